Background: an optimization exercise with open tools, aiming at small area. Do not read the settings as production practice. Only simulation tests tie the RTL to the original design; equivalence was not proved. Order is by start time. A run may have started before the one above it ended, and the first run may already hold edits. The series may have gaps, and a smaller design here may also do less where the tests do not look. No activity file was given, so power comes from the tool's default toggle rates.

<file path="design/flow/config.mk">
export PLATFORM = sky130hd
export DESIGN_NAME = video_core
export DESIGN_NICKNAME = video_core
export VERILOG_FILES = /design/flow/design.v
export SDC_FILE = /design/flow/constraint.sdc
export NUM_CORES = 4
export LEC_CHECK = 0
export CAP_MARGIN = 20
export CORE_MARGIN = 2
export CORE_UTILIZATION = 40
export PLACE_DENSITY = 0.6
export SLEW_MARGIN = 20
</file>
<file path="design/flow/design.v">
`timescale 1ns / 1ps
module SAA7113_decode(
							reset,llck,vpo,capture,error,flag, Img_mean,Iris_int,
							RAM_OE,RAM_WE,RAM_CE,laddr,ldata,
							enhance_enable, 
							addr_4newtable, data_4newtable,
							max_gray
							,vpo_dly,vpo_dly1,vpo_dly2
							);
		input reset;
		input llck;				 
		input [7:0] vpo;		 
		input capture;			 
		output error;				 
		output RAM_OE;
		output RAM_WE;
		output RAM_CE;
		output [19:0] laddr;		 
		output [15:0] ldata;		 
		output	flag;
		output	Iris_int;
		output	[7:0] Img_mean;
		output	[7:0] max_gray;
		reg	[7:0] max_gray;
		reg	[7:0] max_gray_buff;
		input		enhance_enable;
		output	[9:0]	addr_4newtable;		 
		input		[7:0] data_4newtable;				 	
		output	[7:0]vpo_dly;
		output	[7:0]vpo_dly1;
		output	[7:0]vpo_dly2;
		reg	[7:0] data_enhanced;
		wire	[7:0]	addr_4newtable_tmp;
		reg	[7:0]	addr_4newtable_tmppp;
		assign	addr_4newtable = (512*(!flag)) + addr_4newtable_tmp; 
		reg Iris_int;
		reg	[31:0]Img_mean_buff;
		assign	Img_mean = (Img_mean_buff>>17);
		reg [19:0] laddr;
		reg [15:0] ldata;
		reg RAM_OE;
		reg RAM_WE;
		reg RAM_CE;
		reg [7:0]LB_data;
		reg error;																    
		reg		[7:0]	vpo_dly;
		reg		[7:0]	vpo_dly1;
		reg		[7:0]	vpo_dly2;
		always @ (posedge llck or negedge reset) 
		begin
			if(~reset)
			begin
				vpo_dly <= 0;
				vpo_dly1 <= 0;
				vpo_dly2 <= 0;
			end
			else 
			begin
				vpo_dly  <= vpo;
				vpo_dly1  <= vpo_dly;
				vpo_dly2  <= vpo_dly1;
			end		
		end
		reg [3:0] State;
		reg [3:0] returnState;
		parameter 	stIdle = 4'b0000;					 
		parameter	stWaitForEscape = 4'b0001;		 
		parameter	stCheckEscape1 = 4'b0010;		 
		parameter	stCheckEscape2 = 4'b0011;		 
		parameter	stCheckForNewPage = 4'b0100;	 
		parameter	stCheckForFirstLine = 4'b0101; 
		parameter	stChromaBlue = 4'b0110;			 
		parameter	stLumaBlue = 4'b0111;			 
		parameter	stChromaRed = 4'b1000;			 
		parameter	stLumaRed = 4'b1001;				 
		parameter	stCheckForEndLine = 4'b1010;	 
		parameter	stCheckForNewLine = 4'b1011;	 
		parameter	stError = 4'b1100;				 
		reg [9:0] cntr_hori; 
		reg [9:0] cntr_vert; 
		reg [19:0] cntr_pixel;
		reg flag;
		reg field;
		assign	addr_4newtable_tmp = (enhance_enable && (State==stChromaBlue || State==stChromaRed))?vpo_dly:addr_4newtable_tmppp;
		wire [19:0] paraSUM_neg=(field==1'b0)? 20'h329FF :20'h653FF ; 
		always @(posedge llck or negedge reset)
		begin
			if (!reset)
				begin
					State <= stIdle;						
					returnState <= stIdle;							
					cntr_hori <= 10'h000;
					cntr_vert <= 10'h00;
					cntr_pixel <= 20'h00000;
					Img_mean_buff <= 32'h00000000;
					flag <= 1'b0;
					field <= 1'b0;
					Iris_int <= 1'b0;
					error <= 1'b0;
					RAM_OE <= 1'b1; 
					RAM_WE <= 1'b1;
					RAM_CE <= 1'b1;					
					max_gray <= 8'h00;
					max_gray_buff<=8'h00;
					addr_4newtable_tmppp <= 8'h00;
					laddr <=	20'h00000;	
				end
			else 
			begin
				case (State)
					stIdle: 
						begin
							if (capture == 1'b1)
								begin
									error <= 1'b0;											
									cntr_hori <= 10'h000; 
									cntr_vert <= 10'h000; 
									cntr_pixel <= 20'h00000;
									field <= 1'b0;
									flag <= ~flag;
									Img_mean_buff <= 32'h00000000;							
									Iris_int <= 1'b0;
									RAM_OE <= 1'b1; 
									RAM_WE <= 1'b1;
									RAM_CE <= 1'b1; 
									laddr	<= 20'h00000;
									max_gray<=max_gray_buff;
									State <= stWaitForEscape;	 
									returnState <= stCheckForNewPage; 
								end
							else
								State <= stIdle;
						end
					stWaitForEscape: 
						begin		
						if (vpo_dly1 == 8'hFF)
							begin	
							State <= stCheckEscape1;				
							end
						else
							State <= stWaitForEscape;
						end
					stCheckEscape1: 
						begin										
						if (vpo_dly1 == 8'h00)
								State <= stCheckEscape2;
						else
							State <= stError;
						end
					stCheckEscape2: 
						if (vpo_dly1 == 8'h00)
							State <= returnState;
						else
							State <= stError;
					stCheckForNewPage: 
						if (vpo_dly1[6:5] == 2'b01)  
							begin
								State <= stWaitForEscape;
								returnState <= stCheckForFirstLine;																			
								cntr_hori <= 10'h000; 
								cntr_vert <= 10'h000; 
								cntr_pixel <= 20'h00000;
							end
						else   
							begin
								State <= stWaitForEscape;
								returnState <= stCheckForNewPage;
							end
					stCheckForFirstLine: 
					begin
						if (vpo_dly1[6:4] == 3'b000)   
							begin
								State <= stChromaBlue;													
								RAM_CE <= 1'b0;														
							end
						else   
							begin
								State <= stWaitForEscape;
								returnState <= stCheckForFirstLine;
							end
					end
					stChromaBlue: 
					begin																	
						RAM_WE <= 1'b1; 						
						if (vpo_dly1 == 8'hFF)  
							begin
								State <= stCheckEscape1; 
								returnState <= stCheckForEndLine; 
							end
						else if (vpo_dly1 == 8'h00)
							State <= stError;			
						else  
							begin
								State <= stLumaBlue;	
								RAM_CE <= 1'b0;
								LB_data <= vpo_dly1;	
								cntr_hori <= cntr_hori+1;	 
								laddr <= (20'h32A00*(field)) +(720*(cntr_vert) + cntr_hori);
								addr_4newtable_tmppp<=addr_4newtable_tmp;																																																					 		
							end
					end
					stLumaBlue: 
						if ((vpo_dly1 !== 8'hFF) && (vpo_dly1 !== 8'h00))
							begin
								State <= stChromaRed;																							
								cntr_pixel <= cntr_pixel+1;
								if((field == 0)&&(cntr_hori>=104)&&(cntr_hori<616)&&(cntr_vert>=30)&&(cntr_vert<286))	
									Img_mean_buff <= Img_mean_buff + (vpo_dly1);
								if(vpo_dly1>=max_gray_buff)
									max_gray_buff <= vpo_dly1;
								RAM_WE <= 1'b0;
								ldata[7:0] <= LB_data;
								ldata[15:8] <=  (enhance_enable)? data_4newtable : (vpo_dly1);
							end
						else
							begin								
								State <= stError;
							end
					stChromaRed: 
					begin	
						RAM_WE <= 1'b1; 
						if ((vpo_dly1 !== 8'hFF) && (vpo_dly1 !== 8'h00))
							begin
								State <= stLumaRed;	
								LB_data <= vpo_dly1;		
								cntr_hori <= cntr_hori+1;	 
								laddr <= (20'h32A00*(field)) +(720*(cntr_vert) + cntr_hori);
								addr_4newtable_tmppp<=addr_4newtable_tmp;																										
							end
						else
							State <= stError;
					end
					stLumaRed: 
						if ((vpo_dly1 !== 8'hFF) && (vpo_dly1 !== 8'h00))
							begin
								State <= stChromaBlue;						
								cntr_pixel <= cntr_pixel+1;
								if((field == 0)&&(cntr_hori>=104)&&(cntr_hori<616)&&(cntr_vert>=30)&&(cntr_vert<286))	
									Img_mean_buff <= Img_mean_buff + (vpo_dly1);
								if(vpo_dly1>=max_gray_buff)
									max_gray_buff <= vpo_dly1;
								RAM_WE <= 1'b0;
								ldata[7:0] <= LB_data;
								ldata[15:8] <=  (enhance_enable)? data_4newtable : (vpo_dly1);
							end
						else
							State <= stError;
					stCheckForEndLine: 
					begin
						RAM_OE <= 1'b1; 
						RAM_WE <= 1'b1;
						RAM_CE <= 1'b1; 
						laddr	<= 20'h00000;						
						if (vpo_dly1[6:4] == 3'b111)  
							begin
								State <= stIdle;						
								field <= 0;
								cntr_hori <= 10'h000; 
								cntr_vert <= 10'h000; 
								cntr_pixel <= 20'h00000;
							end
						else if (vpo_dly1[6:4] == 3'b011)  
							begin
								State <= stWaitForEscape;
								returnState <= stCheckForNewLine; 
								field <= 1;
								Iris_int <= 1'b0;
								cntr_hori <= 10'h000;  
								cntr_vert <= 10'h000; 
								cntr_pixel <= 20'h00000;
							end
						else if (vpo_dly1[5:4] == 2'b01)  
								begin																		
									cntr_hori <= 10'h000;
									cntr_vert <= cntr_vert + 1;
									if((field == 0)&&(cntr_vert==286))
									begin	
										Iris_int <= 1'b1;
									end
									State <= stWaitForEscape;
									returnState <= stCheckForNewLine; 
								end
							else  
								State <= stError;
					end
					stCheckForNewLine: 
					begin						
						if (vpo_dly1[5:4] == 2'b00)
							begin
								State <= stChromaBlue; 
								RAM_CE <= 1'b0;	
 							end
						else	 
							begin
								State <= stWaitForEscape;
								returnState <= stCheckForNewLine;
							end
					end
					stError: 
						if (capture == 1'b1)
							begin
								State <= stIdle;
							end
						else
							begin
								RAM_OE <= 1'b1; 
								RAM_WE <= 1'b1;
								RAM_CE <= 1'b1; 
								laddr	<= 20'h00000;
								State <= stError;
								error <= 1'b1; 
							end
					default:
						State <= stError;
				endcase
			end
		end
endmodule
`timescale 1ns / 1ps
module adv7179_video_out(
								rst,					
								qd,
								clk,
								qd_out,
								clkout,
								field,
								data_saaSRAM,
								addr_saaSRAM,
								ce_saaSRAM,
								oe_saaSRAM,
								we_saaSRAM,
								config_done,
								video_zoom,
								cross_output,
								video_pip
								,qfv,qfv_cnt,qfv_cnt_2,qd_dly,qd_dly1
								);					
input		rst;
input		[7:0]	qd;
input		clk;
input		video_zoom;
input		cross_output;
input		video_pip;
input 	[15:0]data_saaSRAM;
output	[19:0]addr_saaSRAM;
output	ce_saaSRAM,oe_saaSRAM,we_saaSRAM;
output	[7:0]	qd_out; 
output   clkout;
output	field;
output	qfv;
output		[10:0]qfv_cnt;	 
output		[10:0]qfv_cnt_2;
output		[7:0]	qd_dly;
output		[7:0] qd_dly1;
input		config_done;
reg		ce_saaSRAM,oe_saaSRAM,we_saaSRAM;
wire		[19:0]addr_saaSRAM;
wire		[19:0]addr_saaSRAM_ZOOM;
wire		[19:0]addr_saaSRAM_PIP;
reg		[19:0]addr_saaSRAM_buff;
reg		video_pip_dly;
reg		video_pip_dly1;
	always @(posedge clk or negedge rst)
		begin
			if(!rst)
				begin
					video_pip_dly <= 1'b0;
					video_pip_dly1 <= 1'b0;
				end
			else
				begin
					video_pip_dly  <= video_pip;
					video_pip_dly1 <= video_pip_dly;	
				end	
		end
reg 		qfv;
reg		[10:0]qfv_cnt;	 
wire		[10:0]qfv_cnt_2;
reg		[7:0]	qd_dly,qd_dly1;
reg 		[7:0]	MP;
reg		[8:0] line_cnt;
wire 		clkout;
assign 	clkout = clk;
always @ (posedge clk or negedge rst) 
begin
	if(~rst)
	begin
		qd_dly <= 0;
		qd_dly1 <= 0;
	end
	else 
	begin
	qd_dly  <= qd;
	qd_dly1 <= qd_dly;
	end
end
reg video_zoom_dly;
reg video_zoom_dly1;
reg video_zoom_cmd;	
always @(posedge clk or negedge rst)
	begin
		if(!rst)
			begin
				video_zoom_dly <= 1'b0;
				video_zoom_dly1 <= 1'b0;
			end
		else
			begin
				video_zoom_dly  <= video_zoom;
				video_zoom_dly1 <= video_zoom_dly;	
			end	
	end
reg	flag_cross;
reg	error;
reg	field;
reg	[3:0]	STATE;
reg	[3:0] nextSTATE;
parameter stIdle			 		= 4'd0;
parameter stWaitForEscape 		= 4'd1;
parameter stCheckEscape1  		= 4'd2;
parameter stCheckEscape2  		= 4'd3;
parameter stCheckNEWpage   	= 4'd4;
parameter stCheckODD    		= 4'd5;
parameter stACTIVE    			= 4'd6;	
parameter stCheckForEndLine   = 4'd7;
parameter stCheckForNewLine   = 4'd8;
parameter stError 				= 4'd9;
reg [7:0] Y0,Y1;
reg [7:0] Cb,Cr;
reg [7:0] CbCr;	
assign qfv_cnt_2 = (qfv_cnt >> 1);
assign addr_saaSRAM_ZOOM = (qfv_cnt%8==0)?((20'h32A00*(field)) + 52020 + ((line_cnt>>1)*720) + (qfv_cnt_2>>1)):(addr_saaSRAM_buff+1); 
assign addr_saaSRAM = (video_zoom_dly1)? addr_saaSRAM_ZOOM: ((20'h32A00*(field)) + (line_cnt*720) + qfv_cnt_2 );	 
always @ (posedge clk or negedge rst)
begin
	if(!rst) 
		begin
			STATE <= stIdle;
			nextSTATE <= stIdle;
			qfv_cnt <= 11'b00000000000;
			qfv<=1'b0;
			line_cnt <= 9'h000;
			error <= 1'b0;
			MP <= 8'h00;
			ce_saaSRAM<=1'b1;
			oe_saaSRAM<=1'b1;
			we_saaSRAM<=1'b1;
			Y0	<= 8'h10;
			Y1	<= 8'h10;
			Cb	<= 8'h80; 
			Cr	<= 8'h80; 
			CbCr <= 8'h80;
			flag_cross  <= 0;
			addr_saaSRAM_buff <= 20'h00000;
			field <= 1'b0;
		end
	else
		begin
			case(STATE)
			stIdle:
					begin	
						if(config_done)
						begin
							STATE <= stWaitForEscape;
							nextSTATE <= stCheckNEWpage;
							qfv_cnt <= 11'b00000000000;
							qfv <= 1'b0;
							line_cnt <= 9'h000;
							error <= 1'b0;
							MP <= 8'h00;
							ce_saaSRAM<=1'b1;
							oe_saaSRAM<=1'b1;
							we_saaSRAM<=1'b1;
							Y0	<= 8'h10;
							Y1	<= 8'h10;
							Cb	<= 8'h80; 
							Cr	<= 8'h80; 
							CbCr <= 8'h80;
							flag_cross <= 0;
							field <= 1'b0;
						end
						else
						begin
							STATE <= stIdle;
							nextSTATE <= stIdle;
						end
					end
			stWaitForEscape: 			
					begin
						MP <= 8'h00;
						if(qd_dly==8'hff)
							STATE <= stCheckEscape1;
						else
							STATE <= stWaitForEscape;
					end
			stCheckEscape1:
					begin
						MP <= 8'h00;
						if(qd_dly==8'h00)
							STATE <= stCheckEscape2;
						else 
							STATE <= stError;
					end
			stCheckEscape2:	
					begin
						MP <= 8'h00;
						if(qd_dly==8'h00)
							STATE <= nextSTATE;
						else
							STATE <= stError;
					end
			stCheckNEWpage:
					begin
						MP <= 8'h00;
						if(qd_dly[6:5]==2'b01)
							begin
								STATE <= stWaitForEscape;
								nextSTATE <= stCheckODD;
							end
						else
							begin
								STATE <= stWaitForEscape;
								nextSTATE <= stCheckNEWpage;
							end	
					end
			stCheckODD:	
					begin
						MP <= 8'h00;
						if(qd_dly[6:4] == 3'b000)
							begin
								STATE <= stACTIVE;	 																
								field <= 1'b0;
								ce_saaSRAM<=1'b0;
								oe_saaSRAM<=1'b0;
								we_saaSRAM<=1'b1;
							end
						else
							begin
								STATE <= stWaitForEscape;
								nextSTATE <= stCheckODD;
							end
					end
			stACTIVE: 
					begin								
						if(qd_dly==8'hff)
							begin
								MP <= 8'h00;
								STATE <= stCheckEscape1;
								nextSTATE <= stCheckForEndLine;
							end	
						else
							begin					
								if(qfv_cnt == 11'd1439)
									begin					
										qfv_cnt <= 11'b00000000000;
										qfv <= 1'b0;												
										MP <= 8'h00;
										STATE <= stWaitForEscape;
										nextSTATE <= stCheckForEndLine;
									end
								else
									begin	  								
										qfv_cnt <= qfv_cnt + 1'b1;	
										qfv <= 1'b1;
										if(qfv_cnt%2==0)
											begin
												if( (cross_output == 1)&&(( (line_cnt == 144) && (qfv_cnt_2 >= 335) && (qfv_cnt_2 < 385) ) || ( (qfv_cnt_2 == 360) && (line_cnt > 134) && (line_cnt <= 154) )) )
													begin
														MP <= 8'h80;
													end
												else
												if(video_zoom_dly1) 
													begin
														if(qfv_cnt%8==0) 	
															begin													
																MP <= data_saaSRAM[7:0]; 
																Cb <= data_saaSRAM[7:0];
																Y0 <= data_saaSRAM[15:8];  
																addr_saaSRAM_buff<= addr_saaSRAM;
															end
														else
														if (qfv_cnt%8==2)
															begin
																MP <=data_saaSRAM[7:0]; 
																Cr <= data_saaSRAM[7:0];
																Y1 <= data_saaSRAM[15:8]; 
															end
														else
														if (qfv_cnt%8==4)
															MP <=189;  
														else
														if	(qfv_cnt%8==6)
															MP <= Cr;
													end														 
												else
													begin															
														MP <= 49;
													end																		
											end	
										else
											begin							
												if( (cross_output == 1)&&(( (line_cnt == 144) && (qfv_cnt_2 >= 335) && (qfv_cnt_2 < 385) ) || ( (qfv_cnt_2 == 360) && (line_cnt > 134) && (line_cnt <= 154) )) )
													begin
														MP <= (data_saaSRAM[15:8] > 128)? 20 : 220; 
													end
												else
												if(video_zoom_dly1)  
													begin
														if(qfv_cnt%8==1) 																	
															begin																			
																MP <= Y0;
															end
														else
														if(qfv_cnt%8==3)	 
															begin
																MP <= Y0;																			
															end
														else
														if(qfv_cnt%8==5)	 
															begin
																MP <= Y1;																			
															end
														else
														if(qfv_cnt%8==7)	 
															begin
																MP <= Y1;																			
															end		
													end
												else
													begin
														MP <= data_saaSRAM[15:8];
													end			
											end
										STATE <= stACTIVE;
									end
							end
					end
			stCheckForEndLine:
					begin
						ce_saaSRAM<=1'b1;
						oe_saaSRAM<=1'b1;
						we_saaSRAM<=1'b1;
						MP <= 8'h00;
						if (qd_dly[6:4] == 3'b111)  
								begin
									STATE <= stIdle;						
								end
							else if (qd_dly[6:4] == 3'b011)  
								begin
									STATE <= stWaitForEscape;
									nextSTATE <= stCheckForNewLine;
									field <= 1'b1;
									line_cnt <= 9'h000;	
								end
							else if (qd_dly[5:4] == 2'b01)  
										begin																					
											STATE <= stWaitForEscape;
											nextSTATE <= stCheckForNewLine;
											line_cnt <= line_cnt+1;							
										end
									else 
										STATE <= stError;
					end
			stCheckForNewLine:
					begin
						MP <= 8'h00;
						if (qd_dly[5:4] == 2'b00)
							begin
								STATE <= stACTIVE; 
								ce_saaSRAM<=1'b0;
								oe_saaSRAM<=1'b0;
								we_saaSRAM<=1'b1;																												
							end
						else
							begin
								STATE <= stWaitForEscape;
								nextSTATE <= stCheckForNewLine;
							end
					end
			stError:
					begin
						MP <= 8'h00;
						if (config_done)
						begin
							STATE <= stIdle;
							nextSTATE <= stIdle;
						end
						else
						begin
							STATE <= stError;
							error <= 1'b1; 
							ce_saaSRAM<=1'b1;
							oe_saaSRAM<=1'b1;
							we_saaSRAM<=1'b1;
						end
					end
			default:
						STATE <= stError;
			endcase
		end			
end
wire	[7:0]	qd_out = (qfv)?MP:qd_dly1;
endmodule
`timescale 1ns / 1ps
module bus_control(
							sram_flag,
							data_CH1,addr_CH1,ce_CH1,oe_CH1,we_CH1,
							data_CH2,addr_CH2,ce_CH2,oe_CH2,we_CH2,
							sram1_Ab,sram1_Din,sram1_Dout,sram1_Doe,sram1_ce,sram1_we,sram1_oe,
							sram2_Ab,sram2_Din,sram2_Dout,sram2_Doe,sram2_ce,sram2_we,sram2_oe
							);
	input	sram_flag;
	input		[19:0] addr_CH1;
	input		ce_CH1;
	input		oe_CH1;
	input		we_CH1;
	output	[15:0]data_CH1;
	input		[19:0]addr_CH2;	
	input		ce_CH2;
	input		oe_CH2;
	input		we_CH2;
	input		[15:0]data_CH2;
	output [19:0] 	sram1_Ab;
	input  [15:0] 	sram1_Din;
	output [15:0] 	sram1_Dout;
	output			sram1_Doe;
	output			sram1_ce;
	output			sram1_we;
	output			sram1_oe;
	output [19:0] 	sram2_Ab;
	input  [15:0] 	sram2_Din;
	output [15:0] 	sram2_Dout;
	output			sram2_Doe;
	output			sram2_ce;
	output			sram2_we;
	output			sram2_oe;
	assign	sram1_Ab = (sram_flag)?addr_CH2:addr_CH1;
	assign	sram1_ce = (sram_flag)?ce_CH2:ce_CH1;	
	assign	sram1_we = (sram_flag)?we_CH2:we_CH1;
	assign	sram1_oe	= (sram_flag)?oe_CH2:oe_CH1;
	assign	sram1_Dout = data_CH2;
	assign	sram1_Doe = sram_flag;
	assign	sram2_Ab = (!sram_flag)?addr_CH2:addr_CH1;
	assign	sram2_ce = (!sram_flag)?ce_CH2:ce_CH1;	
	assign	sram2_we = (!sram_flag)?we_CH2:we_CH1;
	assign	sram2_oe	= (!sram_flag)?oe_CH2:oe_CH1;
	assign	sram2_Dout = data_CH2;
	assign	sram2_Doe = !sram_flag;
	assign 	data_CH1 = (sram_flag)?sram2_Din:sram1_Din;
endmodule
`timescale 1ns / 1ps
module video_core(
	input         clk,
	input         rst_n,
	input  [7:0]  vpo,
	input         config_done,
	input         enhance_enable,
	input         video_zoom,
	input         cross_output,
	output [9:0]  lut_addr,
	input  [7:0]  lut_data,
	output [19:0] sram_a_addr,
	output        sram_a_ce_n,
	output        sram_a_we_n,
	output        sram_a_oe_n,
	output [15:0] sram_a_dout,
	output        sram_a_doe,
	input  [15:0] sram_a_din,
	output [19:0] sram_b_addr,
	output        sram_b_ce_n,
	output        sram_b_we_n,
	output        sram_b_oe_n,
	output [15:0] sram_b_dout,
	output        sram_b_doe,
	input  [15:0] sram_b_din,
	output [7:0]  enc_data,
	output        frame_flag,
	output        decode_error,
	output [7:0]  img_mean,
	output        iris_int,
	output [7:0]  max_gray
);
wire        oe_wr, we_wr, ce_wr;
wire [19:0] addr_wr;
wire [15:0] data_wr;
wire        ce_rd, oe_rd, we_rd;
wire [15:0] data_rd;
wire [19:0] addr_rd;
SAA7113_decode decode_u(
	.reset(rst_n),
	.llck(clk),
	.vpo(vpo),
	.capture(config_done),
	.error(decode_error),
	.flag(frame_flag),
	.Img_mean(img_mean),
	.Iris_int(iris_int),
	.max_gray(max_gray),
	.RAM_OE(oe_wr),
	.RAM_WE(we_wr),
	.RAM_CE(ce_wr),
	.laddr(addr_wr),
	.ldata(data_wr),
	.enhance_enable(enhance_enable),
	.addr_4newtable(lut_addr),
	.data_4newtable(lut_data),
	.vpo_dly(),
	.vpo_dly1(),
	.vpo_dly2()
);
adv7179_video_out video_out_u(
	.rst(rst_n),
	.config_done(config_done),
	.qd(vpo),
	.clk(clk),
	.qd_out(enc_data),
	.clkout(),
	.field(),
	.qfv(),
	.qfv_cnt(),
	.qfv_cnt_2(),
	.qd_dly(),
	.qd_dly1(),
	.data_saaSRAM(data_rd),
	.addr_saaSRAM(addr_rd),
	.ce_saaSRAM(ce_rd),
	.oe_saaSRAM(oe_rd),
	.we_saaSRAM(we_rd),
	.video_zoom(video_zoom),
	.cross_output(cross_output),
	.video_pip(1'b0)
);
bus_control bus_u(
	.sram_flag(frame_flag),
	.data_CH1(data_rd),
	.addr_CH1(addr_rd),
	.ce_CH1(ce_rd),
	.oe_CH1(oe_rd),
	.we_CH1(we_rd),
	.addr_CH2(addr_wr),
	.data_CH2(data_wr),
	.ce_CH2(ce_wr),
	.oe_CH2(oe_wr),
	.we_CH2(we_wr),
	.sram1_Ab(sram_b_addr),
	.sram1_Din(sram_b_din),
	.sram1_Dout(sram_b_dout),
	.sram1_Doe(sram_b_doe),
	.sram1_ce(sram_b_ce_n),
	.sram1_we(sram_b_we_n),
	.sram1_oe(sram_b_oe_n),
	.sram2_Ab(sram_a_addr),
	.sram2_Din(sram_a_din),
	.sram2_Dout(sram_a_dout),
	.sram2_Doe(sram_a_doe),
	.sram2_ce(sram_a_ce_n),
	.sram2_we(sram_a_we_n),
	.sram2_oe(sram_a_oe_n)
);
endmodule
</file>
<file path="design/flow/run.sh">
#!/bin/bash
# synth_recipe.tcl (not shown) runs the flow's synth.tcl, then flattens the netlist and writes it again
# the make line also repeats each setting of config.mk as NAME=value (left out here)
make -C /OpenROAD-flow-scripts/flow DESIGN_CONFIG=/design/flow/config.mk WORK_HOME=/design/flow/orfs CLKGATE_MAP_FILE= SYNTH_SCRIPT=/design/flow/synth_recipe.tcl finish
</file>
<file path="design/flow/constraint.sdc">
create_clock -name core_clock -period 10.0 [get_ports {clk}]
set_input_delay 2.0000 -clock core_clock [delete_from_list [all_inputs] [get_ports {clk}]]
set_output_delay 2.0000 -clock core_clock [all_outputs]
set_load 0.01 [all_outputs]
</file>
==> results of run 1 <==
[metrics by stage]
step | cell area (um2) | instances | setup slack, ns | hold WS, ns
2_1_floorplan | 17500 | 1939 | 3.25 | 0.331
6_report | 20400 | 2639 | 1.75 | 0.419
5_1_grt | 20400 | 2639 | 1.33 | 0.427
3_3_place_gp | 19500 | 2591 | 2.43 | 0.403
3_5_place_dp | 19500 | 2591 | 2.36 | 0.405
4_1_cts | 20400 | 2639 | 1.76 | 0.419
[power breakdown]
| part | total, mW | switching, mW | leakage [nW] | internal [mW] |
|---|---|---|---|---|
| clock network | 1.03 | 0.397 | 0.467 | 0.634 |
| registers | 1.23 | 0.166 | 2.92 | 1.06 |
| logic | 2.52 | 1.42 | 6.04 | 1.10 |
[state kept, by name, summed over array words and instances, names as in the netlist, 3 cells and up]
register	flops
video_out_u.Cr	8
video_out_u.nextSTATE	4
video_out_u.qd_dly	8
video_out_u.qfv_cnt	11
decode_u.Img_mean_buff	25
video_out_u.STATE	4
decode_u.returnState	3
decode_u.max_gray_buff	8
decode_u.laddr	20
decode_u.State	4
video_out_u.addr_saaSRAM_buff	20
video_out_u.qd_dly1	8
decode_u.addr_4newtable_tmppp	8
decode_u.LB_data	8
decode_u.cntr_vert	10
decode_u.max_gray	8
video_out_u.line_cnt	9
decode_u.ldata	16
video_out_u.Y0	8
video_out_u.Y1	8
video_out_u.MP	8
decode_u.cntr_hori	10
[critical path: stages (launching register included)]
cell             delay, ns
dfrtp_1               0.51
ha_1                  0.43
ha_1                  0.30
inv_1                 0.05
fa_1                  0.57
inv_1                 0.06
ha_1                  0.29
a21oi_1               0.15
nor2_1                0.07
o21ai_0               0.13
o21ai_0               0.10
a21oi_1               0.31
o21bai_1              0.18
xnor2_1               0.15
ha_1                  0.38
a21o_1                0.20
a21o_1                0.21
nand2_1               0.09
o211ai_1              0.12
or4_1                 0.41
nand3_1               0.11
o21ai_0               0.14
o21ai_0               0.19
clkdlybuf4s50_1       0.56
[kinds of logic after synthesis]
| logic type | Yosys count | share of synthesized area (%) |
|---|---|---|
| AND/OR/NAND/NOR | 579 | 16.2 |
| AO/OA/AOI/OAI | 441 | 15.8 |
| buffers and inverters | 268 | 6.54 |
| flip-flops | 227 | 33.1 |
| adder cells (fa/ha/maj) | 188 | 14.9 |
| multiplexers | 121 | 7.76 |
| XOR/XNOR | 114 | 5.77 |
| other | 1 | 0.0214 |
[worst max path at each step]
stage / end / slack [ns]
final: sram_b_addr[18] / 1.75
after global routing: sram_a_addr[18] / 1.33
after CTS: sram_a_addr[18] / 1.76
after detailed placement: sram_a_addr[18] / 2.36
after global placement: sram_a_addr[18] / 2.43
after floorplan: sram_a_addr[18] / 3.25
[area by class of cell]
class,count,area (um2),share of cell area [%]
clock buffer,39,811,3.97
timing repair buffer,178,1760,8.64
multi-input combinational,1444,10600,51.9
sequential,227,5810,28.5
clock inverter,9,120,0.589
tap,585,732,3.59
inverter,157,589,2.89
[layer usage]
layer  wire length [um]  global-route usage [%]
met1              20900                    27.2
met2              23200                    34.9
met3               1710                    2.46
met4               1300                    5.99
met5                  0                       0
[layout by cell type (no fill, tap or decap), types with 6 or more instances in the layout]
master and count:
a211oi_1 8, a21o_1 22, a21oi_1 105, a22o_1 11, a31oi_1 17, and2_1 10
and3_1 36, buf_4 9, clkbuf_16 27, clkbuf_8 10, clkdlybuf4s50_1 168, clkinv_2 6
dfrtp_1 196, dfstp_2 6, edfxtp_1 24, fa_1 34, ha_1 154, inv_1 156
mux2_2 82, mux2_4 9, mux2i_1 29, nand2_1 169, nand2b_1 20, nand3_1 47
nand4_1 26, nor2_1 165, nor2b_1 20, nor3_1 28, o211ai_1 12, o21a_1 9
o21ai_0 164, o21bai_1 6, o22ai_1 7, o31ai_1 20, or3_1 10, xnor2_1 51
xor2_1 62
==> flow_metrics.py, run 1 <==
metrics = {
    "run_status": {
        "outcome": "finished clean",
    },
    "detailed_routing": {
        "num_vias": 14300,
        "drt_first_pass_iters": 5,
        "antenna_left": 0,
        "via_per_inst": 5.41,
        "routed_wl_mm": 47.1,
        "drt_iter0_markers": 833,
        "drc": 0,
        "wl_per_cell_um": 17.8,
    },
    "min_path": {
        "min_from": "decode_u.LB_data[2]",
        "whs_path_depth": 0,
        "hold_end": "decode_u.ldata[2]",
        "hold_path.class": "reg -> reg",
    },
    "timing": {
        "grt_setup_unrepaired": "false",
        "setup_tns_ns": 0,
        "tightest_slew_ns": 1.06,
        "period_minus_slack_ns": 8.25,
        "drv_slew": 0,
        "final-setup-viol-count": 0,
        "final_hold_viol_count": 0,
        "clock_skew_ns": 0.0161,
        "timing.final.crit_share_pct": 82.5,
        "fmax_mhz": 121,
        "relSlewSlack_pct": 29.0,
    },
    "pwr": {
        "ir_worst_vdd_v": 0.000128,
        "p_leak_nw": 9.43,
        "power_density_nw_per_um2": 234,
        "total_power_mw": 4.77,
    },
    "finish": {
        "nNetsFinal": 2276,
        "syn_to_final_growth_pct": 16.4,
        "fin_util_pct": 47.3,
        "drive_above_1_share_pct": 9.25,
        "fill_cells": 4146,
        "diodes": 0,
    },
    "clock_tree": {
        "cts.sinks": 227,
        "cts-root-buf": "clkbuf_16",
        "cts_tree": "built",
        "cts_made_buffers": 26,
        "cts_resized": 0,
        "clkSlewWorstSetupHoldPaths_ns": 0.06,
        "clockBufferDepth": 3,
        "htreeDepth": 1,
        "cts_hold_buffers": 0,
        "postCtsSetupBuffers": 0,
        "clk_latency_ns": 0.55,
    },
    "run": {
        "maxCapViolCount": 0,
    },
    "floorplan": {
        "dieArea_um2": 45500,
        "core_um2": 43200,
        "pin_count": 171,
        "die_h_um": 213,
        "start_util_pct": 40.6,
        "die_w_um": 213,
        "rows": 76,
    },
    "synth": {
        "synth_enable_flop_cells": 24,
        "yosysMostFrequentCell": "dfrtp_1",
        "synth_top_cell_by_area": "dfrtp_1",
        "synthesis.instances": 1939,
        "ys_seq_area_share_pct": 33.1,
        "synthTopCellsByCount": "197 x dfrtp_1, 169 x nand2_1, 165 x nor2_1",
        "syn_area_um2": 17500,
        "syn_area_per_cell_um2": 9.04,
        "netlist_top_cells_area": "dfrtp_1 28%, ha_1 11%, mux2_2 5.3%",
        "synth_top_area_share_pct": 28.1,
        "ys_warn_count": 2,
        "synth.distinct_cells": 100,
        "synth_nets": 2181,
        "async_flop_share_pct": 89.4,
        "ys_ff_latch": 227,
        "synthFlopType": "dfrtp_1",
    },
    "setup_path": {
        "r2r_cells": 22,
        "critPathKind": "reg -> out",
        "crit_arrival_ns": 6.25,
        "worstReg2RegStart": "video_out_u.line_cnt[1]",
        "crit_path_start_kind": "register",
        "reg2reg_setup_slack_ns": 4.79,
        "startpoint": "video_out_u.line_cnt[1]",
        "reg2reg_to": "video_out_u.addr_saaSRAM_buff[19]",
        "endpoint_kind": "output port",
        "cp.required_ns": 8.00,
        "cp_max_fo": 11,
    },
    "placement": {
        "numPortBuffers": 169,
        "gp_congestion": 0.867,
        "dp_hpwl_mm": 35.4,
    },
    "global_routing": {
        "grt_max_degree": 97,
        "grt_pass1_vias": 13900,
        "overflow": 0,
        "grtUsageTotal_pct": 20.4,
        "grt_pass1_wl_mm": 74.1,
        "antenna_found_initial": 1,
    },
}
==> run 2, diff against run 1 <==
==> design/flow/design.v (replaced) <==
`timescale 1ns / 1ps
module video_core(
	input         clk,
	input         rst_n,
	input  [7:0]  vpo,
	input         config_done,
	input         enhance_enable,
	input         video_zoom,
	input         cross_output,
	output [9:0]  lut_addr,
	input  [7:0]  lut_data,
	output [19:0] sram_a_addr,
	output        sram_a_ce_n,
	output        sram_a_we_n,
	output        sram_a_oe_n,
	output [15:0] sram_a_dout,
	output        sram_a_doe,
	input  [15:0] sram_a_din,
	output [19:0] sram_b_addr,
	output        sram_b_ce_n,
	output        sram_b_we_n,
	output        sram_b_oe_n,
	output [15:0] sram_b_dout,
	output        sram_b_doe,
	input  [15:0] sram_b_din,
	output [7:0]  enc_data,
	output        frame_flag,
	output        decode_error,
	output [7:0]  img_mean,
	output        iris_int,
	output [7:0]  max_gray
);
function [19:0] radd;
	input [19:0] a;
	input [19:0] b;
	input        ci;
	integer i;
	reg c;
	begin
		c = ci;
		for (i = 0; i < 20; i = i + 1) begin
			radd[i] = a[i] ^ b[i] ^ c;
			c = (a[i] & b[i]) | (a[i] & c) | (b[i] & c);
		end
	end
endfunction
reg [7:0] d1, d2;
always @(posedge clk or negedge rst_n)
	if (!rst_n) begin
		d1 <= 8'h00;
		d2 <= 8'h00;
	end else begin
		d1 <= vpo;
		d2 <= d1;
	end
localparam DI  = 4'd0,  DW  = 4'd1,  DE1 = 4'd2,  DE2 = 4'd3,
           DNP = 4'd4,  DFL = 4'd5,  DCB = 4'd6,  DLB = 4'd7,
           DCR = 4'd8,  DLR = 4'd9,  DEL = 4'd10, DNL = 4'd11, DER = 4'd12;
localparam RNP = 2'd0, RFL = 2'd1, REL = 2'd2, RNL = 2'd3;
reg [3:0]  ds;
reg [1:0]  dr;
reg [9:0]  hp;           
reg [9:0]  vc;           
reg        fld;
reg        flag;
reg        iris;
reg        err;
reg        we_w;
reg        ce_w;
reg [7:0]  mgb;          
reg [7:0]  mg;
reg [7:0]  lutr;
reg [24:17] img_hi;
reg [16:0] img_lo;
reg [7:0]  dlo, dhi;     
wire d_ff = (d2 == 8'hFF);
wire d_00 = (d2 == 8'h00);
wire d_ok = !d_ff && !d_00;
wire is_chroma = (ds == DCB) || (ds == DCR);
wire is_luma   = (ds == DLB) || (ds == DLR);
wire [7:0] lut_lo = (enhance_enable && is_chroma) ? d1 : lutr;
assign lut_addr = {!flag, 1'b0, lut_lo};
wire [19:0] img_lo_sum = radd({3'd0, img_lo}, {12'd0, d2}, 1'b0);
wire img_cy = img_lo_sum[17];
wire win = !fld && (hp >= 10'd103) && (hp < 10'd615) && (vc >= 10'd30) && (vc < 10'd286);
always @(posedge clk or negedge rst_n)
	if (!rst_n) begin
		ds <= DI;
		flag <= 1'b0;
		iris <= 1'b0;
		err <= 1'b0;
		we_w <= 1'b1;
		ce_w <= 1'b1;
		mgb <= 8'h00;
		mg <= 8'h00;
		lutr <= 8'h00;
		img_hi <= 8'h00;
	end else begin
		case (ds)
		DI:
			if (config_done) begin
				err <= 1'b0;
				flag <= ~flag;
				img_hi <= 8'h00;
				iris <= 1'b0;
				we_w <= 1'b1;
				ce_w <= 1'b1;
				mg <= mgb;
				ds <= DW;
			end
		DW:
			if (d_ff) ds <= DE1;
		DE1:
			ds <= d_00 ? DE2 : DER;
		DE2:
			if (!d_00) ds <= DER;
			else case (dr)
				RNP: ds <= DNP;
				RFL: ds <= DFL;
				REL: ds <= DEL;
				default: ds <= DNL;
			endcase
		DNP:
			ds <= DW;
		DFL:
			if (d2[6:4] == 3'b000) begin
				ds <= DCB;
				ce_w <= 1'b0;
			end else
				ds <= DW;
		DCB: begin
			we_w <= 1'b1;
			if (d_ff) ds <= DE1;
			else if (d_00) ds <= DER;
			else ds <= DLB;
		end
		DCR: begin
			we_w <= 1'b1;
			if (d_ok) ds <= DLR;
			else ds <= DER;
		end
		DLB, DLR:
			if (d_ok) begin
				ds <= (ds == DLB) ? DCR : DCB;
				if (win) img_hi <= radd({12'd0, img_hi}, 20'd0, img_cy);
				if (d2 >= mgb) mgb <= d2;
				we_w <= 1'b0;
			end else
				ds <= DER;
		DEL: begin
			we_w <= 1'b1;
			ce_w <= 1'b1;
			if (d2[6:4] == 3'b111)
				ds <= DI;
			else if (d2[6:4] == 3'b011) begin
				ds <= DW;
				iris <= 1'b0;
			end else if (d2[5:4] == 2'b01) begin
				if (!fld && vc == 10'd286) iris <= 1'b1;
				ds <= DW;
			end else
				ds <= DER;
		end
		DNL:
			if (d2[5:4] == 2'b00) begin
				ds <= DCB;
				ce_w <= 1'b0;
			end else
				ds <= DW;
		DER:
			if (config_done)
				ds <= DI;
			else begin
				we_w <= 1'b1;
				ce_w <= 1'b1;
				err <= 1'b1;
			end
		default:
			ds <= DER;
		endcase
		if (is_chroma && d_ok && enhance_enable) lutr <= d1;
	end
always @(posedge clk) begin
	case (ds)
	DI:
		if (config_done) begin
			dr <= RNP;
			hp <= 10'h3FF;
			vc <= 10'd0;
			fld <= 1'b0;
			img_lo <= 17'd0;
		end
	DNP:
		if (d2[6:5] == 2'b01) begin
			dr <= RFL;
			hp <= 10'h3FF;
			vc <= 10'd0;
		end
	DCB:
		if (d_ff) dr <= REL;
		else if (!d_00) hp <= radd({10'd0, hp}, 20'd0, 1'b1);
	DCR:
		if (d_ok) hp <= radd({10'd0, hp}, 20'd0, 1'b1);
	DLB, DLR:
		if (d_ok && win) img_lo <= img_lo_sum[16:0];
	DEL:
		if (d2[6:4] == 3'b111) begin
			fld <= 1'b0;
			hp <= 10'h3FF;
			vc <= 10'd0;
		end else if (d2[6:4] == 3'b011) begin
			dr <= RNL;
			fld <= 1'b1;
			hp <= 10'h3FF;
			vc <= 10'd0;
		end else if (d2[5:4] == 2'b01) begin
			hp <= 10'h3FF;
			vc <= radd({10'd0, vc}, 20'd0, 1'b1);
			dr <= RNL;
		end
	default: ;
	endcase
	if (!is_luma) dlo <= d2;
	dhi <= enhance_enable ? lut_data : d2;
end
wire [19:0] vf   = radd({10'd0, vc}, {11'd0, fld, 2'd0, fld, 5'd0}, 1'b0);
wire [19:0] vf5  = radd(vf, {vf[17:0], 2'd0}, 1'b0);
wire [19:0] vf45 = radd(vf5, {vf5[16:0], 3'd0}, 1'b0);
wire [19:0] wr_hi = radd(vf45, {14'd0, hp[9:4]}, 1'b0);
wire [19:0] wr_addr = {wr_hi[15:0], hp[3:0]};
wire [15:0] wr_data = {dhi, dlo};
assign img_mean = img_hi;
assign max_gray = mg;
assign iris_int = iris;
assign decode_error = err;
assign frame_flag = flag;
localparam EI  = 4'd0, EW  = 4'd1, EE1 = 4'd2, EE2 = 4'd3, ENP = 4'd4,
           EOD = 4'd5, EAC = 4'd6, EEL = 4'd7, ENL = 4'd8, EER = 4'd9;
localparam NNP = 2'd0, NOD = 2'd1, NEL = 2'd2, NNL = 2'd3;
reg [3:0]  es;
reg [1:0]  en;
reg        zd, zd1;
reg [10:0] q;
reg        qfv;
reg [8:0]  lc;
reg [7:0]  mp;
reg        ce_r;
reg        fe;
reg [7:0]  y0, y1, cr;
reg [19:1] bf;
wire [15:0] rd_data = flag ? sram_a_din : sram_b_din;
wire [9:0]  q2 = q[10:1];
wire [8:0]  rx  = zd1 ? {1'b0, lc[8:1]} : lc;
wire [9:0]  ry  = zd1 ? {1'b0, q[10:2]} : q[10:1];
wire [19:0] rxf = radd({11'd0, rx}, {11'd0, fe, 1'b0, zd1, fe, 1'b0, zd1, 3'd0}, 1'b0);
wire [19:0] ryk = radd({10'd0, ry}, {12'd0, zd1, 1'b0, zd1, zd1, 1'b0, zd1, 2'd0}, 1'b0);
wire [19:0] rx5  = radd(rxf, {rxf[17:0], 2'd0}, 1'b0);
wire [19:0] rx45 = radd(rx5, {rx5[16:0], 3'd0}, 1'b0);
wire [19:0] rd_hi = radd(rx45, {14'd0, ryk[9:4]}, 1'b0);
wire [19:0] a_calc = {rd_hi[15:0], ryk[3:0]};
wire [19:0] rd_addr = (zd1 && q[2:0] != 3'd0) ? {bf, 1'b1} : a_calc;
wire e_ff = (d1 == 8'hFF);
wire e_00 = (d1 == 8'h00);
wire xhair = cross_output && (((lc == 9'd144) && (q2 >= 10'd335) && (q2 < 10'd385)) ||
                              ((q2 == 10'd360) && (lc > 9'd134) && (lc <= 9'd154)));
always @(posedge clk or negedge rst_n)
	if (!rst_n) begin
		es <= EI;
		qfv <= 1'b0;
		ce_r <= 1'b1;
		bf <= 19'd0;
	end else begin
		case (es)
		EI:
			if (config_done) begin
				es <= EW;
				qfv <= 1'b0;
				ce_r <= 1'b1;
			end
		EW:
			if (e_ff) es <= EE1;
		EE1:
			es <= e_00 ? EE2 : EER;
		EE2:
			if (!e_00) es <= EER;
			else case (en)
				NNP: es <= ENP;
				NOD: es <= EOD;
				NEL: es <= EEL;
				default: es <= ENL;
			endcase
		ENP:
			es <= EW;
		EOD:
			if (d1[6:4] == 3'b000) begin
				es <= EAC;
				ce_r <= 1'b0;
			end else
				es <= EW;
		EAC:
			if (e_ff)
				es <= EE1;
			else if (q == 11'd1439) begin
				qfv <= 1'b0;
				es <= EW;
			end else begin
				qfv <= 1'b1;
				if (!q[0] && !xhair && zd1 && q[2:1] == 2'd0)
					bf <= a_calc[19:1];
			end
		EEL: begin
			ce_r <= 1'b1;
			if (d1[6:4] == 3'b111)
				es <= EI;
			else if (d1[6:4] == 3'b011 || d1[5:4] == 2'b01)
				es <= EW;
			else
				es <= EER;
		end
		ENL:
			if (d1[5:4] == 2'b00) begin
				es <= EAC;
				ce_r <= 1'b0;
			end else
				es <= EW;
		EER:
			if (config_done)
				es <= EI;
			else
				ce_r <= 1'b1;
		default:
			es <= EER;
		endcase
	end
always @(posedge clk) begin
	zd <= video_zoom;
	zd1 <= zd;
	mp <= 8'h00;
	case (es)
	EI:
		if (config_done) begin
			en <= NNP;
			q <= 11'd0;
			lc <= 9'd0;
			y0 <= 8'h10;
			y1 <= 8'h10;
			cr <= 8'h80;
			fe <= 1'b0;
		end else
			mp <= mp;
	ENP:
		if (d1[6:5] == 2'b01) en <= NOD;
	EOD:
		if (d1[6:4] == 3'b000) fe <= 1'b0;
	EAC:
		if (e_ff)
			en <= NEL;
		else if (q == 11'd1439) begin
			q <= 11'd0;
			en <= NEL;
		end else begin
			q <= radd({9'd0, q}, 20'd0, 1'b1);
			if (!q[0]) begin
				if (xhair)
					mp <= 8'h80;
				else if (zd1)
					case (q[2:1])
					2'd0: begin
						mp <= rd_data[7:0];
						y0 <= rd_data[15:8];
					end
					2'd1: begin
						mp <= rd_data[7:0];
						cr <= rd_data[7:0];
						y1 <= rd_data[15:8];
					end
					2'd2: mp <= 8'd189;
					default: mp <= cr;
					endcase
				else
					mp <= 8'd49;
			end else begin
				if (xhair)
					mp <= (rd_data[15:8] > 8'd128) ? 8'd20 : 8'd220;
				else if (zd1)
					mp <= q[2] ? y1 : y0;
				else
					mp <= rd_data[15:8];
			end
		end
	EEL:
		if (d1[6:4] == 3'b111)
			;
		else if (d1[6:4] == 3'b011) begin
			en <= NNL;
			fe <= 1'b1;
			lc <= 9'd0;
		end else if (d1[5:4] == 2'b01) begin
			en <= NNL;
			lc <= radd({11'd0, lc}, 20'd0, 1'b1);
		end
	default: ;
	endcase
end
assign enc_data = qfv ? mp : d2;
assign sram_b_addr = flag ? wr_addr : rd_addr;
assign sram_b_ce_n = flag ? ce_w : ce_r;
assign sram_b_we_n = flag ? we_w : 1'b1;
assign sram_b_oe_n = flag ? 1'b1 : ce_r;
assign sram_b_dout = wr_data;
assign sram_b_doe  = flag;
assign sram_a_addr = flag ? rd_addr : wr_addr;
assign sram_a_ce_n = flag ? ce_r : ce_w;
assign sram_a_we_n = flag ? 1'b1 : we_w;
assign sram_a_oe_n = flag ? ce_r : 1'b1;
assign sram_a_dout = wr_data;
assign sram_a_doe  = !flag;
endmodule
==> run 2 against run 1 <==
Effect of this change:
- highest routed layer unchanged
- setup slack got worse by 1.3 ns
- flip-flop and latch count decreased by 32
- still clean on timing, DRC and antenna
- first-iteration DRC count decreased by 13%
- global-route usage decreased by 2.1 points
- sequential share of layout area increased by 5.7 points
- wire length decreased by 34%
- largest cell class unchanged
==> flow_metrics.py, run 2 <==
metrics = {
    "run_status": {
        "outcome": "finished clean",
    },
    "synth": {
        "ys_ff_latch": 195,
        "synth_top_area_share_pct": 23.5,
        "syn_area_um2": 13200,
        "synth_enable_flop_cells": 103,
        "synth_top_cell_by_area": "edfxtp_1",
        "synthesis.instances": 1258,
        "syn_area_per_cell_um2": 10.5,
        "async_flop_share_pct": 42.1,
        "synth.distinct_cells": 83,
        "synth_nets": 1451,
        "netlist_top_cells_area": "edfxtp_1 24%, dfrtp_1 15%, ha_1 9.7%",
        "synthTopCellsByCount": "103 x edfxtp_1, 102 x ha_1, 101 x nor2_1",
        "yosysMostFrequentCell": "edfxtp_1",
        "synthFlopType": "edfxtp_1",
        "ys_seq_area_share_pct": 40.6,
        "ys_warn_count": 1,
    },
    "setup_path": {
        "cp_num_buf_inv": 3,
        "worstReg2RegStart": "d2[0]",
        "path_cells": "inv_1, fa_1, fa_1, fa_1, fa_1, fa_1, fa_1, fa_1, fa_1, o31ai_1, a22oi_4, maj3_2, xor2_1, ha_1, ha_1, ha_1, xor2_1, inv_1, nand3_1, mux2i_1, a311o_1, clkdlybuf4s50_1",
        "crit_slowest_cell": "fa_1",
        "reg2reg_to": "img_hi[24]",
        "endpoint": "sram_b_addr[19]",
        "path_common_cell": "fa_1",
        "r2r_cells": 28,
        "crit_arrival_ns": 7.56,
        "startpoint": "vc[1]",
        "crit_family": "adder cells",
        "endpoint_kind": "output port",
        "crit_path_start_kind": "register",
        "reg2reg_setup_slack_ns": 3.11,
        "slowest_delay_ns": 0.58,
        "cp.required_ns": 8.00,
        "crit_cells": 22,
        "cp_max_fo": 8,
        "critPathKind": "reg -> out",
    },
    "clock_tree": {
        "cts_tree": "built",
        "clockBufferDepth": 2,
        "cts_made_buffers": 17,
        "htreeDepth": 4,
        "cts.sinks": 195,
        "cts_resized": 0,
        "cts_hold_buffers": 0,
        "clk_latency_ns": 0.44,
        "cts-root-buf": "clkbuf_16",
        "postCtsSetupBuffers": 0,
        "clkSlewWorstSetupHoldPaths_ns": 0.07,
    },
    "timing": {
        "relSlewSlack_pct": 28.9,
        "drv_slew": 0,
        "tightest_slew_ns": 1.06,
        "final_hold_viol_count": 0,
        "period_minus_slack_ns": 9.56,
        "timing.final.crit_share_pct": 95.6,
        "setup_tns_ns": 0,
        "final-setup-viol-count": 0,
        "fmax_mhz": 105,
        "grt_setup_unrepaired": "false",
        "clock_skew_ns": 0.0151,
        "whs_ns": 0.438,
    },
    "detailed_routing": {
        "drt_iter0_markers": 727,
        "num_vias": 9617,
        "antenna_left": 0,
        "drt_first_pass_iters": 5,
        "drc": 0,
        "wl_per_cell_um": 16.8,
        "via_per_inst": 5.24,
        "routed_wl_mm": 30.9,
    },
    "placement": {
        "dp_hpwl_mm": 23.0,
        "gp_congestion": 0.890,
        "numPortBuffers": 169,
        "place_area_um2": 15100,
    },
    "global_routing": {
        "grt_max_degree": 66,
        "busiest_layer": "met2",
        "grtUsageTotal_pct": 18.3,
        "grtUsageMet1_pct": 24.8,
        "overflow": 0,
        "grt_pass1_vias": 9541,
        "grt_use_met2_pct": 30.7,
        "grt_use_met3_pct": 2.36,
        "antenna_found_initial": 1,
        "grt_pass1_wl_mm": 49.6,
    },
    "finish": {
        "layout_commonest_cell": "clkdlybuf4s50_1",
        "syn_to_final_growth_pct": 19.1,
        "fill_cells": 3024,
        "reg_top3": "bf (19), img_lo (17), q (11)",
        "largest_register_ff_count": 19,
        "top_register": "bf",
        "nNetsFinal": 1572,
        "drive_above_1_share_pct": 9.34,
        "diodes": 0,
        "mostFrequentLayoutCells": "168 x clkdlybuf4s50_1, 103 x edfxtp_1, 102 x ha_1",
        "stdcell_area_um2": 15700,
    },
    "floorplan": {
        "die_h_um": 185,
        "pin_count": 171,
        "core_um2": 32500,
        "die_w_um": 185,
        "dieArea_um2": 34400,
        "start_util_pct": 40.6,
        "rows": 66,
    },
    "min_path": {
        "hold_path.class": "reg -> reg",
    },
    "run": {
        "maxCapViolCount": 0,
    },
}
run 2: final cells by class:
type / count / area, um2 / area share, %
repair buffers: 180 / 1770 / 11.3
flip-flops and latches: 195 / 5350 / 34.1
inverters: 77 / 289 / 1.84
clock inverters: 13 / 133 / 0.846
clock buffers: 19 / 464 / 2.96
well taps: 442 / 553 / 3.53
multi-input cells: 908 / 7120 / 45.4
run 2: stage by stage:
step / setup slack, ns / util, % / cells
after floorplan: 1.44 / - / 1258
after global placement: 1.02 / 46.5 / 1802
after detailed placement: 0.924 / 46.5 / 1802
after CTS: 0.431 / 48.3 / 1834
after global routing: 0.143 / 48.3 / 1834
final: 0.438 / 48.3 / 1834
run 2: cell families (layout without fill, tap and decap cells):
logic type,count (synthesis),after routing,share of synthesized area [%]
adder cells (fa/ha/maj),144,144,15.7
multiplexers,120,120,9.82
other,1,1,0.0285
XOR/XNOR,48,48,3.19
flip-flops,195,195,40.6
AO/OA/AOI/OAI,221,221,10.9
AND/OR/NAND/NOR,374,374,14.4
buffers and inverters,155,289,5.30
run 2: layer usage:
| layer | wire length (um) | share of wire (%) |
|---|---|---|
| met3 | 1120 | 3.6 |
| met4 | 465 | 1.5 |
| met1 | 14400 | 47 |
| met5 | 0 | 0 |
| met2 | 14900 | 48 |
run 2: worst min-delay path by stage:
stage          start  endpoint  slack, ns  cells past startpoint
2_1_floorplan     zd       zd1       0.31                      0
3_3_place_gp      zd       zd1       0.43                      0
3_5_place_dp      zd       zd1       0.42                      0
4_1_cts           zd       zd1       0.45                      0
5_1_grt           zd       zd1       0.46                      0
6_report          zd       zd1       0.44                      0
Power of run 2 is not shown: default switching activity piles up to over one toggle a cycle in this logic, so the estimate is an artifact.
==> run 3, diff against run 2 <==
--- a/design/flow/design.v
+++ b/design/flow/design.v
@@ -55,6 +55,7 @@
 	end
-localparam DI  = 4'd0,  DW  = 4'd1,  DE1 = 4'd2,  DE2 = 4'd3,
-           DNP = 4'd4,  DFL = 4'd5,  DCB = 4'd6,  DLB = 4'd7,
-           DCR = 4'd8,  DLR = 4'd9,  DEL = 4'd10, DNL = 4'd11, DER = 4'd12;
-localparam RNP = 2'd0, RFL = 2'd1, REL = 2'd2, RNL = 2'd3;
+localparam DI  = 4'b0000, DW  = 4'b0001, DE1 = 4'b0010, DE2 = 4'b0011,
+           DCB = 4'b0100, DLB = 4'b0101, DCR = 4'b0110, DLR = 4'b0111,
+           DNP = 4'b1000, DFL = 4'b1001, DEL = 4'b1010, DNL = 4'b1011,
+           DER = 4'b1100;
+localparam RNP = 2'b00, RFL = 2'b01, REL = 2'b10, RNL = 2'b11;
 reg [3:0]  ds;
@@ -72,3 +73,3 @@
 reg [7:0]  lutr;
-reg [24:17] img_hi;
+reg [7:0]  img_hi;       
 reg [16:0] img_lo;
@@ -78,9 +79,13 @@
 wire d_ok = !d_ff && !d_00;
-wire is_chroma = (ds == DCB) || (ds == DCR);
-wire is_luma   = (ds == DLB) || (ds == DLR);
+wire in_line   = (ds[3:2] == 2'b01);
+wire is_chroma = in_line && !ds[0];
+wire is_luma   = in_line && ds[0];
+wire st_di  = (ds == DI);
+wire st_del = (ds == DEL);
+wire cap_go = st_di && config_done;
 wire [7:0] lut_lo = (enhance_enable && is_chroma) ? d1 : lutr;
 assign lut_addr = {!flag, 1'b0, lut_lo};
-wire [19:0] img_lo_sum = radd({3'd0, img_lo}, {12'd0, d2}, 1'b0);
-wire img_cy = img_lo_sum[17];
 wire win = !fld && (hp >= 10'd103) && (hp < 10'd615) && (vc >= 10'd30) && (vc < 10'd286);
+wire acc = is_luma && d_ok && win;
+wire [19:0] img_lo_sum = radd({3'd0, img_lo}, {12'd0, acc ? d2 : 8'd0}, 1'b0);
 always @(posedge clk or negedge rst_n)
@@ -103,3 +108,2 @@
 				flag <= ~flag;
-				img_hi <= 8'h00;
 				iris <= 1'b0;
@@ -115,9 +119,3 @@
 		DE2:
-			if (!d_00) ds <= DER;
-			else case (dr)
-				RNP: ds <= DNP;
-				RFL: ds <= DFL;
-				REL: ds <= DEL;
-				default: ds <= DNL;
-			endcase
+			ds <= d_00 ? {2'b10, dr} : DER;
 		DNP:
@@ -138,4 +136,3 @@
 			we_w <= 1'b1;
-			if (d_ok) ds <= DLR;
-			else ds <= DER;
+			ds <= d_ok ? DLR : DER;
 		end
@@ -143,4 +140,3 @@
 			if (d_ok) begin
-				ds <= (ds == DLB) ? DCR : DCB;
-				if (win) img_hi <= radd({12'd0, img_hi}, 20'd0, img_cy);
+				ds <= ds[1] ? DCB : DCR;
 				if (d2 >= mgb) mgb <= d2;
@@ -181,43 +177,15 @@
 		if (is_chroma && d_ok && enhance_enable) lutr <= d1;
+		img_hi <= cap_go ? 8'h00 : radd({12'd0, img_hi}, 20'd0, img_lo_sum[17]);
 	end
 always @(posedge clk) begin
-	case (ds)
-	DI:
-		if (config_done) begin
-			dr <= RNP;
-			hp <= 10'h3FF;
-			vc <= 10'd0;
-			fld <= 1'b0;
-			img_lo <= 17'd0;
-		end
-	DNP:
-		if (d2[6:5] == 2'b01) begin
-			dr <= RFL;
-			hp <= 10'h3FF;
-			vc <= 10'd0;
-		end
-	DCB:
-		if (d_ff) dr <= REL;
-		else if (!d_00) hp <= radd({10'd0, hp}, 20'd0, 1'b1);
-	DCR:
-		if (d_ok) hp <= radd({10'd0, hp}, 20'd0, 1'b1);
-	DLB, DLR:
-		if (d_ok && win) img_lo <= img_lo_sum[16:0];
-	DEL:
-		if (d2[6:4] == 3'b111) begin
-			fld <= 1'b0;
-			hp <= 10'h3FF;
-			vc <= 10'd0;
-		end else if (d2[6:4] == 3'b011) begin
-			dr <= RNL;
-			fld <= 1'b1;
-			hp <= 10'h3FF;
-			vc <= 10'd0;
-		end else if (d2[5:4] == 2'b01) begin
-			hp <= 10'h3FF;
-			vc <= radd({10'd0, vc}, 20'd0, 1'b1);
-			dr <= RNL;
-		end
-	default: ;
-	endcase
+	if (st_di) dr <= RNP;
+	else if (ds == DNP && d2[6:5] == 2'b01) dr <= RFL;
+	else if (in_line) dr <= REL;
+	else if (st_del) dr <= RNL;
+	hp <= in_line ? radd({10'd0, hp}, 20'd0, is_chroma && d_ok) : 10'h3FF;
+	vc <= (st_di || (st_del && d2[6:4] == 3'b011)) ? 10'd0 :
+	      radd({10'd0, vc}, 20'd0, st_del && d2[5:4] == 2'b01);
+	if (st_di) fld <= 1'b0;
+	else if (st_del && d2[6:4] == 3'b011) fld <= 1'b1;
+	img_lo <= st_di ? 17'd0 : img_lo_sum[16:0];
 	if (!is_luma) dlo <= d2;
@@ -236,5 +204,6 @@
 assign frame_flag = flag;
-localparam EI  = 4'd0, EW  = 4'd1, EE1 = 4'd2, EE2 = 4'd3, ENP = 4'd4,
-           EOD = 4'd5, EAC = 4'd6, EEL = 4'd7, ENL = 4'd8, EER = 4'd9;
-localparam NNP = 2'd0, NOD = 2'd1, NEL = 2'd2, NNL = 2'd3;
+localparam EI  = 4'b0000, EW  = 4'b0001, EE1 = 4'b0010, EE2 = 4'b0011,
+           EAC = 4'b0100, EER = 4'b0101,
+           ENP = 4'b1000, EOD = 4'b1001, EEL = 4'b1010, ENL = 4'b1011;
+localparam NNP = 2'b00, NOD = 2'b01, NEL = 2'b10, NNL = 2'b11;
 reg [3:0]  es;
@@ -263,4 +232,13 @@
 wire e_00 = (d1 == 8'h00);
+wire st_ei  = (es == EI);
+wire st_eac = (es == EAC);
+wire st_eel = (es == EEL);
+wire enc_go = st_ei && config_done;
+wire q_end  = (q == 11'd1439);
+wire run    = st_eac && !e_ff && !q_end;
 wire xhair = cross_output && (((lc == 9'd144) && (q2 >= 10'd335) && (q2 < 10'd385)) ||
                               ((q2 == 10'd360) && (lc > 9'd134) && (lc <= 9'd154)));
+wire zload  = run && !q[0] && !xhair && zd1;
+wire load0  = zload && (q[2:1] == 2'd0);
+wire load2  = zload && (q[2:1] == 2'd1);
 always @(posedge clk or negedge rst_n)
@@ -284,9 +262,3 @@
 		EE2:
-			if (!e_00) es <= EER;
-			else case (en)
-				NNP: es <= ENP;
-				NOD: es <= EOD;
-				NEL: es <= EEL;
-				default: es <= ENL;
-			endcase
+			es <= e_00 ? {2'b10, en} : EER;
 		ENP:
@@ -302,10 +274,7 @@
 				es <= EE1;
-			else if (q == 11'd1439) begin
+			else if (q_end) begin
 				qfv <= 1'b0;
 				es <= EW;
-			end else begin
+			end else
 				qfv <= 1'b1;
-				if (!q[0] && !xhair && zd1 && q[2:1] == 2'd0)
-					bf <= a_calc[19:1];
-			end
 		EEL: begin
@@ -333,2 +302,3 @@
 		endcase
+		if (load0) bf <= a_calc[19:1];
 	end
@@ -337,68 +307,44 @@
 	zd1 <= zd;
+	if (st_ei) en <= NNP;
+	else if (es == ENP && d1[6:5] == 2'b01) en <= NOD;
+	else if (st_eac) en <= NEL;
+	else if (st_eel) en <= NNL;
+	q <= (enc_go || (st_eac && !e_ff && q_end)) ? 11'd0 : radd({9'd0, q}, 20'd0, run);
+	lc <= (enc_go || (st_eel && d1[6:4] == 3'b011)) ? 9'd0 :
+	      radd({11'd0, lc}, 20'd0, st_eel && d1[5:4] == 2'b01);
+	if (enc_go) fe <= 1'b0;
+	else if (st_eel && d1[6:4] == 3'b011) fe <= 1'b1;
+	if (enc_go) begin
+		y0 <= 8'h10;
+		y1 <= 8'h10;
+		cr <= 8'h80;
+	end else begin
+		if (load0) y0 <= rd_data[15:8];
+		if (load2) begin
+			y1 <= rd_data[15:8];
+			cr <= rd_data[7:0];
+		end
+	end
 	mp <= 8'h00;
-	case (es)
-	EI:
-		if (config_done) begin
-			en <= NNP;
-			q <= 11'd0;
-			lc <= 9'd0;
-			y0 <= 8'h10;
-			y1 <= 8'h10;
-			cr <= 8'h80;
-			fe <= 1'b0;
-		end else
-			mp <= mp;
-	ENP:
-		if (d1[6:5] == 2'b01) en <= NOD;
-	EOD:
-		if (d1[6:4] == 3'b000) fe <= 1'b0;
-	EAC:
-		if (e_ff)
-			en <= NEL;
-		else if (q == 11'd1439) begin
-			q <= 11'd0;
-			en <= NEL;
+	if (run) begin
+		if (!q[0]) begin
+			if (xhair)
+				mp <= 8'h80;
+			else if (zd1)
+				case (q[2:1])
+				2'd0, 2'd1: mp <= rd_data[7:0];
+				2'd2: mp <= 8'd189;
+				default: mp <= cr;
+				endcase
+			else
+				mp <= 8'd49;
 		end else begin
-			q <= radd({9'd0, q}, 20'd0, 1'b1);
-			if (!q[0]) begin
-				if (xhair)
-					mp <= 8'h80;
-				else if (zd1)
-					case (q[2:1])
-					2'd0: begin
-						mp <= rd_data[7:0];
-						y0 <= rd_data[15:8];
-					end
-					2'd1: begin
-						mp <= rd_data[7:0];
-						cr <= rd_data[7:0];
-						y1 <= rd_data[15:8];
-					end
-					2'd2: mp <= 8'd189;
-					default: mp <= cr;
-					endcase
-				else
-					mp <= 8'd49;
-			end else begin
-				if (xhair)
-					mp <= (rd_data[15:8] > 8'd128) ? 8'd20 : 8'd220;
-				else if (zd1)
-					mp <= q[2] ? y1 : y0;
-				else
-					mp <= rd_data[15:8];
-			end
-		end
-	EEL:
-		if (d1[6:4] == 3'b111)
-			;
-		else if (d1[6:4] == 3'b011) begin
-			en <= NNL;
-			fe <= 1'b1;
-			lc <= 9'd0;
-		end else if (d1[5:4] == 2'b01) begin
-			en <= NNL;
-			lc <= radd({11'd0, lc}, 20'd0, 1'b1);
+			if (xhair)
+				mp <= (rd_data[15:8] > 8'd128) ? 8'd20 : 8'd220;
+			else if (zd1)
+				mp <= q[2] ? y1 : y0;
+			else
+				mp <= rd_data[15:8];
 		end
-	default: ;
-	endcase
+	end
 end
==> run 3 against run 2 <==
Effect of this change:
- synthesized cell count fell by 7.9%
- final cell count shrank 8.4%
- non-clock buffer count rose by 2
- first-iteration DRC count decreased by 25%
- critical path depth increased by 5
- critical endpoint unchanged
- still clean
- synthesized area fell by 10%
- hold slack worse by 0.086 ns
- clock skew increased by 0.0083 ns
- highest routed layer unchanged
- final area is 8.4% lower
- via count shrank 10%
==> flow_metrics.py, run 3 <==
metrics = {
    "synth": {
        "ys_ff_latch": 195,
        "syn_area_um2": 11800,
        "netlist_top_cells_area": "dfxtp_1 18%, dfrtp_1 17%, ha_1 11%",
        "synth_enable_flop_cells": 8,
        "ys_seq_area_share_pct": 37.2,
        "async_flop_share_pct": 42.1,
        "synth_nets": 1370,
        "yosysMostFrequentCell": "dfxtp_1",
        "synthesis.instances": 1159,
        "synthTopCellsByCount": "105 x dfxtp_1, 101 x ha_1, 101 x nor2_1",
        "synthFlopType": "dfxtp_1",
        "synth.distinct_cells": 74,
        "synth_top_cell_by_area": "dfxtp_1",
        "ys_warn_count": 1,
        "syn_area_per_cell_um2": 10.2,
        "synth_top_area_share_pct": 17.8,
    },
    "setup_path": {
        "crit_cells": 27,
        "r2r_cells": 31,
        "worstReg2RegStart": "d2[5]",
        "reg2reg_setup_slack_ns": 1.80,
        "crit_family": "adder cells",
        "path_common_cell": "fa_1",
        "crit_path_start_kind": "register",
        "crit_slowest_cell": "clkdlybuf4s50_1",
        "reg2reg_to": "img_hi[7]",
        "endpoint": "sram_b_addr[19]",
        "slowest_delay_ns": 0.51,
        "cp.required_ns": 8.00,
        "cp_max_fo": 12,
        "cp_num_buf_inv": 7,
        "critPathKind": "reg -> out",
        "crit_arrival_ns": 7.53,
        "startpoint": "zd1",
        "endpoint_kind": "output port",
    },
    "finish": {
        "mostFrequentLayoutCells": "168 x clkdlybuf4s50_1, 104 x dfxtp_1, 101 x nor2_1, 101 x ha_1, 87 x inv_1",
        "reg_top3": "bf (19), img_lo (17), q (11)",
        "top_register": "bf",
        "syn_to_final_growth_pct": 21.4,
        "drive_above_1_share_pct": 10.6,
        "diodes": 0,
        "largest_register_ff_count": 19,
        "nNetsFinal": 1494,
        "fill_cells": 2677,
        "layout_commonest_cell": "clkdlybuf4s50_1",
    },
    "global_routing": {
        "overflow": 0,
        "grtUsageTotal_pct": 19.1,
        "grt_pass1_vias": 8711,
        "antenna_found_initial": 0,
        "grt_max_degree": 58,
        "grt_pass1_wl_mm": 46.6,
    },
    "floorplan": {
        "start_util_pct": 40.9,
        "pin_count": 171,
        "rows": 62,
        "core_um2": 28900,
        "dieArea_um2": 31000,
        "die_w_um": 176,
        "die_h_um": 176,
    },
    "clock_tree": {
        "cts_tree": "built",
        "clkSlewWorstSetupHoldPaths_ns": 0.08,
        "cts_hold_buffers": 0,
        "cts.sinks": 195,
        "cts_made_buffers": 17,
        "clockBufferDepth": 2,
        "htreeDepth": 4,
        "clk_latency_ns": 0.45,
        "cts-root-buf": "clkbuf_16",
    },
    "pwr": {
        "p_clk_share_pct": 20.5,
        "intPower_mw": 2.11,
        "ir_worst_vdd_v": 0.000218,
        "power_frac_seq_pct": 34.3,
        "power_frac_comb_pct": 45.2,
        "p_sw_mw": 1.31,
        "p_leak_nw": 6.34,
        "power_density_nw_per_um2": 238,
        "swShare_pct": 38.2,
    },
    "placement": {
        "numPortBuffers": 169,
        "preCtsSetupSlack_ns": 0.771,
        "gp_congestion": 0.820,
        "dp_hpwl_mm": 21.1,
    },
    "run": {
        "maxCapViolCount": 0,
    },
    "timing": {
        "fmax_mhz": 105,
        "final-setup-viol-count": 0,
        "layout_setup_ws_ns": 0.469,
        "setup_tns_ns": 0,
        "drv_slew": 0,
        "timing.final.crit_share_pct": 95.3,
        "relSlewSlack_pct": 44.7,
        "final_hold_viol_count": 0,
        "period_minus_slack_ns": 9.53,
        "grt_setup_unrepaired": "false",
        "tightest_slew_ns": 0.830,
        "clock_skew_ns": 0.0234,
    },
    "run_status": {
        "outcome": "finished clean",
    },
    "detailed_routing": {
        "drt_first_pass_iters": 4,
        "drt_iter0_markers": 547,
        "wl_per_cell_um": 16.8,
        "routed_wl_mm": 28.2,
        "via_per_inst": 5.15,
        "antenna_left": 0,
        "num_vias": 8649,
        "drc": 0,
    },
    "min_path": {
        "hold_path.class": "reg -> reg",
    },
}
[run 3: changes by cell type after synthesis, moves of 11 or more]
cell / change
and3_1: -16
o21ai_0: -14
nand3_1: -26
edfxtp_1: -95
dfxtp_1: +95
mux2i_1: +14
a211oi_1: +13
fa_1: +19
mux2_1: -11
inv_1: +11
nand2_1: -31
xnor2_1: -23
[run 3: cells by family after synthesis]
kind of cell | count (synthesis) | synth area share (%)
mux | 130 | 11.8
flops | 195 | 37.2
simple gates | 310 | 13.9
buf+inv | 166 | 6.09
xor+xnor | 15 | 1.11
compound gates | 185 | 9.73
other cells | 1 | 0.0317
fa+ha+maj | 157 | 20.1
[run 3: timing repair]
item                       4_1_cts  5_1_grt
setup endpoints to repair        0        4
gates resized for setup          0        3
buffers inserted                 0        0
[run 3: power by group through the flow]
stage	clock (mW)	sequential [mW]	combinational, mW
after global placement	0	1.18	1.54
after floorplan	0	1.10	0.979
final	0.702	1.17	1.54
after global routing	0.751	1.20	1.71
after detailed placement	0	1.19	1.55
after CTS	0.721	1.17	1.56
[run 3: metrics by stage]
| step | total power, mW | hold slack [ns] | area, um2 | util (%) | cells |
|---|---|---|---|---|---|
| floorplan | 2.07 | 0.310 | 11800 | - | 1159 |
| global placement | 2.72 | 0.375 | 13700 | 47.4 | 1646 |
| detailed placement | 2.74 | 0.352 | 13700 | 47.4 | 1646 |
| CTS | 3.45 | 0.362 | 14300 | 49.5 | 1678 |
| global route | 3.67 | 0.357 | 14400 | 49.7 | 1680 |
| finish | 3.42 | 0.352 | 14400 | 49.7 | 1680 |
[run 3: worst min path at each step]
stage / start / endpoint / cells past startpoint
6_report: zd / zd1 / 0
4_1_cts: zd / zd1 / 0
2_1_floorplan: zd / zd1 / 0
5_1_grt: zd / zd1 / 0
3_5_place_dp: zd / zd1 / 0
3_3_place_gp: zd / zd1 / 0
[run 3: area by class of cell]
class                      count  area [um2]  area share (%)
clock buffer                  18         429            2.99
clock inverter                14         185            1.29
inverter                      89         334            2.32
multi-input combinational    798        6730            46.8
sequential                   195        4400            30.6
tap                          384         480            3.34
timing repair buffer         182        1810            12.6
[run 3: metal layers]
layer / part of all wire [%] / vias to the layer above / GRT usage [%]
li1: - / 4228 / -
met1: 47 / 4185 / 25.8
met2: 46 / 216 / 31.0
met3: 6.0 / 20 / 4.54
met4: 1.0 / 0 / 4.27
met5: 0 / - / 0
==> run 4, diff against run 3 <==
==> design/flow/flow/run.sh (new file) <==
#!/bin/bash
# Standard layout, with the port buffers made from the smallest buffer cell.
set -euo pipefail
export BUFFER_PORTS_ARGS="-buffer_cell sky130_fd_sc_hd__buf_1"
bash standard.sh > standard_flow.log 2>&1
==> design/flow/standard.sh (new file) <==
#!/bin/bash
# synth_recipe.tcl (not shown) runs the flow's synth.tcl, then flattens the netlist and writes it again
# the make line also repeats each setting of config.mk as NAME=value (left out here)
make -C /OpenROAD-flow-scripts/flow DESIGN_CONFIG=/design/flow/config.mk WORK_HOME=/design/flow/orfs CLKGATE_MAP_FILE= SYNTH_SCRIPT=/design/flow/synth_recipe.tcl "${@:-finish}"
removed: design/flow/run.sh
==> run 4 against run 3 <==
Effect of this change:
- final area fell by 7.5%
- first-iteration DRC count down 28%
- global-route usage decreased by 0.63 points
- still clean
- sequential power hardly changed
- synthesized cell count unchanged
- setup slack gained 0.18 ns
==> flow_metrics.py, run 4 <==
metrics = {
    "detailed_routing": {
        "antenna_left": 0,
        "wl_per_cell_um": 16.3,
        "num_vias": 8608,
        "drc": 0,
        "drt_iter0_markers": 396,
        "routed_wl_mm": 27.3,
        "via_per_inst": 5.13,
        "drt_first_pass_iters": 5,
    },
    "timing": {
        "relSlewSlack_pct": 42.4,
        "layout_setup_ws_ns": 0.649,
        "setup_tns_ns": 0,
        "fmax_mhz": 107,
        "clock_skew_ns": 0.0201,
        "final_hold_viol_count": 0,
        "timing.final.crit_share_pct": 93.5,
        "grt_setup_unrepaired": "false",
        "drv_slew": 0,
        "period_minus_slack_ns": 9.35,
        "tightest_slew_ns": 0.863,
        "final-setup-viol-count": 0,
    },
    "clock_tree": {
        "clockBufferDepth": 2,
        "cts_made_buffers": 17,
        "cts_resized": 0,
        "cts-root-buf": "clkbuf_16",
        "cts.sinks": 195,
        "cts_hold_buffers": 0,
        "htreeDepth": 4,
        "clkSlewWorstSetupHoldPaths_ns": 0.08,
        "cts_tree": "built",
        "clk_latency_ns": 0.45,
        "postCtsSetupBuffers": 0,
    },
    "global_routing": {
        "grt_pass1_vias": 8473,
        "grtUsageTotal_pct": 18.4,
        "grt_max_degree": 64,
        "overflow": 0,
        "grt_pass1_wl_mm": 44.8,
        "antenna_found_initial": 0,
    },
    "synth": {
        "async_flop_share_pct": 42.1,
        "synthFlopType": "dfxtp_1",
        "yosysMostFrequentCell": "dfxtp_1",
        "ys_warn_count": 1,
        "ys_seq_area_share_pct": 37.2,
        "synthTopCellsByCount": "105 x dfxtp_1, 101 x ha_1, 101 x nor2_1",
        "syn_area_per_cell_um2": 10.2,
        "synth_enable_flop_cells": 8,
        "synth.distinct_cells": 74,
        "synth_nets": 1370,
        "ys_ff_latch": 195,
        "syn_area_um2": 11800,
        "synth_top_area_share_pct": 17.8,
        "synth_top_cell_by_area": "dfxtp_1",
        "synthesis.instances": 1159,
        "netlist_top_cells_area": "dfxtp_1 18%, dfrtp_1 17%, ha_1 11%",
    },
    "floorplan": {
        "die_w_um": 176,
        "die_h_um": 176,
        "pin_count": 171,
        "start_util_pct": 40.9,
        "dieArea_um2": 31000,
        "rows": 62,
        "core_um2": 28900,
    },
    "pwr": {
        "power_frac_comb_pct": 39.9,
        "p_sw_mw": 1.29,
        "p_clk_share_pct": 22.6,
        "p_leak_nw": 5.89,
        "intPower_mw": 1.88,
        "swShare_pct": 40.7,
        "power_frac_seq_pct": 37.5,
        "power_density_nw_per_um2": 238,
        "ir_worst_vdd_v": 0.000175,
    },
    "finish": {
        "mostFrequentLayoutCells": "168 x buf_1, 104 x dfxtp_1, 101 x nor2_1, 101 x ha_1, 87 x inv_1",
        "syn_to_final_growth_pct": 12.3,
        "reg_top3": "bf (19), img_lo (17), q (11)",
        "fin_util_pct": 46.0,
        "nNetsFinal": 1492,
        "largest_register_ff_count": 19,
        "layout_commonest_cell": "buf_1",
        "fill_cells": 2786,
        "top_register": "bf",
        "diodes": 0,
        "drive_above_1_share_pct": 10.6,
    },
    "setup_path": {
        "reg2reg_to": "img_hi[7]",
        "endpoint": "sram_b_addr[19]",
        "startpoint": "zd1",
        "critPathKind": "reg -> out",
        "crit_path_start_kind": "register",
        "reg2reg_setup_slack_ns": 1.90,
        "endpoint_kind": "output port",
        "cp.required_ns": 8.00,
        "cp_max_fo": 37,
        "worstReg2RegStart": "d2[5]",
        "crit_arrival_ns": 7.35,
        "r2r_cells": 31,
    },
    "min_path": {
        "whs_path_depth": 0,
        "hold_path.class": "reg -> reg",
    },
    "placement": {
        "preCtsSetupSlack_ns": 1.08,
        "numPortBuffers": 169,
        "dp_hpwl_mm": 20.5,
        "gp_congestion": 0.830,
    },
    "run_status": {
        "outcome": "finished clean",
    },
    "run": {
        "maxCapViolCount": 0,
    },
}
## run 4: cell type report
| cell class | instances | area [um2] | share of cell area, % |
|---|---|---|---|
| clock buffer | 19 | 475 | 3.58 |
| clock inverter | 13 | 148 | 1.11 |
| inverter | 89 | 334 | 2.51 |
| multi-input combinational | 798 | 6730 | 50.6 |
| sequential | 195 | 4400 | 33.1 |
| tap | 384 | 480 | 3.61 |
| timing repair buffer | 180 | 728 | 5.48 |
## run 4: critical path, stage by stage, from the launching register on
cell     delay (ns)
dfxtp_2        0.47
buf_4          0.44
nand2_1        0.10
o21ai_0        0.12
ha_1           0.21
fa_1           0.42
inv_1          0.13
fa_1           0.47
fa_1           0.46
fa_1           0.38
fa_1           0.39
fa_1           0.39
fa_1           0.39
fa_1           0.39
fa_1           0.37
inv_1          0.08
fa_1           0.16
ha_1           0.13
inv_1          0.05
fa_1           0.47
inv_1          0.04
ha_1           0.20
xor2_1         0.18
nor2_1         0.06
a21oi_1        0.18
mux2i_1        0.09
buf_1          0.15
## run 4: worst min path at each step
stage	startpoint	end	slack (ns)
2_1_floorplan	zd	zd1	0.31
3_3_place_gp	zd	zd1	0.36
3_5_place_dp	zd	zd1	0.34
4_1_cts	zd	zd1	0.37
5_1_grt	zd	zd1	0.38
6_report	zd	zd1	0.37
## run 4: through the flow
stage | hold slack, ns | total power [mW] | cell area [um2] | cells
final | 0.370 | 3.17 | 13300 | 1678
after global routing | 0.383 | 3.40 | 13300 | 1678
after CTS | 0.371 | 3.20 | 13300 | 1677
after detailed placement | 0.339 | 2.47 | 12700 | 1645
after global placement | 0.364 | 2.45 | 12700 | 1645
after floorplan | 0.310 | 2.07 | 11800 | 1159
## run 4: power groups by stage
stage	combinational [mW]	clock [mW]	sequential, mW
floorplan	0.979	0	1.10
global placement	1.25	0	1.20
detailed placement	1.27	0	1.20
CTS	1.28	0.738	1.19
global route	1.41	0.771	1.22
finish	1.26	0.716	1.19
## run 4: per-layer routing
metal,vias to the layer above,share of wire (%),track usage [%]
met3,14,4.4,3.40
met1,4168,49,25.9
met2,204,45,29.7
met5,-,0,0
li1,4222,-,-
met4,0,0.99,4.20
## run 4: cell families after synthesis
family / count (synthesis) / synth area share (%)
compound gates: 185 / 9.73
buf+inv: 166 / 6.09
xor+xnor: 15 / 1.11
fa+ha+maj: 157 / 20.1
mux: 130 / 11.8
other cells: 1 / 0.0317
flops: 195 / 37.2
simple gates: 310 / 13.9
==> run 5, diff against run 4 <==
--- a/design/flow/design.v
+++ b/design/flow/design.v
@@ -63,3 +63,3 @@
 reg [9:0]  hp;           
-reg [9:0]  vc;           
+reg [15:0] pv;           
 reg        fld;
@@ -87,3 +87,5 @@
 assign lut_addr = {!flag, 1'b0, lut_lo};
-wire win = !fld && (hp >= 10'd103) && (hp < 10'd615) && (vc >= 10'd30) && (vc < 10'd286);
+wire pv_last = (pv == (fld ? 16'd58995 : 16'd46035));
+wire pv_inc  = st_del && d2[5:4] == 2'b01;
+wire win = !fld && (hp >= 10'd103) && (hp < 10'd615) && (pv >= 16'd1350) && (pv < 16'd12870);
 wire acc = is_luma && d_ok && win;
@@ -154,3 +156,3 @@
 			end else if (d2[5:4] == 2'b01) begin
-				if (!fld && vc == 10'd286) iris <= 1'b1;
+				if (!fld && pv == 16'd12870) iris <= 1'b1;
 				ds <= DW;
@@ -185,4 +187,10 @@
 	hp <= in_line ? radd({10'd0, hp}, 20'd0, is_chroma && d_ok) : 10'h3FF;
-	vc <= (st_di || (st_del && d2[6:4] == 3'b011)) ? 10'd0 :
-	      radd({10'd0, vc}, 20'd0, st_del && d2[5:4] == 2'b01);
+	if (st_di)
+		pv <= 16'd0;
+	else if ((st_del && d2[6:4] == 3'b011) || (pv_inc && pv_last && fld))
+		pv <= 16'd12960;
+	else if (pv_inc && pv_last)
+		pv <= 16'd0;
+	else
+		pv <= radd({4'd0, pv}, {14'd0, pv_inc, 1'b0, pv_inc, pv_inc, 1'b0, pv_inc}, 1'b0);
 	if (st_di) fld <= 1'b0;
@@ -193,6 +201,3 @@
 end
-wire [19:0] vf   = radd({10'd0, vc}, {11'd0, fld, 2'd0, fld, 5'd0}, 1'b0);
-wire [19:0] vf5  = radd(vf, {vf[17:0], 2'd0}, 1'b0);
-wire [19:0] vf45 = radd(vf5, {vf5[16:0], 3'd0}, 1'b0);
-wire [19:0] wr_hi = radd(vf45, {14'd0, hp[9:4]}, 1'b0);
+wire [19:0] wr_hi = radd({4'd0, pv}, {14'd0, hp[9:4]}, 1'b0);
 wire [19:0] wr_addr = {wr_hi[15:0], hp[3:0]};
==> design/flow/flow/run.sh (replaced) <==
#!/bin/bash
# Standard layout, with the port buffers made from the smallest buffer cell
# and a clock tree of mid-size buffers without dummy loads.
set -euo pipefail
export BUFFER_PORTS_ARGS="-buffer_cell sky130_fd_sc_hd__buf_1"
export CTS_ARGS="-sink_clustering_enable -repair_clock_nets -dont_use_dummy_load -buf_list sky130_fd_sc_hd__clkbuf_8 -sink_clustering_size 30"
bash standard.sh > standard_flow.log 2>&1
==> run 5 against run 4 <==
Effect of this change:
- die area decreased by 2.7%
- clock skew rose by 0.046 ns
- non-clock buffer count grew 4
- register-to-register slack got worse by 0.19 ns
- clock power is 11% lower
- setup slack lost 0.16 ns
- critical path depth is 1 higher
- sequential power is essentially flat
- combinational power shrank 9%
- maximum frequency is 1.7% lower
- via count increased by 1.1%
- global-route usage decreased by 0.53 points
==> flow_metrics.py, run 5 <==
metrics = {
    "global_routing": {
        "busiest_layer": "met2",
        "grt_use_met3_pct": 2.83,
        "antenna_found_initial": 0,
        "overflow": 0,
        "grtUsageTotal_pct": 17.9,
        "grt_use_met2_pct": 30.2,
        "grtUsageMet1_pct": 23.9,
        "grt_pass1_wl_mm": 43.8,
        "grt_pass1_vias": 8267,
        "grt_max_degree": 67,
    },
    "finish": {
        "nNetsFinal": 1484,
        "layout_commonest_cell": "buf_1",
        "drive_above_1_share_pct": 11.2,
        "mostFrequentLayoutCells": "168 x buf_1, 111 x dfxtp_1, 95 x ha_1",
        "fin_util_pct": 45.1,
        "reg_top3": "bf (19), img_lo (17), pv (16)",
        "diodes": 0,
        "largest_register_ff_count": 19,
        "top_register": "bf",
        "fill_cells": 2841,
        "stdcell_area_um2": 12900,
        "syn_to_final_growth_pct": 11.9,
    },
    "floorplan": {
        "dieArea_um2": 30200,
        "pin_count": 171,
        "start_util_pct": 40.3,
        "die_w_um": 174,
        "die_h_um": 174,
        "core_um2": 28500,
        "rows": 62,
    },
    "timing": {
        "setup_tns_ns": 0,
        "tightest_slew_ns": 0.957,
        "clock_skew_ns": 0.0663,
        "period_minus_slack_ns": 9.51,
        "timing.final.crit_share_pct": 95.1,
        "final_hold_viol_count": 0,
        "fmax_mhz": 105,
        "final-setup-viol-count": 0,
        "relSlewSlack_pct": 35.6,
        "drv_slew": 0,
        "layout_setup_ws_ns": 0.489,
        "grt_setup_unrepaired": "false",
    },
    "detailed_routing": {
        "via_per_inst": 5.19,
        "antenna_left": 0,
        "drt_first_pass_iters": 5,
        "wl_per_cell_um": 16.2,
        "num_vias": 8703,
        "drt_iter0_markers": 558,
        "drc": 0,
        "routed_wl_mm": 27.2,
    },
    "setup_path": {
        "critPathKind": "reg -> out",
        "crit_family": "adder cells",
        "slowest_delay_ns": 0.59,
        "cp_num_buf_inv": 7,
        "crit_arrival_ns": 7.51,
        "crit_slowest_cell": "dfxtp_1",
        "crit_path_start_kind": "register",
        "cp_max_fo": 14,
        "cp.required_ns": 8.00,
        "path_common_cell": "fa_1",
        "endpoint_kind": "output port",
    },
    "min_path": {
        "hold_path.class": "reg -> reg",
    },
    "clock_tree": {
        "clkSlewWorstSetupHoldPaths_ns": 0.06,
        "htreeDepth": 2,
        "clockBufferDepth": 3,
        "cts.sinks": 201,
        "cts_hold_buffers": 0,
        "postCtsSetupBuffers": 0,
        "cts-root-buf": "clkbuf_8",
        "cts_tree": "built",
        "cts_resized": 0,
        "cts_made_buffers": 38,
        "clk_latency_ns": 0.54,
    },
    "synth": {
        "ys_warn_count": 1,
        "synthTopCellsByCount": "111 x dfxtp_1, 95 x ha_1, 81 x nor2_1",
        "netlist_top_cells_area": "dfxtp_1 19%, dfrtp_1 17%, ha_1 10%",
        "syn_area_um2": 11500,
        "ys_ff_latch": 201,
        "synth.distinct_cells": 69,
        "yosysMostFrequentCell": "dfxtp_1",
        "synth_enable_flop_cells": 8,
        "synth_top_cell_by_area": "dfxtp_1",
        "synth_nets": 1340,
        "synthesis.instances": 1152,
        "synth_top_area_share_pct": 19.3,
        "syn_area_per_cell_um2": 10.0,
        "synthFlopType": "dfxtp_1",
        "ys_seq_area_share_pct": 39.2,
        "async_flop_share_pct": 40.8,
    },
    "placement": {
        "preCtsSetupSlack_ns": 0.977,
        "place_area_um2": 12400,
        "gp_congestion": 0.821,
        "dp_hpwl_mm": 19.9,
        "numPortBuffers": 169,
    },
    "run": {
        "maxCapViolCount": 0,
    },
    "pwr": {
        "power_density_nw_per_um2": 228,
        "ir_worst_vdd_v": 0.0000923,
        "p_leak_nw": 5.61,
        "total_power_mw": 2.94,
    },
    "run_status": {
        "outcome": "finished clean",
    },
}
==> run 5: cell count changes in the layout (fill, tap and decap cells not counted), sizes merged, moves of 13 or more <==
| cell | previous run | this run |
|---|---|---|
| nor2 | 101 | 81 |
| and2 | 34 | 56 |
| a211oi | 25 | 9 |
| inv | 98 | 59 |
| nand2b | 20 | 7 |
| nand3 | 7 | 33 |
| o21ai | 45 | 60 |
| fa | 56 | 39 |
| nand2 | 45 | 69 |
| mux2i | 61 | 41 |
| a21oi | 67 | 80 |
| nor2b | 32 | 6 |
| clkbuf | 20 | 39 |
==> run 5: area by class of cell <==
class                           count  area, um2  share of cell area, %
Sequential cell                   201       4520                   35.1
Timing Repair Buffer              184        751                   5.83
Clock buffer                       38        523                   4.06
Inverter                           59        221                   1.72
Multi-Input combinational cell    812       6390                   49.6
Tap cell                          384        480                   3.73
==> run 5: routing by layer <==
layer / vias up / part of all wire (%)
met5: - / 0
met4: 0 / 1.4
met3: 38 / 4.0
met2: 203 / 49
met1: 4182 / 46
li1: 4280 / -
==> run 5: through the flow <==
step | cells | hold slack [ns]
after detailed placement | 1640 | 0.392
final | 1678 | 0.427
after CTS | 1678 | 0.414
after global placement | 1640 | 0.396
after global routing | 1678 | 0.421
after floorplan | 1152 | 0.310
==> run 5: cells by family after synthesis <==
family | Yosys count | synth area share, %
AND/OR/NAND/NOR | 331 | 14.8
AO/OA/AOI/OAI | 215 | 11.4
flip-flops | 201 | 39.2
buffers and inverters | 139 | 5.36
adder cells (fa/ha/maj) | 134 | 17.1
multiplexers | 117 | 11.0
XOR/XNOR | 14 | 1.06
other | 1 | 0.0326
==> run 5: power by group <==
group          internal, mW  switching [mW]  leakage (nW)
combinational         0.464           0.682          3.34
sequential            0.983           0.175          2.00
clock                 0.334           0.305         0.273
==> run 5: final timing paths <==
| check | start | depth (start not counted) | slack (ns) | endpoint |
|---|---|---|---|---|
| min in group asynchronous | rst_n | 1 | 1.42 | img_hi[1] |
| worst max-delay path | zd1 | 27 | 0.49 | sram_a_addr[19] |
| worst max register to register | d2[7] | 32 | 1.71 | img_hi[7] |
| worst min register to register | zd | 0 | 0.43 | zd1 |
| max in group asynchronous | rst_n | 2 | 7.45 | es[3] |
| worst min-delay path | zd | 0 | 0.43 | zd1 |
==> run 6, diff against run 5 <==
==> design/flow/flow/run.sh (replaced) <==
#!/bin/bash
# Standard layout, with the port buffers made from the smallest buffer cell
# and a clock tree of mid-size buffers without dummy loads.
set -euo pipefail
export BUFFER_PORTS_ARGS="-buffer_cell sky130_fd_sc_hd__buf_1"
export CTS_ARGS="-sink_clustering_enable -repair_clock_nets -dont_use_dummy_load -buf_list sky130_fd_sc_hd__clkbuf_4 -sink_clustering_size 20"
bash standard.sh > standard_flow.log 2>&1
==> run 6 against run 5 <==
Effect of this change:
- combinational power about the same
- clock power shrank 15%
- setup slack worse by 0.012 ns
- total power down 3.2%
- clock skew is 0.021 ns higher
- final area decreased by 0.83%
==> flow_metrics.py, run 6 <==
metrics = {
    "synth": {
        "ys_ff_latch": 201,
        "ys_seq_area_share_pct": 39.2,
        "syn_area_per_cell_um2": 10.0,
        "synth.distinct_cells": 69,
        "synthFlopType": "dfxtp_1",
        "syn_area_um2": 11500,
        "netlist_top_cells_area": "dfxtp_1 19%, dfrtp_1 17%, ha_1 10%",
        "synthesis.instances": 1152,
        "async_flop_share_pct": 40.8,
        "synth_nets": 1340,
        "synth_top_cell_by_area": "dfxtp_1",
        "yosysMostFrequentCell": "dfxtp_1",
        "synthTopCellsByCount": "111 x dfxtp_1, 95 x ha_1, 81 x nor2_1",
        "ys_warn_count": 1,
        "synth_enable_flop_cells": 8,
        "synth_top_area_share_pct": 19.3,
    },
    "global_routing": {
        "grt_pass1_wl_mm": 43.7,
        "grt_pass1_vias": 8387,
        "antenna_found_initial": 1,
        "grt_max_degree": 67,
        "overflow": 0,
        "grtUsageTotal_pct": 17.9,
    },
    "pwr": {
        "p_leak_nw": 5.59,
        "power_density_nw_per_um2": 223,
        "total_power_mw": 2.85,
        "ir_worst_vdd_v": 0.0000840,
    },
    "setup_path": {
        "cp_max_fo": 14,
        "startpoint": "zd1",
        "endpoint": "sram_a_addr[19]",
        "critPathKind": "reg -> out",
        "endpoint_kind": "output port",
        "crit_path_start_kind": "register",
        "cp.required_ns": 8.00,
        "reg2reg_to": "img_hi[7]",
        "cp_num_buf_inv": 7,
        "crit_slowest_cell": "dfxtp_2",
        "r2r_cells": 32,
        "crit_cells": 27,
        "crit_family": "adder cells",
        "path_common_cell": "fa_1",
        "worstReg2RegStart": "d2[7]",
        "crit_arrival_ns": 7.52,
        "reg2reg_setup_slack_ns": 1.67,
        "slowest_delay_ns": 0.47,
    },
    "run": {
        "maxCapViolCount": 0,
    },
    "finish": {
        "largest_register_ff_count": 19,
        "mostFrequentLayoutCells": "168 x buf_1, 110 x dfxtp_1, 95 x ha_1",
        "fin_util_pct": 44.8,
        "layout_commonest_cell": "buf_1",
        "syn_to_final_growth_pct": 11.0,
        "reg_top3": "bf (19), img_lo (17), pv (16)",
        "final-instance-count-excl-fill": 1696,
        "stdcell_area_um2": 12800,
        "drive_above_1_share_pct": 12.4,
        "top_register": "bf",
        "nNetsFinal": 1501,
    },
    "placement": {
        "numPortBuffers": 169,
        "gp_congestion": 0.821,
        "preCtsSetupSlack_ns": 0.977,
        "dp.cells": 1640,
        "place_area_um2": 12400,
        "dp_hpwl_mm": 19.9,
    },
    "timing": {
        "fmax_mhz": 105,
        "final_hold_viol_count": 0,
        "timing.final.crit_share_pct": 95.2,
        "drv_slew": 0,
        "grt_setup_unrepaired": "false",
        "clock_skew_ns": 0.0874,
        "whs_ns": 0.398,
        "tightest_slew_ns": 0.962,
        "final-setup-viol-count": 0,
        "layout_setup_ws_ns": 0.477,
        "period_minus_slack_ns": 9.52,
        "relSlewSlack_pct": 35.3,
        "setup_tns_ns": 0,
    },
    "detailed_routing": {
        "wl_per_cell_um": 16.0,
        "drt_first_pass_iters": 5,
        "via_per_inst": 5.19,
        "drt_iter0_markers": 576,
        "antenna_left": 0,
        "num_vias": 8799,
        "routed_wl_mm": 27.2,
        "drc": 0,
    },
    "clock_tree": {
        "cts_tree": "built",
        "clockBufferDepth": 3,
        "clkSlewWorstSetupHoldPaths_ns": 0.06,
        "cts-root-buf": "clkbuf_4",
        "cts_made_buffers": 55,
        "cts_hold_buffers": 0,
        "clk_latency_ns": 0.68,
        "htreeDepth": 2,
        "cts.sinks": 201,
    },
    "floorplan": {
        "start_util_pct": 40.3,
        "pin_count": 171,
        "die_w_um": 174,
        "rows": 62,
        "core_um2": 28500,
        "dieArea_um2": 30200,
        "die_h_um": 174,
    },
    "run_status": {
        "outcome": "finished clean",
    },
    "min_path": {
        "hold_path.class": "reg -> reg",
    },
}
run 6: cell counts after synthesis:
No cell type changed its count.
run 6: how the worst min path moves through the flow:
stage / start / endpoint / slack (ns) / cells past startpoint
after floorplan: zd / zd1 / 0.31 / 0
after global placement: zd / zd1 / 0.40 / 0
after detailed placement: zd / zd1 / 0.39 / 0
after CTS: zd / zd1 / 0.40 / 0
after global routing: zd / zd1 / 0.40 / 0
final: zd / zd1 / 0.40 / 0
run 6: what timing repair did:
item                       4_1_cts  5_1_grt
hold endpoints to repair         0        0
buffers inserted                 0        0
gates resized for setup          0        1
setup endpoints to repair        0        2
run 6: layout make-up:
cell class	count	area [um2]
diodes	1	2.50
clock buffers	55	413
fillers	2865	15800
inverters	59	221
multi-input cells	812	6390
flip-flops and latches	201	4520
well taps	384	480
repair buffers	184	751
run 6: logic make-up (layout without fill, tap and decap cells):
logic type / count (synthesis) / in the layout / share of synthesized area (%)
AO/OA/AOI/OAI: 215 / 215 / 11.4
XOR/XNOR: 14 / 14 / 1.06
adder cells (fa/ha/maj): 134 / 134 / 17.1
buffers and inverters: 139 / 298 / 5.36
flip-flops: 201 / 201 / 39.2
multiplexers: 117 / 117 / 11.0
other: 1 / 2 / 0.0326
AND/OR/NAND/NOR: 331 / 331 / 14.8
run 6: where the power goes:
part           internal [mW]  switching, mW
registers              0.983          0.175
clock network          0.247          0.299
logic                  0.464          0.682
total                   1.69           1.16
run 6: layer usage:
metal	vias up	GRT usage (%)	routed length [um]	share of wire (%)
li1	4352	-	-	-
met1	4182	23.7	12200	45
met2	206	29.8	13100	48
met3	59	3.38	1290	4.7
met4	0	5.50	604	2.2
met5	-	0	0	0
==> run 7, diff against run 6 <==
==> design/flow/flow/run.sh (replaced) <==
#!/bin/bash
# Standard layout, with the port buffers made from the smallest buffer cell
# and a clock tree of mid-size buffers without dummy loads.
set -euo pipefail
export BUFFER_PORTS_ARGS="-buffer_cell sky130_fd_sc_hd__buf_1"
export CTS_ARGS="-sink_clustering_enable -repair_clock_nets -dont_use_dummy_load -buf_list sky130_fd_sc_hd__clkbuf_16 -sink_clustering_size 28 -sink_clustering_max_diameter 80 -sink_buffer_max_cap_derate 1.0"
bash standard.sh > standard_flow.log 2>&1
==> run 7 against run 6 <==
Effect of this change:
- still clean
- clock skew down 0.036 ns
- die area unchanged
- final cell count down 2.5%
- via count down 2.3%
- flip-flop and latch count unchanged
- count of clock-buffer cells in the layout down 41
- register-to-register slack worse by 0.03 ns
- critical path type unchanged
- largest power group unchanged
==> flow_metrics.py, run 7 <==
metrics = {
    "setup_path": {
        "worstReg2RegStart": "d2[7]",
        "cp_max_fo": 14,
        "crit_path_start_kind": "register",
        "critPathKind": "reg -> out",
        "crit_slowest_cell": "dfxtp_1",
        "cp.required_ns": 8.00,
        "startpoint": "zd1",
        "crit_arrival_ns": 7.53,
        "endpoint_kind": "output port",
        "slowest_delay_ns": 0.61,
        "path_common_cell": "fa_1",
    },
    "global_routing": {
        "grt_max_degree": 67,
        "overflow": 0,
        "grtUsageTotal_pct": 17.6,
        "grt_pass1_vias": 8070,
        "grt_pass1_wl_mm": 43.2,
        "antenna_found_initial": 0,
    },
    "synth": {
        "synthesis.instances": 1152,
        "yosysMostFrequentCell": "dfxtp_1",
        "ys_warn_count": 1,
        "ys_ff_latch": 201,
        "synth_top_area_share_pct": 19.3,
        "synth_enable_flop_cells": 8,
        "synth.distinct_cells": 69,
        "async_flop_share_pct": 40.8,
        "syn_area_per_cell_um2": 10.0,
        "synthFlopType": "dfxtp_1",
        "synthTopCellsByCount": "111 x dfxtp_1, 95 x ha_1, 81 x nor2_1",
        "synth_nets": 1340,
        "synth_top_cell_by_area": "dfxtp_1",
        "ys_seq_area_share_pct": 39.2,
        "syn_area_um2": 11500,
        "netlist_top_cells_area": "dfxtp_1 19%, dfrtp_1 17%, ha_1 10%",
    },
    "placement": {
        "dp.cells": 1640,
        "place_area_um2": 12400,
        "numPortBuffers": 169,
        "gp_congestion": 0.821,
        "dp_hpwl_mm": 19.9,
    },
    "finish": {
        "syn_to_final_growth_pct": 10.4,
        "stdcell_area_um2": 12700,
        "nNetsFinal": 1460,
        "fin_util_pct": 44.5,
        "mostFrequentLayoutCells": "168 x buf_1, 111 x dfxtp_1, 95 x ha_1",
        "reg_top3": "bf (19), img_lo (17), pv (16)",
        "largest_register_ff_count": 19,
        "multiInputGateArea_um2": 6390,
        "top_register": "bf",
        "regArea_um2": 4520,
        "drive_above_1_share_pct": 9.53,
        "diodes": 0,
        "final-instance-count-excl-fill": 1654,
        "fill_cells": 2840,
        "layout_commonest_cell": "buf_1",
    },
    "timing": {
        "relSlewSlack_pct": 34.9,
        "period_minus_slack_ns": 9.53,
        "timing.final.crit_share_pct": 95.3,
        "final-setup-viol-count": 0,
        "setup_tns_ns": 0,
        "final_hold_viol_count": 0,
        "drv_slew": 0,
        "fmax_mhz": 105,
        "clock_skew_ns": 0.0513,
        "tightest_slew_ns": 0.967,
        "grt_setup_unrepaired": "false",
    },
    "floorplan": {
        "die_h_um": 174,
        "dieArea_um2": 30200,
        "core_um2": 28500,
        "die_w_um": 174,
        "pin_count": 171,
        "start_util_pct": 40.3,
        "rows": 62,
    },
    "run_status": {
        "outcome": "finished clean",
    },
    "detailed_routing": {
        "drc": 0,
        "via_per_inst": 5.20,
        "num_vias": 8599,
        "drt_iter0_markers": 608,
        "antenna_left": 0,
        "routed_wl_mm": 26.8,
        "wl_per_cell_um": 16.2,
        "drt_first_pass_iters": 5,
    },
    "clock_tree": {
        "cts.sinks": 201,
        "cts_made_buffers": 14,
        "clkSlewWorstSetupHoldPaths_ns": 0.09,
        "cts-root-buf": "clkbuf_16",
        "clockBufferDepth": 3,
        "cts_tree": "built",
        "htreeDepth": 1,
        "cts_hold_buffers": 0,
        "clk_latency_ns": 0.49,
        "cts_resized": 0,
        "postCtsSetupBuffers": 0,
    },
    "pwr": {
        "power_density_nw_per_um2": 222,
        "ir_worst_vdd_v": 0.000100,
        "p_leak_nw": 5.51,
        "total_power_mw": 2.82,
    },
    "min_path": {
        "min_from": "zd",
        "hold_path.class": "reg -> reg",
    },
    "run": {
        "maxCapViolCount": 0,
    },
}
-- run 7: cell counts after synthesis --
No cell type changed its count.
-- run 7: cells by family (layout without fill, tap and decap cells) --
kind of cell    Yosys count  after routing  synth area share, %
simple gates            331            331                 14.8
compound gates          215            215                 11.4
flops                   201            201                 39.2
buf+inv                 139            257                 5.36
fa+ha+maj               134            134                 17.1
mux                     117            117                 11.0
xor+xnor                 14             14                 1.06
other cells               1              1               0.0326
-- run 7: path summary, 6_finish.rpt --
| path | end | slack [ns] | cells after the start |
|---|---|---|---|
| max reg2reg | img_hi[7] | 1.64 | 32 |
| min reg2reg | zd1 | 0.40 | 0 |
| min | zd1 | 0.40 | 0 |
| max in group asynchronous | es[3] | 7.42 | 2 |
| min in group asynchronous | img_hi[0] | 1.47 | 1 |
| max | sram_a_addr[19] | 0.47 | 27 |
-- run 7: power by group --
group	switching [mW]	internal [mW]	leakage, nW	total, mW
logic	0.680	0.464	3.34	1.14
clock network	0.272	0.250	0.173	0.522
registers	0.174	0.980	2.00	1.15
-- run 7: per-layer routing --
layer  part of all wire [%]  wire length [um]  GRT usage [%]
met3                    4.4              1170           1.93
met5                      0                 0              0
met2                     48             13000           29.7
met4                    1.6               426           3.92
met1                     46             12200           24.3
-- run 7: cell type report --
class                           instances  area share [%]
Multi-Input combinational cell        812            50.3
Sequential cell                       201            35.5
Timing Repair Buffer                  184            5.90
Tap cell                              384            3.78
Clock buffer                           14            2.76
Inverter                               59            1.74
-- run 7: critical path: cells and delay by family (launching register included) --
family                   cells  cell delay, ns
buffers and inverters        7            0.55
AND/OR/NAND/NOR              1            0.06
adder cells (fa/ha/maj)     15            4.89
XOR/XNOR                     1            0.18
multiplexers                 2            0.53
flip-flops                   1            0.61
AO/OA/AOI/OAI                1            0.20
-- run 7: per-stage QoR --
| step | setup slack [ns] | hold WS [ns] |
|---|---|---|
| floorplan | 1.04 | 0.310 |
| global placement | 1.12 | 0.396 |
| detailed placement | 0.977 | 0.392 |
| CTS | 0.430 | 0.407 |
| global route | 0.0905 | 0.415 |
| finish | 0.466 | 0.402 |
==> run 8, diff against run 7 <==
==> design/flow/flow/run.sh (replaced) <==
#!/bin/bash
# Standard layout, with the port buffers made from the smallest buffer cell
# and a clock tree of mid-size buffers without dummy loads.
set -euo pipefail
export BUFFER_PORTS_ARGS="-buffer_cell sky130_fd_sc_hd__buf_1"
export CTS_ARGS="-sink_clustering_enable -repair_clock_nets -dont_use_dummy_load -buf_list sky130_fd_sc_hd__clkbuf_8 -sink_clustering_size 15 -sink_clustering_max_diameter 60 -sink_buffer_max_cap_derate 1.0"
bash standard.sh > standard_flow.log 2>&1
==> run 8 against run 7 <==
Effect of this change:
- non-clock buffer count unchanged
- still clean on timing, DRC and antenna
- sequential share of layout area up 0.095 points
- sequential power about the same
- count of clock-buffer cells in the layout up 9
- total power down 1.6%
- setup slack worse by 0.035 ns
==> flow_metrics.py, run 8 <==
metrics = {
    "run_status": {
        "outcome": "finished clean",
    },
    "synth": {
        "netlist_top_cells_area": "dfxtp_1 19%, dfrtp_1 17%, ha_1 10%",
        "synthFlopType": "dfxtp_1",
        "ys_seq_area_share_pct": 39.2,
        "synthesis.instances": 1152,
        "synth_compound_area_share_pct": 11.4,
        "synthMuxAreaShare_pct": 11.0,
        "synth_xor_area_share_pct": 1.06,
        "syn_area_um2": 11500,
        "synth-simple-area-share_pct": 14.8,
        "synth.distinct_cells": 69,
        "synth_top_cell_by_area": "dfxtp_1",
        "synthAdderAreaFrac_pct": 17.1,
        "ys_warn_count": 1,
        "synth_nets": 1340,
        "syn_area_per_cell_um2": 10.0,
        "synth_enable_flop_cells": 8,
        "synth_top_family_by_area": "adder cells",
        "synthTopCellsByCount": "111 x dfxtp_1, 95 x ha_1, 81 x nor2_1",
        "async_flop_share_pct": 40.8,
        "ys_ff_latch": 201,
        "yosysMostFrequentCell": "dfxtp_1",
        "synth_top_area_share_pct": 19.3,
    },
    "finish": {
        "fill_cells": 2849,
        "layout_commonest_cell": "buf_1",
        "largest_register_ff_count": 19,
        "diodes": 0,
        "regArea_um2": 4520,
        "multiInputGateArea_um2": 6390,
        "nNetsFinal": 1469,
        "drive_above_1_share_pct": 10.2,
        "fin_util_pct": 44.4,
        "syn_to_final_growth_pct": 10.1,
        "mostFrequentLayoutCells": "168 x buf_1, 111 x dfxtp_1, 95 x ha_1",
        "reg_top3": "bf (19), img_lo (17), pv (16)",
        "top_register": "bf",
    },
    "placement": {
        "preCtsSetupSlack_ns": 0.977,
        "dp_hpwl_mm": 19.9,
        "numPortBuffers": 169,
        "gp_congestion": 0.821,
    },
    "floorplan": {
        "rows": 62,
        "die_w_um": 174,
        "die_h_um": 174,
        "dieArea_um2": 30200,
        "core_um2": 28500,
        "start_util_pct": 40.3,
        "pin_count": 171,
    },
    "clock_tree": {
        "cts_tree": "built",
        "clockBufferDepth": 3,
        "postCtsSetupBuffers": 0,
        "cts-root-buf": "clkbuf_8",
        "htreeDepth": 1,
        "clk_latency_ns": 0.54,
        "clkSlewWorstSetupHoldPaths_ns": 0.07,
        "cts_resized": 0,
        "cts_hold_buffers": 0,
        "cts.sinks": 201,
        "cts_made_buffers": 23,
    },
    "min_path": {
        "hold_path.class": "reg -> reg",
        "whs_path_depth": 0,
    },
    "pwr": {
        "ir_worst_vdd_v": 0.0000957,
        "total_power_mw": 2.78,
        "p_leak_nw": 5.50,
        "power_density_nw_per_um2": 219,
    },
    "detailed_routing": {
        "antenna_left": 0,
        "via_per_inst": 5.17,
        "routed_wl_mm": 27.0,
        "num_vias": 8603,
        "drt_iter0_markers": 556,
        "drc": 0,
        "wl_per_cell_um": 16.2,
        "drt_first_pass_iters": 5,
    },
    "global_routing": {
        "grt_max_degree": 67,
        "grt_pass1_wl_mm": 43.2,
        "grtUsageTotal_pct": 17.6,
        "grt_pass1_vias": 8113,
        "antenna_found_initial": 0,
        "overflow": 0,
    },
    "setup_path": {
        "r2r_cells": 32,
        "cp.required_ns": 8.00,
        "critPathKind": "reg -> out",
        "crit_arrival_ns": 7.57,
        "crit_path_start_kind": "register",
        "endpoint_kind": "output port",
        "cp_max_fo": 14,
    },
    "timing": {
        "tightest_slew_ns": 0.978,
        "grt_setup_unrepaired": "false",
        "fmax_mhz": 105,
        "whs_ns": 0.376,
        "setup_tns_ns": 0,
        "period_minus_slack_ns": 9.57,
        "drv_slew": 0,
        "clock_skew_ns": 0.0546,
        "final-setup-viol-count": 0,
        "timing.final.crit_share_pct": 95.7,
        "relSlewSlack_pct": 34.2,
        "layout_setup_ws_ns": 0.431,
        "final_hold_viol_count": 0,
    },
    "run": {
        "maxCapViolCount": 0,
    },
}
run 8: cell counts after synthesis:
No cell type changed its count.
run 8: critical path, cell delays in order (launching register included):
cell     delay (ns)
dfxtp_1        0.60
mux2_2         0.43
ha_1           0.20
fa_1           0.36
inv_1          0.08
fa_1           0.45
inv_1          0.10
fa_1           0.16
inv_1          0.05
fa_1           0.37
fa_1           0.39
fa_1           0.40
fa_1           0.39
fa_1           0.42
fa_1           0.40
fa_1           0.38
inv_1          0.08
fa_1           0.17
ha_1           0.14
inv_1          0.04
fa_1           0.47
inv_1          0.04
ha_1           0.19
xor2_1         0.18
nor2_1         0.06
a21oi_1        0.20
mux2i_1        0.10
buf_1          0.16
run 8: cell type report:
type                    instances  share of cell area (%)
repair buffers                184                    5.92
inverters                      59                    1.75
well taps                     384                    3.79
flip-flops and latches        201                    35.6
multi-input cells             812                    50.4
clock buffers                  23                    2.50
run 8: worst paths after layout:
| path | start | end | slack (ns) |
|---|---|---|---|
| max | zd1 | sram_a_addr[19] | 0.43 |
| min | zd | zd1 | 0.38 |
| max reg2reg | d2[7] | img_hi[7] | 1.67 |
| min reg2reg | zd | zd1 | 0.38 |
| max in group asynchronous | rst_n | mgb[1] | 7.47 |
| min in group asynchronous | rst_n | img_hi[0] | 1.43 |
run 8: cell families after synthesis:
group           Yosys count
compound gates          215
simple gates            331
mux                     117
other cells               1
buf+inv                 139
fa+ha+maj               134
xor+xnor                 14
flops                   201
run 8: report_power, final:
| part | total, mW | switching [mW] | internal, mW |
|---|---|---|---|
| Combinational | 1.14 | 0.681 | 0.464 |
| Clock | 0.475 | 0.271 | 0.204 |
| Sequential | 1.16 | 0.175 | 0.981 |
| Total | 2.78 | 1.13 | 1.65 |
run 8: per-layer routing:
metal / vias to the layer above / routed length (um) / GRT usage (%)
li1: 4263 / - / -
met1: 4122 / 12500 / 24.1
met2: 175 / 12900 / 29.6
met3: 43 / 1120 / 2.46
met4: 0 / 512 / 4.31
met5: - / 0 / 0
run 8: per-stage QoR:
step | std cells | instance area [um2]
4_1_cts | 1663 | 12700
6_report | 1663 | 12700
3_5_place_dp | 1640 | 12400
2_1_floorplan | 1152 | 11500
3_3_place_gp | 1640 | 12400
5_1_grt | 1663 | 12700
==> run 9, diff against run 8 <==
==> design/flow/flow/run.sh (replaced) <==
#!/bin/bash
# Standard layout with three changes: an area-oriented ABC script in
# synthesis, port buffers made from the smallest buffer cell, and a clock
# tree of mid-size buffers without dummy loads.
set -euo pipefail
W="$(cd "$(dirname "$0")/.." && pwd)"
export AREA_ABC_SCRIPT="$W/flow/area.abc"
export FLOW_SYNTH_TCL="$W/synth_recipe.tcl"
export BUFFER_PORTS_ARGS="-buffer_cell sky130_fd_sc_hd__buf_1"
export CTS_ARGS="-sink_clustering_enable -repair_clock_nets -dont_use_dummy_load -buf_list sky130_fd_sc_hd__clkbuf_8 -sink_clustering_size 15 -sink_clustering_max_diameter 60 -sink_buffer_max_cap_derate 1.0"
sed "s|SYNTH_SCRIPT=[^ ]*|SYNTH_SCRIPT=$W/flow/synth_area.tcl|" "$W/standard.sh" > "$W/standard_area.sh"
grep -q "SYNTH_SCRIPT=$W/flow/synth_area.tcl" "$W/standard_area.sh"
bash "$W/standard_area.sh" > "$W/standard_flow.log" 2>&1
==> design/flow/flow/area.abc (new file) <==
strash
dch
amap
topo
stime -c
dnsize -c
==> design/flow/flow/synth_area.tcl (new file) <==
# The standard flow's synthesis script, with the ABC step run on an area-oriented script
# (flow/area.abc) instead of ORFS's delay-oriented one.  Everything else,
# including flip-flop mapping, is synth_recipe.tcl unchanged.
proc abc {args} {
  set i [lsearch $args -script]
  if {$i >= 0} { lset args [expr {$i + 1}] $::env(AREA_ABC_SCRIPT) }
  yosys abc {*}$args
}
source $::env(FLOW_SYNTH_TCL)
==> run 9 against run 8 <==
Effect of this change:
- synthesized cell count fell by 1.1%
- critical path depth rose by 1
- combinational power rose by 5%
- clock power fell by 5.5%
- highest routed layer unchanged
==> flow_metrics.py, run 9 <==
metrics = {
    "run_status": {
        "outcome": "finished clean",
    },
    "setup_path": {
        "cp_max_fo": 12,
        "slowest_delay_ns": 0.48,
        "endpoint_kind": "output port",
        "cp_num_buf_inv": 9,
        "critPathKind": "reg -> out",
        "crit_slowest_cell": "dfxtp_2",
        "cp.required_ns": 8.00,
        "path_common_cell": "fa_1",
        "crit_family": "adder cells",
        "crit_arrival_ns": 7.63,
        "crit_path_start_kind": "register",
        "reg2reg_setup_slack_ns": 1.31,
    },
    "placement": {
        "preCtsSetupSlack_ns": 0.640,
        "gp_congestion": 0.901,
        "dp.cells": 1640,
        "numPortBuffers": 169,
        "dp_hpwl_mm": 20.8,
    },
    "synth": {
        "netlist_top_cells_area": "dfxtp_1 20%, dfrtp_1 18%, ha_1 11%",
        "synth_compound_area_share_pct": 19.0,
        "yosysMostFrequentCell": "clkinv_1",
        "synth_top_area_share_pct": 20.5,
        "async_flop_share_pct": 40.8,
        "synthesis.instances": 1139,
        "synth_enable_flop_cells": 8,
        "synth_top_family_by_area": "compound AO/OA/AOI/OAI gates",
        "synth_top_cell_by_area": "dfxtp_1",
        "synthTopCellsByCount": "157 x clkinv_1, 119 x nor2_1, 111 x dfxtp_1",
        "ys_warn_count": 1,
        "syn_area_per_cell_um2": 9.52,
        "ys_ff_latch": 201,
        "ys_seq_area_share_pct": 41.7,
        "synthAdderAreaFrac_pct": 18.2,
        "synth_nets": 1327,
        "synth_xor_area_share_pct": 0,
        "syn_area_um2": 10800,
        "synth.distinct_cells": 48,
        "synthFlopType": "dfxtp_1",
        "synth-simple-area-share_pct": 14.4,
        "synthMuxAreaShare_pct": 0,
    },
    "clock_tree": {
        "clk_latency_ns": 0.54,
        "cts_tree": "built",
        "clockBufferDepth": 3,
        "cts_made_buffers": 20,
        "htreeDepth": 1,
        "cts_hold_buffers": 0,
        "clkSlewWorstSetupHoldPaths_ns": 0.09,
        "cts.sinks": 201,
        "cts-root-buf": "clkbuf_8",
    },
    "floorplan": {
        "start_util_pct": 40.5,
        "die_h_um": 169,
        "dieArea_um2": 28400,
        "die_w_um": 169,
        "pin_count": 171,
        "core_um2": 26800,
        "rows": 60,
    },
    "detailed_routing": {
        "num_vias": 8946,
        "drt_first_pass_iters": 5,
        "wl_per_cell_um": 16.6,
        "via_per_inst": 5.39,
        "drt_iter0_markers": 714,
        "drc": 0,
        "routed_wl_mm": 27.6,
        "antenna_left": 0,
    },
    "pwr": {
        "p_sw_mw": 1.17,
        "total_power_mw": 2.77,
        "p_leak_nw": 5.02,
        "ir_worst_vdd_v": 0.000105,
        "power_frac_comb_pct": 43.5,
        "p_clk_share_pct": 16.2,
        "swShare_pct": 42.1,
        "intPower_mw": 1.60,
        "power_density_nw_per_um2": 228,
        "power_frac_seq_pct": 40.3,
    },
    "run": {
        "maxCapViolCount": 0,
    },
    "timing": {
        "whs_ns": 0.410,
        "fmax_mhz": 104,
        "relSlewSlack_pct": 39.1,
        "tightest_slew_ns": 0.908,
        "final-setup-viol-count": 0,
        "clock_skew_ns": 0.0766,
        "period_minus_slack_ns": 9.63,
        "drv_slew": 0,
        "final_hold_viol_count": 0,
        "timing.final.crit_share_pct": 96.3,
        "layout_setup_ws_ns": 0.374,
    },
    "global_routing": {
        "grt_pass1_wl_mm": 44.2,
        "overflow": 0,
        "antenna_found_initial": 0,
        "grtUsageTotal_pct": 19.3,
        "grt_pass1_vias": 8554,
        "grt_max_degree": 63,
    },
    "min_path": {
        "hold_path.class": "reg -> reg",
    },
    "finish": {
        "drive_above_1_share_pct": 3.11,
        "mostFrequentLayoutCells": "168 x buf_1, 155 x clkinv_1, 118 x nor2_1",
        "syn_to_final_growth_pct": 12.0,
        "layout_commonest_cell": "buf_1",
        "diodes": 0,
        "fin_util_pct": 45.3,
        "nNetsFinal": 1509,
        "largest_register_ff_count": 19,
        "top_register": "bf",
        "final-instance-count-excl-fill": 1660,
        "reg_top3": "bf (19), img_lo (17), pv (16)",
        "fill_cells": 2572,
    },
}
-- run 9: repair_timing --
action | CTS | global route
gates resized for setup | 0 | 4
setup buffers | 0 | 0
setup endpoints to repair | 0 | 4
-- run 9: through the flow --
stage | TNS, ns | instance area [um2]
floorplan | 0 | 10800
finish | 0 | 12100
global route | -0.000739 | 12100
global placement | 0 | 11800
detailed placement | 0 | 11800
CTS | 0 | 12100
-- run 9: cell families (layout without fill, tap and decap cells) --
| group | count (synthesis) | after routing |
|---|---|---|
| DFF | 201 | 201 |
| AOI/OAI and AO/OA | 299 | 299 |
| and+or+nand+nor | 328 | 328 |
| other | 1 | 1 |
| adders and majority gates | 134 | 134 |
| buffers and inverters | 176 | 356 |
-- run 9: layout make-up --
class | count | area (um2) | share of cell area, %
timing repair buffer | 179 | 713 | 5.87
clock buffer | 20 | 275 | 2.27
inverter | 157 | 593 | 4.88
sequential | 201 | 4520 | 37.2
multi-input combinational | 762 | 5610 | 46.2
tap | 341 | 427 | 3.51
-- run 9: power by group through the flow --
stage / registers [mW] / logic [mW] / clock network, mW
finish: 1.12 / 1.20 / 0.449
global route: 1.14 / 1.35 / 0.491
CTS: 1.12 / 1.21 / 0.466
detailed placement: 1.13 / 1.21 / 0
global placement: 1.13 / 1.19 / 0
floorplan: 1.14 / 0.797 / 0
-- run 9: final timing paths --
path                       startpoint         endpoint  cells past startpoint
max                               zd1  sram_a_addr[19]                     28
min                             d1[7]            d2[7]                      0
max reg2reg                     d2[3]        img_hi[6]                     34
min reg2reg                     d1[7]            d2[7]                      0
max in group asynchronous       rst_n             ce_w                      2
min in group asynchronous       rst_n        img_hi[7]                      1
-- run 9: per-layer routing --
metal,track usage [%],share of wire (%),vias up
met5,0,0,-
met4,6.22,2.8,0
met3,2.57,4.7,52
met2,32.4,48,249
met1,25.8,44,4213
li1,-,-,4432
==> run 10, diff against run 9 <==
==> design/flow/flow/run.sh (replaced) <==
#!/bin/bash
# Standard layout with three changes: an area-oriented ABC script in
# synthesis, port buffers made from the smallest buffer cell, and a clock
# tree of small buffers without dummy loads.
set -euo pipefail
W="$(cd "$(dirname "$0")/.." && pwd)"
export AREA_ABC_SCRIPT="$W/flow/area.abc"
export FLOW_SYNTH_TCL="$W/synth_recipe.tcl"
export BUFFER_PORTS_ARGS="-buffer_cell sky130_fd_sc_hd__buf_1"
export CTS_ARGS="-sink_clustering_enable -repair_clock_nets -dont_use_dummy_load -buf_list sky130_fd_sc_hd__clkbuf_4 -sink_clustering_size 10 -sink_clustering_max_diameter 50 -sink_buffer_max_cap_derate 1.0"
sed "s|SYNTH_SCRIPT=[^ ]*|SYNTH_SCRIPT=$W/flow/synth_area.tcl|" "$W/standard.sh" > "$W/standard_area.sh"
grep -q "SYNTH_SCRIPT=$W/flow/synth_area.tcl" "$W/standard_area.sh"
bash "$W/standard_area.sh" > "$W/standard_flow.log" 2>&1
==> design/flow/flow/area.abc (replaced) <==
strash
ifraig
dc2
dch -f
amap -m -F 2 -A 8
topo
stime -c
dnsize -c
==> run 10 against run 9 <==
Effect of this change:
- still clean
- final area is 0.99% lower
- setup slack improved by 0.047 ns
- wire length rose by 0.82%
- utilization increased by 0.57 points
- non-clock buffer count increased by 2
- final cell count down 1.7%
- global-route usage rose by 0.35 points
- via count decreased by 0.66%
- largest power group unchanged
==> flow_metrics.py, run 10 <==
metrics = {
    "timing": {
        "whs_ns": 0.428,
        "timing.final.crit_share_pct": 95.8,
        "clock_skew_ns": 0.0747,
        "tightest_slew_ns": 0.929,
        "setup_tns_ns": 0,
        "period_minus_slack_ns": 9.58,
        "fmax_mhz": 104,
        "final-setup-viol-count": 0,
        "layout_setup_ws_ns": 0.421,
        "relSlewSlack_pct": 36.5,
        "drv_slew": 0,
        "final_hold_viol_count": 0,
    },
    "synth": {
        "synthFlopType": "dfxtp_1",
        "ys_warn_count": 1,
        "synthTopCellsByCount": "148 x clkinv_1, 111 x dfxtp_1, 106 x o22ai_1",
        "syn_area_um2": 10700,
        "async_flop_share_pct": 40.8,
        "syn_area_per_cell_um2": 9.69,
        "synth.distinct_cells": 48,
        "ys_seq_area_share_pct": 42.2,
        "synth_nets": 1294,
        "netlist_top_cells_area": "dfxtp_1 21%, dfrtp_1 18%, ha_1 11%",
        "ys_ff_latch": 201,
        "synth_top_area_share_pct": 20.7,
        "synthesis.instances": 1106,
        "synth_enable_flop_cells": 8,
        "yosysMostFrequentCell": "clkinv_1",
        "synth_top_cell_by_area": "dfxtp_1",
    },
    "detailed_routing": {
        "drt_iter0_markers": 613,
        "antenna_left": 0,
        "drt_first_pass_iters": 5,
        "drc": 0,
        "routed_wl_mm": 27.9,
        "wl_per_cell_um": 17.1,
        "num_vias": 8887,
        "via_per_inst": 5.45,
    },
    "clock_tree": {
        "clockBufferDepth": 3,
        "cts_made_buffers": 27,
        "cts_tree": "built",
        "clk_latency_ns": 0.69,
        "cts-root-buf": "clkbuf_4",
        "htreeDepth": 1,
        "cts.sinks": 201,
        "clkSlewWorstSetupHoldPaths_ns": 0.08,
    },
    "run": {
        "maxCapViolCount": 0,
    },
    "pwr": {
        "ir_worst_vdd_v": 0.000139,
        "power_density_nw_per_um2": 219,
        "total_power_mw": 2.63,
        "p_leak_nw": 5.00,
    },
    "setup_path": {
        "endpoint_kind": "output port",
        "crit_path_start_kind": "register",
        "cp.required_ns": 8.00,
        "crit_slowest_cell": "fa_1",
        "slowest_delay_ns": 0.50,
        "crit_arrival_ns": 7.58,
        "cp_max_fo": 12,
        "critPathKind": "reg -> out",
        "path_common_cell": "fa_1",
    },
    "finish": {
        "stdcell_area_um2": 12000,
        "layout_commonest_cell": "buf_1",
        "regArea_um2": 4530,
        "reg_top3": "bf (19), img_lo (17), pv (16)",
        "final-instance-count-excl-fill": 1632,
        "mostFrequentLayoutCells": "167 x buf_1, 145 x clkinv_1, 108 x dfxtp_1",
        "largest_register_ff_count": 19,
        "syn_to_final_growth_pct": 12.2,
        "drive_above_1_share_pct": 4.71,
        "nNetsFinal": 1485,
        "top_register": "bf",
        "fill_cells": 2552,
        "fin_util_pct": 45.9,
        "multiInputGateArea_um2": 5570,
    },
    "floorplan": {
        "die_h_um": 168,
        "dieArea_um2": 28100,
        "rows": 59,
        "start_util_pct": 40.9,
        "core_um2": 26200,
        "die_w_um": 168,
        "pin_count": 171,
    },
    "placement": {
        "dp_hpwl_mm": 20.5,
        "place_area_um2": 11700,
        "preCtsSetupSlack_ns": 0.541,
        "dp.cells": 1600,
        "gp_congestion": 0.956,
        "numPortBuffers": 169,
    },
    "global_routing": {
        "grtUsageTotal_pct": 19.6,
        "grt_max_degree": 68,
        "grt_pass1_vias": 8513,
        "overflow": 0,
        "antenna_found_initial": 3,
        "grt_pass1_wl_mm": 44.6,
    },
    "run_status": {
        "outcome": "finished clean",
    },
    "min_path": {
        "hold_path.class": "reg -> reg",
    },
}
-- run 10: cell types whose count changed after synthesis, moves of 5 or more --
cell / change
and3_1: +9
clkinv_1: -9
nand2_1: -8
nor2_1: -15
nor2b_1: -6
o21a_1: +5
-- run 10: cell families after synthesis --
group           after synthesis  share of synthesized area [%]
flops                       201                           42.2
simple gates                304                           13.7
other cells                   1                         0.0350
mux                           1                          0.105
buf+inv                     167                           6.52
fa+ha+maj                   134                           18.4
compound gates              298                           19.1
-- run 10: path summary, 6_finish.rpt --
check / from / end / slack, ns / depth (start not counted)
setup / recovery: zd1 / sram_b_addr[19] / 0.42 / 30
hold / removal: zd / zd1 / 0.43 / 0
setup reg to reg: d2[1] / img_hi[6] / 1.48 / 36
hold reg to reg: zd / zd1 / 0.43 / 0
max in group asynchronous: rst_n / flag / 7.54 / 2
min in group asynchronous: rst_n / bf[1] / 1.19 / 1
-- run 10: timing repair --
action,in CTS,in global routing
hold buffers,0,0
resized for setup,3,19
pin swaps,0,1
endpoints found under the setup margin,4,4
buffers inserted,0,2
hold endpoints to repair,0,0
-- run 10: layout make-up --
type | instances | area share, %
Multi-Input combinational cell | 738 | 46.3
Sequential cell | 201 | 37.6
Timing Repair Buffer | 181 | 6.13
Inverter | 148 | 4.68
Tap cell | 335 | 3.49
Clock buffer | 27 | 1.69
Antenna cell | 2 | 0.0416
-- run 10: power by group --
part	leakage (nW)	internal (mW)	switching [mW]	total, mW
Combinational	2.87	0.411	0.730	1.14
Clock	0.124	0.123	0.264	0.387
Sequential	2.01	0.985	0.119	1.10
-- run 10: critical path: cells and delay by family, from the launching register on --
kind	cells	cell delay, ns
buffers and inverters	9	0.83
adder cells (fa/ha/maj)	15	5.00
AND/OR/NAND/NOR	2	0.23
AO/OA/AOI/OAI	4	0.44
flip-flops	1	0.44
-- run 10: per-layer routing --
layer	vias up	wire (um)	global-route usage (%)
met3	43	1370	3.21
met2	260	13000	32.3
met1	4213	12800	26.7
met4	0	671	5.90
li1	4371	-	-
met5	-	0	0
==> run 11, diff against run 10 <==
--- a/design/flow/flow/run.sh
+++ b/design/flow/flow/run.sh
@@ -9,3 +9,3 @@
 export BUFFER_PORTS_ARGS="-buffer_cell sky130_fd_sc_hd__buf_1"
-export CTS_ARGS="-sink_clustering_enable -repair_clock_nets -dont_use_dummy_load -buf_list sky130_fd_sc_hd__clkbuf_4 -sink_clustering_size 10 -sink_clustering_max_diameter 50 -sink_buffer_max_cap_derate 1.0"
+export CTS_ARGS="-sink_clustering_enable -repair_clock_nets -dont_use_dummy_load -buf_list sky130_fd_sc_hd__clkbuf_4 -sink_clustering_size 8 -sink_clustering_max_diameter 40 -sink_buffer_max_cap_derate 1.0"
 sed "s|SYNTH_SCRIPT=[^ ]*|SYNTH_SCRIPT=$W/flow/synth_area.tcl|" "$W/standard.sh" > "$W/standard_area.sh"
==> run 11 against run 10 <==
Effect of this change:
- flip-flop and latch count unchanged
- first-iteration DRC count up 3.4%
- register-to-register slack about the same
- largest cell class unchanged
- via count up 0.92%
- critical endpoint unchanged
==> flow_metrics.py, run 11 <==
metrics = {
    "run_status": {
        "outcome": "finished clean",
    },
    "run": {
        "maxCapViolCount": 0,
    },
    "min_path": {
        "whs_path_depth": 0,
        "hold_end": "zd1",
        "min_from": "zd",
        "hold_path.class": "reg -> reg",
    },
    "clock_tree": {
        "htreeDepth": 2,
        "cts_tree": "built",
        "cts_made_buffers": 36,
        "clkSlewWorstSetupHoldPaths_ns": 0.08,
        "cts-root-buf": "clkbuf_4",
        "cts.sinks": 201,
        "clk_latency_ns": 0.64,
        "clockBufferDepth": 3,
    },
    "floorplan": {
        "start_util_pct": 40.9,
        "dieArea_um2": 28100,
        "die_h_um": 168,
        "pin_count": 171,
        "core_um2": 26200,
        "die_w_um": 168,
        "rows": 59,
    },
    "placement": {
        "preCtsSetupSlack_ns": 0.541,
        "dp_hpwl_mm": 20.5,
        "numPortBuffers": 169,
        "gp_congestion": 0.956,
    },
    "setup_path": {
        "reg2reg_to": "img_hi[6]",
        "r2r_cells": 36,
        "worstReg2RegStart": "d2[0]",
        "cp.required_ns": 8.00,
        "crit_slowest_cell": "fa_1",
        "path_common_cell": "fa_1",
        "reg2reg_setup_slack_ns": 1.47,
        "endpoint_kind": "output port",
        "cp_max_fo": 12,
        "startpoint": "zd1",
        "slowest_delay_ns": 0.49,
        "crit_arrival_ns": 7.56,
        "crit_path_start_kind": "register",
        "critPathKind": "reg -> out",
    },
    "synth": {
        "synth_top_area_share_pct": 20.7,
        "syn_area_per_cell_um2": 9.69,
        "yosysMostFrequentCell": "clkinv_1",
        "synth_enable_flop_cells": 8,
        "async_flop_share_pct": 40.8,
        "netlist_top_cells_area": "dfxtp_1 21%, dfrtp_1 18%, ha_1 11%",
        "synth.distinct_cells": 48,
        "synth_top_cell_by_area": "dfxtp_1",
        "synthesis.instances": 1106,
        "ys_warn_count": 1,
        "syn_area_um2": 10700,
        "synth_nets": 1294,
        "synthFlopType": "dfxtp_1",
        "ys_ff_latch": 201,
        "synthTopCellsByCount": "148 x clkinv_1, 111 x dfxtp_1, 106 x o22ai_1",
        "ys_seq_area_share_pct": 42.2,
    },
    "detailed_routing": {
        "antenna_left": 0,
        "wl_per_cell_um": 17.1,
        "num_vias": 8969,
        "via_per_inst": 5.47,
        "routed_wl_mm": 28.0,
        "drt_iter0_markers": 634,
        "drc": 0,
        "drt_first_pass_iters": 5,
    },
    "timing": {
        "clock_skew_ns": 0.0621,
        "relSlewSlack_pct": 37.5,
        "period_minus_slack_ns": 9.56,
        "final_hold_viol_count": 0,
        "final-setup-viol-count": 0,
        "tightest_slew_ns": 0.930,
        "timing.final.crit_share_pct": 95.6,
        "layout_setup_ws_ns": 0.444,
        "setup_tns_ns": 0,
        "drv_slew": 0,
        "fmax_mhz": 105,
    },
    "finish": {
        "drive_above_1_share_pct": 4.83,
        "nNetsFinal": 1494,
        "layout_commonest_cell": "buf_1",
        "fin_util_pct": 46.0,
        "reg_top3": "bf (19), img_lo (17), pv (16)",
        "largest_register_ff_count": 19,
        "mostFrequentLayoutCells": "168 x buf_1, 146 x clkinv_1, 109 x dfxtp_1",
        "top_register": "bf",
        "syn_to_final_growth_pct": 12.5,
    },
    "pwr": {
        "total_power_mw": 2.69,
        "p_leak_nw": 5.04,
        "ir_worst_vdd_v": 0.000139,
        "power_density_nw_per_um2": 223,
    },
    "global_routing": {
        "grtUsageTotal_pct": 19.8,
        "overflow": 0,
        "grt_max_degree": 68,
        "antenna_found_initial": 2,
        "grt_pass1_vias": 8537,
        "grt_pass1_wl_mm": 44.8,
    },
}
==> run 11: cell counts after synthesis <==
Identical to the previous run, type by type.
==> run 11: area by class of cell <==
| type | count | area, um2 |
|---|---|---|
| diodes | 2 | 5.00 |
| clock buffers | 36 | 270 |
| fillers | 2578 | 14100 |
| inverters | 148 | 559 |
| multi-input cells | 738 | 5540 |
| flip-flops and latches | 201 | 4520 |
| well taps | 335 | 419 |
| repair buffers | 181 | 736 |
==> run 11: critical path, delay by kind of cell (launching register included) <==
family / cells / cell delay, ns
buf+inv: 9 / 0.81
simple gates: 1 / 0.07
fa+ha+maj: 15 / 5.01
compound gates: 4 / 0.63
flops: 1 / 0.41
==> run 11: layer usage <==
layer	GRT usage (%)	wire length, um	share of wire [%]	vias to the layer above
met5	0	0	0	-
met4	6.77	804	2.9	0
met3	3.57	1390	5.0	64
met2	32.1	12900	46	293
met1	26.9	12900	46	4225
li1	-	-	-	4387
==> run 11: cell families (layout without fill, tap and decap cells) <==
family | Yosys count | count (layout) | share of synthesized area (%)
compound gates | 298 | 298 | 19.1
other cells | 1 | 3 | 0.0350
buf+inv | 167 | 365 | 6.52
fa+ha+maj | 134 | 134 | 18.4
mux | 1 | 1 | 0.105
flops | 201 | 201 | 42.2
simple gates | 304 | 304 | 13.7
==> run 11: through the flow <==
stage / cells / hold WS, ns / cell area, um2
2_1_floorplan: 1106 / 0.310 / 10700
3_3_place_gp: 1600 / 0.415 / 11700
3_5_place_dp: 1600 / 0.419 / 11700
5_1_grt: 1640 / 0.414 / 12100
6_report: 1641 / 0.405 / 12100
4_1_cts: 1636 / 0.398 / 12000
==> run 11: where the power goes <==
| part | internal, mW | total, mW | switching (mW) | leakage [nW] |
|---|---|---|---|---|
| clock network | 0.166 | 0.443 | 0.277 | 0.166 |
| logic | 0.410 | 1.14 | 0.730 | 2.87 |
| registers | 0.985 | 1.10 | 0.119 | 2.01 |
| total | 1.56 | 2.69 | 1.13 | 5.04 |
==> run 11: timing repair <==
item	4_1_cts	5_1_grt
setup endpoints to repair	4	4
gates resized for setup	2	10
pin swaps	0	0
setup buffers	0	2
hold buffers	0	0
==> run 11: worst max-delay path by stage <==
stage,endpoint,slack (ns),cells after the start
6_report,sram_b_addr[19],0.44,29
5_1_grt,sram_b_addr[19],-0.03,27
4_1_cts,sram_b_addr[19],0.12,29
3_5_place_dp,sram_b_addr[19],0.54,25
3_3_place_gp,sram_b_addr[19],0.74,25
2_1_floorplan,sram_b_addr[19],0.41,29
==> run 12, diff against run 11 <==
==> design/flow/flow/run.sh (replaced) <==
#!/bin/bash
# Standard layout with three changes: an area-oriented ABC script in
# synthesis, port buffers made from the smallest buffer cell, and a clock
# tree of mid-size buffers without dummy loads.
set -euo pipefail
W="$(cd "$(dirname "$0")/.." && pwd)"
export AREA_ABC_SCRIPT="$W/flow/area.abc"
export FLOW_SYNTH_TCL="$W/synth_recipe.tcl"
export BUFFER_PORTS_ARGS="-buffer_cell sky130_fd_sc_hd__buf_1"
export CTS_ARGS="-sink_clustering_enable -repair_clock_nets -dont_use_dummy_load -buf_list sky130_fd_sc_hd__clkbuf_8 -sink_clustering_size 15 -sink_clustering_max_diameter 60 -sink_buffer_max_cap_derate 1.0"
sed "s|SYNTH_SCRIPT=[^ ]*|SYNTH_SCRIPT=$W/flow/synth_area.tcl|" "$W/standard.sh" > "$W/standard_area.sh"
grep -q "SYNTH_SCRIPT=$W/flow/synth_area.tcl" "$W/standard_area.sh"
bash "$W/standard_area.sh" > "$W/standard_flow.log" 2>&1
==> design/flow/flow/area.abc (replaced) <==
strash
dc2
dch -f
amap -m -F 2 -A 8
topo
stime -c
dnsize -c
==> run 12 against run 11 <==
Effect of this change:
- still clean
- count of clock-buffer cells in the layout fell by 15
- sequential power rose by 5%
- critical path depth did not move
- largest cell class unchanged
==> flow_metrics.py, run 12 <==
metrics = {
    "run_status": {
        "outcome": "finished clean",
    },
    "setup_path": {
        "path_common_cell": "fa_1",
        "cp_num_buf_inv": 9,
        "crit_path_start_kind": "register",
        "cp.required_ns": 8.00,
        "crit_slowest_cell": "fa_1",
        "slowest_delay_ns": 0.49,
        "crit_arrival_ns": 7.59,
        "cp_max_fo": 15,
        "endpoint_kind": "output port",
        "crit_family": "adder cells",
        "critPathKind": "reg -> out",
    },
    "timing": {
        "grt_setup_unrepaired": "false",
        "final-setup-viol-count": 0,
        "relSlewSlack_pct": 24.3,
        "tightest_slew_ns": 1.13,
        "drv_slew": 0,
        "final_hold_viol_count": 0,
        "period_minus_slack_ns": 9.59,
        "fmax_mhz": 104,
        "whs_ns": 0.401,
        "setup_tns_ns": 0,
        "timing.final.crit_share_pct": 95.9,
        "clock_skew_ns": 0.0666,
        "layout_setup_ws_ns": 0.410,
    },
    "detailed_routing": {
        "via_per_inst": 5.38,
        "antenna_left": 0,
        "num_vias": 8741,
        "drt_iter0_markers": 618,
        "routed_wl_mm": 27.8,
        "wl_per_cell_um": 17.1,
        "drt_first_pass_iters": 5,
        "drc": 0,
    },
    "synth": {
        "yosysMostFrequentCell": "clkinv_1",
        "syn_area_um2": 10700,
        "synthTopCellsByCount": "148 x clkinv_1, 113 x nor2_1, 112 x o22ai_1",
        "synth_xor_area_share_pct": 0,
        "synth_nets": 1295,
        "synthFlopType": "dfxtp_1",
        "ys_warn_count": 1,
        "synth_compound_area_share_pct": 19.0,
        "synthesis.instances": 1107,
        "ys_seq_area_share_pct": 42.2,
        "synth_enable_flop_cells": 8,
        "ys_ff_latch": 201,
        "netlist_top_cells_area": "dfxtp_1 21%, dfrtp_1 18%, ha_1 11%",
        "synth.distinct_cells": 49,
        "synthAdderAreaFrac_pct": 18.4,
        "synth_top_area_share_pct": 20.8,
        "synth-simple-area-share_pct": 13.9,
        "synth_top_cell_by_area": "dfxtp_1",
        "synth_top_family_by_area": "compound AO/OA/AOI/OAI gates",
        "synthMuxAreaShare_pct": 0,
        "syn_area_per_cell_um2": 9.67,
        "async_flop_share_pct": 40.8,
    },
    "clock_tree": {
        "clockBufferDepth": 3,
        "htreeDepth": 1,
        "cts_hold_buffers": 0,
        "clk_latency_ns": 0.54,
        "cts_tree": "built",
        "clkSlewWorstSetupHoldPaths_ns": 0.09,
        "cts.sinks": 201,
        "cts-root-buf": "clkbuf_8",
        "cts_made_buffers": 21,
    },
    "floorplan": {
        "core_um2": 26100,
        "start_util_pct": 41.0,
        "dieArea_um2": 28100,
        "die_w_um": 168,
        "pin_count": 171,
        "die_h_um": 168,
        "rows": 59,
    },
    "placement": {
        "preCtsSetupSlack_ns": 0.569,
        "gp_congestion": 0.904,
        "place_area_um2": 11700,
        "numPortBuffers": 169,
        "dp.cells": 1603,
        "dp_hpwl_mm": 20.6,
    },
    "global_routing": {
        "grtUsageTotal_pct": 19.6,
        "grt_max_degree": 64,
        "antenna_found_initial": 0,
        "grt_pass1_vias": 8303,
        "grt_pass1_wl_mm": 44.4,
        "overflow": 0,
    },
    "finish": {
        "reg_top3": "bf (19), img_lo (17), pv (16)",
        "diodes": 0,
        "final-instance-count-excl-fill": 1624,
        "regArea_um2": 4520,
        "syn_to_final_growth_pct": 12.4,
        "fill_cells": 2670,
        "multiInputGateArea_um2": 5520,
        "top_register": "bf",
        "nNetsFinal": 1479,
        "mostFrequentLayoutCells": "168 x buf_1, 146 x clkinv_1, 112 x nor2_1",
        "layout_commonest_cell": "buf_1",
        "drive_above_1_share_pct": 3.57,
        "fin_util_pct": 46.0,
        "largest_register_ff_count": 19,
        "stdcell_area_um2": 12000,
    },
    "pwr": {
        "total_power_mw": 2.95,
        "power_density_nw_per_um2": 245,
        "ir_worst_vdd_v": 0.000155,
        "p_leak_nw": 5.06,
    },
    "run": {
        "maxCapViolCount": 0,
    },
    "min_path": {
        "hold_path.class": "reg -> reg",
    },
}
## run 12: changes by cell type in the layout (fill, tap and decap cells not counted), sizes merged, moves of 4 or more
cell / previous run / this run
a221oi: 7 / 3
clkbuf: 37 / 22
nand2: 50 / 46
nor2: 104 / 113
nor3: 36 / 26
o22ai: 106 / 112
or4: 3 / 7
## run 12: worst paths after layout
| path | start | to | slack (ns) | cells after the start |
|---|---|---|---|---|
| setup / recovery | zd1 | sram_a_addr[19] | 0.41 | 29 |
| hold / removal | zd | zd1 | 0.40 | 0 |
| setup reg to reg | d2[2] | img_hi[6] | 1.44 | 37 |
| hold reg to reg | zd | zd1 | 0.40 | 0 |
| max in group asynchronous | rst_n | flag | 7.41 | 2 |
| min in group asynchronous | rst_n | err | 1.45 | 1 |
## run 12: cells by family (layout without fill, tap and decap cells)
group,count (synthesis),in the layout
adder cells (fa/ha/maj),134,134
AND/OR/NAND/NOR,306,306
AO/OA/AOI/OAI,298,298
flip-flops,201,201
buffers and inverters,167,349
other,1,1
## run 12: area by class of cell
cell class	count	share of cell area [%]
clock buffer	21	2.40
inverter	148	4.64
multi-input combinational	739	45.9
sequential	201	37.6
tap	335	3.48
timing repair buffer	180	5.99
## run 12: power by group
group	switching [mW]	internal, mW
sequential	0.137	1.02
combinational	0.854	0.483
clock	0.269	0.187
total	1.26	1.69
## run 12: layer usage
metal,vias to the layer above,wire [um],GRT usage [%]
li1,4331,-,-
met4,0,817,5.97
met5,-,0,0
met3,50,1110,2.46
met1,4152,13100,27.8
met2,208,12800,31.2
## run 12: what timing repair did
item                                    4_1_cts  5_1_grt
setup buffers                                 0        0
endpoints found under the setup margin        2        4
gates resized for setup                       1        5
cloned                                        0        0
==> run 13, diff against run 12 <==
==> design/flow/flow/area.abc (replaced) <==
strash
ifraig
dc2
&get -n
&deepsyn -T 60
&put
dch -f
amap -m -F 2 -A 8
topo
stime -c
dnsize -c
==> run 13 against run 12 <==
Effect of this change:
- non-clock buffer count fell by 1
- total power is 13% lower
- largest power group is now registers
- critical path depth shrank 2
- sequential share of layout area is 0.70 points higher
- first-iteration DRC count decreased by 30%
- flip-flop and latch count unchanged
- highest routed layer unchanged
- wire length down 5.5%
- sequential power shrank 8%
- still clean on timing, DRC and antenna
- hold slack got worse by 0.062 ns
- via count decreased by 4.3%
==> flow_metrics.py, run 13 <==
metrics = {
    "synth": {
        "synth.distinct_cells": 48,
        "synthFlopType": "dfxtp_1",
        "netlist_top_cells_area": "dfxtp_1 21%, dfrtp_1 19%, ha_1 11%",
        "yosysMostFrequentCell": "clkinv_1",
        "synth_enable_flop_cells": 8,
        "synthTopCellsByCount": "142 x clkinv_1, 111 x dfxtp_1, 95 x ha_1",
        "synth_top_area_share_pct": 21.2,
        "syn_area_per_cell_um2": 9.88,
        "async_flop_share_pct": 40.8,
        "synth_top_cell_by_area": "dfxtp_1",
        "ys_warn_count": 1,
        "ys_ff_latch": 201,
        "ys_seq_area_share_pct": 43.1,
        "synth_nets": 1249,
        "synthesis.instances": 1061,
        "syn_area_um2": 10500,
    },
    "clock_tree": {
        "clkSlewWorstSetupHoldPaths_ns": 0.07,
        "cts.sinks": 201,
        "htreeDepth": 1,
        "cts_hold_buffers": 0,
        "cts-root-buf": "clkbuf_8",
        "cts_tree": "built",
        "clk_latency_ns": 0.55,
        "cts_made_buffers": 22,
        "clockBufferDepth": 3,
    },
    "detailed_routing": {
        "antenna_left": 0,
        "routed_wl_mm": 26.2,
        "drc": 0,
        "drt_first_pass_iters": 6,
        "drt_iter0_markers": 435,
        "num_vias": 8366,
        "via_per_inst": 5.30,
        "wl_per_cell_um": 16.6,
    },
    "timing": {
        "grt_setup_unrepaired": "false",
        "tightest_slew_ns": 1.04,
        "layout_setup_ws_ns": 0.385,
        "clock_skew_ns": 0.0727,
        "final_hold_viol_count": 0,
        "final-setup-viol-count": 0,
        "drv_slew": 0,
        "fmax_mhz": 104,
        "period_minus_slack_ns": 9.62,
        "relSlewSlack_pct": 30.3,
        "setup_tns_ns": 0,
        "timing.final.crit_share_pct": 96.2,
    },
    "finish": {
        "stdcell_area_um2": 11800,
        "nNetsFinal": 1433,
        "largest_register_ff_count": 19,
        "fin_util_pct": 45.6,
        "reg_top3": "bf (19), img_lo (17), pv (16)",
        "fill_cells": 2483,
        "diodes": 0,
        "syn_to_final_growth_pct": 12.6,
        "drive_above_1_share_pct": 3.38,
        "mostFrequentLayoutCells": "168 x buf_1, 140 x clkinv_1, 111 x dfxtp_1",
        "layout_commonest_cell": "buf_1",
        "top_register": "bf",
    },
    "setup_path": {
        "cp_max_fo": 23,
        "cp.required_ns": 8.00,
        "cp_num_buf_inv": 7,
        "worstReg2RegStart": "d2[5]",
        "reg2reg_setup_slack_ns": 1.43,
        "path_common_cell": "fa_1",
        "endpoint_kind": "output port",
        "crit_family": "adder cells",
        "slowest_delay_ns": 0.53,
        "crit_path_start_kind": "register",
        "critPathKind": "reg -> out",
        "r2r_cells": 33,
        "reg2reg_to": "img_hi[6]",
        "crit_slowest_cell": "fa_1",
        "crit_arrival_ns": 7.62,
    },
    "global_routing": {
        "antenna_found_initial": 0,
        "grtUsageTotal_pct": 18.6,
        "grt_pass1_vias": 7929,
        "overflow": 0,
        "grt_pass1_wl_mm": 41.9,
        "grt_max_degree": 68,
    },
    "floorplan": {
        "start_util_pct": 40.5,
        "die_h_um": 166,
        "rows": 59,
        "die_w_um": 166,
        "dieArea_um2": 27500,
        "pin_count": 171,
        "core_um2": 25900,
    },
    "pwr": {
        "p_leak_nw": 4.93,
        "power_density_nw_per_um2": 218,
        "ir_worst_vdd_v": 0.000141,
        "total_power_mw": 2.58,
    },
    "min_path": {
        "hold_end": "zd1",
        "whs_path_depth": 0,
        "min_from": "zd",
        "hold_path.class": "reg -> reg",
    },
    "placement": {
        "preCtsSetupSlack_ns": 0.757,
        "gp_congestion": 0.882,
        "place_area_um2": 11500,
        "dp_hpwl_mm": 19.7,
        "numPortBuffers": 169,
    },
    "run_status": {
        "outcome": "finished clean",
    },
    "run": {
        "maxCapViolCount": 0,
    },
}
## run 13: routing by layer
metal / global-route usage [%] / part of all wire (%) / vias up
met3: 2.38 / 4.6 / 34
li1: - / - / 4140
met2: 31.6 / 47 / 225
met5: 0 / 0 / -
met4: 4.99 / 2.1 / 0
met1: 25.3 / 46 / 3967
## run 13: repair_timing
item / 4_1_cts / 5_1_grt
setup endpoints to repair: 0 / 4
hold endpoints to repair: 0 / 0
gates resized for setup: 0 / 5
buffers inserted: 0 / 1
## run 13: per-stage QoR
stage | hold WS, ns | instances
floorplan | 0.310 | 1061
global placement | 0.368 | 1555
detailed placement | 0.369 | 1555
CTS | 0.348 | 1577
global route | 0.338 | 1578
finish | 0.340 | 1578
## run 13: kinds of logic after synthesis
kind of cell / count (synthesis) / synth area share [%]
other: 1 / 0.0358
AO/OA/AOI/OAI: 291 / 19.1
adder cells (fa/ha/maj): 134 / 18.8
buffers and inverters: 161 / 6.44
AND/OR/NAND/NOR: 273 / 12.6
flip-flops: 201 / 43.1
## run 13: how the worst max path moves through the flow
stage               from              end  slack (ns)  depth (start not counted)
floorplan            zd1  sram_a_addr[18]        0.78                         22
global placement     zd1  sram_b_addr[19]        0.88                         26
detailed placement   zd1  sram_b_addr[19]        0.76                         26
CTS                  zd1  sram_b_addr[19]        0.20                         26
global route         zd1  sram_a_addr[19]       0.007                         27
finish               zd1  sram_b_addr[19]        0.38                         27
## run 13: power by group
part / leakage [nW] / internal (mW) / switching, mW
sequential: 1.98 / 0.965 / 0.109
clock: 0.158 / 0.196 / 0.268
combinational: 2.79 / 0.392 / 0.648
total: 4.93 / 1.55 / 1.03
## run 13: area by class of cell
class	count	area [um2]	share of cell area, %
clock buffer	22	303	2.56
sequential	201	4520	38.3
multi-input combinational	699	5310	45.0
tap	335	419	3.55
timing repair buffer	179	717	6.07
inverter	142	537	4.55
==> run 14, diff against run 13 <==
--- a/design/flow/flow/run.sh
+++ b/design/flow/flow/run.sh
@@ -2,3 +2,3 @@
 # Standard layout with three changes: an area-oriented ABC script in
-# synthesis, port buffers made from the smallest buffer cell, and a clock
+# synthesis (with a time-bounded &deepsyn pass), port buffers made from the smallest buffer cell, and a clock
 # tree of mid-size buffers without dummy loads.
==> design/flow/flow/area.abc (replaced) <==
strash
ifraig
dc2
&get -n
&deepsyn -T 120 -S 7
&put
resub -K 8
rewrite -z
dch -f
amap -m -F 2 -A 8
topo
stime -c
dnsize -c
==> run 14 against run 13 <==
Effect of this change:
- global-route usage is 0.19 points higher
- critical endpoint is now sram_a_addr[19]
- wire length is 1.5% higher
- clock power shrank 2%
- count of clock-buffer cells in the layout fell by 1
- highest routed layer unchanged
- synthesized cell count increased by 0.85%
- critical path type unchanged
==> flow_metrics.py, run 14 <==
metrics = {
    "run_status": {
        "outcome": "finished clean",
    },
    "floorplan": {
        "rows": 59,
        "die_h_um": 166,
        "start_util_pct": 40.5,
        "dieArea_um2": 27600,
        "pin_count": 171,
        "die_w_um": 166,
        "core_um2": 25900,
    },
    "detailed_routing": {
        "num_vias": 8429,
        "antenna_left": 0,
        "drt_first_pass_iters": 5,
        "routed_wl_mm": 26.6,
        "wl_per_cell_um": 16.8,
        "drt_iter0_markers": 456,
        "via_per_inst": 5.31,
        "drc": 0,
    },
    "setup_path": {
        "critPathKind": "reg -> out",
        "cp.required_ns": 8.00,
        "endpoint_kind": "output port",
        "crit_arrival_ns": 7.63,
        "r2r_cells": 36,
        "reg2reg_to": "img_hi[6]",
        "slowest_delay_ns": 0.48,
        "crit_slowest_cell": "fa_1",
        "crit_path_start_kind": "register",
        "path_common_cell": "fa_1",
        "cp_max_fo": 12,
        "worstReg2RegStart": "d2[7]",
        "reg2reg_setup_slack_ns": 1.58,
    },
    "placement": {
        "place_area_um2": 11500,
        "preCtsSetupSlack_ns": 0.706,
        "numPortBuffers": 169,
        "gp_congestion": 0.902,
        "dp_hpwl_mm": 20.1,
    },
    "global_routing": {
        "grt_pass1_wl_mm": 42.0,
        "grt_pass1_vias": 7820,
        "grt_use_met2_pct": 30.6,
        "grtUsageTotal_pct": 18.8,
        "overflow": 0,
        "grt_use_met3_pct": 2.79,
        "antenna_found_initial": 0,
        "grt_max_degree": 63,
        "grtUsageMet1_pct": 26.4,
        "busiest_layer": "met2",
    },
    "synth": {
        "synth_nets": 1258,
        "yosysMostFrequentCell": "clkinv_1",
        "ys_warn_count": 1,
        "synth_top_area_share_pct": 21.2,
        "ys_ff_latch": 201,
        "synth_enable_flop_cells": 8,
        "async_flop_share_pct": 40.8,
        "ys_seq_area_share_pct": 43.0,
        "synthesis.instances": 1070,
        "synthFlopType": "dfxtp_1",
        "synthTopCellsByCount": "142 x clkinv_1, 111 x dfxtp_1, 104 x nor2_1",
        "netlist_top_cells_area": "dfxtp_1 21%, dfrtp_1 19%, ha_1 11%",
        "syn_area_um2": 10500,
        "syn_area_per_cell_um2": 9.81,
        "synth.distinct_cells": 47,
        "synth_top_cell_by_area": "dfxtp_1",
    },
    "timing": {
        "setup_tns_ns": 0,
        "fmax_mhz": 104,
        "relSlewSlack_pct": 31.2,
        "final_hold_viol_count": 0,
        "grt_setup_unrepaired": "false",
        "period_minus_slack_ns": 9.63,
        "timing.final.crit_share_pct": 96.3,
        "tightest_slew_ns": 1.02,
        "layout_setup_ws_ns": 0.370,
        "final-setup-viol-count": 0,
        "clock_skew_ns": 0.0770,
        "drv_slew": 0,
    },
    "clock_tree": {
        "cts_hold_buffers": 0,
        "cts_made_buffers": 21,
        "clkSlewWorstSetupHoldPaths_ns": 0.08,
        "cts_tree": "built",
        "clk_latency_ns": 0.55,
        "cts_resized": 0,
        "cts.sinks": 201,
        "postCtsSetupBuffers": 0,
        "htreeDepth": 1,
        "clockBufferDepth": 3,
        "cts-root-buf": "clkbuf_8",
    },
    "pwr": {
        "power_density_nw_per_um2": 222,
        "ir_worst_vdd_v": 0.000183,
        "p_leak_nw": 4.99,
    },
    "finish": {
        "fin_util_pct": 45.6,
        "mostFrequentLayoutCells": "168 x buf_1, 141 x clkinv_1, 110 x dfxtp_1",
        "reg_top3": "bf (19), img_lo (17), pv (16)",
        "nNetsFinal": 1441,
        "syn_to_final_growth_pct": 12.4,
        "top_register": "bf",
        "diodes": 0,
        "drive_above_1_share_pct": 3.36,
        "fill_cells": 2556,
        "layout_commonest_cell": "buf_1",
        "largest_register_ff_count": 19,
        "stdcell_area_um2": 11800,
    },
    "min_path": {
        "whs_path_depth": 0,
        "hold_path.class": "reg -> reg",
        "min_from": "d1[1]",
        "hold_end": "d2[1]",
    },
    "run": {
        "maxCapViolCount": 0,
    },
}
==> run 14: changes by cell type after synthesis, sizes merged, moves of 4 or more <==
cell / change
o22ai: -6
nor3: +5
nor2: +13
nand3: -7
o22a: +4
o21ai: +4
==> run 14: worst max path at each step <==
stage,startpoint,endpoint,slack [ns],depth (start not counted)
after floorplan,zd1,sram_a_addr[19],0.71,28
after global placement,zd1,sram_a_addr[19],0.86,29
after detailed placement,zd1,sram_a_addr[19],0.71,28
after CTS,zd1,sram_a_addr[19],0.18,28
after global routing,zd1,sram_a_addr[19],0.001,28
final,zd1,sram_a_addr[19],0.37,28
==> run 14: layout make-up <==
cell class                 instances  area [um2]  area share (%)
tap                              335         419            3.55
inverter                         142         534            4.53
multi-input combinational        708        5330            45.1
timing repair buffer             179         713            6.04
clock buffer                      21         289            2.45
sequential                       201        4520            38.3
==> run 14: critical path: cells and delay by family, from the launching register on <==
kind            cells  cell delay [ns]
flops               1             0.46
compound gates      4             0.83
fa+ha+maj          15             4.89
buf+inv             9             0.94
==> run 14: kinds of logic after synthesis <==
family / share of synthesized area [%]
flops: 43.0
fa+ha+maj: 18.8
buf+inv: 6.44
simple gates: 12.8
other cells: 0.0357
compound gates: 18.9
==> run 14: where the power goes <==
group / switching (mW) / internal (mW)
combinational: 0.678 / 0.415
clock: 0.266 / 0.187
sequential: 0.105 / 0.966
==> run 14: per-stage QoR <==
stage,power [mW],cells,hold slack [ns]
finish,2.62,1586,0.390
floorplan,1.80,1070,0.310
global placement,2.17,1565,0.367
CTS,2.65,1586,0.391
global route,2.81,1586,0.404
detailed placement,2.18,1565,0.361
==> run 14: per-layer routing <==
metal,part of all wire (%),wire length [um]
met1,47,12500
met2,46,12300
met3,4.5,1200
met4,2.3,618
met5,0,0
==> run 15, diff against run 14 <==
==> design/flow/flow/run.sh (replaced) <==
#!/bin/bash
# Standard layout with three changes: an area-oriented ABC script in
# synthesis (with a time-bounded &deepsyn pass), port buffers made from the smallest buffer cell, and a clock
# tree of small buffers without dummy loads.
set -euo pipefail
W="$(cd "$(dirname "$0")/.." && pwd)"
export AREA_ABC_SCRIPT="$W/flow/area.abc"
export FLOW_SYNTH_TCL="$W/synth_recipe.tcl"
export BUFFER_PORTS_ARGS="-buffer_cell sky130_fd_sc_hd__buf_1"
export CTS_ARGS="-sink_clustering_enable -repair_clock_nets -dont_use_dummy_load -buf_list sky130_fd_sc_hd__clkbuf_4 -sink_clustering_size 7 -sink_clustering_max_diameter 35 -sink_buffer_max_cap_derate 1.0"
sed "s|SYNTH_SCRIPT=[^ ]*|SYNTH_SCRIPT=$W/flow/synth_area.tcl|" "$W/standard.sh" > "$W/standard_area.sh"
grep -q "SYNTH_SCRIPT=$W/flow/synth_area.tcl" "$W/standard_area.sh"
bash "$W/standard_area.sh" > "$W/standard_flow.log" 2>&1
==> run 15 against run 14 <==
Effect of this change:
- still clean
- synthesized area did not move
- flip-flop and latch count did not move
- total power rose by 0.58%
- largest power group unchanged
- non-clock buffer count did not move
- synthesized cell count did not move
- count of clock-buffer cells in the layout rose by 20
- utilization barely moved
- sequential power barely moved
- register-to-register slack improved by 0.05 ns
- wire length rose by 0.48%
==> flow_metrics.py, run 15 <==
metrics = {
    "run_status": {
        "outcome": "finished clean",
    },
    "synth": {
        "ys_ff_latch": 201,
        "syn_area_per_cell_um2": 9.81,
        "synthTopCellsByCount": "142 x clkinv_1, 111 x dfxtp_1, 104 x nor2_1",
        "synthFlopType": "dfxtp_1",
        "ys_warn_count": 1,
        "synth_nets": 1258,
        "syn_area_um2": 10500,
        "synth.distinct_cells": 47,
        "synth_enable_flop_cells": 8,
        "async_flop_share_pct": 40.8,
        "synth_top_cell_by_area": "dfxtp_1",
        "netlist_top_cells_area": "dfxtp_1 21%, dfrtp_1 19%, ha_1 11%",
        "synth_top_area_share_pct": 21.2,
        "synthesis.instances": 1070,
        "ys_seq_area_share_pct": 43.0,
        "yosysMostFrequentCell": "clkinv_1",
    },
    "timing": {
        "setup_tns_ns": 0,
        "final_hold_viol_count": 0,
        "whs_ns": 0.390,
        "drv_slew": 0,
        "clock_skew_ns": 0.0975,
        "relSlewSlack_pct": 31.1,
        "tightest_slew_ns": 1.03,
        "timing.final.crit_share_pct": 95.6,
        "grt_setup_unrepaired": "false",
        "final-setup-viol-count": 0,
        "fmax_mhz": 105,
        "period_minus_slack_ns": 9.56,
    },
    "finish": {
        "regArea_um2": 4520,
        "multiInputGateArea_um2": 5310,
        "layout_commonest_cell": "buf_1",
        "fill_cells": 2584,
        "nNetsFinal": 1461,
        "drive_above_1_share_pct": 4.72,
        "largest_register_ff_count": 19,
        "mostFrequentLayoutCells": "168 x buf_1, 140 x clkinv_1, 110 x dfxtp_1",
        "reg_top3": "bf (19), img_lo (17), pv (16)",
        "syn_to_final_growth_pct": 12.4,
        "top_register": "bf",
    },
    "setup_path": {
        "cp_num_buf_inv": 9,
        "crit_family": "adder cells",
        "endpoint_kind": "output port",
        "crit_cells": 28,
        "r2r_cells": 36,
        "cp_max_fo": 12,
        "crit_arrival_ns": 7.56,
        "critPathKind": "reg -> out",
        "crit_path_start_kind": "register",
        "slowest_delay_ns": 0.48,
        "path_common_cell": "fa_1",
        "cp.required_ns": 8.00,
        "crit_slowest_cell": "fa_1",
        "worstReg2RegStart": "d2[7]",
        "startpoint": "zd1",
    },
    "detailed_routing": {
        "num_vias": 8544,
        "antenna_left": 0,
        "routed_wl_mm": 26.7,
        "drt_first_pass_iters": 5,
        "drt_iter0_markers": 463,
        "wl_per_cell_um": 16.6,
        "drc": 0,
        "via_per_inst": 5.32,
    },
    "min_path": {
        "whs_path_depth": 0,
        "hold_path.class": "reg -> reg",
        "min_from": "d1[1]",
    },
    "placement": {
        "dp_hpwl_mm": 20.1,
        "numPortBuffers": 169,
        "gp_congestion": 0.902,
    },
    "clock_tree": {
        "htreeDepth": 2,
        "clockBufferDepth": 3,
        "cts_tree": "built",
        "postCtsSetupBuffers": 0,
        "cts-root-buf": "clkbuf_4",
        "cts_hold_buffers": 0,
        "clk_latency_ns": 0.65,
        "cts.sinks": 201,
        "cts_made_buffers": 41,
        "clkSlewWorstSetupHoldPaths_ns": 0.08,
    },
    "pwr": {
        "p_leak_nw": 5.02,
        "power_density_nw_per_um2": 223,
        "total_power_mw": 2.63,
        "ir_worst_vdd_v": 0.000186,
    },
    "floorplan": {
        "core_um2": 25900,
        "die_w_um": 166,
        "start_util_pct": 40.5,
        "die_h_um": 166,
        "rows": 59,
        "dieArea_um2": 27600,
        "pin_count": 171,
    },
    "global_routing": {
        "overflow": 0,
        "grt_pass1_wl_mm": 42.3,
        "grtUsageTotal_pct": 19.1,
        "grt_max_degree": 63,
        "grt_pass1_vias": 7970,
        "antenna_found_initial": 1,
    },
    "run": {
        "maxCapViolCount": 0,
    },
}
## run 15: changes by cell type in the layout (fill, tap and decap cells not counted), moves of 3 or more
cell,previous run,this run
o22ai_2,3,0
o22ai_1,61,64
clkbuf_8,21,0
clkbuf_4,1,42
## run 15: cell type report
class / count / area share (%)
sequential: 201 / 38.3
antenna: 1 / 0.0212
inverter: 142 / 4.53
clock buffer: 41 / 2.61
timing repair buffer: 179 / 6.04
tap: 335 / 3.55
multi-input combinational: 708 / 45.0
## run 15: where the power goes
group / switching [mW] / internal, mW
combinational: 0.676 / 0.415
clock: 0.281 / 0.188
sequential: 0.106 / 0.966
total: 1.06 / 1.57
## run 15: worst paths after layout
| kind | endpoint | slack (ns) |
|---|---|---|
| max in group asynchronous | flag | 7.52 |
| worst min-delay path | d2[1] | 0.39 |
| worst max-delay path | sram_a_addr[19] | 0.44 |
| min in group asynchronous | mg[6] | 1.32 |
| worst max register to register | img_hi[6] | 1.63 |
| worst min register to register | d2[1] | 0.39 |
## run 15: logic make-up (layout without fill, tap and decap cells)
logic type	after synthesis	count (layout)	synth area share (%)
DFF	201	201	43.0
other	1	2	0.0357
and+or+nand+nor	283	283	12.8
AOI/OAI and AO/OA	290	290	18.9
adders and majority gates	134	134	18.8
buffers and inverters	161	362	6.44
## run 15: layer usage
| metal | global-route usage, % | vias to the layer above | wire (um) |
|---|---|---|---|
| met1 | 25.9 | 4060 | 12300 |
| met3 | 3.79 | 54 | 1420 |
| li1 | - | 4194 | - |
| met4 | 5.90 | 0 | 577 |
| met5 | 0 | - | 0 |
| met2 | 30.8 | 236 | 12400 |
## run 15: timing repair
| action | in CTS | in global routing |
|---|---|---|
| endpoints found under the hold margin | 0 | 0 |
| resized for setup | 0 | 3 |
| setup endpoints to repair | 0 | 4 |
## run 15: stage by stage
step / instances / worst slack [ns] / utilization [%] / instance area (um2)
after floorplan: 1070 / 0.707 / - / 10500
after global placement: 1565 / 0.860 / 44.4 / 11500
after detailed placement: 1565 / 0.706 / 44.4 / 11500
after CTS: 1606 / 0.0784 / 45.5 / 11800
after global routing: 1607 / 0.0585 / 45.6 / 11800
final: 1607 / 0.440 / 45.6 / 11800
==> run 16, diff against run 15 <==
--- a/design/flow/flow/run.sh
+++ b/design/flow/flow/run.sh
@@ -9,3 +9,3 @@
 export BUFFER_PORTS_ARGS="-buffer_cell sky130_fd_sc_hd__buf_1"
-export CTS_ARGS="-sink_clustering_enable -repair_clock_nets -dont_use_dummy_load -buf_list sky130_fd_sc_hd__clkbuf_4 -sink_clustering_size 7 -sink_clustering_max_diameter 35 -sink_buffer_max_cap_derate 1.0"
+export CTS_ARGS="-sink_clustering_enable -repair_clock_nets -dont_use_dummy_load -buf_list \"sky130_fd_sc_hd__clkbuf_4 sky130_fd_sc_hd__clkbuf_8\" -sink_clustering_size 10 -sink_clustering_max_diameter 45 -sink_buffer_max_cap_derate 1.0"
 sed "s|SYNTH_SCRIPT=[^ ]*|SYNTH_SCRIPT=$W/flow/synth_area.tcl|" "$W/standard.sh" > "$W/standard_area.sh"
==> run 16 against run 15 <==
Effect of this change:
- still clean on timing, DRC and antenna
- count of clock-buffer cells in the layout fell by 12
- first-iteration DRC count shrank 4.8%
- global-route usage decreased by 0.15 points
- wire length shrank 1.1%
- hold slack lost 0.024 ns
- critical path depth shrank 1
- final area is 0.15% lower
- maximum frequency fell by 0.43%
- largest power group is now registers
==> flow_metrics.py, run 16 <==
metrics = {
    "detailed_routing": {
        "drc": 0,
        "num_vias": 8422,
        "routed_wl_mm": 26.5,
        "drt_iter0_markers": 441,
        "wl_per_cell_um": 16.6,
        "via_per_inst": 5.27,
        "drt_first_pass_iters": 5,
        "antenna_left": 0,
    },
    "clock_tree": {
        "clockBufferDepth": 3,
        "cts_made_buffers": 29,
        "htreeDepth": 1,
        "cts.sinks": 201,
        "cts-root-buf": "clkbuf_4",
        "clkSlewWorstSetupHoldPaths_ns": 0.10,
        "clk_latency_ns": 0.69,
        "cts_tree": "built",
    },
    "placement": {
        "numPortBuffers": 169,
        "gp_congestion": 0.856,
        "place_area_um2": 11500,
        "dp_hpwl_mm": 20.0,
    },
    "synth": {
        "synthTopCellsByCount": "145 x clkinv_1, 111 x dfxtp_1, 103 x nor2_1",
        "ys_warn_count": 1,
        "synth_top_area_share_pct": 21.2,
        "synth.distinct_cells": 46,
        "async_flop_share_pct": 40.8,
        "ys_ff_latch": 201,
        "netlist_top_cells_area": "dfxtp_1 21%, dfrtp_1 19%, ha_1 11%",
        "ys_seq_area_share_pct": 43.1,
        "synth_enable_flop_cells": 8,
        "synth_nets": 1255,
        "synthesis.instances": 1067,
        "syn_area_per_cell_um2": 9.83,
        "synthFlopType": "dfxtp_1",
        "synth_top_cell_by_area": "dfxtp_1",
        "syn_area_um2": 10500,
        "yosysMostFrequentCell": "clkinv_1",
    },
    "setup_path": {
        "cp.required_ns": 8.00,
        "path_common_cell": "fa_1",
        "reg2reg_setup_slack_ns": 1.45,
        "cp_max_fo": 25,
        "crit_arrival_ns": 7.60,
        "slowest_delay_ns": 0.49,
        "worstReg2RegStart": "d2[4]",
        "critPathKind": "reg -> out",
        "r2r_cells": 35,
        "endpoint_kind": "output port",
        "reg2reg_to": "img_hi[6]",
        "crit_slowest_cell": "fa_1",
        "crit_path_start_kind": "register",
    },
    "timing": {
        "drv_slew": 0,
        "relSlewSlack_pct": 27.1,
        "grt_setup_unrepaired": "false",
        "setup_tns_ns": 0,
        "final-setup-viol-count": 0,
        "clock_skew_ns": 0.0828,
        "fmax_mhz": 104,
        "final_hold_viol_count": 0,
        "timing.final.crit_share_pct": 96.0,
        "period_minus_slack_ns": 9.60,
        "tightest_slew_ns": 1.08,
    },
    "finish": {
        "layout_commonest_cell": "buf_1",
        "stdcell_area_um2": 11800,
        "largest_register_ff_count": 19,
        "reg_top3": "bf (19), img_lo (17), pv (16)",
        "nNetsFinal": 1451,
        "mostFrequentLayoutCells": "168 x buf_1, 143 x clkinv_1, 111 x dfxtp_1",
        "syn_to_final_growth_pct": 12.4,
        "top_register": "bf",
        "drive_above_1_share_pct": 4.52,
    },
    "floorplan": {
        "pin_count": 171,
        "start_util_pct": 40.5,
        "die_w_um": 166,
        "die_h_um": 166,
        "rows": 59,
        "core_um2": 25900,
        "dieArea_um2": 27500,
    },
    "pwr": {
        "power_density_nw_per_um2": 210,
        "swShare_pct": 40.2,
        "intPower_mw": 1.48,
        "p_clk_share_pct": 15.9,
        "total_power_mw": 2.47,
        "ir_worst_vdd_v": 0.000128,
        "p_sw_uw": 994,
        "p_leak_nw": 4.98,
        "power_frac_seq_pct": 43.6,
        "power_frac_comb_pct": 40.5,
    },
    "global_routing": {
        "grt_pass1_vias": 8098,
        "grtUsageTotal_pct": 18.9,
        "antenna_found_initial": 2,
        "grt_max_degree": 58,
        "overflow": 0,
        "grt_pass1_wl_mm": 42.6,
    },
    "run_status": {
        "outcome": "finished clean",
    },
    "min_path": {
        "min_from": "zd",
        "whs_path_depth": 0,
        "hold_path.class": "reg -> reg",
        "hold_end": "zd1",
    },
    "run": {
        "maxCapViolCount": 0,
    },
}
-- run 16: how the worst max path moves through the flow --
stage                      end  slack (ns)  depth (start not counted)  start
5_1_grt        sram_a_addr[19]       0.003                         27    zd1
3_3_place_gp   sram_a_addr[19]        0.88                         26    zd1
6_report       sram_a_addr[19]        0.40                         27    zd1
4_1_cts        sram_a_addr[19]        0.02                         26    zd1
2_1_floorplan  sram_a_addr[19]        0.75                         24    zd1
3_5_place_dp   sram_a_addr[19]        0.79                         26    zd1
-- run 16: cell type report --
class                   count  area [um2]
diodes                      2        5.00
multi-input cells         702        5320
clock buffers              29         218
repair buffers            184         763
well taps                 335         419
inverters                 145         548
fillers                  2546       14100
flip-flops and latches    201        4520
-- run 16: kinds of logic (layout without fill, tap and decap cells) --
group / count (synthesis) / in the layout / share of synthesized area [%]
AO/OA/AOI/OAI: 284 / 284 / 18.7
buffers and inverters: 164 / 358 / 6.55
other: 1 / 3 / 0.0358
AND/OR/NAND/NOR: 283 / 283 / 12.8
flip-flops: 201 / 201 / 43.1
adder cells (fa/ha/maj): 134 / 134 / 18.8
-- run 16: through the flow --
step	worst slack, ns	cells	util [%]	hold WS, ns
2_1_floorplan	0.755	1067	-	0.310
3_3_place_gp	0.885	1566	44.4	0.332
3_5_place_dp	0.789	1566	44.4	0.330
4_1_cts	0.0175	1595	45.3	0.373
5_1_grt	0.00323	1597	45.5	0.386
6_report	0.399	1598	45.5	0.365
-- run 16: metal layers --
layer / routed length [um] / global-route usage [%] / part of all wire (%)
met5: 0 / 0 / 0
met4: 467 / 4.88 / 1.8
met3: 1220 / 2.76 / 4.6
met2: 12400 / 31.0 / 47
met1: 12400 / 26.3 / 47
-- run 16: timing repair --
item	in CTS	in global routing
setup endpoints to repair	0	4
resized for setup	0	11
buffers inserted	0	1
hold buffers	0	0
-- run 16: power by group through the flow --
stage | Combinational, mW | Clock, mW | Sequential (mW)
after global placement | 0.991 | 0 | 1.09
after detailed placement | 1.00 | 0 | 1.10
after CTS | 1.01 | 0.413 | 1.08
final | 1.00 | 0.392 | 1.08
after global routing | 1.11 | 0.448 | 1.10
after floorplan | 0.640 | 0 | 1.10
-- run 16: worst max-delay path, delay by kind of cell, from the launching register on --
kind                     cells  cell delay [ns]
AND/OR/NAND/NOR              1             0.06
flip-flops                   1             0.36
adder cells (fa/ha/maj)     14             4.88
AO/OA/AOI/OAI                4             0.63
buffers and inverters        8             0.97

-- static timing again, ports no longer ideal --
The flow's constraints put no driver on any port. The routed layouts listed below were extracted and timed again, unchanged, in two steps. Step 1: set_driving_cell puts a clkbuf_16 on clk and a buf_2 on each other input, an assumption about the parent block. Step 2 also shifts input and output timing later by t, the mid clock arrival at the registers, as if the neighbouring blocks saw the same clock. Three values: ideal, step 1, step 2; two values: the first two.
run	t (ns)	setup slack, ns	hold slack, ns	latest minus earliest clock arrival (ns)
run 1	0.598	1.745 / 1.693 / 2.291	0.419 / 0.419 / 0.419	0.016 / 0.016
run 2	0.480	0.438 / 0.389 / 0.869	0.438 / 0.438 / 0.438	0.016 / 0.016
run 3	0.488	0.469 / 0.421 / 0.909	0.352 / 0.352 / 0.352	0.024 / 0.025
run 4	0.486	0.649 / 0.602 / 1.088	0.370 / 0.370 / 0.370	0.020 / 0.020
run 5	0.552	0.489 / 0.442 / 0.994	0.427 / 0.427 / 0.427	0.070 / 0.070
run 6	0.684	0.477 / 0.431 / 1.116	0.398 / 0.398 / 0.398	0.088 / 0.087
run 7	0.510	0.466 / 0.419 / 0.929	0.402 / 0.402 / 0.402	0.051 / 0.052
run 8	0.566	0.431 / 0.383 / 0.949	0.376 / 0.376 / 0.376	0.056 / 0.055
run 9	0.545	0.374 / 0.329 / 0.874	0.410 / 0.410 / 0.410	0.077 / 0.077
run 10	0.698	0.421 / 0.378 / 1.075	0.428 / 0.428 / 0.428	0.075 / 0.075
run 11	0.651	0.444 / 0.402 / 1.053	0.405 / 0.405 / 0.405	0.062 / 0.062
run 12	0.551	0.410 / 0.367 / 0.918	0.401 / 0.401 / 0.401	0.072 / 0.072
run 13	0.556	0.385 / 0.342 / 0.899	0.340 / 0.340 / 0.340	0.073 / 0.073
run 14	0.562	0.370 / 0.323 / 0.885	0.390 / 0.390 / 0.390	0.077 / 0.077
run 15	0.648	0.440 / 0.396 / 1.045	0.390 / 0.390 / 0.390	0.098 / 0.097
run 16	0.689	0.399 / 0.356 / 1.045	0.365 / 0.365 / 0.365	0.084 / 0.085
After both steps every run listed still meets setup and hold.
